This is an optimization exercise on Yosys and OpenROAD, whose aim is small area, not a production implementation.
RTL that was checked went through simulation tests only; none was proved equivalent to the original.
Runs are listed by start time; runs that overlapped did not see each other's results, and the first one shown may already differ from the original design.
Some runs may be left out. An edit can pass the tests and still lose a function that they never use.
No functional check of the RTL was part of runs 3 to 9.
The clock port is modelled as an ideal driver; clocking choices that lean on that would not hold on a real chip.
Power is estimated from default activity; no workload was simulated.

File: design/flow/demo1.mem
165c0d400d400d400d400d40
165c0d400d400d400d400d40
165c0d400d400d400d400d40
165c0d400d400d400d400d40
165c0d400d400d400d400d40
165c0d400d400d400d400d40
165c0d400d400d400d400d40
165c0d400d400d400d400d40
165c0d400d400d400d400d40
165c0d400d400d400d400d40
165c0d400d400d400d400d40
165c0d400d400d400d400d40
165c0d400d400d400d400d40
165c0d400d400d400d400d40
165c0d400d400d400d400d40
165c0d400d400d400d400d40
165c11bc0d400d400d400d40
165c11bc0d400d400d400d40
165c11bc0d400d400d400d40
165c11bc0d400d400d400d40
165c11bc0d400d400d400d40
165c11bc0d400d400d400d40
165c11bc0d400d400d400d40
165c11bc0d400d400d400d40
165c11bc0d400d400d400d40
165c11bc0d400d400d400d40
165c11bc0d400d400d400d40
165c11bc0d400d400d400d40
165c11bc0d400d400d400d40
165c11bc0d400d400d400d40
165c11bc0d400d400d400d40
165c11bc0d400d400d400d40
165c11bc0eec0d400d400d40
165c11bc0eec0d400d400d40
165c11bc0eec0d400d400d40
165c11bc0eec0d400d400d40
165c11bc0eec0d400d400d40
165c11bc0eec0d400d400d40
165c11bc0eec0d400d400d40
165c11bc0eec0d400d400d40
165c11bc0eec0d400d400d40
165c11bc0eec0d400d400d40
165c11bc0eec0d400d400d40
165c11bc0eec0d400d400d40
165c11bc0eec0d400d400d40
165c11bc0eec0d400d400d40
165c11bc0eec0d400d400d40
165c11bc0eec0d400d400d40
165c11bc0eec0b2c0d400d40
165c11bc0eec0b2c0d400d40
165c11bc0eec0b2c0d400d40
165c11bc0eec0b2c0d400d40
165c11bc0eec0b2c0d400d40
165c11bc0eec0b2c0d400d40
165c11bc0eec0b2c0d400d40
165c11bc0eec0b2c0d400d40
165c11bc0eec0b2c0d400d40
165c11bc0eec0b2c0d400d40
165c11bc0eec0b2c0d400d40
165c11bc0eec0b2c0d400d40
165c11bc0eec0b2c0d400d40
165c11bc0eec0b2c0d400d40
165c11bc0eec0b2c0d400d40
165c11bc0eec0b2c0d400d40
165811b80ee80b2808dc0d48
165811b80ee80b2808dc0d48
165811b80ee80b2808dc0d48
165811b80ee80b2808dc0d48
165811b80ee80b2808dc0d48
165811b80ee80b2808dc0d48
165811b80ee80b2808dc0d48
165811b80ee80b2808dc0d48
165811b80ee80b2808dc0d48
165811b80ee80b2808dc0d48
165811b80ee80b2808dc0d48
165811b80ee80b2808dc0d48
165811b80ee80b2808dc0d48
165811b80ee80b2808dc0d48
165811b80ee80b2808dc0d48
165811b80ee80b2808dc0d48
165811b80ee80b2808dc076c
165811b80ee80b2808dc076c
165811b80ee80b2808dc076c
165811b80ee80b2808dc076c
165811b80ee80b2808dc076c
165811b80ee80b2808dc076c
165811b80ee80b2808dc076c
165811b80ee80b2808dc076c
165811b80ee80b2808dc076c
165811b80ee80b2808dc076c
165811b80ee80b2808dc076c
165811b80ee80b2808dc076c
165811b80ee80b2808dc076c
165811b80ee80b2808dc076c
165811b80ee80b2808dc076c
165811b80ee80b2808dc076c
165411b40ee40b2808d80768
165411b40ee40b2808d80768
165411b40ee40b2808d80768
165411b40ee40b2808d80768
165411b40ee40b2808d80768
165411b40ee40b2808d80768
165411b40ee40b2808d80768
165411b40ee40b2808d80768
165411b40ee40b2808d80768
165411b40ee40b2808d80768
165411b40ee40b2808d80768
165411b40ee40b2808d80768
165411b40ee40b2808d80768
165411b40ee40b2808d80768
165411b40ee40b2808d80768
165411b40ee40b2808d80768
165411b40ee40b2408d40764
165411b40ee40b2408d40764
165411b40ee40b2408d40764
165411b40ee40b2408d40764
165411b40ee40b2408d40764
165411b40ee40b2408d40764
165411b40ee40b2408d40764
165411b40ee40b2408d40764
165411b40ee40b2408d40764
165411b40ee40b2408d40764
165411b40ee40b2408d40764
165411b40ee40b2408d40764
165411b40ee40b2408d40764
165411b40ee40b2408d40764
165411b40ee40b2408d40764
165411b40ee40b2408d40764
File: design/flow/config.mk
export PLATFORM = sky130hd
export DESIGN_NAME = main
export DESIGN_NICKNAME = main
export VERILOG_FILES = /design/flow/design.v
export SDC_FILE = /design/flow/constraint.sdc
export NUM_CORES = 4
export LEC_CHECK = 0
export CAP_MARGIN = 20
export CORE_MARGIN = 2
export CORE_UTILIZATION = 40
export SLEW_MARGIN = 20
export SYNTH_MEMORY_MAX_BITS = 16384
File: design/flow/design.v
`timescale 1ns / 1ps
module monostable (clk, rst, button, out);
input wire clk, rst;
input wire button;
output logic out;
logic prev;
always_ff @(posedge clk) begin : monostable_fsm
    prev <= rst ? 0 : button;
end
always_comb begin
    out = button & ~prev;
end
endmodule
`timescale 1ns / 1ps
module debouncer(clk, rst, bouncy_in, debounced_out);
parameter BOUNCE_TICKS = 10;
input wire clk, rst;
input wire bouncy_in;
output logic debounced_out;
enum logic [1:0] {
  S_0 = 2'b00,
  S_MAYBE_1 = 2'b01,
  S_1 = 2'b10,
  S_MAYBE_0 = 2'b11
} state;
logic [$clog2(BOUNCE_TICKS):0] counter;
always_ff @(posedge clk) begin : main_FSM
  if(rst) begin
    state <= S_0;
    counter <= 0;
  end else begin
    case (state)
      S_0: begin
        if(bouncy_in) begin
          state <= S_MAYBE_1;
          counter <= 0;
        end
      end
      S_1: begin
        if(~bouncy_in) begin
            state <= S_MAYBE_0;
            counter <= 0;
        end
      end
      S_MAYBE_0: begin
        if(counter >= BOUNCE_TICKS) begin  
           state <= bouncy_in ? S_1 : S_0;
        end else begin
           counter <= counter + 1;
        end
      end
      S_MAYBE_1: begin
        if(counter >= BOUNCE_TICKS) begin  
          state <= bouncy_in ? S_1 : S_0;
        end else begin
           counter <= counter + 1;
        end
      end
      default: state <= S_0;  
    endcase
  end
end
always_comb begin
   case (state)
     S_0       : debounced_out = 0;
     S_MAYBE_1 : debounced_out = 0;
     S_1       : debounced_out = 1;
     S_MAYBE_0 : debounced_out = 1;
   endcase
end
endmodule
`timescale 1ns / 1ps
module bus_debouncer(clk, rst, bouncy_in, debounced_out);
parameter N = 1;
input wire clk, rst;
input wire [N-1:0] bouncy_in;
output logic [N-1:0] debounced_out;
generate
    genvar i;
    for (i=0; i<N; i++) begin
        debouncer DEBOUNCE_ONE_BIT (
            .clk(clk),
            .rst(rst),
            .bouncy_in(bouncy_in[i]),
            .debounced_out(debounced_out[i])
        );
    end
endgenerate
endmodule
`timescale 1ns / 1ps
module clock_divider( 
   clk_divided,
   clk, divide, rst
   );
   parameter N = 8;
   input  wire  clk, rst;
   output logic clk_divided;
   input  wire  [N-1:0] divide;
   logic [N-1:0] counter;
   always_ff @(posedge clk) begin
      if (rst) begin
         clk_divided <= 0;
         counter     <= 0;
      end
      else begin
         if (counter >= divide) begin  
            clk_divided <= ~clk_divided;
            counter     <= 0;
         end
         else begin
            counter <= counter + 1;
         end
      end
   end
endmodule
`timescale 1ns / 1ps
module sq_wave_generator( 
   square,
   period
   );
   parameter M = 6;
   parameter N = 11;
   input  wire  [M-1:0] period;
   output logic [N-1:0] square;
   always_comb square = (period[M-1]) ? -1 : 0;
endmodule
`timescale 1ns / 1ps
module tri_wave_generator( 
   triangle,
   period
   );
   parameter M = 6;
   parameter N = 11;
   input  wire  [M-1:0] period;
   output logic [N-1:0] triangle;
   always_comb begin
      triangle = period[M-1] ? {~period[M-2:0], ~{(N-M+1){period[0]}}}
                             : { period[M-2:0],  {(N-M+1){period[0]}}};
   end
endmodule
`timescale 1ns / 1ps
module saw_wave_generator( 
   saw,
   period
   );
   parameter M = 6;
   parameter N = 11;
   input  wire  [M-1:0] period;
   output logic [N-1:0] saw;
   always_comb saw = {period, {(N-M){period[0]}}};
endmodule
`default_nettype none
`timescale 1ns / 100ps
module channel ( 
   out,
   clk, ena, pitch, rst, waveform
   );
   parameter M = 6;
   parameter N = 11;
   parameter C = 12;
   output logic [N-1:0] out;  
   input wire [C-1:0] pitch;
   input wire [1:0]   waveform;
   input wire         clk, ena, rst;
   logic [M-1:0] period;  
   wire         clk_div;
   clock_divider #(.N(C)) CLK_DIVIDER ( 
                                        .clk_divided (clk_div),
                                        .clk         (clk),
                                        .rst         (rst),
                                        .divide      (pitch));
   wire clk_div_pulse;  
   monostable CLK_DIVIDER_MONOSTABLE ( 
                                      .out     (clk_div_pulse),
                                      .clk     (clk),
                                      .rst     (rst),
                                      .button  (clk_div));
   always_ff @(posedge clk) begin
      if (rst) begin
         period <= 0;
      end
      else begin
         period <= clk_div_pulse ? period + 1 : period;
      end
   end
   wire [N-1:0] square, triangle, sine, saw;
   sq_wave_generator #(.M(M),.N(N)) SQ_WAVE ( 
                                             .square           (square[N-1:0]),
                                             .period           (period[M-1:0]));
   tri_wave_generator #(.M(M), .N(N)) TRI_WAVE ( 
                                                .triangle       (triangle[N-1:0]),
                                                .period         (period[M-1:0]));
   saw_wave_generator #(.M(M), .N(N)) SAW_WAVE ( 
                                                .saw            (saw[N-1:0]),
                                                .period         (period[M-1:0]));
   always_comb begin
      if (~ena) begin
         out = 0;
      end
      else begin
         case (waveform)
           2'b00  : out = square;
           2'b01  : out = triangle;
           2'b10  : out = saw;
           default: out = square;
         endcase
      end
   end
endmodule
`default_nettype none
`timescale 1ns/10ps
module wave_adder( 
   audio,
   channels
   );
   parameter NUM = 4;  
   parameter N   = 8;  
   input  wire  [(N*NUM)-1:0] channels;
   output logic [11:0] audio;
   logic [12*NUM-1:0] channels_ext, sums;
   always_comb begin
      channels_ext[11:0] = {{12-N{1'b0}}, channels[N-1:0]};
      sums[11:0] = channels_ext [11:0];
      audio = sums[NUM*12-1:(NUM-1)*12];
   end
   generate
      genvar i;
      for (i=1; i<NUM; i++) begin
         always_comb begin
            channels_ext[12*(i+1)-1:12*i] = {{(12-N){1'b0}}, channels[N*(i+1)-1:N*i]};
            sums[12*(i+1)-1:12*i] = sums[12*(i)-1:12*(i-1)] + channels_ext[12*(i+1)-1:12*i];
         end
      end
   endgenerate
endmodule
`default_nettype none
`timescale 1ns/10ps
module channel_mixer ( 
   audio,
   channel_ena, clk, pitches, rst, waveforms
   );
   parameter NUM = 4;   
   parameter M   = 6;   
   parameter C   = 12;  
   parameter N   =  $clog2(4095/NUM);  
   output logic [11:0] audio;
   input wire [(NUM*C)-1:0] pitches;      
   input wire [    NUM-1:0] channel_ena;  
   input wire [(NUM*2)-1:0] waveforms;    
   input wire               clk, rst;
   wire [(NUM*N)-1:0] channels;  
   generate
      genvar i;
      for (i=0; i<NUM; i = i+1) begin
         channel #(.M(M), .N(N), .C(C))
         CHANNEL ( 
                  .out      (channels    [(N*(i+1))-1:(N*i)]),
                  .pitch    (pitches     [(C*(i+1))-1:(C*i)]),
                  .waveform (waveforms   [(2*(i+1))-1:(2*i)]),
                  .ena      (channel_ena [i]),
                  .clk      (clk),
                  .rst      (rst));
      end
   endgenerate
   wave_adder #(.NUM(NUM), .N(N)) WAVE_ADDER ( 
                                              .audio    (audio),
                                              .channels (channels));
endmodule
`timescale 1ns/1ps
`default_nettype none
module audio_pwm_generator( 
   pwm_out,
   audio, clk, ena, rst
   );
   parameter RELOAD = 272;  
   output logic pwm_out;  
   input wire [11:0] audio;  
   input wire        clk,    
                     ena,
                     rst;
   logic [              11:0] sample;        
   logic [$clog2(RELOAD)-1:0] sample_timer;  
   always_ff @(posedge clk) begin
      if (rst) begin
         sample       <= audio;
         sample_timer <= RELOAD;
      end
      else if (ena) begin
         if (sample_timer == 0) begin  
            sample       <= audio;
            sample_timer <= RELOAD;
         end
         else begin  
            sample_timer <= sample_timer - 1;
         end
      end
   end
   logic [11:0] pwm_counter;
   wire  [11:0] pwm_counter_rev;  
   generate  
      genvar i;
      for (i=0; i<12; i++) begin
         assign pwm_counter_rev[i] = pwm_counter[11-i];
      end
   endgenerate
   always_ff @(posedge clk) begin  
      if (rst) begin
         pwm_counter <= 0;
      end
      else if (ena) begin
         pwm_counter <= pwm_counter + 1;
      end
   end
   always_ff @(posedge clk) begin
      if (ena) begin
         pwm_out <= (sample >= pwm_counter_rev) & (sample != 0);
      end
   end
endmodule
`default_nettype none
`timescale 1ns / 1ps
module get_waveform(clk, rst, ena, waveform_button, waveform_out);
input wire clk, rst, ena;
input wire waveform_button;
output logic [1:0] waveform_out;
logic waveform_db_and_mono;
monostable MONO (.clk(clk), .rst(rst), .button(waveform_button), .out(waveform_db_and_mono));
enum logic [1:0] {
    S_SQUARE   = 0,
    S_TRIANGLE = 1,
    S_SAWTOOTH = 2
} state;
always_ff @(posedge clk) begin : waveform_fsm
    if (rst) begin
        state <= S_SQUARE;
    end else if (ena) begin
       if (waveform_db_and_mono) begin
          case (state)
            S_SQUARE   : state <= S_TRIANGLE;
            S_TRIANGLE : state <= S_SAWTOOTH;
            S_SAWTOOTH : state <= S_SQUARE;
            default    : state <= S_SQUARE;
          endcase
       end
    end
end
always_comb begin : state_defs
   case (state)
     S_SQUARE   : waveform_out = 2'b00;
     S_TRIANGLE : waveform_out = 2'b01;
     S_SAWTOOTH : waveform_out = 2'b10;
     default    : waveform_out = 2'b00;
   endcase
end
endmodule
`timescale 1ns/1ps
`default_nettype none
module block_rom(clk, addr, data);
parameter W = 8;  
parameter L = 32;  
parameter INIT = "demo1.mem";  
input wire clk;
input wire [$clog2(L)-1:0] addr;
output logic [W-1:0] data;
logic [W-1:0] rom [0:L-1];
initial begin
  $display("Initializing block rom from file %s.", INIT);
  $readmemh("demo1.mem", rom);  
end
always_ff @(posedge clk) begin : synthesizable_rom
  data <= rom[addr];
end
endmodule
`default_nettype none
`timescale 1ns / 1ps
module demo_decoder( 
   demo_addr, demo_channel_ena, demo_pitches, demo_waveforms,
   clk, demo_data, ena, rst
   );
   parameter DEMO_SONG_LENGTH = 128;
   parameter DEMO_CLK_DIVIDE = 100;  
   parameter NUM    = 25;  
   parameter C      = 12;  
   output logic [(NUM*C)-1:0] demo_pitches;
   output logic [    NUM-1:0] demo_channel_ena;
   output logic [(NUM*2)-1:0] demo_waveforms;
   input  wire  [95       :0] demo_data;
   input  wire                clk, rst, ena;
   output logic [$clog2(DEMO_SONG_LENGTH)-1:0] demo_addr;
   wire clk_divided;
   wire clk_divided_pulse;
   clock_divider #(.N($clog2(DEMO_CLK_DIVIDE)))
   DEMO_DIVIDER ( 
                 .clk_divided (clk_divided),
                 .clk         (clk),
                 .rst         (rst),
                 .divide      (DEMO_CLK_DIVIDE));
   monostable DEMO_MONOSTABLE ( 
                               .out    (clk_divided_pulse),
                               .clk    (clk),
                               .rst    (rst),
                               .button (clk_divided));
   always_ff @(posedge clk) begin
      if (rst) begin
         demo_addr <= 0;
      end
      if (clk_divided_pulse) begin
         if (demo_addr == DEMO_SONG_LENGTH-1) begin
            demo_addr <= 0;
         end else begin
            demo_addr <= ena ? demo_addr + 1 : 0;
         end
      end
   end
   logic [15:0] voice0, voice1, voice2,
                voice3, voice4, voice5;
   logic [11:0] voice0_pitch, voice1_pitch, voice2_pitch,
                voice3_pitch, voice4_pitch, voice5_pitch;
   logic [3:0]  voice0_vol, voice1_vol, voice2_vol,
                voice3_vol, voice4_vol, voice5_vol;
   logic [1:0]  voice0_wave, voice1_wave, voice2_wave,
                voice3_wave, voice4_wave, voice5_wave;
   always_comb begin
      voice0           = demo_data[15:00];
      voice1           = demo_data[31:16];
      voice2           = demo_data[47:32];
      voice3           = demo_data[63:48];
      voice4           = demo_data[79:64];
      voice5           = demo_data[95:80];
      voice0_pitch     = voice0[15:4];
      voice1_pitch     = voice1[15:4];
      voice2_pitch     = voice2[15:4];
      voice3_pitch     = voice3[15:4];
      voice4_pitch     = voice4[15:4];
      voice5_pitch     = voice5[15:4];
      case(voice0[3:2])
        0: voice0_vol  = 4'b0000;
        1: voice0_vol  = 4'b0001;
        2: voice0_vol  = 4'b0011;
        3: voice0_vol  = 4'b1111;
      endcase
      case(voice1[3:2])
        0: voice1_vol  = 4'b0000;
        1: voice1_vol  = 4'b0001;
        2: voice1_vol  = 4'b0011;
        3: voice1_vol  = 4'b1111;
      endcase
      case(voice2[3:2])
        0: voice2_vol  = 4'b0000;
        1: voice2_vol  = 4'b0001;
        2: voice2_vol  = 4'b0011;
        3: voice2_vol  = 4'b1111;
      endcase
      case(voice3[3:2])
        0: voice3_vol  = 4'b0000;
        1: voice3_vol  = 4'b0001;
        2: voice3_vol  = 4'b0011;
        3: voice3_vol  = 4'b1111;
      endcase
      case(voice4[3:2])
        0: voice4_vol  = 4'b0000;
        1: voice4_vol  = 4'b0001;
        2: voice4_vol  = 4'b0011;
        3: voice4_vol  = 4'b1111;
      endcase
      case(voice5[3:2])
        0: voice5_vol  = 4'b0000;
        1: voice5_vol  = 4'b0001;
        2: voice5_vol  = 4'b0011;
        3: voice5_vol  = 4'b1111;
      endcase
      voice0_wave      = voice0[1:0];
      voice1_wave      = voice1[1:0];
      voice2_wave      = voice2[1:0];
      voice3_wave      = voice3[1:0];
      voice4_wave      = voice4[1:0];
      voice5_wave      = voice5[1:0];
      demo_pitches     = {12'b0,
                          {4{voice0_pitch}},
                          {4{voice1_pitch}},
                          {4{voice2_pitch}},
                          {4{voice3_pitch}},
                          {4{voice4_pitch}},
                          {4{voice5_pitch}}};
      demo_waveforms   = {2'b0,
                          {4{voice0_wave}},
                          {4{voice1_wave}},
                          {4{voice2_wave}},
                          {4{voice3_wave}},
                          {4{voice4_wave}},
                          {4{voice5_wave}}};
      demo_channel_ena = {1'b0,
                          voice0_vol,
                          voice1_vol,
                          voice2_vol,
                          voice3_vol,
                          voice4_vol,
                          voice5_vol};
   end
endmodule
`default_nettype none
`timescale 1ns / 1ps
module main( 
   gain, leds, pwm_out, shutdown_b,
   buttons, clk, rst
   );
   parameter NUM_CHANNELS = 25;
   parameter NUM_BUTTONS = 4;
   parameter DEMO_SONG = "demo1.mem";
   parameter DEMO_SONG_LENGTH = 128;
   parameter DEMO_SONG_CLK_DIVIDE = 1499;  
   parameter DEMO_SONG_ADDR_SIZE = $clog2(DEMO_SONG_LENGTH);
   input wire clk, rst;
   input  wire  [NUM_BUTTONS-1:0] buttons;  
   output wire                    pwm_out;  
   output logic                   shutdown_b, gain;  
   output logic [1:0]             leds;
   logic [NUM_BUTTONS-1:0] buttons_db;
   bus_debouncer #(.N(NUM_BUTTONS)) BUS_DEBOUNCER (.clk           (clk),
                                                   .rst           (rst),
                                                   .bouncy_in     (buttons),
                                                   .debounced_out (buttons_db));
   always_comb begin
      leds[0] = state;
      leds[1] = 0;
   end
   always_comb begin
      shutdown_b = 1;  
      gain       = 1;  
   end
   enum logic {PLAY=0, DEMO=1} state;
   always_ff @(posedge clk) begin
      if (rst) begin
         state <= PLAY;
      end
      if (button_demo_db) begin
         state <= DEMO;
      end else if (|buttons_db) begin
         state <= PLAY;
      end
   end
   logic [     NUM_CHANNELS-1:0] channel_ena;
   logic [(NUM_CHANNELS* 2)-1:0] waveforms;
   logic [(NUM_CHANNELS*12)-1:0] pitches;
   logic                         button_waveform, button_demo_db;
   always_comb begin
      button_waveform     = buttons_db[0];
      button_demo_db      = buttons_db[1];
      case (state)
        PLAY: begin
           channel_ena [1:0] = buttons[NUM_BUTTONS-1:2];
           channel_ena [NUM_CHANNELS-1:2] = 0;
           pitches = 0;  
           waveforms      = {NUM_CHANNELS{waveform_type}};
           pitches[11: 0] = 212;  
           pitches[23:12] = 106;  
           demo_ena       = 0;
        end
        DEMO: begin
           channel_ena    = demo_channel_ena;
           waveforms      = demo_waveforms;
           pitches        = demo_pitches;
           demo_ena       = 1;
        end
      endcase
   end
   logic [1:0] waveform_type;
   get_waveform WAVEFORM_MODE( 
                              .waveform_out    (waveform_type),
                              .clk             (clk),
                              .rst             (rst),
                              .ena             (1'b1),
                              .waveform_button (button_waveform));
   wire [11:0] audio;
   channel_mixer #(.NUM(NUM_CHANNELS), .C(12))
   CHANNEL_MIXER( 
                 .audio       (audio),
                 .pitches     (pitches),
                 .channel_ena (channel_ena),
                 .waveforms   (waveforms),
                 .clk         (clk),
                 .rst         (rst));
   audio_pwm_generator PWM_GENERATOR (.ena              (1'b1),
                                      .pwm_out          (pwm_out),
                                      .audio            (audio[11:0]),
                                      .clk              (clk),
                                      .rst              (rst));
   wire [95:0] demo_data;
   wire [DEMO_SONG_ADDR_SIZE-1:0] demo_addr;
   block_rom #(.W(96), .L(DEMO_SONG_LENGTH), .INIT(DEMO_SONG))
   DEMO_ROM ( 
             .data (demo_data),
             .clk  (clk),
             .addr (demo_addr));
   wire  [     NUM_CHANNELS-1:0] demo_channel_ena;
   wire  [(NUM_CHANNELS* 2)-1:0] demo_waveforms;
   wire  [(NUM_CHANNELS*12)-1:0] demo_pitches;
   logic                         demo_ena;
   demo_decoder #(.DEMO_SONG_LENGTH(DEMO_SONG_LENGTH),
                  .DEMO_CLK_DIVIDE (DEMO_SONG_CLK_DIVIDE))
   DEMO_DECODER ( 
                 .demo_addr        (demo_addr),
                 .demo_pitches     (demo_pitches),
                 .demo_channel_ena (demo_channel_ena),
                 .demo_waveforms   (demo_waveforms),
                 .demo_data        (demo_data),
                 .clk              (clk),
                 .rst              (rst),
                 .ena              (demo_ena));
endmodule
File: design/flow/constraint.sdc
create_clock -name core_clock -period 10.0 [get_ports {clk}]
set_input_delay 2.0000 -clock core_clock [delete_from_list [all_inputs] [get_ports {clk}]]
set_output_delay 2.0000 -clock core_clock [all_outputs]
set_load 0.01 [all_outputs]
File: design/flow/run.sh
#!/bin/bash
# synth_recipe.tcl (not shown) runs the flow's synth.tcl, then flattens the netlist and writes it again
# the make line also repeats each setting of config.mk as NAME=value (left out here)
make -C /OpenROAD-flow-scripts/flow DESIGN_CONFIG=/design/flow/config.mk WORK_HOME=/design/flow/orfs CLKGATE_MAP_FILE= SYNTH_SCRIPT=/design/flow/synth_recipe.tcl finish
==> impl_metrics.tcl, run 1 <==
set metrics [dict create \
    status "complete, no violations" \
    critPathCaptureType "flip-flop" \
    synthAdderAreaFrac 0.186 \
    clock_sinks 587 \
    die_w_um 292 \
    root_buffer "clkbuf_16" \
    areaGrowthSynthToFinish_pct 10.4 \
    cp_max_fo 65 \
    synth_compound_area_frac 0.0977 \
    ys_warn_count 15 \
    clkPwrFrac 0.477 \
    synthSimpleGateAreaFrac 0.182 \
    numPortBuffers 7 \
    io_pins 11 \
    r2r_end "PWM_GENERATOR.sample[11]" \
    crit_required_ps 10340 \
    period_share 0.887 \
    cts_tree "done" \
    synth_area_um2 33100 \
    wirelength_um 67800 \
    cp_top_family "adder cells" \
    ir_worst_vdd_uv 124 \
    async_flop_share 0 \
    max_freq_mhz 113 \
    clock_latency_ps 610 \
    crit_buf_inv 6 \
    htreeDepth 3 \
    tightest_slew_ps 882 \
    drc_errors 0 \
    slew_viol_final 0 \
    die_y_um 292 \
    hp-class "flip-flop to flip-flop" \
    grt_pass1_wl_um 114000 \
    gp_congestion 0.824 \
    cp_slowest_cell "clkinv_1" \
    max_cap_viol_count 0 \
    synth_edf_count 19 \
    regToRegStartpoint "WAVEFORM_MODE.state[0]" \
    critPathKind "flip-flop to flip-flop" \
    cts.clk_slew.worst_paths_ps 50 \
    synth_xor_area_frac 0.114 \
    overflow 0 \
    synth_most_common_cell "dfxtp_1" \
    post-cts-setup-buffers 0 \
    rsz0062_at_grt "no" \
    path_cells "nand3b_1 > inv_1 > ha_4 > clkinv_1 > o211ai_1 > nor2_1 > fa_1 > inv_1 > fa_1 > inv_1 > fa_1 > fa_1 > fa_1 > fa_1 > inv_1 > fa_1 > inv_1 > ha_1 > and3_1 > a2111oi_2 > o21ai_0 > a21oi_1 > xnor2_1" \
    ys_seq_area_frac 0.361 \
    avgRoutedWirePerCell_um 14.0 \
    startpoint_type "flip-flop" \
    grt_pass1_vias 22700 \
    grt_usage 0.160 \
    cts_inserted_buffers 68 \
    synth_ff_type "dfxtp_1" \
    max_stage_delay_ps 910 \
    syn_inst 3689 \
    synth.area.mux_share 0.0118 \
    fp-row-count 105 \
    viasPerCell 4.93 \
    vias 23900 \
    yosysTopAreaCell "dfxtp_1" \
    diodes 0 \
    antenna_found_initial 0 \
    avgSynthCellArea_um2 8.98 \
    critical_path_arrival_ps 9210 \
    finalSetupTns_ps 0 \
    p_leak_nw 15.1 \
    drive_gt1_frac 0.0395 \
    hpwlAfterDp_um 48500 \
    cts_max_path_buffers 3 \
    place_ws_ps 1100 \
    swShare 0.228 \
    yosysUniqueCellTypes 65 \
    p_seq_frac 0.489 \
    intPower_w 0.00392 \
    synth_top_area_frac 0.343 \
    whs_endpoint "PWM_GENERATOR.pwm_counter[0]" \
    cts_resized 0 \
    grt_max_degree 86 \
    period_needed_ps 8870 \
    postCtsHoldBufs 0 \
    nets 4131 \
    holdCritStartpoint "PWM_GENERATOR.pwm_counter[0]" \
    relSlewSlack 0.408 \
    finalSetupViolCount 0 \
    synth_top_family_by_area "adder cells" \
    r2r_slack_ps 1130 \
    synthTopCellsByArea "dfxtp_1 (34%), ha_1 (9.9%), fa_1 (8.7%)" \
    ant_nets 0 \
    power_switching_w 0.00116 \
    cp_common_cell "fa_1" \
    start_util 0.404 \
    p_per_area_nw_per_um2 139 \
    setup_slack_ps 1130 \
    synth-seq-cells 587 \
    p_comb_frac 0.034 \
    ff2ff_path_depth 23 \
    fp.coreArea_um2 82000 \
    firstDrtPassIters 5 \
    drtIter0Drc 1380 \
    p_total_w 0.00507 \
    ys_top_cells_by_count "dfxtp_1 (568), nor2_1 (515), inv_1 (280)" \
    design.die.area_um2 85100 \
    whs_path_depth 1 \
    hold_violations 0 \
    fin_skew_ps 28.8 \
]
[layer usage]
layer / part of all wire / vias up / wire length, um / track usage
met5: 0 / - / 0 / 0
met4: 0.029 / 0 / 1960 / 0.0548
met3: 0.030 / 115 / 2030 / 0.0243
met2: 0.44 / 247 / 30100 / 0.254
met1: 0.50 / 11100 / 33700 / 0.222
li1: - / 12400 / - / -
[per-stage QoR]
| step | instances | area, um^2 | utilization | hold slack, ps |
|---|---|---|---|---|
| finish | 4838 | 36600 | 0.446 | 451 |
| global route | 4838 | 36600 | 0.446 | 490 |
| CTS | 4837 | 36500 | 0.446 | 454 |
| detailed placement | 4717 | 34400 | 0.419 | 441 |
| global placement | 4717 | 34400 | 0.419 | 434 |
| floorplan | 3754 | 33400 | - | 346 |
[state kept, by name, summed over array words and instances, names as in the netlist, 12 cells and up, named ones only]
| name | count |
|---|---|
| PWM_GENERATOR.sample | 12 |
| BUS_DEBOUNCER.genblk1.DEBOUNCE_ONE_BIT.counter | 20 |
| DEMO_ROM.data | 21 |
| CHANNEL_MIXER.genblk1.CHANNEL.CLK_DIVIDER.counter | 288 |
| CHANNEL_MIXER.genblk1.CHANNEL.CLK_DIVIDER.clk_divided | 24 |
| PWM_GENERATOR.pwm_counter | 12 |
| CHANNEL_MIXER.genblk1.CHANNEL.CLK_DIVIDER_MONOSTABLE.prev | 24 |
| CHANNEL_MIXER.genblk1.CHANNEL.period | 144 |
[power groups by stage]
stage / registers [W] / logic (W) / clock network (W)
finish: 0.00248 / 0.000174 / 0.00242
global route: 0.00249 / 0.000201 / 0.00260
CTS: 0.00248 / 0.000177 / 0.00250
detailed placement: 0.00253 / 0.000176 / 0
global placement: 0.00253 / 0.000173 / 0
floorplan: 0.00251 / 0.000144 / 0
[layout make-up]
type                            count  area [um^2]
Fill cell                        8040        45400
Multi-Input combinational cell   2761        19900
Sequential cell                   587        11900
Clock buffer                       96         1920
Tap cell                         1070         1340
Inverter                          282         1060
Clock inverter                     24          234
Timing Repair Buffer               18          176
[cell families after synthesis]
kind of cell / Yosys count
xor gates and xnor gates: 432
muxes: 38
and+or+nand+nor: 1289
adders and majority gates: 407
AOI/OAI and AO/OA: 528
buffers and inverters: 406
other: 2
DFF: 587
[placed cells by master (no fill, tap or decap), drive strengths merged, types with 67 or more instances in the layout]
cell type,netlist,layout
nand3,121,121
nand4,78,78
a21oi,231,231
nand2,261,261
nor2,515,515
and3,73,73
inv,281,285
xnor2,176,176
ha,263,263
dfxtp,568,568
xor2,256,256
fa,144,144
o21ai,105,105
conb,2,67
clkbuf,93,97
[worst max-delay path by stage]
stage / cells after the start / from / end
after detailed placement: 27 / buttons[3] / PWM_GENERATOR.sample[11]
after global routing: 29 / WAVEFORM_MODE.state[0] / PWM_GENERATOR.sample[11]
after CTS: 23 / WAVEFORM_MODE.state[0] / PWM_GENERATOR.sample[11]
final: 23 / WAVEFORM_MODE.state[0] / PWM_GENERATOR.sample[11]
after global placement: 27 / buttons[3] / PWM_GENERATOR.sample[11]
after floorplan: 25 / state / PWM_GENERATOR.sample[11]
==> run 2: changes to the inputs <==
==> design/flow/design.v (replaced) <==
`timescale 1ns / 1ps
module debouncer #(parameter RISE = 0)
   (input wire clk, rst, bouncy_in,
    output logic debounced_out,
    output wire  rise);
   logic [3:0] cnt;
   wire settled = cnt[3] & cnt[2];
   always_ff @(posedge clk) begin
      if (rst) begin
         debounced_out <= 0;
         cnt           <= 4'd12;
      end
      else if (settled) begin
         cnt <= (bouncy_in != debounced_out) ? 4'd0 : 4'd12;
      end
      else if (cnt[3] & cnt[1]) begin  
         debounced_out <= bouncy_in;
         cnt           <= (RISE && bouncy_in && !debounced_out) ? 4'd14 : 4'd12;
      end
      else begin
         cnt <= cnt + 1'b1;
      end
   end
   assign rise = RISE ? (cnt[3] & cnt[2] & cnt[1]) : 1'b0;
endmodule
`default_nettype none
`timescale 1ns / 100ps
module channel #(parameter W = 9, parameter PP = 0, parameter PA = 0,
                 parameter PB = 0)
   (input  wire       clk, rst, demo, alt,
    output logic [5:0] period);
   logic [W-1:0] counter;
   logic         clk_div, prev;
   wire wrap = demo ? (alt ? (counter >= PB) : (counter >= PA))
                    : (counter >= PP);
   always_ff @(posedge clk) begin
      if (rst) begin
         counter <= 0;
         clk_div <= 0;
         prev    <= 0;
         period  <= 0;
      end
      else begin
         counter <= wrap ? 0 : counter + 1'b1;
         clk_div <= clk_div ^ wrap;
         prev    <= clk_div;
         if (clk_div & ~prev) period <= period + 1'b1;
      end
   end
endmodule
`default_nettype none
`timescale 1ns / 1ps
module main( 
   gain, leds, pwm_out, shutdown_b,
   buttons, clk, rst
   );
   input wire clk, rst;
   input  wire  [3:0] buttons;
   output logic       pwm_out;
   output logic       shutdown_b, gain;
   output logic [1:0] leds;
   logic [3:0] buttons_db;
   wire        waveform_rise;
   wire [2:0]  unused_rise;
   debouncer #(.RISE(1)) DB0 (.clk(clk), .rst(rst), .bouncy_in(buttons[0]),
                              .debounced_out(buttons_db[0]), .rise(waveform_rise));
   debouncer DB1 (.clk(clk), .rst(rst), .bouncy_in(buttons[1]),
                  .debounced_out(buttons_db[1]), .rise(unused_rise[0]));
   debouncer DB2 (.clk(clk), .rst(rst), .bouncy_in(buttons[2]),
                  .debounced_out(buttons_db[2]), .rise(unused_rise[1]));
   debouncer DB3 (.clk(clk), .rst(rst), .bouncy_in(buttons[3]),
                  .debounced_out(buttons_db[3]), .rise(unused_rise[2]));
   logic state;
   always_ff @(posedge clk) begin
      if (rst) begin
         state <= 0;
      end
      if (buttons_db[1]) begin
         state <= 1;
      end else if (|buttons_db) begin
         state <= 0;
      end
   end
   always_comb begin
      leds[0]    = state;
      leds[1]    = 0;
      shutdown_b = 1;
      gain       = 1;
   end
   logic [1:0] waveform_type;
   always_ff @(posedge clk) begin
      if (rst) begin
         waveform_type <= 0;
      end else if (waveform_rise) begin
         waveform_type <= {waveform_type[0], ~waveform_type[0] & ~waveform_type[1]};
      end
   end
   logic [11:0] pwm_counter;
   logic [8:0]  sample_timer;
   logic [8:0]  song_timer;
   always_ff @(posedge clk) begin
      if (rst) begin
         pwm_counter  <= 0;
         sample_timer <= 0;
         song_timer   <= 0;
      end
      else begin
         pwm_counter  <= pwm_counter + 1'b1;
         sample_timer <= (sample_timer == 272) ? 9'd0 : sample_timer + 1'b1;
         song_timer   <= (song_timer   == 374) ? 9'd0 : song_timer + 1'b1;
      end
   end
   wire take_sample = (sample_timer == 272);
   wire song_step = (pwm_counter[2:0] == 3'd5) & (song_timer == 9'd1);
   logic [6:0] song_pos;
   logic       was_demo;
   always_ff @(posedge clk) begin
      was_demo <= state;
      if (rst) begin
         song_pos <= 0;
      end else if (song_step) begin
         song_pos <= was_demo ? song_pos + 1'b1 : 7'd0;
      end
   end
   wire [2:0] row = song_pos[6:4];
   logic [11:0] vols;
   always_comb begin
      case (row)
        3'd0: vols = 12'b11_00_00_00_00_00;
        3'd1: vols = 12'b11_11_00_00_00_00;
        3'd2: vols = 12'b11_11_11_00_00_00;
        3'd3: vols = 12'b11_11_11_11_00_00;
        3'd4: vols = 12'b10_10_10_10_11_10;
        3'd5: vols = 12'b10_10_10_10_11_11;
        3'd6: vols = 12'b01_01_01_10_10_10;
        default: vols = 12'b01_01_01_01_01_01;
      endcase
   end
   wire [5:0] p0, p1, p2, p4, p8, p12, p16, p20;
   channel #(.W(9), .PP(212), .PA(357), .PB(357)) CH0
     (.clk(clk), .rst(rst), .demo(state), .alt(1'b0), .period(p0));
   channel #(.W(9), .PP(106), .PA(357), .PB(357)) CH1
     (.clk(clk), .rst(rst), .demo(state), .alt(1'b0), .period(p1));
   channel #(.W(9), .PP(0), .PA(357), .PB(357)) CH2
     (.clk(clk), .rst(rst), .demo(state), .alt(1'b0), .period(p2));
   channel #(.W(9), .PP(0), .PA(212), .PB(283)) CH4
     (.clk(clk), .rst(rst), .demo(state), .alt(row >= 3'd1), .period(p4));
   channel #(.W(8), .PP(0), .PA(212), .PB(238)) CH8
     (.clk(clk), .rst(rst), .demo(state), .alt(row >= 3'd2), .period(p8));
   channel #(.W(8), .PP(0), .PA(212), .PB(178)) CH12
     (.clk(clk), .rst(rst), .demo(state), .alt(row >= 3'd3), .period(p12));
   channel #(.W(8), .PP(0), .PA(212), .PB(141)) CH16
     (.clk(clk), .rst(rst), .demo(state), .alt(row >= 3'd4), .period(p16));
   channel #(.W(8), .PP(0), .PA(212), .PB(118)) CH20
     (.clk(clk), .rst(rst), .demo(state), .alt(row >= 3'd5), .period(p20));
   logic [7:0] w0, w1;
   always_comb begin
      case (waveform_type)
        2'd1: begin
           w0 = {p0[4:0], {3{p0[0]}}} ^ {8{p0[5]}};
           w1 = {p1[4:0], {3{p1[0]}}} ^ {8{p1[5]}};
        end
        2'd2: begin
           w0 = {p0, {2{p0[0]}}};
           w1 = {p1, {2{p1[0]}}};
        end
        default: begin
           w0 = {8{p0[5]}};
           w1 = {8{p1[5]}};
        end
      endcase
   end
   wire [8:0] play_audio = (buttons[2] ? w0 : 8'd0) + (buttons[3] ? w1 : 8'd0);
   function automatic [2:0] vol_count(input [1:0] vol);
      vol_count = (vol == 2'd3) ? 3'd4 : {1'b0, vol};
   endfunction
   wire [4:0] high_count =
        {4'd0, p0[5] & (vols[11:10] != 2'd0)}
      + {4'd0, p1[5] & vols[11]}
      + {3'd0, p2[5] & (vols[11:10] == 2'd3), 1'b0}
      + ({5{p4[5]}}  & {2'd0, vol_count(vols[9:8])})
      + ({5{p8[5]}}  & {2'd0, vol_count(vols[7:6])})
      + ({5{p12[5]}} & {2'd0, vol_count(vols[5:4])})
      + ({5{p16[5]}} & {2'd0, vol_count(vols[3:2])})
      + ({5{p20[5]}} & {2'd0, vol_count(vols[1:0])});
   wire [11:0] demo_audio = {high_count, 8'd0} - {7'd0, high_count};
   wire [11:0] audio = state ? demo_audio : {3'd0, play_audio};
   logic [11:0] sample;
   wire  [11:0] pwm_counter_rev;
   genvar i;
   generate
      for (i = 0; i < 12; i++) begin : REV
         assign pwm_counter_rev[i] = pwm_counter[11-i];
      end
   endgenerate
   always_ff @(posedge clk) begin
      if (rst) begin
         sample <= 0;
      end else if (take_sample) begin
         sample <= audio;
      end
      pwm_out <= (sample >= pwm_counter_rev) & (sample != 0);
   end
endmodule
removed: design/flow/demo1.mem
==> impl_metrics.tcl, run 2 <==
set metrics [dict create \
    status "complete, no violations" \
    path_cells "clkinv_1 > nor2_1 > and2_1 > fa_1 > fa_1 > inv_1 > fa_1 > fa_1 > nand2b_1 > a21oi_1 > xor2_1 > inv_1 > ha_1 > xnor2_1 > nor2_1 > o311a_1 > nor3_1" \
    final_cell_mix "dfxtp_1 (206), nor2_1 (180), xor2_1 (70), nand2_1 (69), ha_1 (69)" \
    fp-row-count 58 \
    synth_area_um2 10300 \
    root_buffer "clkbuf_16" \
    synth_ff_type "dfxtp_1" \
    synthTopCellsByArea "dfxtp_1 (40%), ha_1 (8.4%), nor2_1 (6.6%)" \
    wirelength_um 18300 \
    cp_slowest_cell "dfxtp_1" \
    cp_common_cell "fa_1" \
    firstDrtPassIters 4 \
    cts_inserted_buffers 24 \
    yosysTopAreaCell "dfxtp_1" \
    cts_tree "done" \
    cp_top_family "adder cells" \
    startpoint_type "flip-flop" \
    cts_resized 0 \
    critPathKind "flip-flop to flip-flop" \
    grt_max_degree 90 \
    hold_violations 0 \
    tightest_slew_ps 917 \
    fin_skew_ps 7.16 \
    p_leak_nw 4.42 \
    io_pins 11 \
    avgSynthCellArea_um2 8.83 \
    max_cap_viol_count 0 \
    max_stage_delay_ps 560 \
    max_freq_mhz 195 \
    cp_max_fo 13 \
    synth-seq-cells 206 \
    critPathCaptureType "flip-flop" \
    drive_gt1_frac 0.0457 \
    nets 1250 \
    vias 7572 \
    drtIter0Drc 397 \
    die_w_um 164 \
    ant_nets 0 \
    grt_pass1_wl_um 32000 \
    die_y_um 164 \
    slew_viol_final 0 \
    final_util 0.454 \
    fp.coreArea_um2 25200 \
    grt_usage 0.139 \
    start_util 0.408 \
    clock_latency_ps 510 \
    gp_congestion 0.793 \
    yosysUniqueCellTypes 71 \
    ys_warn_count 11 \
    rsz0062_at_grt "no" \
    top_layer "met4" \
    r2r_slack_ps 4860 \
    synth_top_area_frac 0.402 \
    drc_errors 0 \
    instances_no_fill 1511 \
    p_per_area_nw_per_um2 161 \
    ys_seq_area_frac 0.402 \
    setup_slack_ps 4860 \
    finalSetupViolCount 0 \
    layout_commonest_cell "dfxtp_1" \
    ys_top_cells_by_count "dfxtp_1 (206), nor2_1 (180), xor2_1 (70)" \
    relSlewSlack 0.389 \
    async_flop_share 0 \
    diodes 0 \
    clock_sinks 206 \
    grt_pass1_vias 6943 \
    hpwlAfterDp_um 12600 \
    overflow 0 \
    antenna_found_initial 0 \
    post-cts-setup-buffers 0 \
    cts.clk_slew.worst_paths_ps 60 \
    wirelength_met1_um 9350 \
    hp-class "flip-flop to flip-flop" \
    met3_length_um 628 \
    areaGrowthSynthToFinish_pct 11.4 \
    synth_edf_count 0 \
    numPortBuffers 7 \
    viasPerCell 5.01 \
    synth_most_common_cell "dfxtp_1" \
    avgRoutedWirePerCell_um 12.1 \
    wl_met2_um 8020 \
    finalSetupTns_ps 0 \
    period_share 0.514 \
    crit_buf_inv 3 \
    critical_path_arrival_ps 5570 \
    htreeDepth 1 \
    crit_required_ps 10430 \
    period_needed_ps 5140 \
    reg_top3 "pwm_counter: 12 flops, sample: 12 flops" \
    design.die.area_um2 27000 \
    p_total_w 0.00185 \
    place_inst 1468 \
    fillers 2431 \
    place_ws_ps 4900 \
    syn_inst 1162 \
    postCtsHoldBufs 0 \
    ir_worst_vdd_uv 107 \
    cts_max_path_buffers 3 \
]
run 2: kinds of logic after synthesis:
group,Yosys count,share of synthesized area
muxes,17,0.0168
DFF,206,0.402
AOI/OAI and AO/OA,181,0.117
other,2,0.000732
adders and majority gates,80,0.106
and+or+nand+nor,461,0.219
xor gates and xnor gates,119,0.102
buffers and inverters,96,0.0375
run 2: power by group:
group          switching [W]  internal [W]
Sequential         0.0000257      0.000845
Combinational      0.0000442     0.0000373
Clock               0.000327      0.000566
Total               0.000397       0.00145
run 2: layout make-up:
type | instances | area, um^2 | area share
clock buffers | 39 | 758 | 0.0663
well taps | 330 | 413 | 0.0361
multi-input cells | 861 | 5760 | 0.503
flip-flops and latches | 206 | 4120 | 0.360
repair buffers | 9 | 82.6 | 0.00722
inverters | 62 | 233 | 0.0203
clock inverters | 4 | 70.1 | 0.00612
run 2: routing by layer:
metal,GRT usage,up-vias
met4,0.0311,0
met2,0.229,74
met1,0.190,3475
met5,0,-
li1,-,4001
met3,0.0258,22
run 2: worst paths after layout:
path	end	cells past startpoint	start
setup / recovery	sample[8]	17	song_pos[6]
hold / removal	DB1.cnt[0]	1	DB1.cnt[0]
setup reg to reg	sample[8]	17	song_pos[6]
hold reg to reg	DB1.cnt[0]	1	DB1.cnt[0]
run 2: stage by stage:
stage	hold WS, ps	area [um^2]
2_1_floorplan	347	10300
3_3_place_gp	442	10600
3_5_place_dp	446	10600
4_1_cts	454	11400
5_1_grt	464	11400
6_report	450	11400
==> run 3: changes to the inputs <==
--- a/design/flow/design.v
+++ b/design/flow/design.v
@@ -96,22 +96,28 @@
       end
    end
    logic [11:0] pwm_counter;
-   logic [8:0]  sample_timer;
-   logic [8:0]  song_timer;
-   always_ff @(posedge clk) begin
-      if (rst) begin
-         pwm_counter  <= 0;
-         sample_timer <= 0;
-         song_timer   <= 0;
+   logic [1:0]  mod3;    
+   logic [2:0]  mod7;    
+   logic [3:0]  mod13;   
+   logic [6:0]  mod125;  
+   always_ff @(posedge clk) begin
+      if (rst) begin
+         pwm_counter <= 0;
+         mod3        <= 0;
+         mod7        <= 0;
+         mod13       <= 0;
+         mod125      <= 0;
       end
       else begin
-         pwm_counter  <= pwm_counter + 1'b1;
-         sample_timer <= (sample_timer == 272) ? 9'd0 : sample_timer + 1'b1;
-         song_timer   <= (song_timer   == 374) ? 9'd0 : song_timer + 1'b1;
-      end
-   end
-   wire take_sample = (sample_timer == 272);
-   wire song_step = (pwm_counter[2:0] == 3'd5) & (song_timer == 9'd1);
+         pwm_counter <= pwm_counter + 1'b1;
+         mod3        <= {mod3[0], ~(mod3[0] | mod3[1])};
+         mod7        <= {mod7[1:0], ~(mod7[1] ^ mod7[2])};
+         mod13       <= (mod13 == 4'b1010) ? 4'd0 : {mod13[2:0], ~(mod13[2] ^ mod13[3])};
+         mod125      <= (mod125 == 7'b1010000) ? 7'd0 : {mod125[5:0], ~(mod125[5] ^ mod125[6])};
+      end
+   end
+   wire take_sample = mod3[1] & (mod7 == 3'b100) & (mod13 == 4'b1010);
+   wire song_step = (pwm_counter[2:0] == 3'd5) & mod3[0] & (mod125 == 7'b0000001);
    logic [6:0] song_pos;
    logic       was_demo;
    always_ff @(posedge clk) begin
@@ -194,9 +200,7 @@
       end
    endgenerate
    always_ff @(posedge clk) begin
-      if (rst) begin
-         sample <= 0;
-      end else if (take_sample) begin
+      if (rst | take_sample) begin
          sample <= audio;
       end
       pwm_out <= (sample >= pwm_counter_rev) & (sample != 0);
--- a/design/flow/config.mk
+++ b/design/flow/config.mk
@@ -7,6 +7,6 @@
 export LEC_CHECK = 0
 export CAP_MARGIN = 20
 export CORE_MARGIN = 2
-export CORE_UTILIZATION = 40
+export CORE_UTILIZATION = 70
 export SLEW_MARGIN = 20
 export SYNTH_MEMORY_MAX_BITS = 16384
==> impl_metrics.tcl, run 3 <==
set metrics [dict create \
    status "complete, no violations" \
    avgSynthCellArea_um2 9.00 \
    synthTopCellsByArea "dfxtp_1 (38%), ha_1 (8.0%), nor2_1 (6.5%)" \
    place_ws_ps 5340 \
    crit_required_ps 10240 \
    ys_seq_area_frac 0.421 \
    critical_path_arrival_ps 4910 \
    relSlewSlack 0.323 \
    clock_sinks 204 \
    max_freq_mhz 214 \
    grt_max_degree 80 \
    overflow 0 \
    tightest_slew_ps 1010 \
    fp-row-count 43 \
    period_share 0.467 \
    post-cts-setup-buffers 0 \
    synth_most_common_cell "dfxtp_1" \
    finalSetupViolCount 0 \
    nets 1192 \
    ys_warn_count 11 \
    max_stage_delay_ps 570 \
    critPathCaptureType "flip-flop" \
    gp_congestion 0.855 \
    cts.clk_slew.worst_paths_ps 60 \
    areaGrowthSynthToFinish_pct 9.35 \
    wirelength_um 17900 \
    regArea_um2 4200 \
    p_per_area_nw_per_um2 167 \
    start_util 0.717 \
    drc_errors 0 \
    p_seq_frac 0.479 \
    hpwlAfterDp_um 12100 \
    hold_violations 0 \
    cp_slowest_cell "dfxtp_1" \
    intPower_w 0.00144 \
    instances_no_fill 1304 \
    cts_resized 0 \
    reg_top3 "pwm_counter: 12 flops, sample: 12 flops" \
    met3_length_um 545 \
    fin_skew_ps 8.12 \
    fillers 1002 \
    swShare 0.214 \
    p_leak_nw 4.29 \
    clkPwrFrac 0.472 \
    drive_gt1_frac 0.0463 \
    critPathKind "flip-flop to flip-flop" \
    synth_ff_type "dfxtp_1" \
    top_layer "met4" \
    grt_pass1_vias 6862 \
    period_needed_ps 4670 \
    ant_nets 0 \
    viasPerCell 5.60 \
    crit_buf_inv 4 \
    diodes 0 \
    htreeDepth 1 \
    cts_max_path_buffers 3 \
    firstDrtPassIters 7 \
    async_flop_share 0 \
    wirelength_met1_um 8460 \
    final_cell_mix "dfxtp_1 (192), nor2_1 (173), inv_1 (65), ha_1 (64)" \
    avgRoutedWirePerCell_um 13.7 \
    numPortBuffers 7 \
    hp-class "flip-flop to flip-flop" \
    die_w_um 123 \
    rsz0062_at_grt "no" \
    wl_met2_um 8590 \
    drtIter0Drc 400 \
    root_buffer "clkbuf_16" \
    finalSetupTns_ps 0 \
    io_pins 11 \
    layout_commonest_cell "dfxtp_1" \
    synth_top_area_frac 0.385 \
    setup_slack_ps 5330 \
    vias 7301 \
    synth_area_um2 9990 \
    startpoint_type "flip-flop" \
    synth-seq-cells 204 \
    fp.coreArea_um2 13900 \
    r2r_slack_ps 5330 \
    antenna_found_initial 0 \
    cts_inserted_buffers 21 \
    postCtsHoldBufs 0 \
    ir_worst_vdd_uv 166 \
    clock_latency_ps 500 \
    cp_top_family "adder cells" \
    yosysUniqueCellTypes 62 \
    grt_pass1_wl_um 30200 \
    final_util 0.784 \
    synth_edf_count 12 \
    syn_inst 1110 \
    slew_viol_final 0 \
    cts_tree "done" \
    max_cap_viol_count 0 \
    die_y_um 123 \
    p_total_w 0.00183 \
    ys_top_cells_by_count "dfxtp_1 (192), nor2_1 (173), inv_1 (65)" \
    power_switching_w 0.000391 \
    grt_usage 0.241 \
    p_comb_frac 0.049 \
    yosysTopAreaCell "dfxtp_1" \
    multiInputGateArea_um2 5400 \
    design.die.area_um2 15200 \
    path_cells "inv_1 > nor2_1 > nand2_1 > fa_1 > fa_1 > inv_1 > fa_1 > inv_1 > fa_1 > nand2b_1 > a21oi_1 > xor2_1 > inv_1 > ha_1 > xor2_1 > nand2_1 > o21ai_0 > o21ai_0" \
    cp_max_fo 14 \
    place_inst 1267 \
]
run 3: path summary, 6_finish.rpt:
path / end / from / cells past startpoint
worst max-delay path: sample[8] / song_pos[6] / 18
worst min-delay path: mod3[0] / mod3[1] / 1
worst max register to register: sample[8] / song_pos[6] / 18
worst min register to register: mod3[0] / mod3[1] / 1
run 3: metrics by stage:
step                instance area, um^2  hold slack [ps]
floorplan                         10000              391
global placement                  10200              403
detailed placement                10200              410
CTS                               10900              425
global route                      10900              460
finish                            10900              423
run 3: area by class of cell:
cell class              instances  share of cell area
clock buffers                  27              0.0538
inverters                      66              0.0227
well taps                     180              0.0206
multi-input cells             808               0.494
repair buffers                  9             0.00756
clock inverters                10              0.0167
flip-flops and latches        204               0.385
run 3: cell families (layout without fill, tap and decap cells):
| logic type | after synthesis | after routing | share of synthesized area |
|---|---|---|---|
| mux | 12 | 12 | 0.0123 |
| fa+ha+maj | 76 | 76 | 0.104 |
| simple gates | 441 | 441 | 0.219 |
| other cells | 2 | 3 | 0.000751 |
| compound gates | 162 | 162 | 0.104 |
| xor+xnor | 114 | 114 | 0.0999 |
| buf+inv | 99 | 112 | 0.0396 |
| flops | 204 | 204 | 0.421 |
run 3: layer usage:
metal	up-vias	track usage
met3	27	0.0383
met2	105	0.423
met1	3402	0.308
li1	3767	-
met5	-	0
met4	0	0.0632
run 3: power by group through the flow:
stage / logic (W) / registers (W) / clock network [W]
final: 0.0000901 / 0.000874 / 0.000862
after global routing: 0.000103 / 0.000878 / 0.000909
after CTS: 0.0000910 / 0.000874 / 0.000872
after detailed placement: 0.0000889 / 0.000891 / 0
after global placement: 0.0000861 / 0.000890 / 0
after floorplan: 0.0000737 / 0.000885 / 0
==> run 4: changes to the inputs <==
==> design/flow/flow/run.sh (new file) <==
#!/bin/bash
# Own layout flow: the standard synthesis, then the combinational logic
# between the flip-flops is re-mapped by ABC for area (flip-flops, their
# names and cell types untouched), checked equivalent by a SAT miter with the
# flip-flops cut, and the standard layout steps run on the result.
# Each tool's output goes to a log file in the work folder.
set -euo pipefail
W=$PWD
F=$W/flow
LIB=$FLOW_HOME/platforms/sky130hd/lib/sky130_fd_sc_hd__tt_025C_1v80.lib
YOSYS=${YOSYS_EXE:-$(command -v yosys || echo $FLOW_HOME/../tools/install/yosys/bin/yosys)}
R=$W/orfs/results/$FLOW_PLATFORM/main/base

bash standard.sh synth > $W/log_1_standard_synth.txt 2>&1
cp $R/1_2_yosys.v $W/synth_standard.v

sed -e "s|@LIB@|$LIB|g" -e "s|@IN@|$W/synth_standard.v|g" -e "s|@OUT@|$W/synth_reopt.v|g" \
    -e "s|@ABC@|$F/area.abc|g" $F/reopt.tcl > $W/reopt_run.tcl
ok=0
if $YOSYS -c $W/reopt_run.tcl > $W/log_2_reopt.txt 2>&1; then
  python3 $F/cutff.py $W/synth_standard.v $W/eq_gold.v gold
  python3 $F/cutff.py $W/synth_reopt.v $W/eq_gate.v gate
  sed -e "s|@LIB@|$LIB|g" -e "s|@GOLD@|$W/eq_gold.v|g" -e "s|@GATE@|$W/eq_gate.v|g" \
      $F/equiv.tcl > $W/equiv_run.tcl
  if $YOSYS -c $W/equiv_run.tcl > $W/log_3_equiv.txt 2>&1 \
     && grep -q "SUCCESS" $W/log_3_equiv.txt \
     && ! grep -q 'assign .*\(>>\|[&|^~]\)' $W/synth_reopt.v \
     && [ "$(grep -c 'sky130_fd_sc_hd__e\?dfxtp_[0-9]' $W/synth_standard.v)" = \
          "$(grep -c 'sky130_fd_sc_hd__e\?dfxtp_[0-9]' $W/synth_reopt.v)" ]; then
    ok=1
  fi
fi
if [ $ok = 1 ]; then
  echo "re-mapped netlist is equivalent: using it" > $W/log_4_choice.txt
  cp $W/synth_reopt.v $R/1_2_yosys.v
  rm -f $R/1_synth.odb $R/1_synth.sdc
else
  echo "re-mapped netlist not used: standard synthesis kept" > $W/log_4_choice.txt
fi
bash standard.sh > $W/log_5_layout.txt 2>&1
==> design/flow/flow/area.abc (new file) <==
strash; &get -n; &deepsyn -T 30; &put; strash; dch -f; &get -n; &nf -a -R 1000; &put
==> design/flow/flow/cutff.py (new file) <==
#!/usr/bin/env python3
"""Cut flip-flops out of a flat yosys netlist: each FF's Q becomes an input
port, each data/enable pin an output port, named after the instance."""
import re, sys
src = open(sys.argv[1]).read()
name_ = sys.argv[3]
inst_re = re.compile(r'\n\s*(sky130_fd_sc_hd__(?:dfxtp|edfxtp|dfrtp|dfstp|dfbbp|sdf\w*|dfxbp)_\d+)\s+(\S+)\s*\((.*?)\);', re.S)
ins, outs, assigns = [], [], []
k = 0
def repl(m):
    global k
    cell, inst, body = m.groups()
    pins = dict(re.findall(r'\.(\w+)\(([^()]*)\)', body))
    tag = re.sub(r'[^A-Za-z0-9_]', '_', inst)
    for p, net in pins.items():
        net = net.strip() + " "
        if p in ('Q', 'Q_N'):
            port = f'ffq_{tag}_{p}'
            ins.append(port); assigns.append(f'  assign {net} = {port};' if p == 'Q' else f'  assign {net} = ~{port.replace("_Q_N","_Q")};')
        elif p in ('CLK',):
            pass
        else:
            port = f'ffd_{tag}_{p}'
            outs.append(port); assigns.append(f'  assign {port} = {net};')
    return '\n'
src = inst_re.sub(repl, src)
m = re.search(r'module\s+main\s*\((.*?)\);', src, re.S)
plist = m.group(1).strip()
newports = ', '.join(ins + outs)
src = src[:m.start()] + f'module {name_}({plist}, {newports});' + src[m.end():]
decl = '\n'.join([f'  input {p};' for p in sorted(set(i for i in ins if not i.endswith('_Q_N')))] + [f'  output {p};' for p in outs])
src = src.replace('endmodule', decl + '\n' + '\n'.join(assigns) + '\nendmodule', 1)
open(sys.argv[2], 'w').write(src)
==> design/flow/flow/equiv.tcl (new file) <==
yosys read_liberty -overwrite -ignore_miss_func @LIB@
yosys read_verilog @GOLD@
yosys read_verilog @GATE@
yosys flatten gold gate
yosys opt_clean -purge
yosys miter -equiv -flatten -make_assert gold gate miter
yosys hierarchy -top miter
yosys sat -verify -prove-asserts miter
==> design/flow/flow/reopt.tcl (new file) <==
yosys read_liberty -overwrite -ignore_miss_func @LIB@
yosys read_verilog -overwrite @IN@
yosys hierarchy -top main
foreach m {sky130_fd_sc_hd__dfxtp_1 sky130_fd_sc_hd__edfxtp_1} { yosys blackbox $m }
yosys flatten
yosys opt_clean -purge
yosys abc -liberty @LIB@ -dont_use *lpflow* -dont_use *probe* -script @ABC@
yosys opt_clean -purge
yosys splitnets
yosys opt_clean -purge
yosys hilomap -singleton -hicell sky130_fd_sc_hd__conb_1 HI -locell sky130_fd_sc_hd__conb_1 LO
yosys insbuf -buf sky130_fd_sc_hd__buf_1 A X
yosys stat -liberty @LIB@
yosys check
yosys write_verilog -noattr -nohex -nodec -selected @OUT@
==> design/flow/standard.sh (new file) <==
#!/bin/bash
# synth_recipe.tcl (not shown) runs the flow's synth.tcl, then flattens the netlist and writes it again
# the make line also repeats each setting of config.mk as NAME=value (left out here)
make -C /OpenROAD-flow-scripts/flow DESIGN_CONFIG=/design/flow/config.mk WORK_HOME=/design/flow/orfs CLKGATE_MAP_FILE= SYNTH_SCRIPT=/design/flow/synth_recipe.tcl "${@:-finish}"
removed: design/flow/run.sh
==> impl_metrics.tcl, run 4 <==
set metrics [dict create \
    vias 6650 \
    critPathKind "input port to flip-flop" \
    hp-class "flip-flop to flip-flop" \
    cts_inserted_buffers 21 \
    io_pins 11 \
    crit_buf_inv 1 \
    synth_area_um2 8170 \
    fin_skew_ps 13.1 \
    nets 963 \
    gp_congestion 0.914 \
    cts.clk_slew.worst_paths_ps 60 \
    viasPerCell 5.97 \
    tightest_slew_ps 1050 \
    fp.coreArea_um2 11400 \
    crit_required_ps 10190 \
    post-cts-setup-buffers 0 \
    avgSynthCellArea_um2 8.80 \
    grt_max_degree 61 \
    die_w_um 112 \
    use_met3 0.0378 \
    layout_commonest_cell "dfxtp_1" \
    reg_top3 "pwm_counter: 12 flops, sample: 12 flops" \
    max_freq_mhz 207 \
    max_stage_delay_ps 560 \
    relSlewSlack 0.295 \
    critPathCaptureType "flip-flop" \
    cp_top_family "simple AND/OR/NAND/NOR gates" \
    ant_nets 0 \
    cts_resized 0 \
    drive_gt1_frac 0.0381 \
    avgRoutedWirePerCell_um 14.5 \
    rsz0062_at_grt "no" \
    cp_slowest_cell "clkdlybuf4s50_1" \
    critical_path_arrival_ps 5030 \
    root_buffer "clkbuf_16" \
    grt_pass1_wl_um 27700 \
    design.die.area_um2 12600 \
    period_needed_ps 4830 \
    areaGrowthSynthToFinish_pct 12.0 \
    drc_errors 0 \
    fp-row-count 39 \
    slew_viol_final 0 \
    grt.busiest_layer "met2" \
    syn_inst 928 \
    regToRegStartpoint "song_pos[6]" \
    place_ws_ps 4730 \
    grt_usage 0.258 \
    clock_latency_ps 480 \
    cp_max_fo 5 \
    wirelength_um 16100 \
    grt_pass1_vias 6365 \
    fillers 748 \
    diodes 0 \
    die_y_um 112 \
    start_util 0.715 \
    firstDrtPassIters 5 \
    grt_util_met1 0.324 \
    startpoint_type "input port" \
    finalSetupTns_ps 0 \
    cts_max_path_buffers 3 \
    p_per_area_nw_per_um2 202 \
    final_cell_mix "dfxtp_1 (192), nor2_1 (120), a21oi_1 (112), nor3_1 (69), o21ai_0 (61)" \
    numPortBuffers 7 \
    met2_usage 0.456 \
    overflow 0 \
    p_leak_nw 3.37 \
    finalSetupViolCount 0 \
    r2r_slack_ps 6140 \
    ir_worst_vdd_uv 185 \
    postCtsHoldBufs 0 \
    ys_warn_count 11 \
    drtIter0Drc 302 \
    setup_slack_ps 5170 \
    max_cap_viol_count 0 \
    htreeDepth 1 \
    status "complete, no violations" \
    path_cells "clkdlybuf4s50_1 > nand2_1 > nor3_1 > nor2_1 > nand2_1 > and2_0 > xnor2_1 > nor2b_1 > mux2_1 > nor2_1 > or3_1 > a21oi_1 > o21bai_1 > nand2b_1 > nand3_1 > o21ai_0" \
    holdCritStartpoint "mod3[1]" \
    holdWs_ps 426 \
    hpwlAfterDp_um 10500 \
    cts_tree "done" \
    critPathLaunch "buttons[2]" \
    antenna_found_initial 0 \
    period_share 0.483 \
    hold_violations 0 \
    clock_sinks 204 \
]
==> run 4: power by group <==
| group | total, W | internal, W | switching, W |
|---|---|---|---|
| registers | 0.000931 | 0.000880 | 0.0000514 |
| clock network | 0.000794 | 0.000493 | 0.000301 |
| logic | 0.000118 | 0.0000508 | 0.0000669 |
| total | 0.00184 | 0.00142 | 0.000420 |
==> run 4: stage by stage <==
step                      cell area, um^2  utilization  instances  power, W
after floorplan                      8170            -        929   0.00102
after global placement               8420        0.738       1077   0.00105
after detailed placement             8420        0.738       1077   0.00106
after CTS                            9140        0.800       1113   0.00186
after global routing                 9150        0.801       1113   0.00191
final                                9150        0.801       1113   0.00184
==> run 4: path summary, 6_finish.rpt <==
check | endpoint | depth (start not counted)
worst max-delay path | sample[8] | 16
worst min-delay path | mod3[0] | 1
worst max register to register | sample[3] | 12
worst min register to register | mod3[0] | 1
==> run 4: final cells by class <==
type,instances,area [um^2],share of cell area
flip-flops and latches,204,4200,0.460
inverters,32,120,0.0131
clock inverters,8,125,0.0137
clock buffers,28,592,0.0647
repair buffers,9,80.1,0.00875
well taps,143,179,0.0196
multi-input cells,689,3850,0.421
==> run 4: per-layer routing <==
layer  up-vias  wire length [um]
li1       3355                 -
met1      3110              7100
met4         0               472
met5         -                 0
met3        44               655
met2       141              7860
==> run 5: changes to the inputs <==
--- a/design/flow/config.mk
+++ b/design/flow/config.mk
@@ -8,5 +8,6 @@
 export CAP_MARGIN = 20
 export CORE_MARGIN = 2
 export CORE_UTILIZATION = 70
+export CTS_BUF_LIST = sky130_fd_sc_hd__clkbuf_4
 export SLEW_MARGIN = 20
 export SYNTH_MEMORY_MAX_BITS = 16384
==> impl_metrics.tcl, run 5 <==
set metrics [dict create \
    multiInputGateArea_um2 3850 \
    overflow 0 \
    grt_pass1_wl_um 27100 \
    post-cts-setup-buffers 0 \
    critical_path_arrival_ps 4990 \
    hpwlAfterDp_um 10500 \
    fp-row-count 39 \
    startpoint_type "input port" \
    relSlewSlack 0.324 \
    power_switching_w 0.000413 \
    whs_endpoint "mod3[0]" \
    numPortBuffers 7 \
    ys_warn_count 11 \
    slew_viol_final 0 \
    max_cap_viol_count 0 \
    ff2ff_path_depth 12 \
    hold_violations 0 \
    period_share 0.469 \
    start_util 0.715 \
    critPathKind "input port to flip-flop" \
    cts_tree "done" \
    vias 6697 \
    design.die.area_um2 12600 \
    fin_area_um2 9010 \
    gp_congestion 0.914 \
    io_pins 11 \
    final_cell_mix "dfxtp_1 (192), nor2_1 (120), a21oi_1 (112), clkbuf_4 (72), nor3_1 (69)" \
    nets 990 \
    hp-class "flip-flop to flip-flop" \
    whs_path_depth 1 \
    die_w_um 112 \
    grt_usage 0.252 \
    crit_required_ps 10290 \
    drc_errors 0 \
    p_per_area_nw_per_um2 185 \
    max_freq_mhz 213 \
    period_needed_ps 4690 \
    intPower_w 0.00126 \
    clock_sinks 204 \
    clock_latency_ps 580 \
    avgRoutedWirePerCell_um 13.3 \
    clkPwrFrac 0.373 \
    finalSetupTns_ps 0 \
    r2r_end "sample[3]" \
    antenna_found_initial 0 \
    cts_inserted_buffers 48 \
    p_seq_frac 0.557 \
    synth_area_um2 8170 \
    drive_gt1_frac 0.0758 \
    cp_max_fo 5 \
    cts_max_path_buffers 3 \
    cts.clk_slew.worst_paths_ps 70 \
    drtIter0Drc 332 \
    fp.coreArea_um2 11400 \
    r2r_slack_ps 6090 \
    postCtsHoldBufs 0 \
    grt_pass1_vias 6459 \
    critPathLaunch "buttons[2]" \
    regToRegStartpoint "song_pos[6]" \
    areaGrowthSynthToFinish_pct 10.3 \
    tightest_slew_ps 1000 \
    postPlaceCellArea_um2 8420 \
    htreeDepth 2 \
    root_buffer "clkbuf_4" \
    layout_commonest_cell "dfxtp_1" \
    ir_worst_vdd_uv 156 \
    die_y_um 112 \
    critPathCaptureType "flip-flop" \
    regArea_um2 4200 \
    grt_max_degree 61 \
    viasPerCell 5.78 \
    status "complete, no violations" \
    p_leak_nw 3.37 \
    avgSynthCellArea_um2 8.80 \
    syn_inst 928 \
    swShare 0.247 \
    rsz0062_at_grt "no" \
    finalSetupViolCount 0 \
    firstDrtPassIters 5 \
    fin_skew_ps 22.9 \
    ant_nets 0 \
    diodes 0 \
    reg_top3 "pwm_counter: 12 flops, sample: 12 flops" \
    wirelength_um 15400 \
    holdCritStartpoint "mod3[1]" \
    fillers 827 \
    p_comb_frac 0.070 \
    cts_resized 0 \
]
==> run 5: area by class of cell <==
type                    instances  share of cell area
clock buffers                  72              0.0600
flip-flops and latches        204               0.467
repair buffers                  9             0.00889
multi-input cells             689               0.427
inverters                      32              0.0133
clock inverters                10             0.00430
well taps                     143              0.0199
==> run 5: worst max-delay path by stage <==
stage,endpoint
6_report,sample[8]
5_1_grt,sample[8]
4_1_cts,sample[8]
3_5_place_dp,sample[8]
3_3_place_gp,sample[8]
2_1_floorplan,sample[0]
==> run 5: stage by stage <==
step,setup slack (ps),instances,util,hold WS [ps],power (W)
2_1_floorplan,5550,929,-,392,0.00102
3_3_place_gp,4890,1077,0.738,410,0.00105
3_5_place_dp,4730,1077,0.738,411,0.00106
4_1_cts,5350,1159,0.788,426,0.00169
5_1_grt,5010,1159,0.789,448,0.00175
6_report,5310,1159,0.789,431,0.00167
==> run 5: layer usage <==
layer,wire length (um),part of all wire,up-vias,global-route usage
li1,-,-,3429,-
met2,7320,0.48,151,0.429
met3,691,0.045,42,0.0513
met4,414,0.027,0,0.110
met1,6960,0.45,3075,0.314
met5,0,0,-,0
==> run 5: power groups by stage <==
stage               Sequential, W  Clock (W)  Combinational [W]
detailed placement       0.000947          0           0.000115
global route             0.000939   0.000680           0.000134
global placement         0.000941          0           0.000106
CTS                      0.000929   0.000640           0.000117
finish                   0.000930   0.000623           0.000117
floorplan                0.000934          0          0.0000871
==> run 5: critical path, cell delays in order <==
cell	delay [ps]
clkdlybuf4s50_1	560
nand2_1	110
nor3_1	400
nor2_1	100
nand2_1	100
and2_0	200
xnor2_1	80
nor2b_1	190
mux2_1	350
nor2_1	150
or3_1	160
a21oi_1	90
o21bai_1	180
nand2b_1	160
nand3_1	70
o21ai_0	80
==> run 6: changes to the inputs <==
--- a/design/flow/config.mk
+++ b/design/flow/config.mk
@@ -7,7 +7,7 @@
 export LEC_CHECK = 0
 export CAP_MARGIN = 20
 export CORE_MARGIN = 2
-export CORE_UTILIZATION = 70
-export CTS_BUF_LIST = sky130_fd_sc_hd__clkbuf_4
+export CORE_UTILIZATION = 85
+export PLACE_DENSITY = 0.85
 export SLEW_MARGIN = 20
 export SYNTH_MEMORY_MAX_BITS = 16384
==> impl_metrics.tcl, run 6 <==
set metrics [dict create \
    syn_inst 928 \
    stop_error "[ERROR GRT-0232] Routing congestion too high. Check the congestion heatmap in the GUI." \
    post-cts-setup-buffers 0 \
    cts_inserted_buffers 19 \
    fp-row-count 35 \
    grt_usage 0.773 \
    die_w_um 102 \
    synth_area_um2 8170 \
    die_y_um 102 \
    postPlaceCellArea_um2 8410 \
    gp_congestion 0.914 \
    avgSynthCellArea_um2 8.80 \
    cts_max_path_buffers 3 \
    io_pins 11 \
    overflow 60 \
    root_buffer "clkbuf_8" \
    status "aborted with a tool error" \
    htreeDepth 1 \
    numPortBuffers 7 \
    failed_stage "global routing" \
    hpwlAfterDp_um 12500 \
    cts_resized 0 \
    postCtsHoldBufs 0 \
    grt_max_degree 46 \
    start_util 0.880 \
    ys_warn_count 11 \
]
## run 6: power groups by stage
stage	registers, W	clock network [W]	logic (W)
2_1_floorplan	0.000934	0	0.0000871
3_3_place_gp	0.000942	0	0.000105
3_5_place_dp	0.000949	0	0.000117
4_1_cts	0.000944	0.000652	0.000138
## run 6: worst max-delay path by stage
stage,from,end,slack (ps),cells past startpoint
floorplan,rst,sample[0],5550,3
global placement,buttons[2],sample[8],4910,16
detailed placement,buttons[2],sample[8],4630,16
CTS,buttons[3],sample[8],4840,16
## run 6: per-stage QoR
stage | cells | utilization | worst slack, ps | hold WS, ps | power [W]
after floorplan | 929 | - | 5550 | 392 | 0.00102
after global placement | 1063 | 0.905 | 4910 | 408 | 0.00105
after detailed placement | 1063 | 0.905 | 4630 | 420 | 0.00107
after CTS | 1092 | 0.963 | 4840 | 464 | 0.00173
## run 6: layer usage
metal | global-route usage | overflow
met5 | 0.0962 | 0
met4 | 0.830 | 32
met3 | 0.589 | 0
met2 | 0.942 | 28
met1 | 0.783 | 0
==> run 7: changes to the inputs <==
--- a/design/flow/flow/run.sh
+++ b/design/flow/flow/run.sh
@@ -37,4 +37,7 @@
 else
   echo "re-mapped netlist not used: standard synthesis kept" > $W/log_4_choice.txt
 fi
+# Clock tree: the standard arguments, with small buffers and without the
+# dummy loads CTS adds to balance levels.
+export CTS_ARGS="-sink_clustering_enable -repair_clock_nets -dont_use_dummy_load -buf_list $(cat $F/cts_bufs.txt)"
 bash standard.sh > $W/log_5_layout.txt 2>&1
==> design/flow/flow/cts_bufs.txt (new file) <==
sky130_fd_sc_hd__clkbuf_4
--- a/design/flow/config.mk
+++ b/design/flow/config.mk
@@ -7,7 +7,6 @@
 export LEC_CHECK = 0
 export CAP_MARGIN = 20
 export CORE_MARGIN = 2
-export CORE_UTILIZATION = 85
-export PLACE_DENSITY = 0.85
+export CORE_UTILIZATION = 70
 export SLEW_MARGIN = 20
 export SYNTH_MEMORY_MAX_BITS = 16384
==> impl_metrics.tcl, run 7 <==
set metrics [dict create \
    r2r_slack_ps 6090 \
    setup_slack_ps 5260 \
    critPathCaptureType "flip-flop" \
    hpwlAfterDp_um 10500 \
    grt_pass1_wl_um 26900 \
    rsz0062_at_grt "no" \
    r2r_end "sample[3]" \
    wl_met2_um 7350 \
    status "complete, no violations" \
    critical_path_arrival_ps 5020 \
    wirelength_um 15300 \
    fp-row-count 39 \
    cts_max_path_buffers 3 \
    final_cell_mix "dfxtp_1 (192), nor2_1 (120), a21oi_1 (112), nor3_1 (69), o21ai_0 (61)" \
    antenna_found_initial 0 \
    place_ws_ps 4730 \
    cp_max_fo 5 \
    io_pins 11 \
    whs_endpoint "mod3[0]" \
    cts.clk_slew.worst_paths_ps 70 \
    hp-class "flip-flop to flip-flop" \
    diodes 0 \
    synth_area_um2 8170 \
    ir_worst_vdd_uv 130 \
    startpoint_type "input port" \
    place_inst 1077 \
    crit_required_ps 10280 \
    cts_tree "done" \
    post-cts-setup-buffers 0 \
    period_needed_ps 4740 \
    start_util 0.715 \
    reg_top3 "pwm_counter: 12 flops, sample: 12 flops" \
    ys_warn_count 11 \
    clock_sinks 204 \
    finalSetupViolCount 0 \
    clock_latency_ps 570 \
    postCtsHoldBufs 0 \
    htreeDepth 2 \
    p_leak_nw 3.25 \
    ff2ff_path_depth 13 \
    wirelength_met1_um 6980 \
    grt_usage 0.250 \
    grt_pass1_vias 6415 \
    cts_resized 0 \
    relSlewSlack 0.322 \
    whs_path_depth 1 \
    vias 6654 \
    fin_skew_ps 23.8 \
    grt_max_degree 61 \
    layout_commonest_cell "dfxtp_1" \
    areaGrowthSynthToFinish_pct 7.63 \
    drtIter0Drc 274 \
    root_buffer "clkbuf_4" \
    die_y_um 112 \
    finalSetupTns_ps 0 \
    fp.coreArea_um2 11400 \
    drc_errors 0 \
    avgRoutedWirePerCell_um 13.6 \
    max_freq_mhz 211 \
    firstDrtPassIters 5 \
    gp_congestion 0.914 \
    numPortBuffers 7 \
    fin_area_um2 8790 \
    cts_inserted_buffers 48 \
    period_share 0.474 \
    slew_viol_final 0 \
    max_cap_viol_count 0 \
    tightest_slew_ps 1010 \
    design.die.area_um2 12600 \
    holdCritStartpoint "mod3[1]" \
    postPlaceCellArea_um2 8420 \
    p_total_w 0.00153 \
    met3_length_um 594 \
    die_w_um 112 \
    p_per_area_nw_per_um2 174 \
    regToRegStartpoint "song_pos[6]" \
    top_layer "met4" \
    ant_nets 0 \
    avgSynthCellArea_um2 8.80 \
    overflow 0 \
    instances_no_fill 1125 \
    viasPerCell 5.91 \
    critPathKind "input port to flip-flop" \
    hold_violations 0 \
    syn_inst 928 \
    drive_gt1_frac 0.0530 \
    nets 990 \
]
run 7: through the flow:
step	utilization	hold slack, ps
CTS	0.769	426
global route	0.770	448
detailed placement	0.738	411
finish	0.770	431
global placement	0.738	410
floorplan	-	392
run 7: where the power goes:
| group | total [W] | switching [W] | internal, W |
|---|---|---|---|
| logic | 0.000117 | 0.0000659 | 0.0000508 |
| registers | 0.000931 | 0.0000504 | 0.000880 |
| clock network | 0.000481 | 0.000262 | 0.000218 |
run 7: critical path: stages:
cell and delay, ps:
clkdlybuf4s50_1 560, nand2_1 110, nor3_1 430, nor2_1 100, nand2_1 100, and2_0 200
xnor2_1 80, nor2b_1 190, mux2_1 180, nor2_1 60, or3_1 390, a21oi_1 210
o21bai_1 160, and3_1 180, o31ai_1 70
run 7: worst max path at each step:
stage / from / to / slack (ps) / cells past startpoint
2_1_floorplan: rst / sample[0] / 5550 / 3
3_3_place_gp: buttons[2] / sample[8] / 4890 / 16
3_5_place_dp: buttons[2] / sample[8] / 4730 / 16
4_1_cts: buttons[2] / sample[8] / 5340 / 16
5_1_grt: buttons[2] / sample[8] / 4990 / 16
6_report: buttons[2] / sample[7] / 5260 / 15
run 7: metal layers:
metal,vias up,global-route usage
met5,-,0
met4,0,0.105
met3,36,0.0513
met2,132,0.426
met1,3093,0.312
li1,3393,-
run 7: layout make-up:
class	instances	area (um^2)
clock buffer	48	360
fill	849	2630
inverter	32	120
multi-input combinational	689	3850
sequential	204	4200
tap	143	179
timing repair buffer	9	80.1
==> run 8: changes to the inputs <==
--- a/design/flow/config.mk
+++ b/design/flow/config.mk
@@ -7,6 +7,6 @@
 export LEC_CHECK = 0
 export CAP_MARGIN = 20
 export CORE_MARGIN = 2
-export CORE_UTILIZATION = 70
+export CORE_UTILIZATION = 78
 export SLEW_MARGIN = 20
 export SYNTH_MEMORY_MAX_BITS = 16384
==> impl_metrics.tcl, run 8 <==
set metrics [dict create \
    avgRoutedWirePerCell_um 16.0 \
    ff2ff_path_depth 11 \
    p_total_w 0.00155 \
    max_cap_viol_count 0 \
    hp-class "flip-flop to flip-flop" \
    fp.coreArea_um2 10200 \
    ant_nets 0 \
    cts_inserted_buffers 49 \
    nets 991 \
    finalSetupTns_ps 0 \
    areaGrowthSynthToFinish_pct 7.61 \
    multiInputGateArea_um2 3850 \
    viasPerCell 6.29 \
    post-cts-setup-buffers 0 \
    htreeDepth 2 \
    final_util 0.859 \
    final_cell_mix "dfxtp_1 (192), nor2_1 (120), a21oi_1 (112), nor3_1 (69), o21ai_0 (60)" \
    cts_max_path_buffers 3 \
    gp_congestion 0.870 \
    place_inst 1070 \
    grt_pass1_wl_um 30200 \
    wirelength_um 17900 \
    fp-row-count 37 \
    die_y_um 106 \
    regArea_um2 4200 \
    finalSetupViolCount 0 \
    critPathCaptureType "flip-flop" \
    syn_inst 928 \
    ir_worst_vdd_uv 152 \
    relSlewSlack 0.447 \
    critical_path_arrival_ps 5050 \
    drive_gt1_frac 0.0539 \
    layout_commonest_cell "dfxtp_1" \
    max_freq_mhz 209 \
    vias 7037 \
    clock_sinks 204 \
    drtIter0Drc 562 \
    start_util 0.798 \
    period_needed_ps 4790 \
    fin_skew_ps 73.0 \
    antenna_found_initial 0 \
    synth_area_um2 8170 \
    reg_top3 "pwm_counter: 12 flops, sample: 12 flops" \
    firstDrtPassIters 5 \
    io_pins 11 \
    cts_resized 0 \
    grt_max_degree 43 \
    tightest_slew_ps 821 \
    rsz0062_at_grt "no" \
    die_w_um 106 \
    whs_path_depth 1 \
    ys_warn_count 11 \
    numPortBuffers 7 \
    avgSynthCellArea_um2 8.80 \
    grt_pass1_vias 7052 \
    fillers 599 \
    design.die.area_um2 11300 \
    startpoint_type "input port" \
    slew_viol_final 0 \
    cts_tree "done" \
    drc_errors 0 \
    postCtsHoldBufs 0 \
    status "complete, no violations" \
    grt_usage 0.322 \
    root_buffer "clkbuf_4" \
    diodes 0 \
    crit_required_ps 10270 \
    p_leak_nw 3.25 \
    period_share 0.479 \
    hold_violations 0 \
    overflow 0 \
    instances_no_fill 1119 \
    cp_max_fo 5 \
    p_per_area_nw_per_um2 177 \
    clock_latency_ps 590 \
    cts.clk_slew.worst_paths_ps 50 \
    critPathKind "input port to flip-flop" \
    hpwlAfterDp_um 11800 \
]
## run 8: worst max-delay path, stage by stage
cell	delay, ps
clkdlybuf4s50_1	560
nand2_1	120
nor3_1	400
nor2_1	100
nand2_1	100
and2_0	190
xnor2_1	80
nor2b_1	190
mux2_1	360
nor2_1	150
or3_1	170
a21oi_1	100
o21bai_1	190
nand2b_1	170
nand3_1	70
o21ai_0	110
## run 8: final timing paths
check | from | endpoint | slack (ps)
setup / recovery | buttons[3] | sample[8] | 5210
hold / removal | mod3[1] | mod3[0] | 420
setup reg to reg | song_pos[6] | sample[8] | 5920
hold reg to reg | mod3[1] | mod3[0] | 420
## run 8: report_power, final
group	internal [W]	switching (W)
logic	0.0000509	0.0000717
clock network	0.000223	0.000272
registers	0.000880	0.0000549
total	0.00115	0.000398
## run 8: stage by stage
stage | hold WS (ps) | setup WS [ps] | instance area (um^2)
3_3_place_gp | 410 | 4880 | 8410
3_5_place_dp | 430 | 4660 | 8410
4_1_cts | 413 | 5260 | 8780
2_1_floorplan | 392 | 5550 | 8170
5_1_grt | 437 | 4970 | 8790
6_report | 421 | 5210 | 8790
## run 8: layout make-up
class                   count  area share
flip-flops and latches    204       0.478
multi-input cells         689       0.438
clock buffers              49      0.0418
well taps                 136      0.0194
inverters                  32      0.0137
repair buffers              9     0.00911
## run 8: per-layer routing
metal	global-route usage	vias to the layer above	part of all wire	routed length, um
met5	0	-	0	0
met4	0.134	0	0.022	400
met3	0.0601	49	0.049	870
met2	0.579	221	0.51	9200
met1	0.374	3361	0.42	7460
li1	-	3406	-	-
==> run 9: changes to the inputs <==
--- a/design/flow/flow/run.sh
+++ b/design/flow/flow/run.sh
@@ -39,5 +39,5 @@
 fi
 # Clock tree: the standard arguments, with small buffers and without the
 # dummy loads CTS adds to balance levels.
-export CTS_ARGS="-sink_clustering_enable -repair_clock_nets -dont_use_dummy_load -buf_list $(cat $F/cts_bufs.txt)"
+export CTS_ARGS="-sink_clustering_enable -repair_clock_nets -dont_use_dummy_load $(cat $F/cts_args.txt)"
 bash standard.sh > $W/log_5_layout.txt 2>&1
==> design/flow/flow/cts_args.txt (new file) <==
-buf_list sky130_fd_sc_hd__clkbuf_2
--- a/design/flow/config.mk
+++ b/design/flow/config.mk
@@ -7,6 +7,6 @@
 export LEC_CHECK = 0
 export CAP_MARGIN = 20
 export CORE_MARGIN = 2
-export CORE_UTILIZATION = 78
+export CORE_UTILIZATION = 70
 export SLEW_MARGIN = 20
 export SYNTH_MEMORY_MAX_BITS = 16384
removed: design/flow/flow/cts_bufs.txt
==> impl_metrics.tcl, run 9 <==
set metrics [dict create \
    firstDrtPassIters 5 \
    critPathCaptureType "flip-flop" \
    root_buffer "clkbuf_2" \
    avgSynthCellArea_um2 8.80 \
    place_inst 1077 \
    die_w_um 112 \
    design.die.area_um2 12600 \
    max_cap_viol_count 0 \
    cts_max_path_buffers 3 \
    wl_met2_um 7280 \
    rsz0062_at_grt "no" \
    diodes 0 \
    hpwlAfterDp_um 10500 \
    ir_worst_vdd_uv 125 \
    antenna_found_initial 0 \
    clock_sinks 204 \
    clock_latency_ps 710 \
    post-cts-setup-buffers 0 \
    ant_nets 0 \
    final_cell_mix "dfxtp_1 (192), nor2_1 (120), a21oi_1 (112), nor3_1 (69), o21ai_0 (61)" \
    drc_errors 0 \
    ys_warn_count 11 \
    max_stage_delay_ps 560 \
    period_needed_ps 4620 \
    status "complete, no violations" \
    cp_slowest_cell "clkdlybuf4s50_1" \
    final_util 0.759 \
    gp_congestion 0.914 \
    hp-class "flip-flop to flip-flop" \
    areaGrowthSynthToFinish_pct 6.10 \
    cts_inserted_buffers 47 \
    reg_top3 "pwm_counter: 12 flops, sample: 12 flops" \
    grt_max_degree 61 \
    critPathKind "input port to flip-flop" \
    p_per_area_nw_per_um2 165 \
    path_cells "clkdlybuf4s50_1 > nand2_1 > nor3_1 > nor2_1 > nand2_1 > and2_0 > xnor2_1 > nor2b_1 > mux2_1 > nor2_1 > or3_1 > a21oi_1 > o21bai_1 > nand2b_1 > nand3_1 > o21ai_0" \
    critical_path_arrival_ps 5020 \
    crit_required_ps 10400 \
    cts_resized 0 \
    drive_gt1_frac 0.0520 \
    nets 989 \
    postPlaceCellArea_um2 8420 \
    avgRoutedWirePerCell_um 13.5 \
    grt_pass1_wl_um 26700 \
    finalSetupViolCount 0 \
    fin_skew_ps 40.0 \
    cp_max_fo 5 \
    tightest_slew_ps 1010 \
    crit_buf_inv 1 \
    grt_usage 0.251 \
    p_total_w 0.00143 \
    wirelength_met1_um 7000 \
    fp-row-count 39 \
    hold_violations 0 \
    fp.coreArea_um2 11400 \
    numPortBuffers 7 \
    layout_commonest_cell "dfxtp_1" \
    grt_pass1_vias 6405 \
    start_util 0.715 \
    wirelength_um 15200 \
    cts.clk_slew.worst_paths_ps 90 \
    period_share 0.462 \
    max_freq_mhz 216 \
    slew_viol_final 0 \
    synth_area_um2 8170 \
    postCtsHoldBufs 0 \
    finalSetupTns_ps 0 \
    htreeDepth 2 \
    startpoint_type "input port" \
    relSlewSlack 0.323 \
    syn_inst 928 \
    vias 6619 \
    fin_area_um2 8670 \
    io_pins 11 \
    met3_length_um 536 \
    die_y_um 112 \
    instances_no_fill 1124 \
    p_leak_nw 3.22 \
    top_layer "met4" \
    viasPerCell 5.89 \
    overflow 0 \
    drtIter0Drc 325 \
    cts_tree "done" \
    cp_top_family "simple AND/OR/NAND/NOR gates" \
]
==> run 9: cell type report <==
cell class | instances | area (um^2)
inverters | 32 | 120
clock buffers | 47 | 235
well taps | 143 | 179
multi-input cells | 689 | 3850
repair buffers | 9 | 80.1
flip-flops and latches | 204 | 4200
fillers | 866 | 2750
==> run 9: report_power, final <==
group | switching, W | total (W) | internal [W]
Sequential | 0.0000503 | 0.000929 | 0.000879
Clock | 0.000261 | 0.000383 | 0.000122
Combinational | 0.0000652 | 0.000116 | 0.0000508
==> run 9: path summary, 6_finish.rpt <==
check | slack [ps] | from | to | depth (start not counted)
setup / recovery | 5380 | buttons[2] | sample[8] | 16
hold / removal | 430 | mod3[1] | mod3[0] | 1
setup reg to reg | 6100 | song_pos[6] | sample[3] | 12
hold reg to reg | 430 | mod3[1] | mod3[0] | 1
==> run 9: through the flow <==
step / worst slack (ps) / hold slack [ps]
final: 5380 / 433
after CTS: 5500 / 431
after detailed placement: 4730 / 411
after global routing: 5150 / 453
after global placement: 4890 / 410
after floorplan: 5550 / 392
==> run 9: routing by layer <==
metal / vias up / GRT usage
met1: 3065 / 0.313
met5: - / 0
met3: 35 / 0.0513
li1: 3396 / -
met2: 123 / 0.420
met4: 0 / 0.120
==> run 10: changes to the inputs <==
--- a/design/flow/design.v
+++ b/design/flow/design.v
@@ -30,21 +30,24 @@
    (input  wire       clk, rst, demo, alt,
     output logic [5:0] period);
    logic [W-1:0] counter;
-   logic         clk_div, prev;
-   wire wrap = demo ? (alt ? (counter >= PB) : (counter >= PA))
-                    : (counter >= PP);
+   logic         clk_div;
+   localparam PMAX = (PP > PA) ? ((PP > PB) ? PP : PB) : ((PA > PB) ? PA : PB);
+   function automatic ge(input [W-1:0] c, input integer p);
+      if (p == PMAX) ge = &(c | ~p[W-1:0]);
+      else           ge = (c >= p);
+   endfunction
+   wire wrap = demo ? (alt ? ge(counter, PB) : ge(counter, PA))
+                    : ge(counter, PP);
    always_ff @(posedge clk) begin
       if (rst) begin
          counter <= 0;
          clk_div <= 0;
-         prev    <= 0;
          period  <= 0;
       end
       else begin
          counter <= wrap ? 0 : counter + 1'b1;
          clk_div <= clk_div ^ wrap;
-         prev    <= clk_div;
-         if (clk_div & ~prev) period <= period + 1'b1;
+         if (clk_div & (counter == 0)) period <= period + 1'b1;
       end
    end
 endmodule
@@ -189,7 +192,9 @@
       + ({5{p12[5]}} & {2'd0, vol_count(vols[5:4])})
       + ({5{p16[5]}} & {2'd0, vol_count(vols[3:2])})
       + ({5{p20[5]}} & {2'd0, vol_count(vols[1:0])});
-   wire [11:0] demo_audio = {high_count, 8'd0} - {7'd0, high_count};
+   wire [3:0]  high_less = high_count[3:0] - 1'b1;
+   wire [11:0] demo_audio = (high_count == 5'd0) ? 12'd0
+                                                 : {high_less, 4'hF, ~high_less};
    wire [11:0] audio = state ? demo_audio : {3'd0, play_audio};
    logic [11:0] sample;
    wire  [11:0] pwm_counter_rev;
==> design/flow/flow/cts_args.txt (replaced) <==
-buf_list sky130_fd_sc_hd__clkbuf_2 sky130_fd_sc_hd__clkbuf_4 -sink_clustering_size 8
==> impl_metrics.tcl, run 10 <==
set metrics [dict create \
    numPortBuffers 7 \
    postPlaceCellArea_um2 8370 \
    failed_stage "clock tree synthesis" \
    syn_inst 935 \
    stop_error "[ERROR STA-0564] clock_tree_synthesis positional arguments not supported." \
    gp_congestion 0.895 \
    hpwlAfterDp_um 11100 \
    place_ws_ps 4450 \
    avgSynthCellArea_um2 8.67 \
    io_pins 11 \
    fp-row-count 39 \
    die_y_um 112 \
    start_util 0.713 \
    ys_warn_count 11 \
    status "aborted with a tool error" \
    synth_area_um2 8100 \
    die_w_um 112 \
]
==> run 10: how the worst min path moves through the flow <==
stage	from	end	slack, ps	depth (start not counted)
2_1_floorplan	mod3[1]	mod3[0]	390	1
3_3_place_gp	mod3[1]	mod3[0]	420	1
3_5_place_dp	CH20.clk_div	CH20.clk_div	440	1
==> run 10: power by group through the flow <==
| stage | combinational [W] | clock (W) | sequential [W] |
|---|---|---|---|
| after floorplan | 0.000108 | 0 | 0.000905 |
| after global placement | 0.000131 | 0 | 0.000914 |
| after detailed placement | 0.000140 | 0 | 0.000918 |
==> run 10: metrics by stage <==
stage | cells | utilization
2_1_floorplan | 936 | -
3_5_place_dp | 1085 | 0.736
3_3_place_gp | 1085 | 0.736
==> run 11: changes to the inputs <==
--- a/design/flow/flow/run.sh
+++ b/design/flow/flow/run.sh
@@ -40,4 +40,8 @@
 # Clock tree: the standard arguments, with small buffers and without the
 # dummy loads CTS adds to balance levels.
 export CTS_ARGS="-sink_clustering_enable -repair_clock_nets -dont_use_dummy_load $(cat $F/cts_args.txt)"
+# Port buffers: every input and output still gets one, of the cell named here.
+if [ -f $F/buffer_ports_args.txt ]; then
+  export BUFFER_PORTS_ARGS="$(cat $F/buffer_ports_args.txt)"
+fi
 bash standard.sh > $W/log_5_layout.txt 2>&1
==> design/flow/flow/buffer_ports_args.txt (new file) <==
-buffer_cell sky130_fd_sc_hd__buf_1
==> design/flow/flow/cts_args.txt (replaced) <==
-buf_list {sky130_fd_sc_hd__clkbuf_4 sky130_fd_sc_hd__clkbuf_8}
==> impl_metrics.tcl, run 11 <==
set metrics [dict create \
    status "complete, no violations" \
    grt_pass1_wl_um 26700 \
    synth_area_um2 8100 \
    firstDrtPassIters 5 \
    ys_warn_count 11 \
    nets 967 \
    regArea_um2 4040 \
    drc_errors 0 \
    finalSetupViolCount 0 \
    period_share 0.486 \
    avgRoutedWirePerCell_um 13.8 \
    p_seq_frac 0.638 \
    holdWs_ps 436 \
    fp.coreArea_um2 11400 \
    drive_gt1_frac 0.0229 \
    diodes 0 \
    reg_top3 "pwm_counter: 12 flops, sample: 12 flops" \
    multiInputGateArea_um2 3970 \
    die_y_um 112 \
    numPortBuffers 7 \
    design.die.area_um2 12500 \
    vias 6610 \
    cp_slowest_cell "nor3b_1" \
    htreeDepth 4 \
    grt_pass1_vias 6192 \
    intPower_w 0.00106 \
    setup_slack_ps 5140 \
    final_util 0.754 \
    ant_nets 0 \
    wirelength_um 15200 \
    critical_path_arrival_ps 5000 \
    fillers 856 \
    clock_latency_ps 450 \
    cp_max_fo 5 \
    relSlewSlack 0.336 \
    rsz0062_at_grt "no" \
    place_inst 1085 \
    p_comb_frac 0.097 \
    avgSynthCellArea_um2 8.67 \
    max_freq_mhz 206 \
    place_ws_ps 4830 \
    critPathCaptureType "flip-flop" \
    fp-row-count 39 \
    antenna_found_initial 0 \
    io_pins 11 \
    cts_tree "done" \
    crit_buf_inv 3 \
    root_buffer "clkbuf_8" \
    met3_length_um 503 \
    top_layer "met4" \
    max_cap_viol_count 0 \
    hold_violations 0 \
    overflow 0 \
    cts_inserted_buffers 17 \
    swShare 0.248 \
    cts_resized 0 \
    start_util 0.713 \
    drtIter0Drc 366 \
    instances_no_fill 1102 \
    postCtsHoldBufs 0 \
    cts.clk_slew.worst_paths_ps 70 \
    ir_worst_vdd_uv 171 \
    hp-class "flip-flop to flip-flop" \
    startpoint_type "input port" \
    wirelength_met1_um 7070 \
    post-cts-setup-buffers 0 \
    p_leak_nw 3.22 \
    fin_skew_ps 22.4 \
    p_per_area_nw_per_um2 165 \
    finalSetupTns_ps 0 \
    crit_required_ps 10140 \
    cp_top_family "simple AND/OR/NAND/NOR gates" \
    cp_common_cell "a21o_1" \
    grt_usage 0.256 \
    areaGrowthSynthToFinish_pct 5.81 \
    critPathKind "input port to flip-flop" \
    max_stage_delay_ps 470 \
    cts_max_path_buffers 2 \
    die_w_um 112 \
    power_switching_w 0.000351 \
    clkPwrFrac 0.264 \
    wl_met2_um 7470 \
    gp_congestion 0.871 \
    path_cells "buf_1 > clkinv_1 > nor3b_1 > o21ai_0 > nand4_1 > nor2b_1 > a21oi_1 > nor4_1 > clkinv_1 > a21o_1 > a21o_1 > a21o_1 > o21ai_0 > nor2b_1 > o31ai_1" \
    clock_sinks 196 \
    hpwlAfterDp_um 11000 \
    tightest_slew_ps 986 \
    slew_viol_final 0 \
    final_cell_mix "dfxtp_1 (184), nor2_1 (127), a21oi_1 (91), nor3_1 (68), nand2_1 (65)" \
    grt_max_degree 69 \
    period_needed_ps 4860 \
    viasPerCell 6.00 \
    layout_commonest_cell "dfxtp_1" \
    syn_inst 935 \
]
## run 11: final timing paths
path	start	end	slack [ps]	cells past startpoint
setup / recovery	buttons[2]	sample[7]	5140	15
hold / removal	mod3[1]	mod3[0]	440	1
setup reg to reg	waveform_type[0]	sample[7]	6170	14
hold reg to reg	mod3[1]	mod3[0]	440	1
## run 11: worst reg2reg max path: stages (launching register included)
cell and delay (ps):
dfxtp_1 400, nor2b_1 380, nor3b_1 510, o21ai_0 230, nand4_1 180, nor2b_1 170, a21oi_1 70, nor4_1 450
clkinv_1 160, a21o_1 210, a21o_1 210, a21o_1 190, o21ai_0 120, nor2b_1 170, o31ai_1 80
## run 11: layout make-up
cell class	instances	area share
Sequential cell	196	0.472
Inverter	26	0.0114
Timing Repair Buffer	10	0.00584
Clock buffer	17	0.0273
Multi-Input combinational cell	710	0.463
Tap cell	143	0.0209
## run 11: per-layer routing
metal / track usage / vias to the layer above
li1: - / 3377
met2: 0.442 / 111
met4: 0.0848 / 0
met5: 0 / -
met3: 0.0566 / 21
met1: 0.322 / 3101
## run 11: power groups by stage
stage               logic, W  clock network (W)  registers [W]
floorplan           0.000108                  0       0.000905
global placement    0.000128                  0       0.000913
detailed placement  0.000138                  0       0.000919
CTS                 0.000139           0.000382       0.000901
global route        0.000161           0.000411       0.000911
finish              0.000138           0.000374       0.000902
## run 11: metrics by stage
stage / instance area, um^2 / power (W)
4_1_cts: 8560 / 0.00142
3_5_place_dp: 8330 / 0.00106
6_report: 8570 / 0.00141
5_1_grt: 8570 / 0.00148
2_1_floorplan: 8110 / 0.00101
3_3_place_gp: 8330 / 0.00104
==> run 12: changes to the inputs <==
--- a/design/flow/flow/run.sh
+++ b/design/flow/flow/run.sh
@@ -14,24 +14,37 @@
 bash standard.sh synth > $W/log_1_standard_synth.txt 2>&1
 cp $R/1_2_yosys.v $W/synth_standard.v
 
-sed -e "s|@LIB@|$LIB|g" -e "s|@IN@|$W/synth_standard.v|g" -e "s|@OUT@|$W/synth_reopt.v|g" \
-    -e "s|@ABC@|$F/area.abc|g" $F/reopt.tcl > $W/reopt_run.tcl
+# Four ABC runs with different seeds in parallel; the smallest that is
+# proven equivalent is used.
+python3 $F/cutff.py $W/synth_standard.v $W/eq_gold.v gold
+for k in 1 2 3 4; do
+  (
+    sed -e "s|@SEED@|$k|" $F/area.abc > $W/area_$k.abc
+    sed -e "s|@LIB@|$LIB|g" -e "s|@IN@|$W/synth_standard.v|g" -e "s|@OUT@|$W/synth_reopt_$k.v|g" \
+        -e "s|@ABC@|$W/area_$k.abc|g" $F/reopt.tcl > $W/reopt_run_$k.tcl
+    if $YOSYS -c $W/reopt_run_$k.tcl > $W/log_2_reopt_$k.txt 2>&1; then
+      python3 $F/cutff.py $W/synth_reopt_$k.v $W/eq_gate_$k.v gate
+      sed -e "s|@LIB@|$LIB|g" -e "s|@GOLD@|$W/eq_gold.v|g" -e "s|@GATE@|$W/eq_gate_$k.v|g" \
+          $F/equiv.tcl > $W/equiv_run_$k.tcl
+      if $YOSYS -c $W/equiv_run_$k.tcl > $W/log_3_equiv_$k.txt 2>&1 \
+         && grep -q "SUCCESS" $W/log_3_equiv_$k.txt \
+         && ! grep -q 'assign .*\(>>\|[&|^~]\)' $W/synth_reopt_$k.v \
+         && [ "$(grep -c 'sky130_fd_sc_hd__e\?dfxtp_[0-9]' $W/synth_standard.v)" = \
+              "$(grep -c 'sky130_fd_sc_hd__e\?dfxtp_[0-9]' $W/synth_reopt_$k.v)" ]; then
+        grep "Chip area for module '.main'" $W/log_2_reopt_$k.txt | tail -1 | awk -v k=$k '{print $NF, k}' > $W/area_$k.txt
+      fi
+    fi
+  ) &
+done
+wait
 ok=0
-if $YOSYS -c $W/reopt_run.tcl > $W/log_2_reopt.txt 2>&1; then
-  python3 $F/cutff.py $W/synth_standard.v $W/eq_gold.v gold
-  python3 $F/cutff.py $W/synth_reopt.v $W/eq_gate.v gate
-  sed -e "s|@LIB@|$LIB|g" -e "s|@GOLD@|$W/eq_gold.v|g" -e "s|@GATE@|$W/eq_gate.v|g" \
-      $F/equiv.tcl > $W/equiv_run.tcl
-  if $YOSYS -c $W/equiv_run.tcl > $W/log_3_equiv.txt 2>&1 \
-     && grep -q "SUCCESS" $W/log_3_equiv.txt \
-     && ! grep -q 'assign .*\(>>\|[&|^~]\)' $W/synth_reopt.v \
-     && [ "$(grep -c 'sky130_fd_sc_hd__e\?dfxtp_[0-9]' $W/synth_standard.v)" = \
-          "$(grep -c 'sky130_fd_sc_hd__e\?dfxtp_[0-9]' $W/synth_reopt.v)" ]; then
-    ok=1
-  fi
+best=$(cat $W/area_*.txt 2>/dev/null | sort -g | head -1 | awk "{print \$2}" || true)
+if [ -n "$best" ]; then
+  cp $W/synth_reopt_$best.v $W/synth_reopt.v
+  ok=1
 fi
 if [ $ok = 1 ]; then
-  echo "re-mapped netlist is equivalent: using it" > $W/log_4_choice.txt
+  echo "re-mapped netlist $best is equivalent and smallest: using it" > $W/log_4_choice.txt; cat $W/area_*.txt >> $W/log_4_choice.txt || true
   cp $W/synth_reopt.v $R/1_2_yosys.v
   rm -f $R/1_synth.odb $R/1_synth.sdc
 else
==> design/flow/flow/area.abc (replaced) <==
strash; &get -n; &deepsyn -T 45 -S @SEED@; &put; strash; dch -f; &get -n; &nf -a -R 1000; &put
==> impl_metrics.tcl, run 12 <==
set metrics [dict create \
    ir_worst_vdd_uv 143 \
    fp-row-count 39 \
    hp-class "flip-flop to flip-flop" \
    firstDrtPassIters 5 \
    numPortBuffers 7 \
    holdWs_ps 418 \
    die_y_um 111 \
    finalSetupTns_ps 0 \
    crit_buf_inv 1 \
    period_share 0.470 \
    setup_slack_ps 5300 \
    postCtsHoldBufs 0 \
    reg_top3 "pwm_counter: 12 flops, sample: 12 flops" \
    p_total_w 0.00141 \
    cp_max_fo 5 \
    holdCritStartpoint "mod3[1]" \
    whs_endpoint "mod3[0]" \
    overflow 0 \
    max_stage_delay_ps 400 \
    critPathCaptureType "flip-flop" \
    path_cells "buf_1 > nand2_1 > nor3_1 > nor2_1 > a22oi_1 > o21ai_0 > a21oi_1 > nor2_1 > a21oi_1 > nor2_1 > or3_1 > a21oi_1 > o21bai_1 > and3_1 > o31ai_1" \
    cts_max_path_buffers 2 \
    period_needed_ps 4700 \
    cp_top_family "simple AND/OR/NAND/NOR gates" \
    max_freq_mhz 213 \
    hold_violations 0 \
    grt_pass1_wl_um 26000 \
    fp.coreArea_um2 11300 \
    whs_path_depth 1 \
    avgRoutedWirePerCell_um 13.6 \
    areaGrowthSynthToFinish_pct 5.59 \
    critPathLaunch "buttons[3]" \
    cts_resized 0 \
    cp_slowest_cell "nor3_1" \
    relSlewSlack 0.310 \
    drive_gt1_frac 0.0220 \
    drc_errors 0 \
    crit_required_ps 10170 \
    fin_skew_ps 32.9 \
    tightest_slew_ps 1020 \
    syn_inst 929 \
    design.die.area_um2 12400 \
    cts_tree "done" \
    regArea_um2 4040 \
    max_cap_viol_count 0 \
    root_buffer "clkbuf_8" \
    vias 6591 \
    p_leak_nw 3.06 \
    ant_nets 0 \
    wirelength_um 14900 \
    gp_congestion 0.862 \
    startpoint_type "input port" \
    fillers 857 \
    critPathKind "input port to flip-flop" \
    r2r_slack_ps 6450 \
    post-cts-setup-buffers 0 \
    clock_sinks 196 \
    slew_viol_final 0 \
    status "complete, no violations" \
    grt_max_degree 68 \
    htreeDepth 4 \
    hpwlAfterDp_um 10600 \
    start_util 0.710 \
    p_per_area_nw_per_um2 166 \
    r2r_end "sample[7]" \
    regToRegStartpoint "waveform_type[0]" \
    nets 961 \
    grt_usage 0.251 \
    multiInputGateArea_um2 3880 \
    viasPerCell 6.01 \
    finalSetupViolCount 0 \
    layout_commonest_cell "dfxtp_1" \
    cts.clk_slew.worst_paths_ps 70 \
    diodes 0 \
    cts_inserted_buffers 17 \
    place_ws_ps 4890 \
    grt_pass1_vias 6117 \
    critical_path_arrival_ps 4870 \
    clock_latency_ps 480 \
    rsz0062_at_grt "no" \
    synth_area_um2 8040 \
    drtIter0Drc 528 \
    final_cell_mix "dfxtp_1 (184), nor2_1 (128), a21oi_1 (97), nor3_1 (69), o21ai_0 (58)" \
    ys_warn_count 11 \
    ff2ff_path_depth 14 \
    die_w_um 111 \
    io_pins 11 \
    avgSynthCellArea_um2 8.65 \
    antenna_found_initial 0 \
]
-- run 12: area by class of cell --
| type | count | share of cell area |
|---|---|---|
| clock buffers | 17 | 0.0276 |
| multi-input cells | 701 | 0.457 |
| flip-flops and latches | 196 | 0.476 |
| inverters | 29 | 0.0128 |
| repair buffers | 10 | 0.00560 |
| well taps | 143 | 0.0211 |
-- run 12: power breakdown --
group          internal (W)  switching, W  leakage (nW)  total (W)
Combinational     0.0000585     0.0000758          1.31   0.000134
Clock              0.000150      0.000227         0.122   0.000377
Sequential         0.000850     0.0000494          1.62   0.000899
-- run 12: worst max path at each step --
stage,end,slack (ps),cells past startpoint
6_report,sample[7],5300,15
5_1_grt,sample[7],5010,15
4_1_cts,sample[7],5360,15
3_5_place_dp,sample[7],4890,15
3_3_place_gp,sample[7],5060,15
2_1_floorplan,sample[7],5470,14
-- run 12: per-layer routing --
metal	track usage	up-vias	wire length, um
met5	0	-	0
met3	0.0683	37	605
met2	0.407	122	7000
met4	0.117	0	390
met1	0.312	3058	6860
li1	-	3374	-
-- run 12: through the flow --
step	utilization	instances	instance area [um^2]
final	0.750	1096	8490
after global routing	0.750	1096	8490
after CTS	0.749	1095	8480
after detailed placement	0.729	1078	8250
after global placement	0.729	1078	8250
after floorplan	-	930	8040
==> run 13: changes to the inputs <==
--- a/design/flow/design.v
+++ b/design/flow/design.v
@@ -4,29 +4,29 @@
     output logic debounced_out,
     output wire  rise);
    logic [3:0] cnt;
-   wire settled = cnt[3] & cnt[2];
+   wire settled = ~cnt[3] & ~cnt[2];
    always_ff @(posedge clk) begin
       if (rst) begin
          debounced_out <= 0;
-         cnt           <= 4'd12;
+         cnt           <= 4'd0;
       end
       else if (settled) begin
-         cnt <= (bouncy_in != debounced_out) ? 4'd0 : 4'd12;
-      end
-      else if (cnt[3] & cnt[1]) begin  
+         cnt <= (bouncy_in != debounced_out) ? 4'd5 : 4'd0;
+      end
+      else if (&cnt) begin  
          debounced_out <= bouncy_in;
-         cnt           <= (RISE && bouncy_in && !debounced_out) ? 4'd14 : 4'd12;
+         cnt           <= (RISE && bouncy_in && !debounced_out) ? 4'd1 : 4'd0;
       end
       else begin
          cnt <= cnt + 1'b1;
       end
    end
-   assign rise = RISE ? (cnt[3] & cnt[2] & cnt[1]) : 1'b0;
+   assign rise = RISE ? cnt[0] & ~cnt[2] & ~cnt[3] : 1'b0;
 endmodule
 `default_nettype none
 `timescale 1ns / 100ps
 module channel #(parameter W = 9, parameter PP = 0, parameter PA = 0,
-                 parameter PB = 0)
+                 parameter PB = 0, parameter LFSR = 0)
    (input  wire       clk, rst, demo, alt,
     output logic [5:0] period);
    logic [W-1:0] counter;
@@ -36,8 +36,11 @@
       if (p == PMAX) ge = &(c | ~p[W-1:0]);
       else           ge = (c >= p);
    endfunction
-   wire wrap = demo ? (alt ? ge(counter, PB) : ge(counter, PA))
-                    : ge(counter, PP);
+   wire wrap = LFSR ? (~demo | (counter == 9'b010001001))
+                    : demo ? (alt ? ge(counter, PB) : ge(counter, PA))
+                           : ge(counter, PP);
+   wire [W-1:0] counter_next = LFSR ? {counter[W-2:0], ~(counter[4] ^ counter[W-1])}
+                                    : counter + 1'b1;
    always_ff @(posedge clk) begin
       if (rst) begin
          counter <= 0;
@@ -45,7 +48,7 @@
          period  <= 0;
       end
       else begin
-         counter <= wrap ? 0 : counter + 1'b1;
+         counter <= wrap ? 0 : counter_next;
          clk_div <= clk_div ^ wrap;
          if (clk_div & (counter == 0)) period <= period + 1'b1;
       end
@@ -150,7 +153,7 @@
      (.clk(clk), .rst(rst), .demo(state), .alt(1'b0), .period(p0));
    channel #(.W(9), .PP(106), .PA(357), .PB(357)) CH1
      (.clk(clk), .rst(rst), .demo(state), .alt(1'b0), .period(p1));
-   channel #(.W(9), .PP(0), .PA(357), .PB(357)) CH2
+   channel #(.W(9), .PP(0), .PA(357), .PB(357), .LFSR(1)) CH2
      (.clk(clk), .rst(rst), .demo(state), .alt(1'b0), .period(p2));
    channel #(.W(9), .PP(0), .PA(212), .PB(283)) CH4
      (.clk(clk), .rst(rst), .demo(state), .alt(row >= 3'd1), .period(p4));
==> impl_metrics.tcl, run 13 <==
set metrics [dict create \
    status "complete, no violations" \
    design.die.area_um2 12300 \
    overflow 0 \
    cts_resized 0 \
    reg_top3 "pwm_counter: 12 flops, sample: 12 flops" \
    cp_max_fo 10 \
    viasPerCell 5.96 \
    root_buffer "clkbuf_8" \
    hold_violations 0 \
    grt_max_degree 77 \
    cts_tree "done" \
    drive_gt1_frac 0.0255 \
    place_ws_ps 5250 \
    syn_inst 918 \
    slew_viol_final 0 \
    firstDrtPassIters 5 \
    crit_required_ps 10190 \
    drtIter0Drc 393 \
    ff2ff_path_depth 12 \
    final_util 0.751 \
    instances_no_fill 1086 \
    max_cap_viol_count 0 \
    hp-class "flip-flop to flip-flop" \
    ant_nets 0 \
    p_per_area_nw_per_um2 154 \
    wirelength_um 14700 \
    areaGrowthSynthToFinish_pct 5.97 \
    whs_path_depth 2 \
    drc_errors 0 \
    gp_congestion 0.906 \
    clock_latency_ps 460 \
    period_share 0.405 \
    relSlewSlack 0.334 \
    layout_commonest_cell "dfxtp_1" \
    die_w_um 111 \
    p_leak_nw 3.19 \
    synth_area_um2 8020 \
    rsz0062_at_grt "no" \
    antenna_found_initial 0 \
    finalSetupTns_ps 0 \
    grt_pass1_wl_um 25900 \
    diodes 0 \
    final_cell_mix "dfxtp_1 (184), nor2_1 (122), a21oi_1 (86), nor3_1 (70), nand2_1 (60)" \
    period_needed_ps 4050 \
    cts.clk_slew.worst_paths_ps 80 \
    max_freq_mhz 247 \
    cts_inserted_buffers 17 \
    fp.coreArea_um2 11300 \
    r2r_end "sample[7]" \
    hpwlAfterDp_um 10200 \
    grt_pass1_vias 6162 \
    setup_slack_ps 5950 \
    finalSetupViolCount 0 \
    post-cts-setup-buffers 0 \
    ir_worst_vdd_uv 142 \
    multiInputGateArea_um2 3900 \
    fin_skew_ps 16.6 \
    htreeDepth 4 \
    cts_max_path_buffers 2 \
    regToRegStartpoint "waveform_type[0]" \
    clock_sinks 196 \
    vias 6470 \
    postCtsHoldBufs 0 \
    numPortBuffers 7 \
    r2r_slack_ps 6410 \
    start_util 0.709 \
    regArea_um2 4040 \
    die_y_um 111 \
    place_inst 1069 \
    critPathCaptureType "flip-flop" \
    fillers 834 \
    critical_path_arrival_ps 4240 \
    tightest_slew_ps 997 \
    whs_endpoint "mod125[5]" \
    startpoint_type "input port" \
    critPathKind "input port to flip-flop" \
    io_pins 11 \
    nets 951 \
    avgSynthCellArea_um2 8.74 \
    fp-row-count 39 \
    ys_warn_count 11 \
    avgRoutedWirePerCell_um 13.5 \
    holdCritStartpoint "mod125[4]" \
    grt_usage 0.251 \
]
-- run 13: final cells by class --
class,instances,area share
flip-flops and latches,196,0.476
multi-input cells,697,0.459
clock buffers,17,0.0275
well taps,143,0.0210
inverters,22,0.00971
repair buffers,11,0.00677
-- run 13: critical path, stage by stage --
cell and delay (ps):
buf_1 270, o21ai_0 140, a21oi_1 160, and2_0 230, mux2i_1 260, nand4_1 170, a21o_1 230, a21o_1 200
a21oi_1 180, o21bai_1 170, and2_0 150, o31ai_1 70
-- run 13: worst max path at each step --
stage / startpoint / to / slack [ps] / depth (start not counted)
finish: buttons[2] / sample[7] / 5950 / 12
global route: buttons[2] / sample[7] / 5660 / 12
CTS: rst / sample[5] / 5720 / 5
detailed placement: rst / sample[0] / 5250 / 5
global placement: rst / sample[6] / 5360 / 5
floorplan: rst / sample[0] / 5620 / 3
-- run 13: power by group --
group,switching (W),internal (W),leakage [nW]
Combinational,0.0000477,0.0000339,1.46
Clock,0.000225,0.000150,0.122
Sequential,0.0000256,0.000823,1.61
Total,0.000299,0.00101,3.19
-- run 13: per-layer routing --
layer  global-route usage  wire, um  share of wire  vias to the layer above
met1                0.301      6910           0.47                     3022
met5                    0         0              0                        -
met4               0.0963       189          0.013                        0
met2                0.438      7070           0.48                      116
li1                     -         -              -                     3308
met3               0.0618       516          0.035                       24
-- run 13: per-stage QoR --
step,total power (W),hold slack (ps),area [um^2]
2_1_floorplan,0.000920,391,8030
3_3_place_gp,0.000938,420,8250
3_5_place_dp,0.000946,423,8250
4_1_cts,0.00131,434,8490
5_1_grt,0.00136,453,8500
6_report,0.00131,430,8500
==> run 14: changes to the inputs <==
--- a/design/flow/flow/run.sh
+++ b/design/flow/flow/run.sh
@@ -57,4 +57,11 @@
 if [ -f $F/buffer_ports_args.txt ]; then
   export BUFFER_PORTS_ARGS="$(cat $F/buffer_ports_args.txt)"
 fi
+# Optional small leaf clock buffers placed before CTS (flow/leafbuf.txt holds
+# the buffer cell and the largest group of flip-flops per buffer).
+if [ -f $F/leafbuf.txt ]; then
+  export PRE_CTS_TCL=$F/leafbuf.tcl
+  export LEAF_BUF=$(awk '{print $1}' $F/leafbuf.txt)
+  export LEAF_MAX=$(awk '{print $2}' $F/leafbuf.txt)
+fi
 bash standard.sh > $W/log_5_layout.txt 2>&1
==> design/flow/flow/leafbuf.tcl (new file) <==
# Before CTS: split the clock's flip-flop sinks into small groups of nearby
# flip-flops (recursive bisection along the longer side) and give each group
# its own small clock buffer, placed at the group's centre. CTS then builds
# the tree from the clock port to these buffers.
set leaf_master_name $::env(LEAF_BUF)
set leaf_max $::env(LEAF_MAX)
set db [ord::get_db]
set block [ord::get_db_block]
set master [$db findMaster $leaf_master_name]
set clk [$block findNet clk]
set sinks {}
foreach it [$clk getITerms] {
  if {[$it isInputSignal] || [[$it getMTerm] getSigType] == "CLOCK" || [$it isInput]} {
    set inst [$it getInst]
    if {[[$inst getMaster] isSequential]} {
      set box [$inst getBBox]
      lappend sinks [list $it [expr {([$box xMin] + [$box xMax]) / 2}] [expr {([$box yMin] + [$box yMax]) / 2}]]
    }
  }
}
proc bisect {items maxn} {
  if {[llength $items] <= $maxn} { return [list $items] }
  set xs {}; set ys {}
  foreach s $items { lappend xs [lindex $s 1]; lappend ys [lindex $s 2] }
  set xs [lsort -integer $xs]; set ys [lsort -integer $ys]
  set dx [expr {[lindex $xs end] - [lindex $xs 0]}]
  set dy [expr {[lindex $ys end] - [lindex $ys 0]}]
  set k [expr {$dx >= $dy ? 1 : 2}]
  set sorted [lsort -integer -index $k $items]
  # split so that both halves fill groups evenly
  set n [llength $sorted]
  set groups [expr {($n + $maxn - 1) / $maxn}]
  set left [expr {($groups / 2) * $n / $groups}]
  return [concat [bisect [lrange $sorted 0 [expr {$left - 1}]] $maxn] \
                 [bisect [lrange $sorted $left end] $maxn]]
}
set i 0
set leaf_nets {}
foreach g [bisect $sinks $leaf_max] {
  set sx 0; set sy 0
  foreach s $g { incr sx [lindex $s 1]; incr sy [lindex $s 2] }
  set cx [expr {$sx / [llength $g]}]; set cy [expr {$sy / [llength $g]}]
  set inst [odb::dbInst_create $block $master "leafclkbuf_$i"]
  set net [odb::dbNet_create $block "leafclk_$i"]
  $net setSigType CLOCK
  lappend leaf_nets "leafclk_$i"
  foreach s $g {
    set it [lindex $s 0]
    $it disconnect
    $it connect $net
  }
  [$inst findITerm A] connect $clk
  [$inst findITerm X] connect $net
  $inst setLocation $cx $cy
  $inst setPlacementStatus PLACED
  incr i
}
puts "leafbuf: [llength $sinks] flip-flops in $i groups of at most $leaf_max, buffer $leaf_master_name"
# CTS builds the tree to the leaf buffers only; the leaf nets stay as they are.
set_cts_config -skip_nets $leaf_nets
detailed_placement
==> design/flow/flow/leafbuf.txt (new file) <==
sky130_fd_sc_hd__clkbuf_2 6
==> impl_metrics.tcl, run 14 <==
set metrics [dict create \
    drive_gt1_frac 0.0456 \
    cts_resized 0 \
    period_share 0.404 \
    drc_errors 0 \
    cts_tree "done" \
    p_comb_frac 0.062 \
    final_cell_mix "dfxtp_1 (184), nor2_1 (122), a21oi_1 (86), nor3_1 (70), nand2_1 (60)" \
    critPathCaptureType "flip-flop" \
    power_switching_w 0.000326 \
    numPortBuffers 7 \
    hpwlAfterDp_um 10200 \
    areaGrowthSynthToFinish_pct 5.91 \
    path_cells "buf_1 > o21ai_0 > a21oi_1 > and2_0 > mux2i_1 > nand4_1 > a21o_1 > a21o_1 > a21oi_1 > o21bai_1 > and2_0 > o31ai_1" \
    layout_commonest_cell "dfxtp_1" \
    synth_area_um2 8020 \
    grt_max_degree 77 \
    critical_path_arrival_ps 4260 \
    wirelength_um 14900 \
    hp-class "flip-flop to flip-flop" \
    viasPerCell 5.91 \
    intPower_w 0.000990 \
    gp_congestion 0.906 \
    fp-row-count 39 \
    max_stage_delay_ps 280 \
    fin_skew_ps 36.1 \
    ys_warn_count 11 \
    slew_viol_final 0 \
    p_seq_frac 0.644 \
    die_w_um 111 \
    fillers 851 \
    place_ws_ps 5250 \
    cp_slowest_cell "buf_1" \
    critPathKind "input port to flip-flop" \
    period_needed_ps 4040 \
    clkPwrFrac 0.294 \
    max_freq_mhz 247 \
    swShare 0.248 \
    fp.coreArea_um2 11300 \
    ant_nets 0 \
    reg_top3 "pwm_counter: 12 flops, sample: 12 flops" \
    crit_buf_inv 1 \
    relSlewSlack 0.332 \
    avgSynthCellArea_um2 8.74 \
    grt_pass1_wl_um 26100 \
    finalSetupViolCount 0 \
    overflow 0 \
    clock_latency_ps 490 \
    postCtsHoldBufs 0 \
    vias 6538 \
    p_leak_nw 3.24 \
    status "complete, no violations" \
    max_cap_viol_count 0 \
    nets 972 \
    p_per_area_nw_per_um2 155 \
    cp_top_family "compound AO/OA/AOI/OAI gates" \
    ir_worst_vdd_uv 124 \
    antenna_found_initial 0 \
    die_y_um 111 \
    design.die.area_um2 12300 \
    grt_usage 0.247 \
    firstDrtPassIters 7 \
    cts.clk_slew.worst_paths_ps 100 \
    crit_required_ps 10220 \
    cp_max_fo 10 \
    tightest_slew_ps 992 \
    post-cts-setup-buffers 0 \
    rsz0062_at_grt "no" \
    avgRoutedWirePerCell_um 13.5 \
    finalSetupTns_ps 0 \
    diodes 0 \
    start_util 0.709 \
    cts_inserted_buffers 5 \
    drtIter0Drc 387 \
    setup_slack_ps 5960 \
    syn_inst 918 \
    startpoint_type "input port" \
    io_pins 11 \
    grt_pass1_vias 6237 \
    hold_violations 0 \
]
## run 14: cell types whose count changed in the layout (fill, tap and decap cells not counted), sizes merged
cell / delta
clkbuf: +21
## run 14: metal layers
layer  vias up  routed length [um]  track usage
met2       138                7080        0.434
met4         0                 273       0.0963
li1       3362                   -            -
met1      3009                6910        0.300
met3        29                 626       0.0492
met5         -                   0            0
## run 14: final cells by class, clock buffers not listed
type	count	area, um^2	area share
multi-input combinational	697	3900	0.459
tap	143	179	0.0211
timing repair buffer	11	57.6	0.00677
sequential	196	4040	0.476
buffer	33	165	0.0194
inverter	22	82.6	0.00972
## run 14: through the flow
stage / cell area [um^2] / utilization / std cells / total power, W / hold WS [ps]
after global routing: 8500 / 0.750 / 1107 / 0.00138 / 455
after CTS: 8490 / 0.750 / 1107 / 0.00133 / 431
after floorplan: 8030 / - / 919 / 0.000920 / 391
final: 8500 / 0.750 / 1107 / 0.00132 / 439
after detailed placement: 8250 / 0.729 / 1069 / 0.000946 / 423
after global placement: 8250 / 0.729 / 1069 / 0.000938 / 420
## run 14: power by group through the flow
stage / Clock [W] / Combinational (W) / Sequential (W)
global placement: 0 / 0.0000751 / 0.000863
CTS: 0.000400 / 0.0000813 / 0.000848
detailed placement: 0 / 0.0000806 / 0.000866
finish: 0.000387 / 0.0000816 / 0.000848
floorplan: 0 / 0.0000610 / 0.000859
global route: 0.000427 / 0.0000942 / 0.000855
## run 14: path summary, 6_finish.rpt
path / slack, ps / cells after the start / startpoint / endpoint
worst max-delay path: 5960 / 12 / buttons[2] / sample[7]
worst min-delay path: 440 / 1 / mod3[1] / mod3[0]
worst max register to register: 6380 / 12 / waveform_type[0] / sample[7]
worst min register to register: 440 / 1 / mod3[1] / mod3[0]
==> run 15: changes to the inputs <==
--- a/design/flow/design.v
+++ b/design/flow/design.v
@@ -211,6 +211,6 @@
       if (rst | take_sample) begin
          sample <= audio;
       end
-      pwm_out <= (sample >= pwm_counter_rev) & (sample != 0);
+      pwm_out <= (sample >= {pwm_counter_rev[11:1], pwm_counter_rev[0] | (pwm_counter == 12'd0)});
    end
 endmodule
--- a/design/flow/flow/run.sh
+++ b/design/flow/flow/run.sh
@@ -2,7 +2,8 @@
 # Own layout flow: the standard synthesis, then the combinational logic
 # between the flip-flops is re-mapped by ABC for area (flip-flops, their
 # names and cell types untouched), checked equivalent by a SAT miter with the
-# flip-flops cut, and the standard layout steps run on the result.
+# flip-flops cut, and the standard layout steps run on the result, with the
+# clock tree and port buffers set by cts_args.txt and buffer_ports_args.txt.
 # Each tool's output goes to a log file in the work folder.
 set -euo pipefail
 W=$PWD
@@ -14,10 +15,10 @@
 bash standard.sh synth > $W/log_1_standard_synth.txt 2>&1
 cp $R/1_2_yosys.v $W/synth_standard.v
 
-# Four ABC runs with different seeds in parallel; the smallest that is
+# Eight ABC runs with different seeds, four at a time; the smallest that is
 # proven equivalent is used.
 python3 $F/cutff.py $W/synth_standard.v $W/eq_gold.v gold
-for k in 1 2 3 4; do
+for k in 1 2 3 4 5 6 7 8; do
   (
     sed -e "s|@SEED@|$k|" $F/area.abc > $W/area_$k.abc
     sed -e "s|@LIB@|$LIB|g" -e "s|@IN@|$W/synth_standard.v|g" -e "s|@OUT@|$W/synth_reopt_$k.v|g" \
@@ -35,6 +36,7 @@
       fi
     fi
   ) &
+  if [ $k = 4 ]; then wait; fi
 done
 wait
 ok=0
@@ -57,11 +59,4 @@
 if [ -f $F/buffer_ports_args.txt ]; then
   export BUFFER_PORTS_ARGS="$(cat $F/buffer_ports_args.txt)"
 fi
-# Optional small leaf clock buffers placed before CTS (flow/leafbuf.txt holds
-# the buffer cell and the largest group of flip-flops per buffer).
-if [ -f $F/leafbuf.txt ]; then
-  export PRE_CTS_TCL=$F/leafbuf.tcl
-  export LEAF_BUF=$(awk '{print $1}' $F/leafbuf.txt)
-  export LEAF_MAX=$(awk '{print $2}' $F/leafbuf.txt)
-fi
 bash standard.sh > $W/log_5_layout.txt 2>&1
removed: design/flow/flow/leafbuf.tcl
removed: design/flow/flow/leafbuf.txt
==> impl_metrics.tcl, run 15 <==
set metrics [dict create \
    status "complete, no violations" \
    max_freq_mhz 242 \
    fp.coreArea_um2 11300 \
    io_pins 11 \
    drc_errors 0 \
    postCtsHoldBufs 0 \
    critPathKind "input port to flip-flop" \
    clock_sinks 196 \
    fillers 824 \
    drive_gt1_frac 0.0234 \
    antenna_found_initial 0 \
    critical_path_arrival_ps 4270 \
    overflow 0 \
    period_share 0.413 \
    vias 6431 \
    hold_violations 0 \
    ff2ff_path_depth 13 \
    finalSetupTns_ps 0 \
    areaGrowthSynthToFinish_pct 5.87 \
    nets 947 \
    max_stage_delay_ps 370 \
    synth_area_um2 8020 \
    relSlewSlack 0.302 \
    grt_pass1_vias 5940 \
    fin_skew_ps 22.2 \
    ys_warn_count 11 \
    multiInputGateArea_um2 3910 \
    final_cell_mix "dfxtp_1 (184), nor2_1 (126), a21oi_1 (83), nor3_1 (76), nand2_1 (55)" \
    syn_inst 915 \
    period_needed_ps 4130 \
    cts_tree "done" \
    place_ws_ps 5490 \
    whs_path_depth 1 \
    rsz0062_at_grt "no" \
    avgRoutedWirePerCell_um 13.6 \
    setup_slack_ps 5870 \
    diodes 0 \
    tightest_slew_ps 1040 \
    startpoint_type "input port" \
    post-cts-setup-buffers 0 \
    critPathCaptureType "flip-flop" \
    crit_required_ps 10150 \
    finalSetupViolCount 0 \
    firstDrtPassIters 6 \
    cp.depth 15 \
    grt_pass1_wl_um 25700 \
    numPortBuffers 7 \
    crit_buf_inv 2 \
    ir_worst_vdd_uv 127 \
    avgSynthCellArea_um2 8.76 \
    die_y_um 111 \
    gp_congestion 0.901 \
    cp_top_family "simple AND/OR/NAND/NOR gates" \
    cts.clk_slew.worst_paths_ps 80 \
    grt_max_degree 76 \
    cts_max_path_buffers 2 \
    hp-class "flip-flop to flip-flop" \
    grt_usage 0.248 \
    fin_area_um2 8490 \
    clock_latency_ps 460 \
    start_util 0.711 \
    viasPerCell 5.94 \
    cts_inserted_buffers 17 \
    cts_resized 0 \
    cp_common_cell "nor2_1" \
    fp-row-count 39 \
    wirelength_um 14700 \
    drtIter0Drc 426 \
    cp_max_fo 7 \
    p_leak_nw 3.10 \
    htreeDepth 4 \
    p_per_area_nw_per_um2 151 \
    postPlaceCellArea_um2 8250 \
    ant_nets 0 \
    cp_slowest_cell "nor3_1" \
    hpwlAfterDp_um 10200 \
    path_cells "buf_1 > clkinv_1 > nor3_1 > nand2_1 > o21ai_0 > a311oi_1 > or2_0 > nand2_1 > a21o_1 > a21oi_1 > o21a_1 > nor2_1 > nor2_1 > nor2_1 > o22ai_1" \
    layout_commonest_cell "dfxtp_1" \
    die_w_um 111 \
    reg_top3 "pwm_counter: 12 flops, sample: 12 flops" \
    root_buffer "clkbuf_8" \
    slew_viol_final 0 \
    regArea_um2 4040 \
    max_cap_viol_count 0 \
    design.die.area_um2 12300 \
]
run 15: final cells by class:
cell class | count | area share
Timing Repair Buffer | 10 | 0.00590
Multi-Input combinational cell | 697 | 0.461
Clock buffer | 17 | 0.0276
Sequential cell | 196 | 0.476
Tap cell | 143 | 0.0211
Inverter | 19 | 0.00840
run 15: final timing paths:
check	slack, ps	start	end
hold reg to reg	450	mod3[1]	mod3[0]
setup reg to reg	6100	song_pos[4]	sample[3]
setup / recovery	5870	buttons[2]	sample[8]
hold / removal	450	mod3[1]	mod3[0]
run 15: through the flow:
stage               hold WS, ps  utilization  total power [W]  std cells
floorplan                   390            -         0.000903        916
global placement            411        0.731         0.000919       1065
detailed placement          426        0.732         0.000926       1065
CTS                         448        0.753          0.00129       1082
global route                475        0.753          0.00133       1082
finish                      449        0.753          0.00128       1082
run 15: report_power, final:
group	internal [W]	switching (W)	total [W]
registers	0.000818	0.0000218	0.000839
logic	0.0000297	0.0000399	0.0000696
clock network	0.000150	0.000224	0.000375
total	0.000998	0.000286	0.00128
run 15: metal layers:
layer,track usage,share of wire,up-vias
met5,0,0,-
met4,0.102,0.021,0
met3,0.0552,0.039,31
met2,0.410,0.47,132
met1,0.316,0.47,2954
li1,-,-,3314
==> run 16: changes to the inputs <==
--- a/design/flow/design.v
+++ b/design/flow/design.v
@@ -107,18 +107,15 @@
    logic [3:0]  mod13;   
    logic [6:0]  mod125;  
    always_ff @(posedge clk) begin
+      mod3  <= {mod3[0], ~(mod3[0] | mod3[1] | rst)};
+      mod7  <= {mod7[1:0], ~(mod7[1] ^ mod7[2]) & ~rst};
+      mod13 <= (mod13 == 4'b1010) ? 4'd0 : {mod13[2:0], ~(mod13[2] ^ mod13[3]) & ~rst};
       if (rst) begin
          pwm_counter <= 0;
-         mod3        <= 0;
-         mod7        <= 0;
-         mod13       <= 0;
          mod125      <= 0;
       end
       else begin
          pwm_counter <= pwm_counter + 1'b1;
-         mod3        <= {mod3[0], ~(mod3[0] | mod3[1])};
-         mod7        <= {mod7[1:0], ~(mod7[1] ^ mod7[2])};
-         mod13       <= (mod13 == 4'b1010) ? 4'd0 : {mod13[2:0], ~(mod13[2] ^ mod13[3])};
          mod125      <= (mod125 == 7'b1010000) ? 7'd0 : {mod125[5:0], ~(mod125[5] ^ mod125[6])};
       end
    end
==> design/flow/flow/cts_args.txt (replaced) <==
-buf_list sky130_fd_sc_hd__buf_6
==> impl_metrics.tcl, run 16 <==
set metrics [dict create \
    status "complete, no violations" \
    cts.clk_slew.worst_paths_ps 70 \
    cts_max_path_buffers 2 \
    layout_commonest_cell "dfxtp_1" \
    post-cts-setup-buffers 0 \
    avgSynthCellArea_um2 8.66 \
    critPathKind "input port to flip-flop" \
    postPlaceCellArea_um2 8220 \
    syn_inst 924 \
    rsz0062_at_grt "no" \
    holdWs_ps 357 \
    place_inst 1073 \
    viasPerCell 5.99 \
    fillers 862 \
    firstDrtPassIters 5 \
    design.die.area_um2 12300 \
    die_y_um 111 \
    fp-row-count 39 \
    p_leak_nw 3.08 \
    cts_resized 0 \
    cts_inserted_buffers 17 \
    die_w_um 111 \
    ant_nets 0 \
    antenna_found_initial 0 \
    max_cap_viol_count 0 \
    hp-class "flip-flop to flip-flop" \
    grt_pass1_vias 6277 \
    grt_pass1_wl_um 26800 \
    clock_sinks 196 \
    max_freq_mhz 226 \
    relSlewSlack 0.300 \
    period_needed_ps 4420 \
    slew_viol_final 0 \
    period_share 0.442 \
    p_per_area_nw_per_um2 154 \
    hold_violations 0 \
    clock_latency_ps 440 \
    postCtsHoldBufs 0 \
    areaGrowthSynthToFinish_pct 5.07 \
    crit_required_ps 10140 \
    drtIter0Drc 411 \
    htreeDepth 4 \
    reg_top3 "pwm_counter: 12 flops, sample: 12 flops" \
    drive_gt1_frac 0.0222 \
    ys_warn_count 11 \
    drc_errors 0 \
    ir_worst_vdd_uv 163 \
    vias 6529 \
    cts_tree "done" \
    start_util 0.710 \
    root_buffer "buf_6" \
    numPortBuffers 7 \
    io_pins 11 \
    grt_usage 0.260 \
    critPathCaptureType "flip-flop" \
    nets 955 \
    cp_max_fo 7 \
    startpoint_type "input port" \
    fin_skew_ps 27.5 \
    fin_area_um2 8410 \
    gp_congestion 0.859 \
    wirelength_um 15200 \
    fp.coreArea_um2 11300 \
    hpwlAfterDp_um 10600 \
    finalSetupViolCount 0 \
    final_util 0.746 \
    tightest_slew_ps 1040 \
    instances_no_fill 1090 \
    overflow 0 \
    synth_area_um2 8000 \
    avgRoutedWirePerCell_um 13.9 \
    final_cell_mix "dfxtp_1 (184), nor2_1 (127), a21oi_1 (83), nor3_1 (72), nand2_1 (63)" \
    grt_max_degree 63 \
    critical_path_arrival_ps 4560 \
    diodes 0 \
    finalSetupTns_ps 0 \
]
[run 16: worst max-delay path: stages]
cell and delay [ps]:
buf_1 230, nand2_1 130, nor3_1 390, nor2_1 140, a22oi_1 310, o21a_1 230
nor3_1 100, o21ai_0 310, a21o_1 200, a21oi_1 90, nor2_1 130, nor2_1 80
a21oi_1 140, o22ai_1 90
[run 16: power by group]
group / switching, W / total, W / internal [W]
clock: 0.000228 / 0.000358 / 0.000130
combinational: 0.0000459 / 0.0000835 / 0.0000376
sequential: 0.0000264 / 0.000855 / 0.000829
[run 16: final cells by class]
type	instances	area, um^2	share of cell area
inverter	25	93.8	0.0112
tap	143	179	0.0213
timing repair buffer	10	50.0	0.00595
sequential	196	4040	0.481
clock buffer	17	191	0.0228
multi-input combinational	699	3850	0.458
[run 16: path summary, 6_finish.rpt]
path / slack, ps / cells past startpoint / start / end
hold / removal: 360 / 0 / mod13[0] / mod13[1]
setup / recovery: 5580 / 14 / buttons[2] / sample[8]
setup reg to reg: 6300 / 10 / song_pos[6] / sample[4]
hold reg to reg: 360 / 0 / mod13[0] / mod13[1]
[run 16: stage by stage]
| stage | total power (W) | setup WS [ps] |
|---|---|---|
| 2_1_floorplan | 0.000930 | 5930 |
| 3_3_place_gp | 0.000947 | 5520 |
| 3_5_place_dp | 0.000955 | 5220 |
| 4_1_cts | 0.00131 | 5670 |
| 5_1_grt | 0.00135 | 5210 |
| 6_report | 0.00130 | 5580 |
[run 16: routing by layer]
metal  GRT usage  up-vias  part of all wire
li1            -     3316                 -
met1       0.312     3051              0.45
met2       0.451      127              0.49
met3      0.0552       35             0.037
met4       0.114        0             0.023
met5           0        -                 0
==> run 17: changes to the inputs <==
--- a/design/flow/design.v
+++ b/design/flow/design.v
@@ -192,11 +192,13 @@
       + ({5{p12[5]}} & {2'd0, vol_count(vols[5:4])})
       + ({5{p16[5]}} & {2'd0, vol_count(vols[3:2])})
       + ({5{p20[5]}} & {2'd0, vol_count(vols[1:0])});
-   wire [3:0]  high_less = high_count[3:0] - 1'b1;
-   wire [11:0] demo_audio = (high_count == 5'd0) ? 12'd0
-                                                 : {high_less, 4'hF, ~high_less};
-   wire [11:0] audio = state ? demo_audio : {3'd0, play_audio};
-   logic [11:0] sample;
+   wire [8:0] audio_code = state ? {4'd0, high_count} : play_audio;
+   logic        sample_demo;
+   logic [8:0]  sample_code;
+   wire  [3:0]  high_less = sample_code[3:0] - 1'b1;
+   wire  [11:0] sample = !sample_demo ? {3'd0, sample_code}
+                       : (sample_code[4:0] == 5'd0) ? 12'd0
+                       : {high_less, 4'hF, ~high_less};
    wire  [11:0] pwm_counter_rev;
    genvar i;
    generate
@@ -206,7 +208,8 @@
    endgenerate
    always_ff @(posedge clk) begin
       if (rst | take_sample) begin
-         sample <= audio;
+         sample_demo <= state;
+         sample_code <= audio_code;
       end
       pwm_out <= (sample >= {pwm_counter_rev[11:1], pwm_counter_rev[0] | (pwm_counter == 12'd0)});
    end
==> impl_metrics.tcl, run 17 <==
set metrics [dict create \
    nets 934 \
    final_cell_mix "dfxtp_1 (184), nor2_1 (133), a21oi_1 (71), nor3_1 (68)" \
    firstDrtPassIters 6 \
    cp_common_cell "nor2_1" \
    max_freq_mhz 206 \
    drive_gt1_frac 0.0216 \
    antenna_found_initial 0 \
    gp_congestion 0.870 \
    start_util 0.724 \
    die_y_um 111 \
    fp.coreArea_um2 11000 \
    hpwlAfterDp_um 10500 \
    layout_commonest_cell "dfxtp_1" \
    clock_latency_ps 440 \
    avgRoutedWirePerCell_um 14.3 \
    critPathKind "input port to flip-flop" \
    cts_inserted_buffers 17 \
    design.die.area_um2 12200 \
    critical_path_arrival_ps 5000 \
    clock_sinks 194 \
    max_stage_delay_ps 490 \
    cp_slowest_cell "nor3b_1" \
    period_share 0.485 \
    root_buffer "buf_6" \
    vias 6466 \
    startpoint_type "input port" \
    place_ws_ps 4750 \
    fp-row-count 38 \
    numPortBuffers 7 \
    drtIter0Drc 452 \
    fin_skew_ps 37.5 \
    avgSynthCellArea_um2 8.79 \
    grt_max_degree 67 \
    post-cts-setup-buffers 0 \
    rsz0062_at_grt "no" \
    cts.clk_slew.worst_paths_ps 100 \
    htreeDepth 4 \
    postPlaceCellArea_um2 8150 \
    regToRegStartpoint "waveform_type[1]" \
    slew_viol_final 0 \
    grt_pass1_wl_um 26500 \
    tightest_slew_ps 932 \
    grt_pass1_vias 6136 \
    cts_resized 0 \
    io_pins 11 \
    largest_register_ffs 12 \
    overflow 0 \
    viasPerCell 6.07 \
    status "complete, no violations" \
    ant_nets 0 \
    holdCritStartpoint "mod7[0]" \
    cts_max_path_buffers 2 \
    grt_usage 0.258 \
    fin_area_um2 8340 \
    cts_tree "done" \
    path_cells "buf_1 > nor3b_1 > a21o_1 > a211o_1 > and2_0 > mux2i_1 > a21oi_1 > o21a_1 > nor2_1 > o32ai_1 > maj3_1 > and2_0 > nor2_1 > xnor2_1 > nor2_1" \
    syn_inst 904 \
    top_register "pwm_counter" \
    hp-class "flip-flop to flip-flop" \
    p_per_area_nw_per_um2 155 \
    p_leak_nw 3.14 \
    relSlewSlack 0.372 \
    synth_area_um2 7950 \
    setup_slack_ps 5150 \
    period_needed_ps 4850 \
    critPathLaunch "buttons[3]" \
    place_inst 1049 \
    areaGrowthSynthToFinish_pct 4.96 \
    diodes 0 \
    final_util 0.760 \
    cp_max_fo 11 \
    finalSetupViolCount 0 \
    ys_warn_count 11 \
    crit_required_ps 10150 \
    finalSetupTns_ps 0 \
    instances_no_fill 1066 \
    critPathCaptureType "flip-flop" \
    ir_worst_vdd_uv 124 \
    drc_errors 0 \
    hold_violations 0 \
    max_cap_viol_count 0 \
    postCtsHoldBufs 0 \
    die_w_um 111 \
    wirelength_um 15200 \
]
-- run 17: path summary, 6_finish.rpt --
path | end | slack, ps | cells after the start
min reg2reg | mod7[1] | 360 | 0
max reg2reg | sample_code[7] | 6240 | 14
max | sample_code[7] | 5150 | 15
min | mod7[1] | 360 | 0
-- run 17: area by class of cell --
class,instances,area (um^2)
clock buffer,17,191
fill,807,2640
inverter,12,45.0
multi-input combinational,694,3910
sequential,194,3980
tap,140,175
timing repair buffer,9,42.5
-- run 17: worst max-delay path: cells and delay by family --
family,cells,cell delay (ps)
adder cells (fa/ha/maj),1,410
XOR/XNOR,1,140
AO/OA/AOI/OAI,5,640
buffers and inverters,1,340
AND/OR/NAND/NOR,6,1230
multiplexers,1,250
-- run 17: power by group --
part,total [W],leakage [nW],internal [W],switching (W)
clock network,0.000359,0.103,0.000130,0.000229
logic,0.0000856,1.44,0.0000382,0.0000474
registers,0.000847,1.60,0.000820,0.0000279
total,0.00129,3.14,0.000987,0.000304
-- run 17: layer usage --
layer,global-route usage,vias to the layer above,routed length (um)
li1,-,3267,-
met1,0.314,3014,6980
met2,0.440,156,7300
met3,0.0719,29,693
met4,0.0892,0,236
met5,0,-,0
-- run 17: through the flow --
step	power (W)	hold slack, ps
detailed placement	0.000947	347
global route	0.00134	353
global placement	0.000939	341
finish	0.00129	356
CTS	0.00130	359
floorplan	0.000921	331
==> run 18: changes to the inputs <==
--- a/design/flow/flow/run.sh
+++ b/design/flow/flow/run.sh
@@ -15,10 +15,10 @@
 bash standard.sh synth > $W/log_1_standard_synth.txt 2>&1
 cp $R/1_2_yosys.v $W/synth_standard.v
 
-# Eight ABC runs with different seeds, four at a time; the smallest that is
+# Twelve ABC runs with different seeds, four at a time; the smallest that is
 # proven equivalent is used.
 python3 $F/cutff.py $W/synth_standard.v $W/eq_gold.v gold
-for k in 1 2 3 4 5 6 7 8; do
+for k in 1 2 3 4 5 6 7 8 9 10 11 12; do
   (
     sed -e "s|@SEED@|$k|" $F/area.abc > $W/area_$k.abc
     sed -e "s|@LIB@|$LIB|g" -e "s|@IN@|$W/synth_standard.v|g" -e "s|@OUT@|$W/synth_reopt_$k.v|g" \
@@ -36,7 +36,7 @@
       fi
     fi
   ) &
-  if [ $k = 4 ]; then wait; fi
+  if [ $k = 4 ] || [ $k = 8 ]; then wait; fi
 done
 wait
 ok=0
==> design/flow/flow/area.abc (replaced) <==
strash; &get -n; &deepsyn -T 60 -S @SEED@; &put; strash; dch -f; &get -n; &nf -a -R 1000; &put
==> impl_metrics.tcl, run 18 <==
set metrics [dict create \
    post-cts-setup-buffers 0 \
    fp.coreArea_um2 10900 \
    grt.busiest_layer "met2" \
    hpwlAfterDp_um 10500 \
    cp_slowest_cell "maj3_1" \
    slew_viol_final 0 \
    top_register "pwm_counter" \
    synth_area_um2 7920 \
    cts.clk_slew.worst_paths_ps 90 \
    avgRoutedWirePerCell_um 14.1 \
    period_share 0.439 \
    clock_latency_ps 450 \
    fin_area_um2 8310 \
    syn_inst 897 \
    ir_worst_vdd_uv 140 \
    setup_slack_ps 5610 \
    overflow 0 \
    cp_max_fo 11 \
    cts_tree "done" \
    viasPerCell 6.04 \
    clock_sinks 194 \
    numPortBuffers 7 \
    layout_commonest_cell "dfxtp_1" \
    crit_buf_inv 1 \
    status "complete, no violations" \
    met2_usage 0.452 \
    avgSynthCellArea_um2 8.83 \
    design.die.area_um2 12200 \
    io_pins 11 \
    grt_util_met1 0.318 \
    startpoint_type "input port" \
    use_met3 0.0570 \
    critPathKind "input port to flip-flop" \
    ant_nets 0 \
    wirelength_um 14900 \
    fin_skew_ps 33.6 \
    rsz0062_at_grt "no" \
    vias 6391 \
    p_per_area_nw_per_um2 153 \
    max_cap_viol_count 0 \
    grt_usage 0.262 \
    fp-row-count 38 \
    antenna_found_initial 0 \
    hold_violations 0 \
    root_buffer "buf_6" \
    period_needed_ps 4390 \
    critical_path_arrival_ps 4530 \
    regToRegStartpoint "waveform_type[1]" \
    diodes 0 \
    path_cells "buf_1 > nand2_1 > nor3_1 > a31oi_1 > o311ai_0 > xor2_1 > nor2b_1 > a21oi_1 > maj3_1 > nor2_1 > a21oi_1 > xnor2_1 > nor2_1" \
    start_util 0.724 \
    drive_gt1_frac 0.0207 \
    p_total_w 0.00127 \
    postCtsHoldBufs 0 \
    tightest_slew_ps 1070 \
    grt_pass1_vias 5915 \
    grt_pass1_wl_um 25300 \
    p_leak_nw 3.10 \
    cp_top_family "simple AND/OR/NAND/NOR gates" \
    drtIter0Drc 439 \
    critPathLaunch "buttons[2]" \
    cts_resized 0 \
    max_freq_mhz 228 \
    holdCritStartpoint "mod13[0]" \
    postPlaceCellArea_um2 8120 \
    final_cell_mix "dfxtp_1 (184), nor2_1 (118), a21oi_1 (79), nor3_1 (63), nand2_1 (60)" \
    finalSetupViolCount 0 \
    cts_max_path_buffers 2 \
    relSlewSlack 0.281 \
    drc_errors 0 \
    ys_warn_count 11 \
    fillers 822 \
    areaGrowthSynthToFinish_pct 4.88 \
    crit_required_ps 10140 \
    nets 926 \
    max_stage_delay_ps 400 \
    hp-class "flip-flop to flip-flop" \
    die_w_um 110 \
    place_ws_ps 5260 \
    finalSetupTns_ps 0 \
    die_y_um 110 \
    gp_congestion 0.879 \
    cts_inserted_buffers 17 \
    critPathCaptureType "flip-flop" \
    firstDrtPassIters 5 \
    largest_register_ffs 12 \
    grt_max_degree 72 \
    htreeDepth 4 \
]
-- run 18: path summary, 6_finish.rpt --
check	slack, ps	end	depth (start not counted)
hold reg to reg	360	mod13[1]	0
hold / removal	360	mod13[1]	0
setup reg to reg	6460	sample_code[7]	12
setup / recovery	5610	sample_code[7]	13
-- run 18: final cells by class --
class                      count  area (um^2)  share of cell area
tap                          140          175              0.0211
timing repair buffer           8         35.0             0.00422
inverter                      16         60.1             0.00723
multi-input combinational    683         3860               0.465
sequential                   194         3980               0.480
clock buffer                  17          191              0.0230
-- run 18: routing by layer --
metal | up-vias | part of all wire
met4 | 0 | 0.019
li1 | 3265 | -
met2 | 111 | 0.48
met5 | - | 0
met1 | 2987 | 0.47
met3 | 28 | 0.033
-- run 18: stage by stage --
step	util	std cells	hold WS, ps
2_1_floorplan	-	898	331
3_3_place_gp	0.742	1041	341
3_5_place_dp	0.742	1041	350
4_1_cts	0.760	1058	368
5_1_grt	0.760	1058	376
6_report	0.760	1058	363
-- run 18: report_power, final --
group / switching (W) / total, W / internal [W]
combinational: 0.0000436 / 0.0000766 / 0.0000330
clock: 0.000226 / 0.000355 / 0.000129
sequential: 0.0000260 / 0.000841 / 0.000815
total: 0.000295 / 0.00127 / 0.000978
==> run 19: changes to the inputs <==
==> design/flow/flow/area.abc (replaced) <==
strash; &get -n; &deepsyn -T 100 -S @SEED@; &put; strash; dch -f; &get -n; &nf -a -R 1000; &put
==> impl_metrics.tcl, run 19 <==
set metrics [dict create \
    numPortBuffers 7 \
    grt_usage 0.262 \
    ff2ff_path_depth 12 \
    critPathKind "input port to flip-flop" \
    io_pins 11 \
    top_register "pwm_counter" \
    r2r_slack_ps 6460 \
    tightest_slew_ps 1070 \
    finalSetupViolCount 0 \
    clock_latency_ps 450 \
    grt_pass1_vias 5915 \
    design.die.area_um2 12200 \
    status "complete, no violations" \
    ant_nets 0 \
    startpoint_type "input port" \
    overflow 0 \
    period_needed_ps 4390 \
    layout_commonest_cell "dfxtp_1" \
    drtIter0Drc 439 \
    areaGrowthSynthToFinish_pct 4.88 \
    ir_worst_vdd_uv 140 \
    die_y_um 110 \
    clock_sinks 194 \
    p_per_area_nw_per_um2 153 \
    viasPerCell 6.04 \
    htreeDepth 4 \
    p_leak_nw 3.10 \
    root_buffer "buf_6" \
    r2r_end "sample_code[7]" \
    antenna_found_initial 0 \
    largest_register_ffs 12 \
    cts_inserted_buffers 17 \
    endpoint "sample_code[7]" \
    cp_max_fo 11 \
    finalSetupTns_ps 0 \
    vias 6391 \
    postCtsHoldBufs 0 \
    cts.clk_slew.worst_paths_ps 90 \
    drive_gt1_frac 0.0207 \
    cts_tree "done" \
    hpwlAfterDp_um 10500 \
    max_cap_viol_count 0 \
    grt_pass1_wl_um 25300 \
    fp-row-count 38 \
    avgRoutedWirePerCell_um 14.1 \
    grt_max_degree 72 \
    rsz0062_at_grt "no" \
    cts_max_path_buffers 2 \
    max_freq_mhz 228 \
    hp-class "flip-flop to flip-flop" \
    fin_skew_ps 33.6 \
    drc_errors 0 \
    diodes 0 \
    syn_inst 897 \
    wirelength_um 14900 \
    die_w_um 110 \
    regToRegStartpoint "waveform_type[1]" \
    critPathLaunch "buttons[2]" \
    critical_path_arrival_ps 4530 \
    final_cell_mix "dfxtp_1 (184), nor2_1 (118), a21oi_1 (79), nor3_1 (63), nand2_1 (60)" \
    nets 926 \
    cts_resized 0 \
    final_util 0.760 \
    synth_area_um2 7920 \
    post-cts-setup-buffers 0 \
    critPathCaptureType "flip-flop" \
    hold_violations 0 \
    avgSynthCellArea_um2 8.83 \
    ys_warn_count 11 \
    relSlewSlack 0.281 \
    fp.coreArea_um2 10900 \
    gp_congestion 0.879 \
    crit_required_ps 10140 \
    period_share 0.439 \
    start_util 0.724 \
    firstDrtPassIters 5 \
    slew_viol_final 0 \
    p_total_w 0.00127 \
]
==> run 19: cell counts in the layout (fill, tap and decap cells not counted) <==
Identical to the previous run, type by type.
==> run 19: layout make-up <==
class	count	area (um^2)
Sequential cell	194	3980
Timing Repair Buffer	8	35.0
Clock buffer	17	191
Tap cell	140	175
Multi-Input combinational cell	683	3860
Inverter	16	60.1
Fill cell	822	2630
==> run 19: worst min-delay path by stage <==
stage                   from       end  slack (ps)  cells past startpoint
floorplan           mod13[0]  mod13[1]         330                      0
global placement     mod7[0]   mod7[1]         340                      0
detailed placement  mod13[0]  mod13[1]         350                      0
CTS                 mod13[0]  mod13[1]         370                      0
global route         mod7[0]   mod7[1]         380                      0
finish              mod13[0]  mod13[1]         360                      0
==> run 19: per-stage QoR <==
step                instances  instance area, um^2  hold slack (ps)  worst slack, ps
finish                   1058                 8310              363             5610
global route             1058                 8310              376             5280
CTS                      1058                 8310              368             5690
detailed placement       1041                 8120              350             5260
global placement         1041                 8120              341             5400
floorplan                 898                 7920              331             5990
==> run 19: worst max-delay path, cell delays in order <==
cell      delay (ps)
buf_1            330
nand2_1          220
nor3_1           300
a31oi_1           80
o311ai_0         210
xor2_1           230
nor2b_1          190
a21oi_1           90
maj3_1           400
nor2_1           160
a21oi_1           90
xnor2_1          180
nor2_1            60
==> run 19: layer usage <==
| metal | track usage | vias to the layer above | share of wire |
|---|---|---|---|
| met5 | 0 | - | 0 |
| met3 | 0.0570 | 28 | 0.033 |
| met4 | 0.104 | 0 | 0.019 |
| met1 | 0.318 | 2987 | 0.47 |
| met2 | 0.452 | 111 | 0.48 |
| li1 | - | 3265 | - |
==> run 19: power by group <==
| group | switching, W | internal [W] | total, W |
|---|---|---|---|
| sequential | 0.0000260 | 0.000815 | 0.000841 |
| clock | 0.000226 | 0.000129 | 0.000355 |
| combinational | 0.0000436 | 0.0000330 | 0.0000766 |
| total | 0.000295 | 0.000978 | 0.00127 |
==> run 20: changes to the inputs <==
--- a/design/flow/design.v
+++ b/design/flow/design.v
@@ -42,13 +42,12 @@
    wire [W-1:0] counter_next = LFSR ? {counter[W-2:0], ~(counter[4] ^ counter[W-1])}
                                     : counter + 1'b1;
    always_ff @(posedge clk) begin
-      if (rst) begin
-         counter <= 0;
+      counter <= (wrap | (rst && PP != 0)) ? 0 : counter_next;
+      if (rst) begin
          clk_div <= 0;
          period  <= 0;
       end
       else begin
-         counter <= wrap ? 0 : counter_next;
          clk_div <= clk_div ^ wrap;
          if (clk_div & (counter == 0)) period <= period + 1'b1;
       end
==> impl_metrics.tcl, run 20 <==
set metrics [dict create \
    status "complete, no violations" \
    firstDrtPassIters 5 \
    ant_nets 0 \
    p_total_w 0.00123 \
    layout_commonest_cell "dfxtp_1" \
    start_util 0.725 \
    power_switching_w 0.000274 \
    p_seq_frac 0.668 \
    die_w_um 111 \
    post-cts-setup-buffers 0 \
    avgSynthCellArea_um2 8.78 \
    grt_pass1_vias 6089 \
    max_freq_mhz 204 \
    cts_resized 0 \
    p_per_area_nw_per_um2 147 \
    fin_skew_ps 28.1 \
    overflow 0 \
    io_pins 11 \
    postCtsHoldBufs 0 \
    root_buffer "buf_6" \
    diodes 0 \
    cts_tree "done" \
    startpoint_type "input port" \
    avgRoutedWirePerCell_um 13.8 \
    r2r_end "sample_code[8]" \
    p_comb_frac 0.044 \
    finalSetupViolCount 0 \
    vias 6401 \
    finalSetupTns_ps 0 \
    numPortBuffers 7 \
    grt_usage 0.248 \
    design.die.area_um2 12200 \
    drc_errors 0 \
    max_cap_viol_count 0 \
    grt_max_degree 43 \
    drive_gt1_frac 0.0247 \
    clock_latency_ps 440 \
    whs_endpoint "mod13[1]" \
    synth_area_um2 7960 \
    r2r_slack_ps 6130 \
    nets 939 \
    intPower_w 0.000955 \
    whs_path_depth 0 \
    regToRegStartpoint "waveform_type[1]" \
    die_y_um 111 \
    path_cells "buf_1 > nand2_1 > nor3_1 > a211oi_1 > nor2_1 > a21o_1 > a21boi_0 > nand3_1 > o211a_1 > maj3_1 > o21a_1 > nand2_1 > o21ai_0 > a21oi_1 > nor2_1" \
    fillers 788 \
    syn_inst 906 \
    postPlaceCellArea_um2 8180 \
    holdCritStartpoint "mod13[0]" \
    hold_violations 0 \
    swShare 0.223 \
    cp_slowest_cell "nor3_1" \
    rsz0062_at_grt "no" \
    largest_register_ffs 12 \
    ys_warn_count 11 \
    cts_inserted_buffers 17 \
    ir_worst_vdd_uv 142 \
    period_needed_ps 4910 \
    htreeDepth 4 \
    crit_required_ps 10160 \
    viasPerCell 5.98 \
    critPathKind "input port to flip-flop" \
    final_cell_mix "dfxtp_1 (184), nor2_1 (130), nor3_1 (76), a21oi_1 (75), nand2_1 (59)" \
    ff2ff_path_depth 15 \
    hp-class "flip-flop to flip-flop" \
    cts_max_path_buffers 2 \
    fin_area_um2 8370 \
    cts.clk_slew.worst_paths_ps 90 \
    p_leak_nw 3.18 \
    fp-row-count 38 \
    clock_sinks 194 \
    period_share 0.491 \
    top_register "pwm_counter" \
    antenna_found_initial 0 \
    grt_pass1_wl_um 25600 \
    critical_path_arrival_ps 5070 \
    clkPwrFrac 0.288 \
    gp_congestion 0.868 \
    max_stage_delay_ps 400 \
    critPathCaptureType "flip-flop" \
    cp_max_fo 10 \
    hpwlAfterDp_um 10500 \
    drtIter0Drc 427 \
    tightest_slew_ps 1070 \
    fp.coreArea_um2 11000 \
    final_util 0.762 \
    slew_viol_final 0 \
    relSlewSlack 0.282 \
    wirelength_um 14800 \
    areaGrowthSynthToFinish_pct 5.20 \
]
-- run 20: layer usage --
metal	wire, um	vias up	share of wire	GRT usage
met2	7380	106	0.50	0.436
met3	495	26	0.033	0.0532
met5	0	-	0	0
met4	221	0	0.015	0.0867
li1	-	3279	-	-
met1	6710	2990	0.45	0.302
-- run 20: worst max-delay path by stage --
stage	startpoint	end	slack (ps)	cells past startpoint
2_1_floorplan	buttons[2]	sample_code[8]	5500	14
3_3_place_gp	buttons[2]	sample_code[8]	4970	15
3_5_place_dp	buttons[2]	sample_code[8]	4750	15
4_1_cts	buttons[2]	sample_code[8]	5170	15
5_1_grt	buttons[2]	sample_code[8]	4730	15
6_report	buttons[2]	sample_code[8]	5090	15
-- run 20: layout make-up --
class | count | area [um^2] | area share
multi-input cells | 694 | 3910 | 0.467
clock buffers | 17 | 191 | 0.0229
repair buffers | 12 | 62.6 | 0.00747
flip-flops and latches | 194 | 3980 | 0.476
well taps | 140 | 175 | 0.0209
inverters | 14 | 52.6 | 0.00628
-- run 20: power by group through the flow --
stage	logic [W]	registers (W)	clock network (W)
floorplan	0.0000392	0.000832	0
global placement	0.0000506	0.000835	0
detailed placement	0.0000545	0.000837	0
CTS	0.0000546	0.000820	0.000363
global route	0.0000620	0.000824	0.000388
finish	0.0000544	0.000821	0.000354
-- run 20: critical path: cells and delay by family --
kind / cells / cell delay, ps
buf+inv: 1 / 340
simple gates: 6 / 1090
fa+ha+maj: 1 / 400
compound gates: 7 / 1220
-- run 20: metrics by stage --
| step | worst slack (ps) | instances | hold slack (ps) |
|---|---|---|---|
| global placement | 4970 | 1053 | 336 |
| finish | 5090 | 1071 | 355 |
| floorplan | 5500 | 907 | 331 |
| detailed placement | 4750 | 1053 | 343 |
| CTS | 5170 | 1070 | 359 |
| global route | 4730 | 1071 | 369 |
==> run 21: changes to the inputs <==
--- a/design/flow/design.v
+++ b/design/flow/design.v
@@ -42,12 +42,13 @@
    wire [W-1:0] counter_next = LFSR ? {counter[W-2:0], ~(counter[4] ^ counter[W-1])}
                                     : counter + 1'b1;
    always_ff @(posedge clk) begin
-      counter <= (wrap | (rst && PP != 0)) ? 0 : counter_next;
-      if (rst) begin
+      if (rst) begin
+         counter <= 0;
          clk_div <= 0;
          period  <= 0;
       end
       else begin
+         counter <= wrap ? 0 : counter_next;
          clk_div <= clk_div ^ wrap;
          if (clk_div & (counter == 0)) period <= period + 1'b1;
       end
--- a/design/flow/flow/run.sh
+++ b/design/flow/flow/run.sh
@@ -15,10 +15,10 @@
 bash standard.sh synth > $W/log_1_standard_synth.txt 2>&1
 cp $R/1_2_yosys.v $W/synth_standard.v
 
-# Twelve ABC runs with different seeds, four at a time; the smallest that is
+# Sixteen ABC runs with different seeds, four at a time; the smallest that is
 # proven equivalent is used.
 python3 $F/cutff.py $W/synth_standard.v $W/eq_gold.v gold
-for k in 1 2 3 4 5 6 7 8 9 10 11 12; do
+for k in $(seq 1 16); do
   (
     sed -e "s|@SEED@|$k|" $F/area.abc > $W/area_$k.abc
     sed -e "s|@LIB@|$LIB|g" -e "s|@IN@|$W/synth_standard.v|g" -e "s|@OUT@|$W/synth_reopt_$k.v|g" \
@@ -36,7 +36,7 @@
       fi
     fi
   ) &
-  if [ $k = 4 ] || [ $k = 8 ]; then wait; fi
+  if [ $((k % 4)) = 0 ]; then wait; fi
 done
 wait
 ok=0
==> design/flow/flow/area.abc (replaced) <==
strash; &get -n; &deepsyn -T 60 -S @SEED@; &put; strash; dch -f; &get -n; &nf -a -R 1000; &put
==> impl_metrics.tcl, run 21 <==
set metrics [dict create \
    p_comb_frac 0.060 \
    hpwlAfterDp_um 10600 \
    cp_top_family "simple AND/OR/NAND/NOR gates" \
    fp-row-count 38 \
    grt_max_degree 70 \
    grt_pass1_vias 6145 \
    hp-class "flip-flop to flip-flop" \
    synth_area_um2 7930 \
    period_share 0.488 \
    relSlewSlack 0.303 \
    vias 6505 \
    swShare 0.232 \
    grt_pass1_wl_um 26700 \
    max_stage_delay_ps 370 \
    multiInputGateArea_um2 3900 \
    path_cells "buf_1 > nand2_1 > nor3_1 > a211oi_1 > nor2_1 > xor2_1 > nand2b_1 > a21oi_1 > nor3_1 > o21bai_1 > and2_0 > o21bai_1 > and2_0 > o21bai_1 > o21bai_1 > a21oi_1" \
    top_register "pwm_counter" \
    firstDrtPassIters 5 \
    p_leak_nw 3.15 \
    clkPwrFrac 0.279 \
    design.die.area_um2 12200 \
    overflow 0 \
    ir_worst_vdd_uv 133 \
    final_cell_mix "dfxtp_1 (184), nor2_1 (116), a21oi_1 (82), nor3_1 (65), o21ai_0 (56)" \
    cp_max_fo 11 \
    layout_commonest_cell "dfxtp_1" \
    drtIter0Drc 463 \
    power_switching_w 0.000295 \
    startpoint_type "input port" \
    avgSynthCellArea_um2 8.88 \
    hold_violations 0 \
    avgRoutedWirePerCell_um 14.4 \
    crit_buf_inv 1 \
    status "complete, no violations" \
    ys_warn_count 11 \
    intPower_w 0.000978 \
    period_needed_ps 4880 \
    final_util 0.762 \
    critical_path_arrival_ps 5060 \
    nets 924 \
    largest_register_ffs 12 \
    drive_gt1_frac 0.0229 \
    cts_resized 0 \
    cts_inserted_buffers 17 \
    finalSetupViolCount 0 \
    start_util 0.726 \
    tightest_slew_ps 1040 \
    io_pins 11 \
    regArea_um2 3980 \
    crit_required_ps 10180 \
    cp_common_cell "o21bai_1" \
    critPathCaptureType "flip-flop" \
    diodes 0 \
    critPathKind "input port to flip-flop" \
    postCtsHoldBufs 0 \
    clock_latency_ps 440 \
    drc_errors 0 \
    syn_inst 893 \
    gp_congestion 0.868 \
    cts_max_path_buffers 2 \
    fp.coreArea_um2 10900 \
    cp_slowest_cell "buf_1" \
    clock_sinks 194 \
    fillers 810 \
    antenna_found_initial 0 \
    numPortBuffers 7 \
    rsz0062_at_grt "no" \
    post-cts-setup-buffers 0 \
    finalSetupTns_ps 0 \
    p_per_area_nw_per_um2 153 \
    die_w_um 110 \
    wirelength_um 15200 \
    ant_nets 0 \
    p_seq_frac 0.661 \
    grt_usage 0.258 \
    die_y_um 110 \
    max_cap_viol_count 0 \
    cts.clk_slew.worst_paths_ps 100 \
    fin_skew_ps 24.9 \
    root_buffer "buf_6" \
    slew_viol_final 0 \
    areaGrowthSynthToFinish_pct 5.06 \
    viasPerCell 6.16 \
    max_freq_mhz 205 \
    cts_tree "done" \
    htreeDepth 4 \
]
-- run 21: stage by stage --
stage	setup slack, ps	std cells	power [W]	area [um^2]	hold slack [ps]
2_1_floorplan	5470	894	0.000908	7940	331
3_5_place_dp	4740	1039	0.000933	8140	352
5_1_grt	4870	1056	0.00132	8340	339
4_1_cts	5200	1056	0.00128	8340	329
3_3_place_gp	5030	1039	0.000925	8140	339
6_report	5120	1056	0.00127	8340	333
-- run 21: worst paths after layout --
path	slack, ps	startpoint	endpoint	depth (start not counted)
max	5120	buttons[3]	sample_code[7]	16
min	330	mod7[0]	mod7[1]	0
max reg2reg	6050	waveform_type[1]	sample_code[7]	16
min reg2reg	330	mod7[0]	mod7[1]	0
-- run 21: worst register-to-register path, stage by stage, from the launching register on --
cell	delay, ps
dfxtp_1	400
nor2b_1	640
and2_0	380
nand3b_1	150
o21ai_0	120
nor2_1	220
xor2_1	110
nand2b_1	150
a21oi_1	230
nor3_1	90
o21bai_1	180
and2_0	180
o21bai_1	180
and2_0	180
o21bai_1	200
o21bai_1	200
a21oi_1	70
-- run 21: final cells by class --
type | instances | share of cell area
Clock buffer | 17 | 0.0230
Tap cell | 140 | 0.0210
Sequential cell | 194 | 0.478
Timing Repair Buffer | 10 | 0.00600
Inverter | 10 | 0.00450
Multi-Input combinational cell | 685 | 0.468
-- run 21: per-layer routing --
metal / global-route usage / vias to the layer above / routed length [um]
met5: 0 / - / 0
met4: 0.115 / 0 / 346
met3: 0.0565 / 32 / 629
met2: 0.435 / 131 / 7450
met1: 0.316 / 3094 / 6810
li1: - / 3248 / -
-- run 21: power groups by stage --
stage | registers, W | clock network (W) | logic [W]
3_5_place_dp | 0.000858 | 0 | 0.0000752
3_3_place_gp | 0.000854 | 0 | 0.0000704
5_1_grt | 0.000846 | 0.000391 | 0.0000856
6_report | 0.000842 | 0.000355 | 0.0000764
2_1_floorplan | 0.000850 | 0 | 0.0000575
4_1_cts | 0.000841 | 0.000361 | 0.0000763

[static timing again, ports no longer ideal]
How much do the figures lean on ideal ports? The routed layouts below were timed once more, with nothing changed but the port constraints. Step 1 assumes that a clkbuf_16 drives the clock port and a buf_2 every other input. Step 2 times the ports against the registers' clock, not the clock port: input delays grow and output delays shrink by t, the midpoint of the rising clock arrivals with the driver on. Three values: ideal ports, drivers, drivers and shift; two values: the first two.
run | shift t [ns] | setup slack, ns | latest minus earliest clock arrival (ns)
run 1 | 0.649 | 1.133 / 1.133 / 1.105 | 0.029 / 0.029
run 2 | 0.546 | 4.862 / 4.862 / 4.862 | 0.007 / 0.007
run 3 | 0.534 | 5.333 / 5.333 / 5.333 | 0.008 / 0.009
run 4 | 0.520 | 5.166 / 5.186 / 4.666 | 0.015 / 0.015
run 5 | 0.603 | 5.307 / 5.319 / 4.716 | 0.026 / 0.026
run 7 | 0.593 | 5.259 / 5.273 / 4.680 | 0.033 / 0.033
run 8 | 0.579 | 5.215 / 5.228 / 4.649 | 0.087 / 0.086
run 9 | 0.722 | 5.380 / 5.391 / 4.669 | 0.050 / 0.050
run 11 | 0.473 | 5.137 / 5.136 / 4.663 | 0.025 / 0.025
run 12 | 0.500 | 5.303 / 5.317 / 4.816 | 0.033 / 0.033
run 13 | 0.486 | 5.953 / 5.954 / 5.468 | 0.019 / 0.019
run 14 | 0.511 | 5.955 / 5.957 / 5.446 | 0.037 / 0.036
run 15 | 0.482 | 5.874 / 5.886 / 5.404 | 0.023 / 0.023
run 16 | 0.462 | 5.581 / 5.595 / 5.133 | 0.029 / 0.029
run 17 | 0.462 | 5.152 / 5.166 / 4.704 | 0.038 / 0.038
run 18 | 0.472 | 5.612 / 5.618 / 5.146 | 0.034 / 0.034
run 19 | 0.472 | 5.612 / 5.618 / 5.146 | 0.034 / 0.034
run 20 | 0.469 | 5.087 / 5.100 / 4.631 | 0.035 / 0.035
run 21 | 0.469 | 5.115 / 5.122 / 4.654 | 0.025 / 0.025
After both steps every run listed still meets setup and hold. For run 9, which loses most, drivers alone change the setup slack by +0.011 ns; drivers and shift together by -0.711 ns.
